Background: an optimization exercise with open tools, aiming at small area. Do not read the settings as production practice. In this exercise RTL edits were held to simulation tests only and were not proved equivalent to the original. The runs stand in the order in which they began. Some may have run side by side, so a run need not build on the results above it, and the first need not be the original design. Some runs may be left out. An edit can pass the tests and still lose a function that they never use.

[flow/design.v]
module keccak_next_round(in, out);
    input [7:0] in;
    output [7:0] out;
    assign out[0] = in[7];
    assign out[1] = in[0]^ in[4]^ in[5]^ in[6];
    assign out[2] = in[1]^ in[5]^ in[6]^ in[7];
    assign out[3] = in[0]^ in[2]^ in[4]^ in[5]^ in[7];
    assign out[4] = in[0]^ in[1]^ in[3]^ in[4];
    assign out[5] = in[1]^ in[2]^ in[4]^ in[5];
    assign out[6] = in[2]^ in[3]^ in[5]^ in[6];
    assign out[7] = in[3]^ in[4]^ in[6]^ in[7];
endmodule
module keccak_key_expand(in, out);
    input [7:0] in;
    output [31:0] out;
    assign out = {in[5], 15'b0, in[4], 7'b0, in[3], 3'b0, in[2], 1'b0, in[1], in[0]};
endmodule
module keccak_theta(in, out);
    input [799:0] in;
    output [799:0] out;
    wire [31:0] parity [4:0];
    genvar i;
    generate
    for (i = 0; i < 5; i = i+1)
    begin : loop1
        assign parity[i] = in[((i)*(32)) +: 32] ^ in[((i+5)*(32)) +: 32] ^ in[((i+10)*(32)) +: 32] ^ in[((i+15)*(32)) +: 32] ^ in[((i+20)*(32)) +: 32];
    end
    endgenerate
    generate
    for (i = 0; i < 25; i = i+1)
    begin : loop2
        wire [31:0] tmp = {parity[(i+1)%5][30:0], parity[(i+1)%5][31]};
        assign out[((i)*(32)) +: 32] = in[((i)*(32)) +: 32] ^ parity[(i+4)%5] ^ tmp;
    end
    endgenerate
endmodule
module keccak_rho(in, out);
    input [799:0] in;
    output [799:0] out;
    assign out = {
        in[785:768],in[799:786],
        in[743:736],in[767:744],
        in[706:704],in[735:707],
        in[701:672],in[703:702],
        in[653:640],in[671:654],
        in[631:608],in[639:632],
        in[586:576],in[607:587],
        in[560:544],in[575:561],
        in[530:512],in[543:531],
        in[502:480],in[511:503],
        in[472:448],in[479:473],
        in[422:416],in[447:423],
        in[404:384],in[415:405],
        in[373:352],in[383:374],
        in[348:320],in[351:349],
        in[299:288],in[319:300],
        in[264:256],in[287:265],
        in[249:224],in[255:250],
        in[211:192],in[223:212],
        in[187:160],in[191:188],
        in[132:128],in[159:133],
        in[99:96],in[127:100],
        in[65:64],in[95:66],
        in[62:32],in[63:63],
        in[31:0]
    };
endmodule
module keccak_pi(in, out);
    input [799:0] in;
    output [799:0] out;
    genvar x;
    genvar y;
    generate
    for (x = 0; x < 5; x = x+1)
    begin : outer
        for (y = 0; y < 5; y = y+1)
        begin : loop
            assign out[(((((0*x+1*y)%5)+5*((2*x+3*y)%5)))*(32)) +: 32] = in[(((((x)%5)+5*((y)%5)))*(32)) +: 32];
        end
    end
    endgenerate
endmodule
module keccak_chi(in, out);
    input [799:0] in;
    output [799:0] out;
    genvar i;
    generate
    for (i = 0; i < 25; i = i+1)
    begin : loop
        localparam i1 = i-(i%5)+((i+1)%5);
        localparam i2 = i-(i%5)+((i+2)%5);
        assign out[((i)*(32)) +: 32] = in[((i)*(32)) +: 32] ^ ((~in[((i1)*(32)) +: 32]) & in[((i2)*(32)) +: 32]);
    end
    endgenerate
endmodule
module keccak_iota(in, roundkey, out);
    input [799:0] in;
    input [7:0] roundkey;
    output [799:0] out;
    wire [31:0] expanded;
    keccak_key_expand re(roundkey, expanded);
    assign out = {in[799:32], in[31:0] ^ expanded};
endmodule    
module keccak_round_comb(in, roundkey, out);
    input [799:0] in;
    input [7:0] roundkey;
    output [799:0] out;
    wire [799:0] midstate [4:0];
    keccak_theta  theta (in, midstate[0]);
    keccak_rho    rho   (midstate[0], midstate[1]);
    keccak_pi     pi    (midstate[1], midstate[2]);
    keccak_chi    chi   (midstate[2], midstate[3]);
    keccak_iota   iota  (midstate[3], roundkey, out);
endmodule
module keccak_padding(in, out);
    parameter WIDTH = 0;
    input [WIDTH-1:0] in;
    output [807:0] out;
    assign out = {8'h35, {799-WIDTH{1'b0}}, 1'b1, in};
endmodule
module keccak_hasher(clk, rst, in, read, out, write);
    parameter WIDTH = 0;  
    parameter THROUGHPUT = 0;  
    localparam ROUNDS = 12;
    localparam UNROLLING = ROUNDS / THROUGHPUT;
    input clk;
    input rst;
    input [WIDTH-1:0] in;
    input read;
    output [255:0] out;
    output write;
    reg [799:0] state;
    reg [THROUGHPUT-1:0] progress;
    wire [807:0] padded;
    keccak_padding #(WIDTH) padder(in, padded);
    wire [7:0] key [ROUNDS:0];
    assign key[0] = padded[807:800];
    genvar i, j;
    generate
    for (i = 0; i < ROUNDS; i = i+1)
    begin : keys
        keccak_next_round next(key[i], key[i+1]);
    end
    endgenerate
    wire [THROUGHPUT-1:0] step = {progress[THROUGHPUT-2:0], read};
    wire [799:0] mid [UNROLLING:0];
    assign mid[0] = read ? padded[799:0] : state;
    generate
    for (i = 0; i < UNROLLING; i = i+1)
    begin : rounds
        reg [7:0] rk;
        integer s;
        always @(*)
        begin
            rk = 8'b0;
            for (s = 0; s < THROUGHPUT; s = s+1)
                if (step[s])
                    rk = rk | key[s*UNROLLING+i];
        end
        keccak_round_comb round(mid[i], rk, mid[i+1]);
    end
    endgenerate
    always @(posedge clk)
    begin
        state <= mid[UNROLLING];
        progress <= rst ? {THROUGHPUT{1'b0}} : {progress[THROUGHPUT-2:0], read};
    end
    assign out = state[255:0];
    assign write = progress[THROUGHPUT-1];
endmodule
module odo_keccak800(clk, rst, in, read, out, write);
    input clk;
    input rst;
    input [639:0] in;
    input read;
    output [255:0] out;
    output write;
    keccak_hasher #(640, 4) hash(clk, rst, in, read, out, write);
endmodule
[flow/run.sh]
#!/bin/bash
# synth_recipe.tcl (not shown) runs the flow's synth.tcl, then flattens the netlist and writes it again
# the make line also repeats each setting of config.mk as NAME=value (left out here)
make -C /OpenROAD-flow-scripts/flow DESIGN_CONFIG=/design/flow/config.mk WORK_HOME=/design/flow/orfs CLKGATE_MAP_FILE= SYNTH_SCRIPT=/design/flow/synth_recipe.tcl finish
[flow/config.mk]
export PLATFORM = sky130hd
export DESIGN_NAME = odo_keccak800
export DESIGN_NICKNAME = odo_keccak800
export VERILOG_FILES = /design/flow/design.v
export SDC_FILE = /design/flow/constraint.sdc
export NUM_CORES = 4
export LEC_CHECK = 0
export CAP_MARGIN = 40
export CORE_MARGIN = 2
export CORE_UTILIZATION = 25
export PLACE_DENSITY = 0.32
export SLEW_MARGIN = 40
[flow/constraint.sdc]
create_clock -name core_clock -period 5.0 [get_ports {clk}]
set_input_delay 1.0000 -clock core_clock [delete_from_list [all_inputs] [get_ports {clk}]]
set_output_delay 1.0000 -clock core_clock [all_outputs]
set_load 0.01 [all_outputs]
==> metrics.log, run 1 <==
[metrics] distinct cell type count after synthesis: 33
[metrics] number of primary I/O pins: 900
[metrics] Fail Reasons: negative setup slack
[metrics] Global Route Usage Sum: 0.541
[metrics] highest fanout seen on the critical path: 7
[metrics] Final Wtd Congestion: 1.26
[metrics] Die Outline Area: 600000 µm²
[metrics] most numerous cell types in the synthesized netlist: sky130_fd_sc_hd__xnor3_1, sky130_fd_sc_hd__xnor2_1, sky130_fd_sc_hd__xor2_1
[metrics] Die X-Extent: 774 µm
[metrics] leftover overflow at the end of global routing: 0
[metrics] pin count of the biggest net entering global routing: 65
[metrics] number of global-route vias before repair: 143k
[metrics] time the worst path needs with I/O delays and setup: 7.27 ns
[metrics] f_max: 0.138 GHz
[metrics] sink count of the clock tree: 804
[metrics] clock network latency to the later pin of the worst-skew pair: 1.06 ns
[metrics] Post-Synthesis Net Count: 12.5k
[metrics] Area growth syn-to-layout: 83.8%
[metrics] DP Cell Count: 28.5k
[metrics] number of rows created at floorplan: 282
[metrics] most frequently used flop master after synthesis: sky130_fd_sc_hd__dfxtp_1
[metrics] number of hold violations in the final report: 0
[metrics] core area: 591000 µm²
[metrics] count of flip-flops with a built-in enable after synthesis: 0
[metrics] routed vias/inst: 5.31
[metrics] type of the tightest min-delay check: reg -> reg
[metrics] vertical extent of the die: 774 µm
[metrics] port buffer count: 899
[metrics] Worst slew margin: 0.386
[metrics] category of the worst setup path launch point: input pin
[metrics] wire length reported by the detailed router: 1690000 µm
[metrics] clock slew at reported path FFs: 0.06 ns
[metrics] share of synthesized flip-flops with an asynchronous set or reset: 0
[metrics] type of the worst setup path: in -> reg
[metrics] part of the Yosys area used for sequential elements: 0.108
[metrics] antenna violations before repair: 287
[metrics] top post-synthesis cells by area: sky130_fd_sc_hd__xnor3_1, sky130_fd_sc_hd__xnor2_1, sky130_fd_sc_hd__dfxtp_1, sky130_fd_sc_hd__xor2_1, sky130_fd_sc_hd__mux2i_1
[metrics] largest area contributor in the netlist: sky130_fd_sc_hd__xnor3_1
[metrics] total setup violations reported at the end of the flow: 800
[metrics] gate count after technology mapping: 11.9k
[metrics] number of storage elements in the synthesis netlist: 804
[metrics] type of element capturing the critical path: register
[metrics] final standard cell count with taps included and fillers excluded: 29.3k
[metrics] vias after detailed routing: 156k
[metrics] WL/cell: 57.6 µm
[metrics] Iteration-0 DRC Markers: 23.1k
[metrics] H-tree levels: 3
[metrics] fraction of post-synthesis cell area in the top cell type by area: 0.407
[metrics] Clk Tree Root Cell: sky130_fd_sc_hd__clkbuf_16
[metrics] global-route wire length before repair: 1970000 µm
[metrics] Arrival @ worst endpoint: 8.16 ns
[metrics] run status: finished with violations
[metrics] maximum buffer depth of the clock tree: 4
[metrics] final worst-path cycle share: 1.45
[metrics] slew at the pin with the worst max-slew slack: 0.921 ns
[metrics] unrepaired setup endpoints after global routing: yes
[metrics] CTS Buf Count: 122
[metrics] Synth Warn #: 3
[metrics] mean instance size in the synthesized netlist: 12.5 µm²
[metrics] Post-DP HPWL: 1550000 µm
[metrics] number of max-slew violations in the final report: 0
[metrics] CTS tree: built
[metrics] share of post-route cells with drive strength above 1: 0.530
[metrics] Hold-fix buffers, CTS: 0
[metrics] net total in the final layout: 21.8k
[metrics] number of detailed-routing iterations run before antenna repair: 6
[metrics] Cell Area, Synth: 148000 µm²
[metrics] remaining routing DRC violations: 0
[metrics] fin worst setup slack: -2.27 ns
[metrics] count of nets left with antenna violations after detail routing: 0
[metrics] Max-cap violations: 0
[metrics] data required time of the worst path: 5.89 ns
[metrics] worst clock skew: 0.134 ns
[metrics] cell with the most instances after synthesis: sky130_fd_sc_hd__xnor3_1
[metrics] starting density of the core: 0.251
registers in the layout, indices dropped and copies added (netlist names):
signal	count
hash.state	800
hash.progress	4
routing by layer:
layer,wire length [µm],vias up,track usage
li1,-,58100,-
met1,585000,80300,0.580
met2,626000,13400,0.698
met3,255000,3670,0.332
met4,218000,82,0.562
met5,3000,-,0.00277
critical path: stages:
cell and delay, ns:
sky130_fd_sc_hd__buf_16 0.18, sky130_fd_sc_hd__clkinv_16 0.16, sky130_fd_sc_hd__clkbuf_16 0.33, sky130_fd_sc_hd__buf_4 0.15, sky130_fd_sc_hd__mux2i_2 0.16, sky130_fd_sc_hd__buf_12 0.16
sky130_fd_sc_hd__buf_12 0.13, sky130_fd_sc_hd__xnor2_4 0.28, sky130_fd_sc_hd__buf_4 0.18, sky130_fd_sc_hd__buf_6 0.10, sky130_fd_sc_hd__xnor3_1 0.34, sky130_fd_sc_hd__buf_12 0.18
sky130_fd_sc_hd__nand2_1 0.19, sky130_fd_sc_hd__xnor2_2 0.15, sky130_fd_sc_hd__xnor3_2 0.43, sky130_fd_sc_hd__xnor2_4 0.19, sky130_fd_sc_hd__buf_12 0.15, sky130_fd_sc_hd__buf_16 0.15
sky130_fd_sc_hd__buf_12 0.20, sky130_fd_sc_hd__xnor3_4 0.61, sky130_fd_sc_hd__nor2b_1 0.21, sky130_fd_sc_hd__xnor2_1 0.18, sky130_fd_sc_hd__xnor3_2 0.35, sky130_fd_sc_hd__xnor2_4 0.27
sky130_fd_sc_hd__buf_4 0.26, sky130_fd_sc_hd__xnor3_2 0.48, sky130_fd_sc_hd__nand2b_1 0.13, sky130_fd_sc_hd__xnor2_1 0.48
through the flow:
step	worst slack, ns	instance area (µm²)	util	TNS (ns)	hold WS (ns)
final	-2.27	273000	0.462	-1560.85	0.615
after detailed placement	-4.16	256000	0.434	-2748.27	0.597
after global routing	-2.08	272000	0.461	-1498.53	0.633
after global placement	-4.37	256000	0.434	-2781.59	0.566
after floorplan	-1.19	153000	-	-884.49	0.470
after CTS	-1.97	265000	0.449	-1421.05	0.612
worst paths after layout:
kind                                         end  depth (start not counted)        startpoint  slack, ns
worst max-delay path             hash.state[285]                         28              read      -2.27
worst min-delay path            hash.progress[2]                          2  hash.progress[1]       0.61
worst max register to register   hash.state[649]                         23   hash.state[108]      -2.17
worst min register to register  hash.progress[2]                          2  hash.progress[1]       0.61
layout by cell type, fill, tap and decap left out, types with 31 or more instances in the layout:
| master | netlist | layout |
|---|---|---|
| sky130_fd_sc_hd__buf_4 | 311 | 6535 |
| sky130_fd_sc_hd__xnor3_1 | 2684 | 2076 |
| sky130_fd_sc_hd__xnor2_1 | 2610 | 2018 |
| sky130_fd_sc_hd__buf_12 | 0 | 1988 |
| sky130_fd_sc_hd__xor2_1 | 1178 | 904 |
| sky130_fd_sc_hd__clkdlybuf4s50_1 | 0 | 896 |
| sky130_fd_sc_hd__nand2_1 | 840 | 825 |
| sky130_fd_sc_hd__dfxtp_1 | 804 | 764 |
| sky130_fd_sc_hd__nor2_1 | 755 | 697 |
| sky130_fd_sc_hd__mux2i_1 | 855 | 680 |
| sky130_fd_sc_hd__xnor2_2 | 195 | 617 |
| sky130_fd_sc_hd__xnor3_2 | 0 | 577 |
| sky130_fd_sc_hd__nor2b_1 | 603 | 568 |
| sky130_fd_sc_hd__nand2b_1 | 354 | 337 |
| sky130_fd_sc_hd__xnor2_4 | 117 | 287 |
| sky130_fd_sc_hd__diode_2 | 0 | 274 |
| sky130_fd_sc_hd__xor2_2 | 53 | 225 |
| sky130_fd_sc_hd__xor3_1 | 235 | 175 |
| sky130_fd_sc_hd__mux2i_4 | 12 | 149 |
| sky130_fd_sc_hd__clkbuf_16 | 0 | 130 |
| sky130_fd_sc_hd__xor2_4 | 13 | 115 |
| sky130_fd_sc_hd__buf_6 | 32 | 103 |
| sky130_fd_sc_hd__mux2i_2 | 54 | 92 |
| sky130_fd_sc_hd__xor3_2 | 4 | 59 |
| sky130_fd_sc_hd__mux2_2 | 49 | 47 |
| sky130_fd_sc_hd__nor2_2 | 0 | 46 |
| sky130_fd_sc_hd__xnor3_4 | 0 | 31 |
| sky130_fd_sc_hd__dfxtp_2 | 0 | 31 |
logic make-up after synthesis:
| family | synth area share |
|---|---|
| XOR/XNOR | 0.721 |
| AND/OR/NAND/NOR | 0.0811 |
| multiplexers | 0.0682 |
| flip-flops | 0.108 |
| buffers and inverters | 0.0216 |
| AO/OA/AOI/OAI | 0.0000674 |
repair_timing:
| item | in CTS | in global routing |
|---|---|---|
| gates resized for setup | 769 | 884 |
| pin swaps | 175 | 344 |
| endpoints found under the setup margin | 800 | 800 |
| setup buffers | 91 | 211 |
| gates cloned | 1 | 9 |
area by class of cell:
class	instances	area, µm²
sequential	804	16200
multi-input combinational	10600	142000
timing repair buffer	9559	99800
fill	53000	318000
inverter	3	37.5
tap	7810	9770
clock buffer	159	3440
antenna	274	686
timing repair inverter	3	61.3
clock inverter	65	877
Power of run 1 is not shown: default switching activity piles up to over one toggle a cycle in this logic, so the estimate is an artifact.
==> run 2, diff against run 1 <==
--- a/flow/design.v
+++ b/flow/design.v
@@ -17,2 +17,31 @@
 endmodule
+module keccak_xor(a, b, y);
+    parameter W = 32;
+    input [W-1:0] a;
+    input [W-1:0] b;
+    output [W-1:0] y;
+    assign y = a ^ b;
+endmodule
+module keccak_xnor(a, b, y);
+    parameter W = 32;
+    input [W-1:0] a;
+    input [W-1:0] b;
+    output [W-1:0] y;
+    assign y = ~(a ^ b);
+endmodule
+module keccak_orn(a, b, y);
+    parameter W = 32;
+    input [W-1:0] a;
+    input [W-1:0] b;
+    output [W-1:0] y;
+    assign y = a | (~b);
+endmodule
+module keccak_muxn(s, a, b, y);
+    parameter W = 32;
+    input s;
+    input [W-1:0] a;
+    input [W-1:0] b;
+    output [W-1:0] y;
+    assign y = ~(s ? b : a);
+endmodule
 module keccak_theta(in, out);
@@ -20,3 +49,3 @@
     output [799:0] out;
-    wire [31:0] parity [4:0];
+    wire [159:0] p01, p23, p03, parity, rotated, d;
     genvar i;
@@ -25,3 +54,11 @@
     begin : loop1
-        assign parity[i] = in[((i)*(32)) +: 32] ^ in[((i+5)*(32)) +: 32] ^ in[((i+10)*(32)) +: 32] ^ in[((i+15)*(32)) +: 32] ^ in[((i+20)*(32)) +: 32];
+        keccak_xor x01(in[((i)*(32)) +: 32], in[((i+5)*(32)) +: 32], p01[((i)*(32)) +: 32]);
+        keccak_xor x23(in[((i+10)*(32)) +: 32], in[((i+15)*(32)) +: 32], p23[((i)*(32)) +: 32]);
+        keccak_xor x03(p01[((i)*(32)) +: 32], p23[((i)*(32)) +: 32], p03[((i)*(32)) +: 32]);
+        keccak_xor x04(p03[((i)*(32)) +: 32], in[((i+20)*(32)) +: 32], parity[((i)*(32)) +: 32]);
+        assign rotated[((i)*(32)) +: 32] = {parity[32*i+30:32*i], parity[32*i+31]};
+    end
+    for (i = 0; i < 5; i = i+1)
+    begin : loop2
+        keccak_xor xd(parity[(((i+4)%5)*(32)) +: 32], rotated[(((i+1)%5)*(32)) +: 32], d[((i)*(32)) +: 32]);
     end
@@ -30,5 +67,4 @@
     for (i = 0; i < 25; i = i+1)
-    begin : loop2
-        wire [31:0] tmp = {parity[(i+1)%5][30:0], parity[(i+1)%5][31]};
-        assign out[((i)*(32)) +: 32] = in[((i)*(32)) +: 32] ^ parity[(i+4)%5] ^ tmp;
+    begin : loop3
+        keccak_xor xo(in[((i)*(32)) +: 32], d[((i%5)*(32)) +: 32], out[((i)*(32)) +: 32]);
     end
@@ -82,5 +118,9 @@
 endmodule
-module keccak_chi(in, out);
-    input [799:0] in;
-    output [799:0] out;
+module keccak_chi_iota(in, roundkey, out);
+    parameter INV = 0;
+    input [799:0] in;
+    input [7:0] roundkey;
+    output [799:0] out;
+    wire [31:0] expanded = {roundkey[5], 15'b0, roundkey[4], 7'b0, roundkey[3], 3'b0,
+                            roundkey[2], 1'b0, roundkey[1], roundkey[0]};
     genvar i;
@@ -91,7 +131,27 @@
         localparam i2 = i-(i%5)+((i+2)%5);
-        assign out[((i)*(32)) +: 32] = in[((i)*(32)) +: 32] ^ ((~in[((i1)*(32)) +: 32]) & in[((i2)*(32)) +: 32]);
-    end
-    endgenerate
-endmodule
-module keccak_iota(in, roundkey, out);
+        wire [31:0] a;
+        wire [31:0] t;
+        if (i == 0)
+        begin : lane0
+            assign a = in[((i)*(32)) +: 32] ^ expanded;
+        end
+        else
+        begin : lanen
+            assign a = in[((i)*(32)) +: 32];
+        end
+        if (INV)
+        begin : inv
+            keccak_orn n(in[((i2)*(32)) +: 32], in[((i1)*(32)) +: 32], t);
+            keccak_xor x(a, t, out[((i)*(32)) +: 32]);
+        end
+        else
+        begin : noinv
+            keccak_orn n(in[((i1)*(32)) +: 32], in[((i2)*(32)) +: 32], t);
+            keccak_xnor x(a, t, out[((i)*(32)) +: 32]);
+        end
+    end
+    endgenerate
+endmodule
+module keccak_round_comb(in, roundkey, out);
+    parameter INV = 0;  
     input [799:0] in;
@@ -99,16 +159,45 @@
     output [799:0] out;
-    wire [31:0] expanded;
-    keccak_key_expand re(roundkey, expanded);
-    assign out = {in[799:32], in[31:0] ^ expanded};
-endmodule    
-module keccak_round_comb(in, roundkey, out);
-    input [799:0] in;
-    input [7:0] roundkey;
-    output [799:0] out;
-    wire [799:0] midstate [4:0];
-    keccak_theta  theta (in, midstate[0]);
-    keccak_rho    rho   (midstate[0], midstate[1]);
-    keccak_pi     pi    (midstate[1], midstate[2]);
-    keccak_chi    chi   (midstate[2], midstate[3]);
-    keccak_iota   iota  (midstate[3], roundkey, out);
+    function [799:0] rho;
+        input [799:0] in;
+        rho = {
+            in[785:768],in[799:786],
+            in[743:736],in[767:744],
+            in[706:704],in[735:707],
+            in[701:672],in[703:702],
+            in[653:640],in[671:654],
+            in[631:608],in[639:632],
+            in[586:576],in[607:587],
+            in[560:544],in[575:561],
+            in[530:512],in[543:531],
+            in[502:480],in[511:503],
+            in[472:448],in[479:473],
+            in[422:416],in[447:423],
+            in[404:384],in[415:405],
+            in[373:352],in[383:374],
+            in[348:320],in[351:349],
+            in[299:288],in[319:300],
+            in[264:256],in[287:265],
+            in[249:224],in[255:250],
+            in[211:192],in[223:212],
+            in[187:160],in[191:188],
+            in[132:128],in[159:133],
+            in[99:96],in[127:100],
+            in[65:64],in[95:66],
+            in[62:32],in[63:63],
+            in[31:0]
+        };
+    endfunction
+    function [799:0] pi;
+        input [799:0] in;
+        integer x, y;
+        begin
+            pi = 800'b0;
+            for (x = 0; x < 5; x = x+1)
+                for (y = 0; y < 5; y = y+1)
+                    pi[(((((0*x+1*y)%5)+5*((2*x+3*y)%5)))*(32)) +: 32] = in[(((((x)%5)+5*((y)%5)))*(32)) +: 32];
+        end
+    endfunction
+    wire [799:0] after_theta;
+    keccak_theta    theta (in, after_theta);
+    keccak_chi_iota #(INV) chi (pi(rho(after_theta)), roundkey, out);
 endmodule
@@ -124,3 +213,2 @@
     localparam ROUNDS = 12;
-    localparam UNROLLING = ROUNDS / THROUGHPUT;
     input clk;
@@ -132,39 +220,43 @@
     reg [799:0] state;
-    reg [THROUGHPUT-1:0] progress;
-    wire [807:0] padded;
-    keccak_padding #(WIDTH) padder(in, padded);
-    wire [7:0] key [ROUNDS:0];
-    assign key[0] = padded[807:800];
-    genvar i, j;
-    generate
-    for (i = 0; i < ROUNDS; i = i+1)
-    begin : keys
-        keccak_next_round next(key[i], key[i+1]);
-    end
-    endgenerate
-    wire [THROUGHPUT-1:0] step = {progress[THROUGHPUT-2:0], read};
-    wire [799:0] mid [UNROLLING:0];
-    assign mid[0] = read ? padded[799:0] : state;
-    generate
-    for (i = 0; i < UNROLLING; i = i+1)
-    begin : rounds
-        reg [7:0] rk;
-        integer s;
-        always @(*)
+    reg [3:0] progress;
+    genvar i;
+    wire [807:0] padded = {8'h35, {799-WIDTH{1'b0}}, 1'b1, in};
+    function [7:0] key;
+        input integer r;
+        integer j;
+        reg [7:0] k;
         begin
-            rk = 8'b0;
-            for (s = 0; s < THROUGHPUT; s = s+1)
-                if (step[s])
-                    rk = rk | key[s*UNROLLING+i];
-        end
-        keccak_round_comb round(mid[i], rk, mid[i+1]);
-    end
-    endgenerate
+            k = 8'h35;
+            for (j = 0; j < r; j = j+1)
+                k = {k[3]^k[4]^k[6]^k[7], k[2]^k[3]^k[5]^k[6], k[1]^k[2]^k[4]^k[5],
+                     k[0]^k[1]^k[3]^k[4], k[0]^k[2]^k[4]^k[5]^k[7], k[1]^k[5]^k[6]^k[7],
+                     k[0]^k[4]^k[5]^k[6], k[7]};
+            key = k;
+        end
+    endfunction
+    wire load = ~(progress[0] | progress[1] | progress[2]);
+    wire [7:0] key_a = progress[0] ? key(2) : progress[1] ? key(5) :
+                       progress[2] ? key(8) : key(11);
+    wire [7:0] key_b0 = progress[0] ? key(3) : progress[1] ? key(6) :
+                        progress[2] ? key(9) : key(0);
+    wire [7:0] key_b1 = progress[0] ? key(4) : progress[1] ? key(7) :
+                        progress[2] ? key(10) : key(1);
+    wire [799:0] after_a, start_n, after_b0, after_b1;
+    keccak_round_comb round_a(state, key_a, after_a);
+    generate
+    for (i = 0; i < 640; i = i+1)
+    begin : muxes
+        keccak_muxn #(1) mux(load, after_a[i], padded[i], start_n[i]);
+    end
+    endgenerate
+    assign start_n[799:640] = ~(load ? padded[799:640] : after_a[799:640]);
+    keccak_round_comb #(1) round_b0(start_n, key_b0, after_b0);
+    keccak_round_comb round_b1(after_b0, key_b1, after_b1);
     always @(posedge clk)
     begin
-        state <= mid[UNROLLING];
-        progress <= rst ? {THROUGHPUT{1'b0}} : {progress[THROUGHPUT-2:0], read};
-    end
-    assign out = state[255:0];
-    assign write = progress[THROUGHPUT-1];
+        state <= after_b1;
+        progress <= rst ? 4'b0 : {progress[2:0], read};
+    end
+    assign out = after_a[255:0];
+    assign write = progress[3];
 endmodule
--- a/flow/config.mk
+++ b/flow/config.mk
@@ -7,6 +7,8 @@
 export LEC_CHECK = 0
-export CAP_MARGIN = 40
+export CAP_MARGIN = 20
 export CORE_MARGIN = 2
-export CORE_UTILIZATION = 25
-export PLACE_DENSITY = 0.32
-export SLEW_MARGIN = 40
+export CORE_UTILIZATION = 45
+export PLACE_DENSITY = 0.55
+export SLEW_MARGIN = 20
+export SYNTH_HIERARCHICAL = 1
+export SYNTH_MINIMUM_KEEP_SIZE = 0
==> run 2 against run 1 <==
Compared with the run above: area after synthesis down 32%; synthesized cell count decreased by 5.2%; the run now fails in global routing.
==> metrics.log, run 2 <==
[metrics] run status: did not finish
[metrics] last step reached: global routing
[metrics] Err: [ERROR GRT-0116] Global routing finished with congestion. Check the congestion regions in the DRC Viewer.
[metrics] count of flip-flops with a built-in enable after synthesis: 0 (unchanged)
[metrics] H-tree levels: 3 (unchanged)
[metrics] sink count of the clock tree: 804 (unchanged)
[metrics] leftover overflow at the end of global routing: 23.2k
[metrics] share of synthesized flip-flops with an asynchronous set or reset: 0 (unchanged)
[metrics] fraction of post-synthesis cell area in the top cell type by area: 0.484 (+0.0767)
[metrics] Post-Synthesis Net Count: 11.9k (-4.9%)
[metrics] most frequently used flop master after synthesis: sky130_fd_sc_hd__dfxtp_1
[metrics] Synth Warn #: 9 (+6)
[metrics] cell with the most instances after synthesis: sky130_fd_sc_hd__xor2_1
[metrics] Die X-Extent: 479 µm (-38%)
[metrics] starting density of the core: 0.452 (+0.201)
[metrics] CTS Buf Count: 99 (-19%)
[metrics] largest area contributor in the netlist: sky130_fd_sc_hd__xor2_1
[metrics] mean instance size in the synthesized netlist: 9.03 µm² (-28%)
[metrics] top post-synthesis cells by area: sky130_fd_sc_hd__xor2_1, sky130_fd_sc_hd__dfxtp_1, sky130_fd_sc_hd__nand2b_1, sky130_fd_sc_hd__xnor2_1, sky130_fd_sc_hd__mux2i_1
[metrics] number of global-route vias before repair: 183k
[metrics] pin count of the biggest net entering global routing: 66
[metrics] gate count after technology mapping: 11.3k (-5.2%)
[metrics] vertical extent of the die: 479 µm (-38%)
[metrics] number of storage elements in the synthesis netlist: 804 (unchanged)
[metrics] Clk Tree Root Cell: sky130_fd_sc_hd__clkbuf_16
[metrics] port buffer count: 899 (unchanged)
[metrics] number of primary I/O pins: 900 (unchanged)
[metrics] Post-DP HPWL: 902000 µm (-42%)
[metrics] maximum buffer depth of the clock tree: 3 (-1)
[metrics] Global Route Usage Sum: 1.05
[metrics] distinct cell type count after synthesis: 20 (-39%)
[metrics] number of rows created at floorplan: 174 (-38%)
[metrics] global-route wire length before repair: 1710000 µm
[metrics] Cell Area, Synth: 102000 µm² (-32%)
[metrics] part of the Yosys area used for sequential elements: 0.158 (+0.0499)
[metrics] Final Wtd Congestion: 1.75 (+38%)
[metrics] most numerous cell types in the synthesized netlist: sky130_fd_sc_hd__xor2_1, sky130_fd_sc_hd__nand2b_1, sky130_fd_sc_hd__xnor2_1
[metrics] Hold-fix buffers, CTS: 0 (unchanged)
## run 2: changes by cell type after synthesis, moves of 81 or more
cell	previous run	this run
sky130_fd_sc_hd__nor2_1	755	3
sky130_fd_sc_hd__xor2_1	1178	5618
sky130_fd_sc_hd__nand2_1	840	129
sky130_fd_sc_hd__buf_2	83	2
sky130_fd_sc_hd__xor3_1	235	0
sky130_fd_sc_hd__buf_4	311	0
sky130_fd_sc_hd__xnor2_2	195	0
sky130_fd_sc_hd__xnor2_4	117	0
sky130_fd_sc_hd__nor2b_1	603	3
sky130_fd_sc_hd__xnor3_1	2684	0
sky130_fd_sc_hd__nand2b_1	354	2401
sky130_fd_sc_hd__xnor2_1	2610	1600
sky130_fd_sc_hd__mux2i_1	855	640
## run 2: through the flow
stage	setup WS [ns]	instances	cell area, µm²	setup TNS (ns)	hold slack [ns]
floorplan	-12.47	11300	105000	-9905.80	0.473
global placement	-3.77	23300	184000	-2014.94	0.587
detailed placement	-3.23	23300	184000	-2014.08	0.623
CTS	-1.65	24100	208000	-1249.80	0.633
## run 2: worst min path at each step
stage / startpoint / endpoint / slack, ns
after global placement: hash.progress[2] / hash.progress[3] / 0.59
after CTS: hash.progress[2] / hash.progress[3] / 0.63
after floorplan: hash.progress[1] / hash.progress[2] / 0.47
after detailed placement: hash.progress[2] / hash.progress[3] / 0.62
## run 2: kinds of logic after synthesis
kind of cell | synth area share
xor+xnor | 0.622
simple gates | 0.155
compound gates | 0.000197
mux | 0.0630
other cells | 0.0000369
flops | 0.158
buf+inv | 0.00161
## run 2: Yosys stat by module (local to each module, per instance), excerpt
| module | cells inside | area, µm² |
|---|---|---|
| keccak_xnor | 32 | 280 |
| keccak_orn | 32 | 200 |
| keccak_xor | 32 | 280 |
## run 2: what timing repair did
action | in CTS
pin swaps | 878
resized for setup | 2280
endpoints found under the setup margin | 985
buffers inserted | 576
## run 2: layer usage
metal,GRT usage,overflow
met1,0.925,790
met2,1.38,18600
met3,0.839,494
met4,1.05,3280
met5,0.730,35
==> run 3, diff against run 2 <==
--- a/flow/config.mk
+++ b/flow/config.mk
@@ -7,7 +7,7 @@
 export LEC_CHECK = 0
-export CAP_MARGIN = 20
+export CAP_MARGIN = 10
 export CORE_MARGIN = 2
-export CORE_UTILIZATION = 45
-export PLACE_DENSITY = 0.55
-export SLEW_MARGIN = 20
+export CORE_UTILIZATION = 60
+export PLACE_DENSITY = 0.7
+export SLEW_MARGIN = 10
 export SYNTH_HIERARCHICAL = 1
==> run 3 against run 2 <==
Compared with the run above: the run fails in detailed placement; synthesized cell count unchanged; area after synthesis unchanged.
==> metrics.log, run 3 <==
[metrics] cell with the most instances after synthesis: sky130_fd_sc_hd__xor2_1
[metrics] largest area contributor in the netlist: sky130_fd_sc_hd__xor2_1
[metrics] share of synthesized flip-flops with an asynchronous set or reset: 0 (unchanged)
[metrics] run status: did not finish
[metrics] last step reached: detailed placement
[metrics] most numerous cell types in the synthesized netlist: sky130_fd_sc_hd__xor2_1, sky130_fd_sc_hd__nand2b_1, sky130_fd_sc_hd__xnor2_1
[metrics] Cell Area, Synth: 102000 µm² (unchanged)
[metrics] mean instance size in the synthesized netlist: 9.03 µm² (unchanged)
[metrics] fraction of post-synthesis cell area in the top cell type by area: 0.484 (unchanged)
[metrics] number of rows created at floorplan: 151 (-13%)
[metrics] Die X-Extent: 416 µm (-13%)
[metrics] Post-Synthesis Net Count: 11.9k (unchanged)
[metrics] gate count after technology mapping: 11.3k (unchanged)
[metrics] Err: [ERROR DPL-0038] Utilization greater than 100%, impossible to legalize
[metrics] number of primary I/O pins: 900 (unchanged)
[metrics] most frequently used flop master after synthesis: sky130_fd_sc_hd__dfxtp_1
[metrics] port buffer count: 899 (unchanged)
[metrics] part of the Yosys area used for sequential elements: 0.158 (unchanged)
[metrics] distinct cell type count after synthesis: 20 (unchanged)
[metrics] top post-synthesis cells by area: sky130_fd_sc_hd__xor2_1, sky130_fd_sc_hd__dfxtp_1, sky130_fd_sc_hd__nand2b_1, sky130_fd_sc_hd__xnor2_1, sky130_fd_sc_hd__mux2i_1
[metrics] starting density of the core: 0.602 (+0.149)
[metrics] number of storage elements in the synthesis netlist: 804 (unchanged)
[metrics] vertical extent of the die: 416 µm (-13%)
[metrics] Synth Warn #: 9 (unchanged)
[metrics] Final Wtd Congestion: 1.98 (+13%)
[metrics] count of flip-flops with a built-in enable after synthesis: 0 (unchanged)
[run 3: cell families after synthesis]
logic type | count (synthesis) | synth area share
AO/OA/AOI/OAI | 3 | 0.000197
AND/OR/NAND/NOR | 2567 | 0.155
other | 1 | 0.0000369
flip-flops | 804 | 0.158
XOR/XNOR | 7218 | 0.622
multiplexers | 640 | 0.0630
buffers and inverters | 22 | 0.00161
[run 3: worst max path at each step]
stage	from	endpoint	slack [ns]	cells after the start
global placement	hash.state[390]	hash.state[297]	-4.07	29
floorplan	hash.progress[0]	hash.state[250]	-12.47	19
[run 3: per-stage QoR]
stage | worst slack (ns) | hold WS (ns) | setup TNS [ns]
after global placement | -4.07 | 0.591 | -2407.31
after floorplan | -12.47 | 0.473 | -9905.80
[run 3: modules after synthesis, one instance, submodules excluded, a selection]
module,flops+latches,cell area (µm²)
keccak_xnor,0,280
keccak_orn,0,200
keccak_xor,0,280
==> run 4, diff against run 3 <==
--- a/flow/config.mk
+++ b/flow/config.mk
@@ -7,7 +7,8 @@
 export LEC_CHECK = 0
-export CAP_MARGIN = 10
+export CAP_MARGIN = 20
 export CORE_MARGIN = 2
-export CORE_UTILIZATION = 60
-export PLACE_DENSITY = 0.7
-export SLEW_MARGIN = 10
+export CORE_UTILIZATION = 45
+export GPL_TIMING_DRIVEN = 0
+export PLACE_DENSITY = 0.55
+export SLEW_MARGIN = 20
 export SYNTH_HIERARCHICAL = 1
==> run 4 against run 3 <==
Compared with the run above: the run fails in global routing; synthesized cell count unchanged; area after synthesis unchanged.
==> metrics.log, run 4 <==
[metrics] gate count after technology mapping: 11.3k (unchanged)
[metrics] port buffer count: 899 (unchanged)
[metrics] mux contribution to synthesized area: 0.0630 (unchanged)
[metrics] number of rows created at floorplan: 174 (+15%)
[metrics] number of global-route vias before repair: 138k
[metrics] Cell Area, Synth: 102000 µm² (unchanged)
[metrics] count of flip-flops with a built-in enable after synthesis: 0 (unchanged)
[metrics] Clk Tree Root Cell: sky130_fd_sc_hd__clkbuf_16
[metrics] most numerous cell types in the synthesized netlist: sky130_fd_sc_hd__xor2_1, sky130_fd_sc_hd__nand2b_1, sky130_fd_sc_hd__xnor2_1
[metrics] vertical extent of the die: 479 µm (+15%)
[metrics] most frequently used flop master after synthesis: sky130_fd_sc_hd__dfxtp_1
[metrics] part of the Yosys area used for sequential elements: 0.158 (unchanged)
[metrics] share of synthesized flip-flops with an asynchronous set or reset: 0 (unchanged)
[metrics] leftover overflow at the end of global routing: 14.2k
[metrics] largest family of logic cells by synthesized area: XOR/XNOR gates
[metrics] adder-cell area share of the yosys netlist: 0 (unchanged)
[metrics] Post-DP HPWL: 879000 µm
[metrics] sink count of the clock tree: 804
[metrics] Synth Warn #: 9 (unchanged)
[metrics] maximum buffer depth of the clock tree: 3
[metrics] CTS Buf Count: 96
[metrics] Err: [ERROR GRT-0116] Global routing finished with congestion. Check the congestion regions in the DRC Viewer.
[metrics] cell with the most instances after synthesis: sky130_fd_sc_hd__xor2_1
[metrics] Final Wtd Congestion: 1.71 (-14%)
[metrics] fraction of post-synthesis cell area in the top cell type by area: 0.484 (unchanged)
[metrics] XOR/XNOR Fraction of Synth Area: 0.622 (unchanged)
[metrics] H-tree levels: 3
[metrics] compound-cell area share of the yosys netlist: 0.000197 (unchanged)
[metrics] global-route wire length before repair: 1540000 µm
[metrics] Die X-Extent: 479 µm (+15%)
[metrics] distinct cell type count after synthesis: 20 (unchanged)
[metrics] Post-Synthesis Net Count: 11.9k (unchanged)
[metrics] mean instance size in the synthesized netlist: 9.03 µm² (unchanged)
[metrics] Global Route Usage Sum: 0.965
[metrics] synthesized-area fraction occupied by and/or/nand/nor cells: 0.155 (unchanged)
[metrics] run status: did not finish
[metrics] starting density of the core: 0.452 (-0.149)
[metrics] top post-synthesis cells by area: sky130_fd_sc_hd__xor2_1, sky130_fd_sc_hd__dfxtp_1, sky130_fd_sc_hd__nand2b_1, sky130_fd_sc_hd__xnor2_1, sky130_fd_sc_hd__mux2i_1
[metrics] last step reached: global routing
[metrics] number of primary I/O pins: 900 (unchanged)
[metrics] pin count of the biggest net entering global routing: 31
[metrics] number of storage elements in the synthesis netlist: 804 (unchanged)
[metrics] largest area contributor in the netlist: sky130_fd_sc_hd__xor2_1
==> run 4: cell counts after synthesis <==
No cell type changed its count.
==> run 4: metrics by stage <==
stage / setup TNS (ns) / instance area, µm² / utilization / instances / setup WS (ns)
4_1_cts: -2349.03 / 181000 / 0.806 / 16800 / -2.94
3_5_place_dp: -4182.49 / 132000 / 0.588 / 15600 / -6.68
3_3_place_gp: - / 118000 / 0.525 / 15100 / -24.72
2_1_floorplan: -9905.80 / 105000 / - / 11300 / -12.47
==> run 4: cell families after synthesis <==
| family | after synthesis |
|---|---|
| multiplexers | 640 |
| XOR/XNOR | 7218 |
| AND/OR/NAND/NOR | 2567 |
| AO/OA/AOI/OAI | 3 |
| flip-flops | 804 |
| other | 1 |
| buffers and inverters | 22 |
==> run 4: how the worst min path moves through the flow <==
stage                                 from          endpoint  slack (ns)  cells past startpoint
after floorplan           hash.progress[1]  hash.progress[2]        0.47                      2
after detailed placement  hash.progress[0]  hash.progress[1]        0.55                      1
after global placement    hash.progress[1]  hash.progress[2]        0.52                      2
after CTS                 hash.progress[0]  hash.progress[1]        0.56                      1
==> run 4: routing by layer <==
metal	GRT overflow	GRT usage
met2	11200	1.19
met5	32	0.693
met1	306	0.902
met3	270	0.820
met4	2387	0.933
==> run 4: timing repair <==
item / 4_1_cts
resized for setup: 3467
gates cloned: 7
buffers inserted: 1060
pin swaps: 397
setup endpoints to repair: 1056
hold buffers: 0
==> run 4: Yosys stat by module (local to each module, per instance), a selection <==
module / times used / cell area [µm²] / cells / flip-flops and latches
keccak_orn: 75 / 200 / 32 / 0
keccak_xor: 175 / 280 / 32 / 0
keccak_xnor: 50 / 280 / 32 / 0
==> run 5, diff against run 4 <==
--- a/flow/config.mk
+++ b/flow/config.mk
@@ -9,5 +9,5 @@
 export CORE_MARGIN = 2
-export CORE_UTILIZATION = 45
+export CORE_UTILIZATION = 35
 export GPL_TIMING_DRIVEN = 0
-export PLACE_DENSITY = 0.55
+export PLACE_DENSITY = 0.45
 export SLEW_MARGIN = 20
==> run 5 against run 4 <==
Compared with the run above: area after synthesis unchanged; synthesized cell count unchanged; the flow again stops in global routing.
==> metrics.log, run 5 <==
[metrics] run status: did not finish
[metrics] last step reached: global routing
[metrics] Err: [ERROR GRT-0116] Global routing finished with congestion. Check the congestion regions in the DRC Viewer.
[metrics] vertical extent of the die: 543 µm (+13%)
[metrics] most frequently used flop master after synthesis: sky130_fd_sc_hd__dfxtp_1
[metrics] fraction of post-synthesis cell area in the top cell type by area: 0.484 (unchanged)
[metrics] largest area contributor in the netlist: sky130_fd_sc_hd__xor2_1
[metrics] gate count after technology mapping: 11.3k (unchanged)
[metrics] part of the Yosys area used for sequential elements: 0.158 (unchanged)
[metrics] number of rows created at floorplan: 197 (+13%)
[metrics] pin count of the biggest net entering global routing: 29
[metrics] maximum buffer depth of the clock tree: 3 (unchanged)
[metrics] leftover overflow at the end of global routing: 7114
[metrics] Hold-fix buffers, CTS: 0 (unchanged)
[metrics] Cell Area, Synth: 102000 µm² (unchanged)
[metrics] count of flip-flops with a built-in enable after synthesis: 0 (unchanged)
[metrics] Clk Tree Root Cell: sky130_fd_sc_hd__clkbuf_16
[metrics] most numerous cell types in the synthesized netlist: sky130_fd_sc_hd__xor2_1, sky130_fd_sc_hd__nand2b_1, sky130_fd_sc_hd__xnor2_1
[metrics] global-route wire length before repair: 1720000 µm
[metrics] mean instance size in the synthesized netlist: 9.03 µm² (unchanged)
[metrics] CTS Buf Count: 104 (+8.3%)
[metrics] cell with the most instances after synthesis: sky130_fd_sc_hd__xor2_1
[metrics] Post-DP HPWL: 982000 µm (+12%)
[metrics] Global Route Usage Sum: 0.847
[metrics] Final Wtd Congestion: 1.53 (-10%)
[metrics] number of global-route vias before repair: 140k
[metrics] number of storage elements in the synthesis netlist: 804 (unchanged)
[metrics] port buffer count: 899 (unchanged)
[metrics] Die X-Extent: 543 µm (+13%)
[metrics] Post-Synthesis Net Count: 11.9k (unchanged)
[metrics] sink count of the clock tree: 804 (unchanged)
[metrics] distinct cell type count after synthesis: 20 (unchanged)
[metrics] share of synthesized flip-flops with an asynchronous set or reset: 0 (unchanged)
[metrics] starting density of the core: 0.352 (-0.0999)
[metrics] top post-synthesis cells by area: sky130_fd_sc_hd__xor2_1, sky130_fd_sc_hd__dfxtp_1, sky130_fd_sc_hd__nand2b_1, sky130_fd_sc_hd__xnor2_1, sky130_fd_sc_hd__mux2i_1
[metrics] Synth Warn #: 9 (unchanged)
[metrics] number of primary I/O pins: 900 (unchanged)
[metrics] H-tree levels: 3 (unchanged)
## run 5: cell counts after synthesis
No cell type changed its count.
## run 5: metal layers
layer,track usage,GRT overflow
met1,0.845,77
met4,0.780,2114
met3,0.745,78
met5,0.567,4
met2,0.988,4841
## run 5: modules after synthesis, one instance, submodules excluded, a selection
module	times used	flip-flops and latches	cells inside	cell area [µm²]
keccak_orn	75	0	32	200
keccak_xnor	50	0	32	280
keccak_xor	175	0	32	280
## run 5: repair_timing
item	CTS
buffers inserted	1246
gates resized for setup	3768
hold endpoints to repair	0
gates cloned	12
setup endpoints to repair	1056
pin swaps	583
## run 5: cells by family after synthesis
logic type / after synthesis / synth area share
mux: 640 / 0.0630
flops: 804 / 0.158
simple gates: 2567 / 0.155
buf+inv: 22 / 0.00161
other cells: 1 / 0.0000369
xor+xnor: 7218 / 0.622
compound gates: 3 / 0.000197
## run 5: how the worst max path moves through the flow
stage | endpoint | slack, ns | from
3_5_place_dp | hash.state[426] | -6.93 | hash.state[270]
2_1_floorplan | hash.state[250] | -12.47 | hash.progress[0]
3_3_place_gp | hash.state[102] | -27.11 | hash.progress[0]
4_1_cts | hash.state[102] | -2.91 | hash.state[453]
## run 5: per-stage QoR
stage	hold slack, ns	setup slack (ns)	util	cell area (µm²)	instances
floorplan	0.473	-12.47	-	105000	11300
global placement	0.528	-27.11	0.412	119000	15900
detailed placement	0.578	-6.93	0.482	139000	16500
CTS	0.586	-2.91	0.669	193000	17900
==> run 6, diff against run 5 <==
--- a/flow/design.v
+++ b/flow/design.v
@@ -38,8 +38,12 @@
 endmodule
-module keccak_muxn(s, a, b, y);
-    parameter W = 32;
-    input s;
-    input [W-1:0] a;
-    input [W-1:0] b;
-    output [W-1:0] y;
+module keccak_muxn(clk, s_next, a, b, y);
+    parameter W = 32;
+    input clk;
+    input s_next;
+    input [W-1:0] a;
+    input [W-1:0] b;
+    output [W-1:0] y;
+    reg s;
+    always @(posedge clk)
+        s <= s_next;
     assign y = ~(s ? b : a);
@@ -154,3 +158,3 @@
 endmodule
-module keccak_round_comb(in, roundkey, out);
+module keccak_rpci(in, roundkey, out);
     parameter INV = 0;  
@@ -199,5 +203,3 @@
     endfunction
-    wire [799:0] after_theta;
-    keccak_theta    theta (in, after_theta);
-    keccak_chi_iota #(INV) chi (pi(rho(after_theta)), roundkey, out);
+    keccak_chi_iota #(INV) chi (pi(rho(in)), roundkey, out);
 endmodule
@@ -219,5 +221,5 @@
     output write;
-    reg [799:0] state;
-    reg [3:0] progress;
     genvar i;
+    reg [799:0] ra, rb, rc;
+    reg [ROUNDS-1:0] progress;
     wire [807:0] padded = {8'h35, {799-WIDTH{1'b0}}, 1'b1, in};
@@ -236,27 +238,33 @@
     endfunction
-    wire load = ~(progress[0] | progress[1] | progress[2]);
-    wire [7:0] key_a = progress[0] ? key(2) : progress[1] ? key(5) :
-                       progress[2] ? key(8) : key(11);
-    wire [7:0] key_b0 = progress[0] ? key(3) : progress[1] ? key(6) :
-                        progress[2] ? key(9) : key(0);
-    wire [7:0] key_b1 = progress[0] ? key(4) : progress[1] ? key(7) :
-                        progress[2] ? key(10) : key(1);
-    wire [799:0] after_a, start_n, after_b0, after_b1;
-    keccak_round_comb round_a(state, key_a, after_a);
-    generate
-    for (i = 0; i < 640; i = i+1)
+    wire [7:0] key_a = (progress[0] ? key(0) : 8'b0) | (progress[3] ? key(3) : 8'b0) |
+                       (progress[6] ? key(6) : 8'b0) | (progress[9] ? key(9) : 8'b0);
+    wire [7:0] key_b = (progress[1] ? key(1) : 8'b0) | (progress[4] ? key(4) : 8'b0) |
+                       (progress[7] ? key(7) : 8'b0) | (progress[10] ? key(10) : 8'b0);
+    wire [7:0] key_c = (progress[2] ? key(2) : 8'b0) | (progress[5] ? key(5) : 8'b0) |
+                       (progress[8] ? key(8) : 8'b0) | (progress[11] ? key(11) : 8'b0);
+    wire load = ~(progress[2] | progress[5] | progress[8]);
+    wire load_next = rst | ~(progress[1] | progress[4] | progress[7]);
+    wire [799:0] xa, xb, xc, start_n, ta_n, tb, tc;
+    keccak_rpci #(1) rpci_a(ra, key_a, xa);
+    keccak_theta     theta_b(xa, tb);
+    keccak_rpci #(0) rpci_b(rb, key_b, xb);
+    keccak_theta     theta_c(xb, tc);
+    keccak_rpci #(0) rpci_c(rc, key_c, xc);
+    generate
+    for (i = 0; i < 20; i = i+1)
     begin : muxes
-        keccak_muxn #(1) mux(load, after_a[i], padded[i], start_n[i]);
-    end
-    endgenerate
-    assign start_n[799:640] = ~(load ? padded[799:640] : after_a[799:640]);
-    keccak_round_comb #(1) round_b0(start_n, key_b0, after_b0);
-    keccak_round_comb round_b1(after_b0, key_b1, after_b1);
+        keccak_muxn #(32) mux(clk, load_next, xc[((i)*(32)) +: 32], padded[((i)*(32)) +: 32], start_n[((i)*(32)) +: 32]);
+    end
+    endgenerate
+    assign start_n[799:640] = ~(load ? padded[799:640] : xc[799:640]);
+    keccak_theta     theta_a(start_n, ta_n);
     always @(posedge clk)
     begin
-        state <= after_b1;
-        progress <= rst ? 4'b0 : {progress[2:0], read};
-    end
-    assign out = after_a[255:0];
-    assign write = progress[3];
+        ra <= ta_n;
+        rb <= tb;
+        rc <= tc;
+        progress <= rst ? {ROUNDS{1'b0}} : {progress[ROUNDS-2:0], read};
+    end
+    assign out = xc[255:0];
+    assign write = progress[ROUNDS-1];
 endmodule
--- a/flow/config.mk
+++ b/flow/config.mk
@@ -9,5 +9,5 @@
 export CORE_MARGIN = 2
-export CORE_UTILIZATION = 35
+export CORE_UTILIZATION = 30
 export GPL_TIMING_DRIVEN = 0
-export PLACE_DENSITY = 0.45
+export PLACE_DENSITY = 0.4
 export SLEW_MARGIN = 20
==> run 6 against run 5 <==
Compared with the run above: synthesized cell count grew 15%; area after synthesis grew 33%; the layout now fails its checks (max-capacitance violations, max-slew violations, negative setup slack).
==> metrics.log, run 6 <==
[metrics] Max-cap violations: 33
[metrics] data required time of the worst path: 5.82 ns
[metrics] H-tree levels: 5 (+2)
[metrics] Hold-fix buffers, CTS: 0 (unchanged)
[metrics] Fail Reasons: max-capacitance violations, max-slew violations, negative setup slack
[metrics] DR WL met3: 221000 µm
[metrics] Worst slew margin: -0.619
[metrics] vertical extent of the die: 676 µm (+24%)
[metrics] fin worst setup slack: -0.855 ns
[metrics] count of nets left with antenna violations after detail routing: 0
[metrics] WL/cell: 60.8 µm
[metrics] Die Outline Area: 457000 µm²
[metrics] core area: 449000 µm²
[metrics] number of rows created at floorplan: 246 (+25%)
[metrics] summed negative setup slack over all endpoints: -45.71 ns
[metrics] final worst-path cycle share: 1.17
[metrics] category of the worst setup path launch point: register
[metrics] final cell utilization of the core: 0.401
[metrics] pin count of the biggest net entering global routing: 21
[metrics] maximum buffer depth of the clock tree: 4 (+1)
[metrics] run status: finished with violations
[metrics] starting density of the core: 0.301 (-0.0510)
[metrics] Clk Tree Root Cell: sky130_fd_sc_hd__clkbuf_16
[metrics] highest metal layer used by the detailed router: met5
[metrics] Cell Area, Synth: 135000 µm² (+33%)
[metrics] largest registers: hash.ra: 800 flops, hash.rb: 800 flops, hash.rc: 800 flops
[metrics] port buffer count: 899 (unchanged)
[metrics] type of the tightest min-delay check: reg -> reg
[metrics] sink count of the clock tree: 2432 (+200%)
[metrics] CTS Buf Count: 309 (+200%)
[metrics] Synth Warn #: 10 (+1)
[metrics] type of the worst setup path: reg -> reg
[metrics] gate count after technology mapping: 13.0k (+15%)
[metrics] met2 wire length: 535000 µm
[metrics] mean instance size in the synthesized netlist: 10.4 µm² (+16%)
[metrics] Iteration-0 DRC Markers: 25.3k
[metrics] remaining routing DRC violations: 0
[metrics] CTS tree: built
[metrics] clock network latency to the later pin of the worst-skew pair: 1.07 ns
[metrics] number of primary I/O pins: 900 (unchanged)
[metrics] f_max: 0.171 GHz
[metrics] Die X-Extent: 676 µm (+24%)
[metrics] Final Wtd Congestion: 1.26 (-17%)
[metrics] most common cell after layout, fill and taps aside: sky130_fd_sc_hd__xor2_1
[metrics] Post-Synthesis Net Count: 13.6k (+14%)
[metrics] share of post-route cells with drive strength above 1: 0.110
[metrics] routed vias/inst: 5.78
[metrics] number of detailed-routing iterations run before antenna repair: 7
[metrics] Area growth syn-to-layout: 33.0%
[metrics] worst clock skew: 0.0870 ns
[metrics] number of filler instances in the final layout: 44.4k
[metrics] clock slew at reported path FFs: 0.07 ns
[metrics] antenna violations before repair: 780
[metrics] vias after detailed routing: 136k
[metrics] wire length reported by the detailed router: 1430000 µm
[metrics] Global Route Usage Sum: 0.602
[metrics] number of global-route vias before repair: 109k
[metrics] number of hold violations in the final report: 0
[metrics] leftover overflow at the end of global routing: 0
[metrics] Post-DP HPWL: 1270000 µm (+29%)
[metrics] global-route wire length before repair: 1650000 µm
[metrics] total setup violations reported at the end of the flow: 192
[metrics] slew at the pin with the worst max-slew slack: 2.42 ns
[metrics] number of max-slew violations in the final report: 213
[metrics] type of element capturing the critical path: register
[metrics] Arrival @ worst endpoint: 6.68 ns
[metrics] time the worst path needs with I/O delays and setup: 5.85 ns
[metrics] highest fanout seen on the critical path: 10
[metrics] met1 WL: 497000 µm
[metrics] commonest cells after routing, fill and taps aside: sky130_fd_sc_hd__xor2_1, sky130_fd_sc_hd__nand2b_1, sky130_fd_sc_hd__dfxtp_1
[metrics] net total in the final layout: 15.1k
## run 6: per-layer routing
| metal | up-vias | track usage |
|---|---|---|
| met2 | 16800 | 0.779 |
| li1 | 45700 | - |
| met3 | 5467 | 0.407 |
| met4 | 192 | 0.603 |
| met1 | 68000 | 0.625 |
| met5 | - | 0.0363 |
## run 6: path summary, 6_finish.rpt
check	cells past startpoint	from	endpoint	slack, ns
worst min-delay path	1	hash.progress[9]	hash.progress[10]	0.50
worst min register to register	1	hash.progress[9]	hash.progress[10]	0.50
worst max register to register	8	hash.muxes[3].mux.s	hash.ra[788]	-0.85
worst max-delay path	8	hash.muxes[3].mux.s	hash.ra[788]	-0.85
## run 6: worst max-delay path, stage by stage, from the launching register on
cell	delay, ns
sky130_fd_sc_hd__dfxtp_1	0.33
sky130_fd_sc_hd__buf_6	0.37
sky130_fd_sc_hd__buf_8	0.35
sky130_fd_sc_hd__mux2i_1	0.59
sky130_fd_sc_hd__xor2_1	0.22
sky130_fd_sc_hd__xor2_1	0.22
sky130_fd_sc_hd__xor2_1	1.48
sky130_fd_sc_hd__xor2_1	0.65
sky130_fd_sc_hd__xor2_1	1.30
## run 6: what timing repair did
action | 4_1_cts | 5_1_grt
resized for setup | 30 | 11
endpoints found under the setup margin | 25 | 11
cloned | 0 | 0
setup buffers | 1 | 1
pin swaps | 1 | 1
## run 6: layout make-up
cell class	count	area, µm²	share of cell area
plain buffers	98	1290	0.00715
clock inverters	148	2160	0.0120
multi-input cells	10400	91300	0.507
well taps	5952	7450	0.0414
repair buffers	1155	13100	0.0727
diodes	2914	7290	0.0405
clock buffers	411	8670	0.0481
inverters	1	6.26	0.0000348
flip-flops and latches	2432	48800	0.271
## run 6: metrics by stage
stage	std cells	hold WS [ns]	instance area (µm²)	setup WS, ns
floorplan	13000	0.446	135000	2.27
global placement	19800	0.473	152000	-1.78
detailed placement	20100	0.484	161000	-0.978
CTS	20600	0.496	172000	-0.0162
global route	22200	0.514	177000	-1.02
finish	23600	0.498	180000	-0.855
Power of run 6 is left out for the same reason.
==> run 7, diff against run 6 <==
--- a/flow/config.mk
+++ b/flow/config.mk
@@ -9,5 +9,4 @@
 export CORE_MARGIN = 2
-export CORE_UTILIZATION = 30
-export GPL_TIMING_DRIVEN = 0
-export PLACE_DENSITY = 0.4
+export CORE_UTILIZATION = 25
+export PLACE_DENSITY = 0.32
 export SLEW_MARGIN = 20
==> run 7 against run 6 <==
Compared with the run above: still fails the layout checks on max-capacitance violations, max-slew violations, negative setup slack; clock skew increased by 0.016 ns; worst hold slack better by 0.026 ns; area after synthesis unchanged; utilization shrank 5.4 points; register-to-register slack gained 0.75 ns; cell count increased by 11%; maximum frequency up 15%; via count fell by 3.1%; critical path depth unchanged.
==> metrics.log, run 7 <==
[metrics] depth of the worst register-to-register path: 8 (unchanged)
[metrics] clock network latency to the later pin of the worst-skew pair: 1.09 ns (+0.02 ns)
[metrics] sink count of the clock tree: 2432 (unchanged)
[metrics] type of element capturing the critical path: register
[metrics] routed vias/inst: 5.06 (-12%)
[metrics] wire length reported by the detailed router: 1540000 µm (+7.7%)
[metrics] Fail Reasons: max-capacitance violations, max-slew violations, negative setup slack
[metrics] Synth Warn #: 10 (unchanged)
[metrics] Die X-Extent: 740 µm (+9.5%)
[metrics] minimum setup slack among reg-to-reg paths: -0.10 ns (+0.75 ns)
[metrics] CTS Buf Count: 322 (+4.2%)
[metrics] fin worst setup slack: -0.104 ns (+0.751 ns)
[metrics] Global Route Usage Sum: 0.538 (-0.0638)
[metrics] mean instance size in the synthesized netlist: 10.4 µm² (unchanged)
[metrics] share of post-route cells with drive strength above 1: 0.171 (+0.0612)
[metrics] largest registers: hash.ra: 800 flops, hash.rb: 800 flops, hash.rc: 800 flops
[metrics] Worst slew margin: -0.187 (+0.432)
[metrics] gate count after technology mapping: 13.0k (unchanged)
[metrics] Post-Synthesis Net Count: 13.6k (unchanged)
[metrics] port buffer count: 899 (unchanged)
[metrics] count of nets left with antenna violations after detail routing: 0 (unchanged)
[metrics] postcts setup bufs: 0 (-1)
[metrics] Die Outline Area: 547000 µm² (+20%)
[metrics] finished layout cell area: 188000 µm² (+4.2%)
[metrics] number of hold violations in the final report: 0 (unchanged)
[metrics] starting density of the core: 0.251 (-0.0508)
[metrics] antenna violations before repair: 730 (-6.4%)
[metrics] highest fanout seen on the critical path: 19 (+9)
[metrics] Iteration-0 DRC Markers: 22.3k (-12%)
[metrics] Cell Area, Synth: 135000 µm² (unchanged)
[metrics] core area: 540000 µm² (+20%)
[metrics] number of rows created at floorplan: 270 (+9.8%)
[metrics] final worst-path cycle share: 1.02 (-0.150)
[metrics] maximum buffer depth of the clock tree: 4 (unchanged)
[metrics] number of primary I/O pins: 900 (unchanged)
[metrics] slew at the pin with the worst max-slew slack: 1.78 ns (-0.639 ns)
[metrics] Arrival @ worst endpoint: 5.96 ns (-0.72 ns)
[metrics] vertical extent of the die: 740 µm (+9.5%)
[metrics] CTS tree: built
[metrics] unrepaired setup endpoints after global routing: no
[metrics] pin count of the biggest net entering global routing: 79 (+280%)
[metrics] Hold-fix buffers, CTS: 0 (unchanged)
[metrics] Clk Tree Root Cell: sky130_fd_sc_hd__clkbuf_16
[metrics] worst clock skew: 0.103 ns (+0.0162 ns)
[metrics] Post-DP HPWL: 1400000 µm (+11%)
[metrics] global-route wire length before repair: 1760000 µm (+6.5%)
[metrics] run status: finished with violations
[metrics] type of the worst setup path: reg -> reg
[metrics] vias after detailed routing: 132k (-3.1%)
[metrics] clock slew at reported path FFs: 0.06 ns (about the same)
[metrics] commonest cells after routing, fill and taps aside: sky130_fd_sc_hd__xor2_1, sky130_fd_sc_hd__nand2b_1, sky130_fd_sc_hd__dfxtp_1
[metrics] number of detailed-routing iterations run before antenna repair: 5 (-2)
[metrics] most common cell after layout, fill and taps aside: sky130_fd_sc_hd__xor2_1
[metrics] WL/cell: 59.1 µm (-2.8%)
[metrics] category of the worst setup path launch point: register
[metrics] H-tree levels: 5 (unchanged)
[metrics] total setup violations reported at the end of the flow: 1 (-99%)
[metrics] number of global-route vias before repair: 112k (+3.1%)
[metrics] net total in the final layout: 16.5k (+9.6%)
[metrics] remaining routing DRC violations: 0 (unchanged)
[metrics] f_max: 0.196 GHz (+15%)
[metrics] total cell area at the placement stage: 169000 µm² (+5.3%)
[metrics] type of the tightest min-delay check: reg -> reg
[metrics] CTS-repair resized insts: 0 (-100%)
[metrics] leftover overflow at the end of global routing: 0 (unchanged)
[metrics] worst hold slack: 0.524 ns (+0.0264 ns)
[metrics] data required time of the worst path: 5.86 ns (+0.04 ns)
[metrics] Max-cap violations: 2 (-94%)
[metrics] Final Wtd Congestion: 1.16 (-8.0%)
[metrics] depth of the worst hold-timing path: 1 (unchanged)
[metrics] time the worst path needs with I/O delays and setup: 5.10 ns (-0.751 ns)
[metrics] number of max-slew violations in the final report: 13 (-94%)
[metrics] number of filler instances in the final layout: 55.8k (+26%)
[metrics] Area growth syn-to-layout: 38.6%
-- run 7: critical path, cell delays in order (launching register included) --
cell and delay [ns]:
sky130_fd_sc_hd__dfxtp_4 1.09, sky130_fd_sc_hd__buf_4 0.42, sky130_fd_sc_hd__mux2i_1 0.71, sky130_fd_sc_hd__xor2_1 0.24
sky130_fd_sc_hd__xor2_1 0.20, sky130_fd_sc_hd__xor2_1 0.94, sky130_fd_sc_hd__xor2_1 0.24, sky130_fd_sc_hd__buf_4 0.27
sky130_fd_sc_hd__xor2_1 0.61
-- run 7: through the flow --
step                TNS (ns)  setup WS (ns)   util  std cells
finish                -0.104         -0.104  0.347      26100
global placement       -5.70          -1.78  0.313      22800
floorplan                  0           2.27      -      13000
detailed placement         0          0.296  0.313      22800
global route               0          0.146  0.344      25300
CTS                        0         0.0987  0.335      23400
-- run 7: routing by layer --
layer	up-vias	track usage	wire length, µm
met1	67400	0.615	575000
met3	3483	0.262	200000
met2	12400	0.697	579000
li1	48500	-	-
met5	-	0	1180
met4	176	0.565	187000
-- run 7: area by class of cell --
| type | instances | area (µm²) | area share |
|---|---|---|---|
| Multi-Input combinational cell | 10400 | 88400 | 0.471 |
| Sequential cell | 2432 | 48800 | 0.260 |
| Timing Repair Buffer | 2688 | 23100 | 0.123 |
| Clock buffer | 433 | 9160 | 0.0488 |
| Tap cell | 7208 | 9020 | 0.0481 |
| Antenna cell | 2723 | 6810 | 0.0363 |
| Clock inverter | 156 | 2220 | 0.0118 |
| Inverter | 1 | 8.76 | 0.0000467 |
-- run 7: worst paths after layout --
check	end	from
max reg2reg	hash.ra[251]	hash.muxes[8].mux.s
min reg2reg	hash.progress[9]	hash.progress[8]
max	hash.ra[251]	hash.muxes[8].mux.s
min	hash.progress[9]	hash.progress[8]
Power of run 7 is left out for the same reason.
==> run 8, diff against run 7 <==
--- a/flow/config.mk
+++ b/flow/config.mk
@@ -7,7 +7,9 @@
 export LEC_CHECK = 0
-export CAP_MARGIN = 20
+export CAP_MARGIN = 10
 export CORE_MARGIN = 2
-export CORE_UTILIZATION = 25
-export PLACE_DENSITY = 0.32
-export SLEW_MARGIN = 20
+export CORE_UTILIZATION = 45
+export CTS_BUF_LIST = sky130_fd_sc_hd__clkbuf_8
+export GPL_TIMING_DRIVEN = 0
+export PLACE_DENSITY = 0.55
+export SLEW_MARGIN = 10
 export SYNTH_HIERARCHICAL = 1
==> run 8 against run 7 <==
Compared with the run above: the flow now stops in global routing; synthesized cell count unchanged; area after synthesis unchanged.
==> metrics.log, run 8 <==
[metrics] Synth Warn #: 10 (unchanged)
[metrics] CTS Buf Count: 417 (+30%)
[metrics] Die X-Extent: 552 µm (-25%)
[metrics] Post-Synthesis Net Count: 13.6k (unchanged)
[metrics] Cell Area, Synth: 135000 µm² (unchanged)
[metrics] number of global-route vias before repair: 137k
[metrics] port buffer count: 899 (unchanged)
[metrics] Global Route Usage Sum: 0.819
[metrics] number of rows created at floorplan: 201 (-26%)
[metrics] number of primary I/O pins: 900 (unchanged)
[metrics] Post-DP HPWL: 1010000 µm (-28%)
[metrics] gate count after technology mapping: 13.0k (unchanged)
[metrics] last step reached: global routing
[metrics] mean instance size in the synthesized netlist: 10.4 µm² (unchanged)
[metrics] Setup Slack @ Placement: -0.370 ns (-0.667 ns)
[metrics] leftover overflow at the end of global routing: 5490
[metrics] H-tree levels: 5 (unchanged)
[metrics] maximum buffer depth of the clock tree: 4 (unchanged)
[metrics] pin count of the biggest net entering global routing: 21
[metrics] Hold-fix buffers, CTS: 0 (unchanged)
[metrics] Clk Tree Root Cell: sky130_fd_sc_hd__clkbuf_8
[metrics] global-route wire length before repair: 1710000 µm
[metrics] starting density of the core: 0.452 (+0.201)
[metrics] run status: did not finish
[metrics] vertical extent of the die: 552 µm (-25%)
[metrics] Err: [ERROR GRT-0116] Global routing finished with congestion. Check the congestion regions in the DRC Viewer.
[metrics] sink count of the clock tree: 2432 (unchanged)
[metrics] Final Wtd Congestion: 1.40 (+21%)
## run 8: timing repair
action / 4_1_cts
setup buffers: 0
hold endpoints to repair: 0
cloned: 0
endpoints found under the setup margin: 2
gates resized for setup: 1
## run 8: how the worst max path moves through the flow
stage	cells after the start	end	from	slack, ns
floorplan	11	hash.ra[130]	hash.progress[2]	2.27
global placement	7	hash.ra[714]	in[202]	-0.92
detailed placement	7	hash.ra[287]	in[158]	-0.37
CTS	8	hash.ra[287]	hash.muxes[4].mux.s	-0.006
## run 8: stage by stage
stage,std cells,area [µm²]
after global placement,17800,149000
after floorplan,13000,135000
after CTS,18700,163000
after detailed placement,18000,153000
## run 8: routing by layer
layer / overflow / global-route usage
met5: 2 / 0.457
met4: 1596 / 0.734
met3: 26 / 0.718
met2: 3845 / 0.946
met1: 21 / 0.839
==> run 9, diff against run 8 <==
--- a/flow/config.mk
+++ b/flow/config.mk
@@ -7,9 +7,9 @@
 export LEC_CHECK = 0
-export CAP_MARGIN = 10
+export CAP_MARGIN = 15
 export CORE_MARGIN = 2
-export CORE_UTILIZATION = 45
-export CTS_BUF_LIST = sky130_fd_sc_hd__clkbuf_8
+export CORE_UTILIZATION = 38
+export CTS_BUF_LIST = sky130_fd_sc_hd__clkbuf_4 sky130_fd_sc_hd__clkbuf_8
 export GPL_TIMING_DRIVEN = 0
-export PLACE_DENSITY = 0.55
-export SLEW_MARGIN = 10
+export PLACE_DENSITY = 0.47
+export SLEW_MARGIN = 15
 export SYNTH_HIERARCHICAL = 1
==> run 9 against run 8 <==
Compared with the run above: the flow again stops in global routing; area after synthesis stayed put; synthesized cell count stayed put.
==> metrics.log, run 9 <==
[metrics] Global Route Usage Sum: 0.733
[metrics] Err: [ERROR GRT-0116] Global routing finished with congestion. Check the congestion regions in the DRC Viewer.
[metrics] maximum buffer depth of the clock tree: 4 (unchanged)
[metrics] last step reached: global routing
[metrics] number of rows created at floorplan: 219 (+9.0%)
[metrics] gate count after technology mapping: 13.0k (unchanged)
[metrics] Hold-fix buffers, CTS: 0 (unchanged)
[metrics] number of global-route vias before repair: 133k
[metrics] DP Cell Count: 18.8k (+4.5%)
[metrics] H-tree levels: 5 (unchanged)
[metrics] leftover overflow at the end of global routing: 2406
[metrics] port buffer count: 899 (unchanged)
[metrics] Synth Warn #: 10 (unchanged)
[metrics] mean instance size in the synthesized netlist: 10.4 µm² (unchanged)
[metrics] starting density of the core: 0.381 (-0.0708)
[metrics] sink count of the clock tree: 2432 (unchanged)
[metrics] CTS Buf Count: 438 (+5.0%)
[metrics] global-route wire length before repair: 1750000 µm
[metrics] Cell Area, Synth: 135000 µm² (unchanged)
[metrics] pin count of the biggest net entering global routing: 21
[metrics] Clk Tree Root Cell: sky130_fd_sc_hd__clkbuf_8
[metrics] Final Wtd Congestion: 1.36 (-3.0%)
[metrics] Post-DP HPWL: 1090000 µm (+8.8%)
[metrics] Die X-Extent: 601 µm (+8.8%)
[metrics] number of primary I/O pins: 900 (unchanged)
[metrics] Setup Slack @ Placement: -0.560 ns (-0.189 ns)
[metrics] total cell area at the placement stage: 155000 µm² (+1.4%)
[metrics] Post-Synthesis Net Count: 13.6k (unchanged)
[metrics] vertical extent of the die: 601 µm (+8.8%)
[metrics] run status: did not finish
[metrics] postcts setup bufs: 0 (unchanged)
-- run 9: worst min-delay path by stage --
| stage | from | endpoint | slack (ns) | depth (start not counted) |
|---|---|---|---|---|
| after floorplan | hash.progress[6] | hash.progress[7] | 0.45 | 1 |
| after CTS | read | hash.progress[0] | 0.29 | 2 |
| after global placement | hash.progress[7] | hash.progress[8] | 0.47 | 1 |
| after detailed placement | hash.progress[8] | hash.progress[9] | 0.48 | 1 |
-- run 9: per-layer routing --
layer / overflow / GRT usage
met1: 4 / 0.782
met2: 1556 / 0.873
met3: 11 / 0.590
met4: 832 / 0.652
met5: 3 / 0.223
-- run 9: repair_timing --
action | 4_1_cts
setup endpoints to repair | 21
resized for setup | 12
pin swaps | 1
-- run 9: stage by stage --
step	util	hold WS, ns
2_1_floorplan	-	0.446
3_3_place_gp	0.423	0.472
3_5_place_dp	0.437	0.485
4_1_cts	0.465	0.290
==> run 10, diff against run 9 <==
==> flow/config.mk (replaced) <==
export PLATFORM = sky130hd
export DESIGN_NAME = odo_keccak800
export DESIGN_NICKNAME = odo_keccak800
export VERILOG_FILES = /design/flow/design.v
export SDC_FILE = /design/flow/constraint.sdc
export NUM_CORES = 4
export LEC_CHECK = 0
export CAP_MARGIN = 35
export CORE_MARGIN = 2
export CORE_UTILIZATION = 25
export CTS_BUF_LIST = sky130_fd_sc_hd__clkbuf_8
export GPL_TIMING_DRIVEN = 0
export PLACE_DENSITY = 0.32
export SETUP_SLACK_MARGIN = 0.7
export SLEW_MARGIN = 35
export SYNTH_HIERARCHICAL = 1
export SYNTH_MINIMUM_KEEP_SIZE = 0
==> run 10 against run 9 <==
Compared with the run above: the layout now fails its checks (antenna violations, max-capacitance violations, max-slew violations); area after synthesis did not move; synthesized cell count did not move.
==> metrics.log, run 10 <==
[metrics] vias after detailed routing: 128k
[metrics] CP Cell Sequence: nand2b_1 -> xnor2_1 -> xor2_1 -> xor2_1 -> xor2_1 -> xor2_2 -> xor2_2
[metrics] Post-Synthesis Net Count: 13.6k (unchanged)
[metrics] unrepaired setup endpoints after global routing: yes
[metrics] buffering stage count on the worst path with inverters included: 0
[metrics] Worst slew margin: -0.0469
[metrics] number of max-slew violations in the final report: 15
[metrics] Final Wtd Congestion: 1.16 (-15%)
[metrics] fin worst setup slack: 0.157 ns
[metrics] slowest CP cell: sky130_fd_sc_hd__xor2_2
[metrics] net total in the final layout: 15.3k
[metrics] Fail Reasons: antenna violations, max-capacitance violations, max-slew violations
[metrics] maximum buffer depth of the clock tree: 4 (unchanged)
[metrics] starting density of the core: 0.251 (-0.131)
[metrics] summed negative setup slack over all endpoints: 0 ns
[metrics] final standard cell count with taps included and fillers excluded: 25.5k
[metrics] data required time of the worst path: 6.05 ns
[metrics] Max-cap violations: 1
[metrics] delay of the slowest cell on the worst path: 1.22 ns
[metrics] leftover overflow at the end of global routing: 0
[metrics] Iteration-0 DRC Markers: 21.4k
[metrics] Area growth syn-to-layout: 44.7%
[metrics] most common cell after layout, fill and taps aside: sky130_fd_sc_hd__xor2_1
[metrics] share of post-route cells with drive strength above 1: 0.197
[metrics] Crit path top cell by count: sky130_fd_sc_hd__xor2_1
[metrics] Setup Slack @ Placement: -1.04 ns (-0.478 ns)
[metrics] clock slew at reported path FFs: 0.07 ns
[metrics] highest fanout seen on the critical path: 14
[metrics] remaining routing DRC violations: 0
[metrics] number of rows created at floorplan: 270 (+23%)
[metrics] type of element capturing the critical path: register
[metrics] count of nets left with antenna violations after detail routing: 3
[metrics] routed vias/inst: 5.00
[metrics] pin count of the biggest net entering global routing: 23
[metrics] f_max: 0.206 GHz
[metrics] WL/cell: 59.9 µm
[metrics] clock network latency to the later pin of the worst-skew pair: 1.39 ns
[metrics] slew at the pin with the worst max-slew slack: 1.57 ns
[metrics] commonest cells after routing, fill and taps aside: sky130_fd_sc_hd__xor2_1, sky130_fd_sc_hd__nand2b_1, sky130_fd_sc_hd__dfxtp_1
[metrics] sink count of the clock tree: 2432 (unchanged)
[metrics] Synth Warn #: 10 (unchanged)
[metrics] Post-DP HPWL: 1380000 µm (+26%)
[metrics] type of the tightest min-delay check: in -> reg
[metrics] final worst-path cycle share: 0.969
[metrics] number of primary I/O pins: 900 (unchanged)
[metrics] run status: finished with violations
[metrics] Die Outline Area: 547000 µm²
[metrics] type of the worst setup path: reg -> reg
[metrics] Top Family by Delay on Critical Path: XOR/XNOR gates
[metrics] time the worst path needs with I/O delays and setup: 4.84 ns
[metrics] Global Route Usage Sum: 0.536
[metrics] number of global-route vias before repair: 107k
[metrics] CTS Buf Count: 474 (+8.2%)
[metrics] number of hold violations in the final report: 0
[metrics] total setup violations reported at the end of the flow: 0
[metrics] Clk Tree Root Cell: sky130_fd_sc_hd__clkbuf_8
[metrics] mean instance size in the synthesized netlist: 10.4 µm² (unchanged)
[metrics] antenna violations before repair: 804
[metrics] Cell Area, Synth: 135000 µm² (unchanged)
[metrics] CTS tree: built
[metrics] vertical extent of the die: 740 µm (+23%)
[metrics] DP Cell Count: 21.4k (+14%)
[metrics] Arrival @ worst endpoint: 5.89 ns
[metrics] H-tree levels: 5 (unchanged)
[metrics] minimum setup slack among reg-to-reg paths: 0.16 ns
[metrics] Die X-Extent: 740 µm (+23%)
[metrics] largest registers: hash.ra: 800 flops, hash.rb: 800 flops, hash.rc: 800 flops
[metrics] core area: 540000 µm²
[metrics] gate count after technology mapping: 13.0k (unchanged)
[metrics] number of detailed-routing iterations run before antenna repair: 6
[metrics] global-route wire length before repair: 1740000 µm
[metrics] port buffer count: 899 (unchanged)
[metrics] worst clock skew: 0.142 ns
[metrics] category of the worst setup path launch point: register
[metrics] wire length reported by the detailed router: 1530000 µm
[run 10: worst reg2reg max path: stages (launching register included)]
cell                       delay [ns]
sky130_fd_sc_hd__dfxtp_2         0.91
sky130_fd_sc_hd__nand2b_1        0.22
sky130_fd_sc_hd__xnor2_1         0.37
sky130_fd_sc_hd__xor2_1          0.33
sky130_fd_sc_hd__xor2_1          0.24
sky130_fd_sc_hd__xor2_1          0.67
sky130_fd_sc_hd__xor2_2          0.58
sky130_fd_sc_hd__xor2_2          1.22
[run 10: worst paths after layout]
kind	startpoint	depth (start not counted)	endpoint
setup / recovery	hash.rb[717]	7	hash.rc[683]
hold / removal	read	2	hash.progress[0]
setup reg to reg	hash.rb[717]	7	hash.rc[683]
hold reg to reg	hash.progress[7]	1	hash.progress[8]
[run 10: through the flow]
step                      hold slack, ns   util  instance area [µm²]
after floorplan                    0.446      -               135000
after global placement             0.480  0.284               153000
after detailed placement           0.492  0.320               173000
after global routing               0.241  0.358               193000
final                              0.212  0.363               196000
after CTS                          0.146  0.345               186000
[run 10: area by class of cell]
type	instances	area (µm²)
clock buffer	618	8510
antenna	3223	8070
fill	54600	344000
timing repair buffer	1235	15100
tap	7208	9020
buffer	98	1300
inverter	1	11.3
clock inverter	263	2330
sequential	2432	49000
multi-input combinational	10400	103000
[run 10: timing repair]
action                     CTS  global route
hold buffers                 0             0
setup endpoints to repair  556           118
gates resized for setup    345            85
pin swaps                    9             9
setup buffers                9             7
[run 10: routing by layer]
metal  wire length, µm  track usage  vias up
met2            584000        0.693    12700
met1            569000        0.606    65100
met4            180000        0.557      200
li1                  -            -    45900
met5              1640      0.00314        -
met3            196000        0.277     3607
Power of run 10 is left out for the same reason.
==> run 11, diff against run 10 <==
--- a/flow/config.mk
+++ b/flow/config.mk
@@ -7,3 +7,3 @@
 export LEC_CHECK = 0
-export CAP_MARGIN = 35
+export CAP_MARGIN = 50
 export CORE_MARGIN = 2
@@ -14,3 +14,3 @@
 export SETUP_SLACK_MARGIN = 0.7
-export SLEW_MARGIN = 35
+export SLEW_MARGIN = 50
 export SYNTH_HIERARCHICAL = 1
==> run 11 against run 10 <==
Compared with the run above: fails the layout checks on antenna violations; area after synthesis did not move; register-to-register slack better by 0.14 ns; global-route usage rose by 0.089 points; worst setup slack improved by 0.14 ns; die area did not move; count of clock-buffer cells in the layout fell by 11; wire length barely moved; synthesized cell count stayed put; first-iteration DRC count fell by 6.1%; via count hardly changed; critical endpoint is now hash.ra[484].
==> metrics.log, run 11 <==
[metrics] run status: finished with violations
[metrics] Fail Reasons: antenna violations
[metrics] worst hold slack: 0.157 ns (-0.0552 ns)
[metrics] total setup violations reported at the end of the flow: 0 (unchanged)
[metrics] delay of the slowest cell on the worst path: 0.63 ns (-0.59 ns)
[metrics] global-route wire length before repair: 1740000 µm (+0.13%)
[metrics] clock slew at reported path FFs: 0.06 ns (about the same)
[metrics] Arrival @ worst endpoint: 5.88 ns (about the same)
[metrics] number of rows created at floorplan: 270 (unchanged)
[metrics] Die X-Extent: 740 µm (unchanged)
[metrics] leftover overflow at the end of global routing: 0 (unchanged)
[metrics] clock network latency to the later pin of the worst-skew pair: 1.42 ns (+0.03 ns)
[metrics] slowest CP cell: sky130_fd_sc_hd__xor2_2
[metrics] mean instance size in the synthesized netlist: 10.4 µm² (unchanged)
[metrics] DP Cell Count: 21.5k (+0.57%)
[metrics] CTS Buf Count: 477 (+0.63%)
[metrics] net total in the final layout: 15.5k (+0.89%)
[metrics] Worst slew margin: 0.315 (+0.362)
[metrics] final standard cell count with taps included and fillers excluded: 25.5k (-0.21%)
[metrics] Hold-fix buffers, CTS: 0 (unchanged)
[metrics] multi-input logic area: 112000 µm² (+8.7%)
[metrics] wire length reported by the detailed router: 1530000 µm (about the same)
[metrics] highest fanout seen on the critical path: 12 (-2)
[metrics] antenna violations before repair: 769 (-4.4%)
[metrics] unrepaired setup endpoints after global routing: yes
[metrics] type of element capturing the critical path: register
[metrics] type of the tightest min-delay check: in -> reg
[metrics] Die Outline Area: 547000 µm² (unchanged)
[metrics] final cell utilization of the core: 0.383 (+0.0204)
[metrics] pin count of the biggest net entering global routing: 25 (+8.7%)
[metrics] port buffer count: 899 (unchanged)
[metrics] area taken by flip-flops and latches: 49300 µm² (+0.74%)
[metrics] Max-cap violations: 0 (-1)
[metrics] core area: 540000 µm² (unchanged)
[metrics] number of filler instances in the final layout: 53.1k (-2.9%)
[metrics] sink count of the clock tree: 2432 (unchanged)
[metrics] routed vias/inst: 5.00 (+0.12%)
[metrics] share of post-route cells with drive strength above 1: 0.254 (+0.0571)
[metrics] f_max: 0.213 GHz (+2.9%)
[metrics] number of global-route vias before repair: 108k (+1.1%)
[metrics] time the worst path needs with I/O delays and setup: 4.71 ns (-0.137 ns)
[metrics] Global Route Usage Sum: 0.537 (+0.000888)
[metrics] count of nets left with antenna violations after detail routing: 1 (-2)
[metrics] Clk Tree Root Cell: sky130_fd_sc_hd__clkbuf_8
[metrics] most common cell after layout, fill and taps aside: sky130_fd_sc_hd__xor2_1
[metrics] category of the worst setup path launch point: register
[metrics] starting density of the core: 0.251 (unchanged)
[metrics] H-tree levels: 5 (unchanged)
[metrics] WL/cell: 60.1 µm (+0.18%)
[metrics] finished layout cell area: 207000 µm² (+5.6%)
[metrics] Crit path top cell by count: sky130_fd_sc_hd__xor2_1
[metrics] gate count after technology mapping: 13.0k (unchanged)
[metrics] commonest cells after routing, fill and taps aside: sky130_fd_sc_hd__xor2_1, sky130_fd_sc_hd__nand2b_1, sky130_fd_sc_hd__dfxtp_1
[metrics] worst clock skew: 0.143 ns (+0.000565 ns)
[metrics] slew at the pin with the worst max-slew slack: 1.03 ns (-0.543 ns)
[metrics] Iteration-0 DRC Markers: 20.1k (-6.1%)
[metrics] Cell Area, Synth: 135000 µm² (unchanged)
[metrics] CP Cell Sequence: buf_6 -> buf_8 -> mux2i_1 -> xor2_1 -> xor2_1 -> xor2_1 -> xor2_2 -> xor2_4
[metrics] total cell area at the placement stage: 186000 µm² (+7.9%)
[metrics] remaining routing DRC violations: 0 (unchanged)
[metrics] number of detailed-routing iterations run before antenna repair: 6 (unchanged)
[metrics] vertical extent of the die: 740 µm (unchanged)
[metrics] type of the worst setup path: reg -> reg
[metrics] minimum setup slack among reg-to-reg paths: 0.29 ns (+0.14 ns)
[metrics] data required time of the worst path: 6.17 ns (+0.12 ns)
[metrics] Synth Warn #: 10 (unchanged)
[metrics] Post-Synthesis Net Count: 13.6k (unchanged)
[metrics] maximum buffer depth of the clock tree: 4 (unchanged)
[metrics] number of max-slew violations in the final report: 0 (-15)
[metrics] number of hold violations in the final report: 0 (unchanged)
[metrics] Area growth syn-to-layout: 52.8%
[metrics] Final Wtd Congestion: 1.16 (unchanged)
[metrics] Post-DP HPWL: 1380000 µm (about the same)
[metrics] vias after detailed routing: 127k (-0.095%)
[metrics] CTS tree: built
[metrics] final worst-path cycle share: 0.941 (-0.0274)
[metrics] number of primary I/O pins: 900 (unchanged)
[metrics] largest registers: hash.ra: 800 flops, hash.rb: 800 flops, hash.rc: 800 flops
## run 11: layout make-up
type                            count  area share
Multi-Input combinational cell  10400       0.539
Sequential cell                  2432       0.238
Inverter                            1   0.0000544
Buffer                             98     0.00630
Timing Repair Buffer             1368      0.0838
Tap cell                         7208      0.0436
Antenna cell                     3028      0.0366
Clock inverter                    282      0.0117
Clock buffer                      607      0.0404
## run 11: worst max-delay path: cells and delay by family (launching register included)
| kind | cells | cell delay (ns) |
|---|---|---|
| xor gates and xnor gates | 5 | 2.71 |
| DFF | 1 | 0.33 |
| muxes | 1 | 0.52 |
| buffers and inverters | 2 | 0.75 |
## run 11: path summary, 6_finish.rpt
kind                              from                to  cells past startpoint
setup / recovery  hash.muxes[16].mux.s      hash.ra[484]                      8
hold / removal                    read  hash.progress[0]                      2
setup reg to reg  hash.muxes[16].mux.s      hash.ra[484]                      8
hold reg to reg       hash.progress[7]  hash.progress[8]                      1
## run 11: metrics by stage
step / setup slack [ns] / TNS (ns)
floorplan: 2.27 / 0
global placement: -2.48 / -319.87
detailed placement: -0.524 / -3.39
CTS: 0.545 / 0
global route: 0.450 / 0
finish: 0.294 / 0
## run 11: routing by layer
metal	routed length (µm)	vias to the layer above	part of all wire	global-route usage
met2	580000	12400	0.38	0.690
met5	1410	-	0.00092	0.00577
met1	567000	65500	0.37	0.604
li1	-	45800	-	-
met4	184000	188	0.12	0.568
met3	197000	3553	0.13	0.281
## run 11: timing repair
action	4_1_cts	5_1_grt
pin swaps	11	3
gates resized for setup	67	9
endpoints found under the setup margin	98	20
buffers inserted	12	6
Power of run 11 is left out for the same reason.
==> run 12, diff against run 11 <==
==> flow/flow/run.sh (new file) <==
#!/bin/bash
# The standard layout (standard.sh: the standard synthesis and the
# standard ORFS steps), with one change: the buffer that ORFS puts on every
# input and output port is the platform's smallest buffer (buf_1) instead of
# ORFS's default choice. make's full output goes to standard_flow.log in the
# work folder.
set -euo pipefail
export BUFFER_PORTS_ARGS="-buffer_cell sky130_fd_sc_hd__buf_1"
bash standard.sh "BUFFER_PORTS_ARGS=$BUFFER_PORTS_ARGS" finish > standard_flow.log 2>&1
==> flow/standard.sh (new file) <==
#!/bin/bash
# synth_recipe.tcl (not shown) runs the flow's synth.tcl, then flattens the netlist and writes it again
# the make line also repeats each setting of config.mk as NAME=value (left out here)
make -C /OpenROAD-flow-scripts/flow DESIGN_CONFIG=/design/flow/config.mk WORK_HOME=/design/flow/orfs CLKGATE_MAP_FILE= SYNTH_SCRIPT=/design/flow/synth_recipe.tcl "${@:-finish}"
removed: flow/run.sh
==> run 12 against run 11 <==
Compared with the run above: the layout still fails its checks (antenna violations); die area did not move; sequential share of layout area rose by 0.77 points; final area fell by 3.1%; critical endpoint is now hash.ra[661].
==> metrics.log, run 12 <==
[metrics] most common cell after layout, fill and taps aside: sky130_fd_sc_hd__xor2_1
[metrics] number of max-slew violations in the final report: 0 (unchanged)
[metrics] FF-to-FF End: hash.ra[661]
[metrics] number of rows created at floorplan: 270 (unchanged)
[metrics] Synth Warn #: 10 (unchanged)
[metrics] type of element capturing the critical path: register
[metrics] starting density of the core: 0.251 (unchanged)
[metrics] unrepaired setup endpoints after global routing: no
[metrics] clock slew at reported path FFs: 0.07 ns (about the same)
[metrics] vias after detailed routing: 126k (-0.78%)
[metrics] antenna violations before repair: 787 (+2.3%)
[metrics] Die X-Extent: 740 µm (unchanged)
[metrics] sink count of the clock tree: 2432 (unchanged)
[metrics] gate count after technology mapping: 13.0k (unchanged)
[metrics] beginning of the critical path: hash.muxes[6].mux.s
[metrics] worst clock skew: 0.126 ns (-0.0171 ns)
[metrics] minimum setup slack among reg-to-reg paths: 0.43 ns (+0.14 ns)
[metrics] M2 GR Usage: 0.687 (-0.00311)
[metrics] Worst slew margin: 0.307 (-0.00857)
[metrics] number of detailed-routing iterations run before antenna repair: 7 (+1)
[metrics] remaining routing DRC violations: 0 (unchanged)
[metrics] highest fanout seen on the critical path: 10 (-2)
[metrics] Crit path top cell by count: sky130_fd_sc_hd__xor2_1
[metrics] Clk Tree Root Cell: sky130_fd_sc_hd__clkbuf_8
[metrics] global routing's busiest layer: met2
[metrics] met1 track demand over resource in global routing: 0.618 (+0.0133)
[metrics] Area growth syn-to-layout: 48.1%
[metrics] final worst-path cycle share: 0.913 (-0.0277)
[metrics] slowest CP cell: sky130_fd_sc_hd__mux2i_2
[metrics] maximum buffer depth of the clock tree: 4 (unchanged)
[metrics] net total in the final layout: 15.4k (-0.14%)
[metrics] global-route wire length before repair: 1740000 µm (about the same)
[metrics] Global Route Usage Sum: 0.537 (about the same)
[metrics] vertical extent of the die: 740 µm (unchanged)
[metrics] CTS Buf Count: 477 (unchanged)
[metrics] slew at the pin with the worst max-slew slack: 1.04 ns (+0.0128 ns)
[metrics] depth of the worst hold-timing path: 3 (+1)
[metrics] Iteration-0 DRC Markers: 20.8k (+3.4%)
[metrics] H-tree levels: 5 (unchanged)
[metrics] type of the tightest min-delay check: in -> reg
[metrics] time the worst path needs with I/O delays and setup: 4.57 ns (-0.138 ns)
[metrics] core area: 540000 µm² (unchanged)
[metrics] worst hold slack: 0.0247 ns (-0.132 ns)
[metrics] data required time of the worst path: 6.20 ns (+0.03 ns)
[metrics] Post-Synthesis Net Count: 13.6k (unchanged)
[metrics] hold-critical path endpoint: hash.ra[181]
[metrics] total setup violations reported at the end of the flow: 0 (unchanged)
[metrics] Max-cap violations: 0 (unchanged)
[metrics] largest registers: hash.ra: 800 flops, hash.rb: 800 flops, hash.rc: 800 flops
[metrics] Arrival @ worst endpoint: 5.77 ns (-0.11 ns)
[metrics] number of hold violations in the final report: 0 (unchanged)
[metrics] pin count of the biggest net entering global routing: 24 (-4.0%)
[metrics] run status: finished with violations
[metrics] port buffer count: 899 (unchanged)
[metrics] clock network latency to the later pin of the worst-skew pair: 1.40 ns (-0.02 ns)
[metrics] min-delay src: in[181]
[metrics] Die Outline Area: 547000 µm² (unchanged)
[metrics] Top Family by Delay on Critical Path: XOR/XNOR gates
[metrics] final cell utilization of the core: 0.371 (-0.0117)
[metrics] number of global-route vias before repair: 108k (-0.053%)
[metrics] buffering stage count on the worst path with inverters included: 2 (unchanged)
[metrics] routing usage on met3: 0.270 (-0.0112)
[metrics] wire length reported by the detailed router: 1530000 µm (-0.12%)
[metrics] Fail Reasons: antenna violations
[metrics] launching point of the worst reg2reg path: hash.muxes[6].mux.s
[metrics] number of primary I/O pins: 900 (unchanged)
[metrics] CTS tree: built
[metrics] type of the worst setup path: reg -> reg
[metrics] commonest cells after routing, fill and taps aside: sky130_fd_sc_hd__xor2_1, sky130_fd_sc_hd__nand2b_1, sky130_fd_sc_hd__dfxtp_1
[metrics] count of nets left with antenna violations after detail routing: 2 (+1)
[metrics] mean instance size in the synthesized netlist: 10.4 µm² (unchanged)
[metrics] Cell Area, Synth: 135000 µm² (unchanged)
[metrics] CP Cell Sequence: buf_6 -> buf_8 -> mux2i_2 -> xor2_1 -> xor2_1 -> xor2_4 -> xor2_2 -> xor2_1
[metrics] delay of the slowest cell on the worst path: 0.63 ns (about the same)
[metrics] depth of the worst register-to-register path: 8 (unchanged)
[metrics] category of the worst setup path launch point: register
[metrics] leftover overflow at the end of global routing: 0 (unchanged)
[metrics] Post-DP HPWL: 1380000 µm (+0.29%)
[metrics] Final Wtd Congestion: 1.24 (+6.7%)
[metrics] share of post-route cells with drive strength above 1: 0.256 (+0.00280)
[metrics] routed vias/inst: 5.01 (+0.18%)
[metrics] f_max: 0.219 GHz (+3.0%)
[metrics] WL/cell: 60.6 µm (+0.86%)
==> run 12: how the worst max path moves through the flow <==
stage                        end  slack [ns]  depth (start not counted)
finish              hash.ra[661]        0.43                          8
global route        hash.ra[758]        0.68                          8
CTS                       out[1]        0.60                          8
detailed placement  hash.ra[673]        0.21                         11
global placement    hash.rb[232]       -2.29                          6
floorplan           hash.ra[130]        2.27                         11
==> run 12: metal layers <==
metal | part of all wire | vias to the layer above
met5 | 0.0014 | -
met4 | 0.12 | 174
met3 | 0.13 | 3416
met2 | 0.38 | 12300
met1 | 0.37 | 65100
li1 | - | 45500
==> run 12: final cells by class <==
type	instances	area, µm²
flip-flops and latches	2432	49400
clock buffers	626	8620
plain buffers	98	1300
multi-input cells	10400	112000
well taps	7208	9020
repair buffers	1346	11100
diodes	2812	7040
clock inverters	255	2390
fillers	54000	340000
inverters	1	6.26
==> run 12: worst min-delay path, cell delays in order <==
cell	delay (ns)
sky130_fd_sc_hd__buf_1	0.07
sky130_fd_sc_hd__mux2i_1	0.12
sky130_fd_sc_hd__xor2_1	0.15
==> run 12: repair_timing <==
item,in CTS,in global routing
setup buffers,5,0
pin swaps,4,2
gates cloned,0,0
setup endpoints to repair,30,6
hold buffers,33,0
endpoints found under the hold margin,33,0
gates resized for setup,18,2
==> run 12: through the flow <==
step	cell area (µm²)	worst slack [ns]	cells	setup TNS, ns
after CTS	192000	0.602	22400	0
after detailed placement	180000	0.211	21500	0
after global placement	148000	-2.29	21100	-219.01
after floorplan	135000	2.27	13000	0
final	201000	0.433	25200	0
after global routing	198000	0.682	24200	0
Power of run 12 is left out for the same reason.
==> run 13, diff against run 12 <==
==> flow/run.sh (new file) <==
#!/bin/bash
# synth_recipe.tcl (not shown) runs the flow's synth.tcl, then flattens the netlist and writes it again
# the make line also repeats each setting of config.mk as NAME=value (left out here)
make -C /OpenROAD-flow-scripts/flow DESIGN_CONFIG=/design/flow/config.mk WORK_HOME=/design/flow/orfs CLKGATE_MAP_FILE= SYNTH_SCRIPT=/design/flow/synth_recipe.tcl finish
--- a/flow/config.mk
+++ b/flow/config.mk
@@ -7,10 +7,10 @@
 export LEC_CHECK = 0
-export CAP_MARGIN = 50
+export CAP_MARGIN = 45
 export CORE_MARGIN = 2
-export CORE_UTILIZATION = 25
+export CORE_UTILIZATION = 26
 export CTS_BUF_LIST = sky130_fd_sc_hd__clkbuf_8
 export GPL_TIMING_DRIVEN = 0
-export PLACE_DENSITY = 0.32
+export PLACE_DENSITY = 0.33
 export SETUP_SLACK_MARGIN = 0.7
-export SLEW_MARGIN = 50
+export SLEW_MARGIN = 45
 export SYNTH_HIERARCHICAL = 1
removed: flow/flow/run.sh
removed: flow/standard.sh
==> run 13 against run 12 <==
Compared with the run above: the layout still fails its checks (antenna violations); count of clock-buffer cells in the layout fell by 3; maximum frequency shrank 1.7%; wire length down 2.5%; sequential share of layout area is 0.11 points higher; area after synthesis did not move; cell count down 0.75%; via count rose by 1.0%; synthesized cell count did not move; critical endpoint is now hash.ra[571].
==> metrics.log, run 13 <==
[metrics] leftover overflow at the end of global routing: 0 (unchanged)
[metrics] sink count of the clock tree: 2432 (unchanged)
[metrics] routed vias/inst: 5.10 (+1.8%)
[metrics] final worst-path cycle share: 0.929 (+0.0157)
[metrics] vias after detailed routing: 128k (+1.0%)
[metrics] number of primary I/O pins: 900 (unchanged)
[metrics] Worst slew margin: 0.269 (-0.0375)
[metrics] met1 WL: 545000 µm (-4.6%)
[metrics] Die X-Extent: 726 µm (-1.9%)
[metrics] worst clock skew: 0.111 ns (-0.0145 ns)
[metrics] gate count after technology mapping: 13.0k (unchanged)
[metrics] number of filler instances in the final layout: 51.7k (-4.3%)
[metrics] Top Family by Delay on Critical Path: XOR/XNOR gates
[metrics] met2 wire length: 563000 µm (-2.4%)
[metrics] CTS Buf Count: 475 (-0.42%)
[metrics] Synth Warn #: 10 (unchanged)
[metrics] clock slew at reported path FFs: 0.06 ns (about the same)
[metrics] slowest CP cell: sky130_fd_sc_hd__xor2_1
[metrics] number of detailed-routing iterations run before antenna repair: 7 (unchanged)
[metrics] run status: finished with violations
[metrics] area taken by flip-flops and latches: 49100 µm² (-0.45%)
[metrics] Iteration-0 DRC Markers: 21.1k (+1.5%)
[metrics] antenna violations before repair: 779 (-1.0%)
[metrics] Hold-fix buffers, CTS: 0 (-100%)
[metrics] Post-Synthesis Net Count: 13.6k (unchanged)
[metrics] Arrival @ worst endpoint: 5.74 ns (-0.03 ns)
[metrics] data required time of the worst path: 6.09 ns (-0.11 ns)
[metrics] Area growth syn-to-layout: 46.8%
[metrics] WL/cell: 59.5 µm (-1.8%)
[metrics] highest metal layer used by the detailed router: met5
[metrics] minimum setup slack among reg-to-reg paths: 0.35 ns (-0.08 ns)
[metrics] Global Route Usage Sum: 0.543 (+0.00540)
[metrics] type of element capturing the critical path: register
[metrics] Setup Slack @ Placement: -0.451 ns (-0.662 ns)
[metrics] number of rows created at floorplan: 265 (-1.9%)
[metrics] CTS tree: built
[metrics] number of max-slew violations in the final report: 0 (unchanged)
[metrics] Clk Tree Root Cell: sky130_fd_sc_hd__clkbuf_8
[metrics] time the worst path needs with I/O delays and setup: 4.65 ns (+0.0784 ns)
[metrics] Fail Reasons: antenna violations
[metrics] wire length reported by the detailed router: 1490000 µm (-2.5%)
[metrics] Post-DP HPWL: 1340000 µm (-3.0%)
[metrics] remaining routing DRC violations: 0 (unchanged)
[metrics] pin count of the biggest net entering global routing: 24 (unchanged)
[metrics] Cell Area, Synth: 135000 µm² (unchanged)
[metrics] f_max: 0.215 GHz (-1.7%)
[metrics] number of global-route vias before repair: 107k (-1.0%)
[metrics] Max-cap violations: 0 (unchanged)
[metrics] vertical extent of the die: 726 µm (-1.9%)
[metrics] category of the worst setup path launch point: register
[metrics] largest registers: hash.ra: 800 flops, hash.rb: 800 flops, hash.rc: 800 flops
[metrics] net total in the final layout: 15.3k (-0.63%)
[metrics] type of the worst setup path: reg -> reg
[metrics] core area: 520000 µm² (-3.8%)
[metrics] multi-input logic area: 106000 µm² (-5.3%)
[metrics] fin worst setup slack: 0.354 ns (-0.0784 ns)
[metrics] port buffer count: 899 (unchanged)
[metrics] share of post-route cells with drive strength above 1: 0.217 (-0.0390)
[metrics] Final Wtd Congestion: 1.18 (-4.6%)
[metrics] clock network latency to the later pin of the worst-skew pair: 1.34 ns (-0.06 ns)
[metrics] buffering stage count on the worst path with inverters included: 2 (unchanged)
[metrics] total setup violations reported at the end of the flow: 0 (unchanged)
[metrics] number of hold violations in the final report: 0 (unchanged)
[metrics] mean instance size in the synthesized netlist: 10.4 µm² (unchanged)
[metrics] Crit path top cell by count: sky130_fd_sc_hd__xor2_1
[metrics] count of nets left with antenna violations after detail routing: 1 (-1)
[metrics] H-tree levels: 5 (unchanged)
[metrics] global-route wire length before repair: 1700000 µm (-2.6%)
[metrics] Die Outline Area: 526000 µm² (-3.8%)
[metrics] unrepaired setup endpoints after global routing: yes
[metrics] CP Cell Sequence: buf_6 -> buf_8 -> mux2i_2 -> xor2_1 -> xor2_1 -> xor2_2 -> xor2_4 -> xor2_1
[metrics] DR WL met3: 194000 µm (-0.57%)
[metrics] maximum buffer depth of the clock tree: 4 (unchanged)
[metrics] slew at the pin with the worst max-slew slack: 1.10 ns (+0.0571 ns)
[metrics] type of the tightest min-delay check: in -> reg
[metrics] commonest cells after routing, fill and taps aside: sky130_fd_sc_hd__xor2_1, sky130_fd_sc_hd__nand2b_1, sky130_fd_sc_hd__dfxtp_1
[metrics] most common cell after layout, fill and taps aside: sky130_fd_sc_hd__xor2_1
[metrics] delay of the slowest cell on the worst path: 0.73 ns (+0.10 ns)
[metrics] highest fanout seen on the critical path: 10 (unchanged)
[metrics] starting density of the core: 0.260 (+0.00978)
run 13: layout make-up:
class                      count  area share
multi-input combinational  10400       0.533
sequential                  2432       0.247
timing repair buffer        1251      0.0773
tap                         6942      0.0437
clock buffer                 623      0.0431
antenna                     2982      0.0375
clock inverter               261      0.0120
buffer                        98     0.00652
inverter                       1   0.0000567
run 13: worst reg2reg max path: cells and delay by family (launching register included):
family / cells / cell delay, ns
xor gates and xnor gates: 5 / 2.61
buffers and inverters: 2 / 0.76
muxes: 1 / 0.75
DFF: 1 / 0.32
run 13: path summary, 6_finish.rpt:
| check | depth (start not counted) | end | from |
|---|---|---|---|
| setup / recovery | 8 | hash.ra[571] | hash.muxes[1].mux.s |
| hold / removal | 2 | hash.progress[0] | read |
| setup reg to reg | 8 | hash.ra[571] | hash.muxes[1].mux.s |
| hold reg to reg | 1 | hash.progress[11] | hash.progress[10] |
run 13: stage by stage:
step	hold WS [ns]	TNS, ns	area (µm²)	instances	util
2_1_floorplan	0.446	0	135000	13000	-
3_3_place_gp	0.478	-215.59	153000	20800	0.294
3_5_place_dp	0.501	-2.16	178000	21200	0.343
4_1_cts	0.186	0	190000	22100	0.365
5_1_grt	0.282	0	196000	23900	0.377
6_report	0.270	0	199000	25000	0.382
run 13: metal layers:
layer	track usage	vias to the layer above
met5	0.0132	-
met4	0.586	194
met3	0.287	3559
met2	0.697	13100
met1	0.605	65300
li1	-	45600
run 13: timing repair:
| action | CTS | global route |
|---|---|---|
| gates resized for setup | 65 | 21 |
| pin swaps | 6 | 2 |
| setup endpoints to repair | 233 | 27 |
| buffers inserted | 7 | 1 |
Power of run 13 is left out for the same reason.
==> run 14, diff against run 13 <==
--- a/flow/config.mk
+++ b/flow/config.mk
@@ -7,10 +7,9 @@
 export LEC_CHECK = 0
-export CAP_MARGIN = 45
+export CAP_MARGIN = 35
 export CORE_MARGIN = 2
-export CORE_UTILIZATION = 26
+export CORE_UTILIZATION = 25
 export CTS_BUF_LIST = sky130_fd_sc_hd__clkbuf_8
-export GPL_TIMING_DRIVEN = 0
-export PLACE_DENSITY = 0.33
-export SETUP_SLACK_MARGIN = 0.7
-export SLEW_MARGIN = 45
+export PLACE_DENSITY = 0.32
+export SETUP_SLACK_MARGIN = 0.5
+export SLEW_MARGIN = 35
 export SYNTH_HIERARCHICAL = 1
==> run 14 against run 13 <==
Compared with the run above: the run now finishes clean; final area fell by 5.2%; die area up 4.0%; flip-flop and latch count unchanged; utilization down 3.4 points; maximum frequency up 0.67%.
==> metrics.log, run 14 <==
[metrics] Post-DP HPWL: 1400000 µm (+4.5%)
[metrics] vertical extent of the die: 740 µm (+2.0%)
[metrics] unrepaired setup endpoints after global routing: no
[metrics] count of nets left with antenna violations after detail routing: 0 (-1)
[metrics] Global Route Usage Sum: 0.540 (-0.00322)
[metrics] number of detailed-routing iterations run before antenna repair: 6 (-1)
[metrics] final standard cell count with taps included and fillers excluded: 26.5k (+6.0%)
[metrics] port buffer count: 899 (unchanged)
[metrics] core area: 540000 µm² (+3.9%)
[metrics] highest fanout seen on the critical path: 6 (-4)
[metrics] time the worst path needs with I/O delays and setup: 4.62 ns (-0.0308 ns)
[metrics] multi-input logic area: 89200 µm² (-16%)
[metrics] mean instance size in the synthesized netlist: 10.4 µm² (unchanged)
[metrics] leftover overflow at the end of global routing: 0 (unchanged)
[metrics] Die Outline Area: 547000 µm² (+4.0%)
[metrics] share of post-route cells with drive strength above 1: 0.189 (-0.0289)
[metrics] wire length reported by the detailed router: 1550000 µm (+3.8%)
[metrics] minimum setup slack among reg-to-reg paths: 0.38 ns (+0.03 ns)
[metrics] run status: timing/DRC/antenna clean
[metrics] area taken by flip-flops and latches: 49000 µm² (-0.33%)
[metrics] global-route wire length before repair: 1770000 µm (+4.3%)
[metrics] maximum buffer depth of the clock tree: 4 (unchanged)
[metrics] clock network latency to the later pin of the worst-skew pair: 1.36 ns (+0.02 ns)
[metrics] final worst-path cycle share: 0.923 (-0.00615)
[metrics] f_max: 0.217 GHz (+0.67%)
[metrics] total cell area at the placement stage: 170000 µm² (-4.4%)
[metrics] CTS Buf Count: 479 (+0.84%)
[metrics] remaining routing DRC violations: 0 (unchanged)
[metrics] Arrival @ worst endpoint: 5.80 ns (+0.06 ns)
[metrics] number of filler instances in the final layout: 55.9k (+8.3%)
[metrics] Hold-fix buffers, CTS: 0 (unchanged)
[metrics] net total in the final layout: 16.7k (+8.8%)
[metrics] Final Wtd Congestion: 1.16 (-1.8%)
[metrics] Die X-Extent: 740 µm (+2.0%)
[metrics] category of the worst setup path launch point: register
[metrics] antenna violations before repair: 736 (-5.5%)
[metrics] Clk Tree Root Cell: sky130_fd_sc_hd__clkbuf_8
[metrics] routed vias/inst: 5.05 (-1.1%)
[metrics] Post-Synthesis Net Count: 13.6k (unchanged)
[metrics] type of the worst setup path: reg -> reg
[metrics] gate count after technology mapping: 13.0k (unchanged)
[metrics] starting density of the core: 0.251 (-0.00978)
[metrics] type of the tightest min-delay check: in -> reg
[metrics] Cell Area, Synth: 135000 µm² (unchanged)
[metrics] pin count of the biggest net entering global routing: 79 (+230%)
[metrics] type of element capturing the critical path: register
[metrics] Iteration-0 DRC Markers: 21.8k (+3.4%)
[metrics] number of global-route vias before repair: 114k (+6.7%)
[metrics] DP Cell Count: 22.8k (+7.6%)
[metrics] number of max-slew violations in the final report: 0 (unchanged)
[metrics] clock slew at reported path FFs: 0.07 ns (about the same)
[metrics] finished layout cell area: 188000 µm² (-5.2%)
[metrics] Max-cap violations: 0 (unchanged)
[metrics] WL/cell: 58.2 µm (-2.1%)
[metrics] commonest cells after routing, fill and taps aside: sky130_fd_sc_hd__xor2_1, sky130_fd_sc_hd__nand2b_1, sky130_fd_sc_hd__dfxtp_1
[metrics] number of hold violations in the final report: 0 (unchanged)
[metrics] number of primary I/O pins: 900 (unchanged)
[metrics] H-tree levels: 5 (unchanged)
[metrics] largest registers: hash.ra: 800 flops, hash.rb: 800 flops, hash.rc: 800 flops
[metrics] number of rows created at floorplan: 270 (+1.9%)
[metrics] data required time of the worst path: 6.18 ns (+0.09 ns)
[metrics] most common cell after layout, fill and taps aside: sky130_fd_sc_hd__xor2_1
[metrics] Area growth syn-to-layout: 39.1%
[metrics] Synth Warn #: 10 (unchanged)
[metrics] slew at the pin with the worst max-slew slack: 1.31 ns (+0.218 ns)
[metrics] vias after detailed routing: 134k (+4.8%)
[metrics] total setup violations reported at the end of the flow: 0 (unchanged)
[metrics] CTS tree: built
[metrics] sink count of the clock tree: 2432 (unchanged)
[metrics] Worst slew margin: 0.124 (-0.146)
[metrics] worst clock skew: 0.0939 ns (-0.0175 ns)
[run 14: cell type report]
class | count | share of cell area
Inverter | 1 | 0.0000465
Antenna cell | 2883 | 0.0383
Tap cell | 7208 | 0.0479
Clock inverter | 262 | 0.0112
Timing Repair Buffer | 2695 | 0.124
Multi-Input combinational cell | 10400 | 0.474
Clock buffer | 618 | 0.0452
Sequential cell | 2432 | 0.260
[run 14: repair_timing]
| item | CTS | global route |
|---|---|---|
| pin swaps | 1 | 0 |
| buffers inserted | 1 | 0 |
| resized for setup | 11 | 2 |
| endpoints found under the setup margin | 9 | 2 |
[run 14: routing by layer]
layer,GRT usage,vias up,share of wire
met5,0.000175,-,0.0011
met3,0.268,3659,0.13
met1,0.614,68000,0.37
li1,-,49100,-
met4,0.567,172,0.12
met2,0.698,13100,0.37
[run 14: final timing paths]
kind | from | endpoint | cells past startpoint
min | in[90] | hash.ra[90] | 3
min reg2reg | hash.progress[8] | hash.progress[9] | 1
max reg2reg | hash.muxes[7].mux.s | hash.ra[213] | 9
max | hash.muxes[7].mux.s | hash.ra[213] | 9
[run 14: critical path, cell delays in order (launching register included)]
cell                      delay [ns]
sky130_fd_sc_hd__dfxtp_4        0.81
sky130_fd_sc_hd__buf_12         0.28
sky130_fd_sc_hd__buf_4          0.21
sky130_fd_sc_hd__mux2i_1        0.77
sky130_fd_sc_hd__xor2_1         0.25
sky130_fd_sc_hd__xor2_1         0.25
sky130_fd_sc_hd__xor2_2         0.76
sky130_fd_sc_hd__xor2_1         0.20
sky130_fd_sc_hd__buf_4          0.23
sky130_fd_sc_hd__xor2_1         0.55
[run 14: metrics by stage]
| stage | hold WS (ns) | TNS, ns | util | worst slack [ns] |
|---|---|---|---|---|
| detailed placement | 0.510 | 0 | 0.315 | 0.463 |
| floorplan | 0.446 | 0 | - | 2.27 |
| global route | 0.426 | 0 | 0.344 | 0.521 |
| CTS | 0.342 | 0 | 0.335 | 0.349 |
| global placement | 0.517 | -5.70 | 0.313 | -1.78 |
| finish | 0.399 | 0 | 0.349 | 0.385 |
Power of run 14 is left out for the same reason.
==> run 15, diff against run 14 <==
--- a/flow/design.v
+++ b/flow/design.v
@@ -223,3 +223,4 @@
     reg [799:0] ra, rb, rc;
-    reg [ROUNDS-1:0] progress;
+    reg [ROUNDS:0] progress;
+    reg [255:0] result;
     wire [807:0] padded = {8'h35, {799-WIDTH{1'b0}}, 1'b1, in};
@@ -265,6 +266,7 @@
         rc <= tc;
-        progress <= rst ? {ROUNDS{1'b0}} : {progress[ROUNDS-2:0], read};
-    end
-    assign out = xc[255:0];
-    assign write = progress[ROUNDS-1];
+        progress <= rst ? {(ROUNDS+1){1'b0}} : {progress[ROUNDS-1:0], read};
+        result <= xc[255:0];
+    end
+    assign out = result;
+    assign write = progress[ROUNDS];
 endmodule
--- a/flow/config.mk
+++ b/flow/config.mk
@@ -7,3 +7,3 @@
 export LEC_CHECK = 0
-export CAP_MARGIN = 35
+export CAP_MARGIN = 40
 export CORE_MARGIN = 2
@@ -11,5 +11,6 @@
 export CTS_BUF_LIST = sky130_fd_sc_hd__clkbuf_8
+export GPL_TIMING_DRIVEN = 0
 export PLACE_DENSITY = 0.32
-export SETUP_SLACK_MARGIN = 0.5
-export SLEW_MARGIN = 35
+export SETUP_SLACK_MARGIN = 0.6
+export SLEW_MARGIN = 40
 export SYNTH_HIERARCHICAL = 1
==> run 15 against run 14 <==
Compared with the run above: worst hold slack got worse by 0.18 ns; worst setup slack got worse by 0.24 ns; critical path depth fell by 1; clock skew rose by 0.020 ns; register-to-register slack got worse by 0.24 ns; final area rose by 7.0%; non-clock buffer count fell by 1411; synthesized cell count rose by 2.0%; die area rose by 3.8%; via count fell by 5.8%; global-route usage fell by 2.1 points; highest routed layer unchanged.
==> metrics.log, run 15 <==
[metrics] Max-cap violations: 0 (unchanged)
[metrics] unrepaired setup endpoints after global routing: yes
[metrics] Cell Area, Synth: 141000 µm² (+3.8%)
[metrics] min-delay src: read
[metrics] type of element capturing the critical path: register
[metrics] number of filler instances in the final layout: 56.4k (+0.90%)
[metrics] beginning of the critical path: hash.rc[200]
[metrics] Post-Synthesis Net Count: 13.9k (+1.9%)
[metrics] type of the worst setup path: reg -> reg
[metrics] clock network latency to the later pin of the worst-skew pair: 1.44 ns (+0.08 ns)
[metrics] mean instance size in the synthesized netlist: 10.6 µm² (+1.8%)
[metrics] type of the tightest min-delay check: in -> reg
[metrics] worst clock skew: 0.114 ns (+0.0202 ns)
[metrics] Synth Warn #: 10 (unchanged)
[metrics] Worst slew margin: 0.154 (+0.0301)
[metrics] Clk Tree Root Cell: sky130_fd_sc_hd__clkbuf_8
[metrics] summed negative setup slack over all endpoints: 0 ns (unchanged)
[metrics] sink count of the clock tree: 2689 (+11%)
[metrics] commonest cells after routing, fill and taps aside: sky130_fd_sc_hd__xor2_1, sky130_fd_sc_hd__dfxtp_1, sky130_fd_sc_hd__nand2b_1
[metrics] CTS tree: built
[metrics] largest registers: hash.ra: 800 flops, hash.rb: 800 flops, hash.rc: 800 flops
[metrics] leftover overflow at the end of global routing: 0 (unchanged)
[metrics] launching point of the worst reg2reg path: hash.rc[200]
[metrics] routed vias/inst: 4.85 (-3.8%)
[metrics] Die X-Extent: 754 µm (+1.9%)
[metrics] slew at the pin with the worst max-slew slack: 1.27 ns (-0.0452 ns)
[metrics] net total in the final layout: 15.6k (-6.5%)
[metrics] number of primary I/O pins: 900 (unchanged)
[metrics] WL/cell: 58.8 µm (+1.1%)
[metrics] CTS Buf Count: 555 (+16%)
[metrics] antenna violations before repair: 781 (+6.1%)
[metrics] port buffer count: 899 (unchanged)
[metrics] category of the worst setup path launch point: register
[metrics] number of rows created at floorplan: 275 (+1.9%)
[metrics] number of hold violations in the final report: 0 (unchanged)
[metrics] Die Outline Area: 568000 µm² (+3.8%)
[metrics] Iteration-0 DRC Markers: 20.3k (-6.9%)
[metrics] Hold-fix buffers, CTS: 0 (unchanged)
[metrics] wire length reported by the detailed router: 1530000 µm (-1.0%)
[metrics] Global Route Usage Sum: 0.518 (-0.0212)
[metrics] highest fanout seen on the critical path: 9 (+3)
[metrics] starting density of the core: 0.251 (about the same)
[metrics] remaining routing DRC violations: 0 (unchanged)
[metrics] number of detailed-routing iterations run before antenna repair: 6 (unchanged)
[metrics] maximum buffer depth of the clock tree: 4 (unchanged)
[metrics] gate count after technology mapping: 13.2k (+2.0%)
[metrics] f_max: 0.206 GHz (-5.0%)
[metrics] Arrival @ worst endpoint: 6.03 ns (+0.23 ns)
[metrics] final worst-path cycle share: 0.972 (+0.0486)
[metrics] clock slew at reported path FFs: 0.06 ns (about the same)
[metrics] pin count of the biggest net entering global routing: 21 (-73%)
[metrics] H-tree levels: 6 (+1)
[metrics] data required time of the worst path: 6.18 ns (about the same)
[metrics] vertical extent of the die: 754 µm (+1.9%)
[metrics] number of max-slew violations in the final report: 0 (unchanged)
[metrics] global-route wire length before repair: 1740000 µm (-1.4%)
[metrics] count of nets left with antenna violations after detail routing: 0 (unchanged)
[metrics] Final Wtd Congestion: 1.14 (-2.1%)
[metrics] time the worst path needs with I/O delays and setup: 4.86 ns (+0.243 ns)
[metrics] core area: 561000 µm² (+3.8%)
[metrics] most common cell after layout, fill and taps aside: sky130_fd_sc_hd__xor2_1
[metrics] vias after detailed routing: 126k (-5.8%)
[metrics] total setup violations reported at the end of the flow: 0 (unchanged)
[metrics] Area growth syn-to-layout: 43.4%
[metrics] run status: timing/DRC/antenna clean
[metrics] Post-DP HPWL: 1380000 µm (-1.6%)
[metrics] share of post-route cells with drive strength above 1: 0.196 (+0.00767)
[metrics] number of global-route vias before repair: 108k (-5.5%)
==> run 15: critical path, stage by stage (launching register included) <==
cell	delay (ns)
sky130_fd_sc_hd__dfxtp_1	0.87
sky130_fd_sc_hd__nand2b_1	0.30
sky130_fd_sc_hd__xnor2_1	0.13
sky130_fd_sc_hd__mux2i_1	0.52
sky130_fd_sc_hd__xor2_1	0.22
sky130_fd_sc_hd__xor2_1	0.24
sky130_fd_sc_hd__xor2_2	0.69
sky130_fd_sc_hd__xor2_2	0.72
sky130_fd_sc_hd__xor2_2	0.89
==> run 15: path summary, 6_finish.rpt <==
path         slack, ns  cells past startpoint               end
min               0.22                      2  hash.progress[0]
min reg2reg       0.50                      1  hash.result[248]
max reg2reg       0.14                      8      hash.ra[789]
max               0.14                      8      hash.ra[789]
==> run 15: what timing repair did <==
item                       CTS  global route
gates resized for setup     85            29
pin swaps                    3             3
setup endpoints to repair  261            34
buffers inserted             2             3
==> run 15: layer usage <==
layer | vias up | part of all wire | global-route usage
li1 | 46600 | - | -
met1 | 65000 | 0.38 | 0.609
met2 | 11500 | 0.38 | 0.672
met3 | 2925 | 0.12 | 0.242
met4 | 184 | 0.12 | 0.517
met5 | - | 0.0010 | 0
==> run 15: area by class of cell <==
cell class / count / area (µm²) / area share
multi-input combinational: 10400 / 102000 / 0.508
antenna: 3127 / 7830 / 0.0388
timing repair buffer: 1186 / 14800 / 0.0735
inverter: 1 / 8.76 / 0.0000435
clock buffer: 695 / 9570 / 0.0475
clock inverter: 282 / 2020 / 0.0100
tap: 7479 / 9360 / 0.0464
buffer: 98 / 1290 / 0.00640
sequential: 2689 / 54200 / 0.269
==> run 15: metrics by stage <==
step | instances | util | hold slack, ns | instance area [µm²] | setup WS [ns]
global route | 25200 | 0.356 | 0.235 | 199000 | 0.292
CTS | 22900 | 0.343 | 0.153 | 192000 | 0.551
finish | 26000 | 0.360 | 0.217 | 202000 | 0.142
global placement | 21600 | 0.283 | 0.476 | 159000 | -2.89
floorplan | 13200 | - | 0.444 | 141000 | 2.36
detailed placement | 21900 | 0.321 | 0.489 | 180000 | -0.813
Power of run 15 is left out for the same reason.
==> run 16, diff against run 15 <==
--- a/flow/design.v
+++ b/flow/design.v
@@ -223,4 +223,3 @@
     reg [799:0] ra, rb, rc;
-    reg [ROUNDS:0] progress;
-    reg [255:0] result;
+    reg [ROUNDS-1:0] progress;
     wire [807:0] padded = {8'h35, {799-WIDTH{1'b0}}, 1'b1, in};
@@ -266,7 +265,6 @@
         rc <= tc;
-        progress <= rst ? {(ROUNDS+1){1'b0}} : {progress[ROUNDS-1:0], read};
-        result <= xc[255:0];
-    end
-    assign out = result;
-    assign write = progress[ROUNDS];
+        progress <= rst ? {ROUNDS{1'b0}} : {progress[ROUNDS-2:0], read};
+    end
+    assign out = xc[255:0];
+    assign write = progress[ROUNDS-1];
 endmodule
==> flow/flow/run.sh (new file) <==
#!/bin/bash
# The standard layout (standard.sh: the standard synthesis and the
# standard ORFS steps), with one change: the buffer that ORFS puts on every
# input and output port is the platform's smallest buffer (buf_1) instead of
# ORFS's default choice. make's full output goes to standard_flow.log in the
# work folder.
set -euo pipefail
export BUFFER_PORTS_ARGS="-buffer_cell sky130_fd_sc_hd__buf_1"
bash standard.sh "BUFFER_PORTS_ARGS=$BUFFER_PORTS_ARGS" finish > standard_flow.log 2>&1
==> flow/standard.sh (new file) <==
#!/bin/bash
# synth_recipe.tcl (not shown) runs the flow's synth.tcl, then flattens the netlist and writes it again
# the make line also repeats each setting of config.mk as NAME=value (left out here)
make -C /OpenROAD-flow-scripts/flow DESIGN_CONFIG=/design/flow/config.mk WORK_HOME=/design/flow/orfs CLKGATE_MAP_FILE= SYNTH_SCRIPT=/design/flow/synth_recipe.tcl "${@:-finish}"
--- a/flow/config.mk
+++ b/flow/config.mk
@@ -7,3 +7,3 @@
 export LEC_CHECK = 0
-export CAP_MARGIN = 40
+export CAP_MARGIN = 35
 export CORE_MARGIN = 2
@@ -11,6 +11,5 @@
 export CTS_BUF_LIST = sky130_fd_sc_hd__clkbuf_8
-export GPL_TIMING_DRIVEN = 0
 export PLACE_DENSITY = 0.32
-export SETUP_SLACK_MARGIN = 0.6
-export SLEW_MARGIN = 40
+export SETUP_SLACK_MARGIN = 0.5
+export SLEW_MARGIN = 35
 export SYNTH_HIERARCHICAL = 1
removed: flow/run.sh
==> run 16 against run 15 <==
Compared with the run above: sequential share of layout area shrank 0.16 points; worst hold slack lost 0.17 ns; maximum frequency is essentially flat; count of clock-buffer cells in the layout is 54 lower; register-to-register slack hardly changed; global-route usage up 1.9 points; cell count rose by 1.3%; first-iteration DRC count is 6.0% higher; largest cell class unchanged.
==> metrics.log, run 16 <==
[metrics] type of the worst setup path: reg -> reg
[metrics] clock slew at reported path FFs: 0.06 ns (about the same)
[metrics] Post-Synthesis Net Count: 13.6k (-1.9%)
[metrics] count of nets left with antenna violations after detail routing: 0 (unchanged)
[metrics] Top Family by Delay on Critical Path: XOR/XNOR gates
[metrics] highest metal layer used by the detailed router: met5
[metrics] time the worst path needs with I/O delays and setup: 4.86 ns (+0.00218 ns)
[metrics] number of hold violations in the final report: 0 (unchanged)
[metrics] DR WL met3: 199000 µm (+6.1%)
[metrics] CTS tree: built
[metrics] Max-cap violations: 0 (unchanged)
[metrics] global-route wire length before repair: 1760000 µm (+1.0%)
[metrics] met2 wire length: 580000 µm (about the same)
[metrics] run status: timing/DRC/antenna clean
[metrics] Iteration-0 DRC Markers: 21.5k (+6.0%)
[metrics] slowest CP cell: sky130_fd_sc_hd__dfxtp_4
[metrics] gate count after technology mapping: 13.0k (-1.9%)
[metrics] highest fanout seen on the critical path: 15 (+6)
[metrics] Global Route Usage Sum: 0.538 (+0.0192)
[metrics] largest registers: hash.ra: 800 flops, hash.rb: 800 flops, hash.rc: 800 flops
[metrics] data required time of the worst path: 6.14 ns (-0.04 ns)
[metrics] number of filler instances in the final layout: 56.5k (+0.11%)
[metrics] remaining routing DRC violations: 0 (unchanged)
[metrics] Area growth syn-to-layout: 35.3%
[metrics] maximum buffer depth of the clock tree: 4 (unchanged)
[metrics] routed vias/inst: 5.04 (+3.9%)
[metrics] vias after detailed routing: 133k (+5.2%)
[metrics] worst hold slack: 0.0433 ns (-0.173 ns)
[metrics] number of global-route vias before repair: 114k (+5.7%)
[metrics] type of element capturing the critical path: register
[metrics] number of primary I/O pins: 900 (unchanged)
[metrics] buffering stage count on the worst path with inverters included: 1 (+1)
[metrics] wire length reported by the detailed router: 1540000 µm (+0.47%)
[metrics] unrepaired setup endpoints after global routing: no
[metrics] commonest cells after routing, fill and taps aside: sky130_fd_sc_hd__xor2_1, sky130_fd_sc_hd__nand2b_1, sky130_fd_sc_hd__dfxtp_1
[metrics] sink count of the clock tree: 2432 (-9.6%)
[metrics] net total in the final layout: 16.6k (+6.2%)
[metrics] Final Wtd Congestion: 1.19 (+4.6%)
[metrics] Cell Area, Synth: 135000 µm² (-3.7%)
[metrics] WL/cell: 58.4 µm (-0.78%)
[metrics] final cell utilization of the core: 0.339 (-0.0205)
[metrics] Clk Tree Root Cell: sky130_fd_sc_hd__clkbuf_8
[metrics] CP Cell Sequence: buf_12 -> mux2i_1 -> xor2_1 -> xor2_1 -> xor2_1 -> xor2_1 -> xor2_1
[metrics] number of max-slew violations in the final report: 0 (unchanged)
[metrics] core area: 540000 µm² (-3.6%)
[metrics] Die X-Extent: 740 µm (-1.8%)
[metrics] Arrival @ worst endpoint: 6.00 ns (-0.03 ns)
[metrics] slew at the pin with the worst max-slew slack: 1.22 ns (-0.0502 ns)
[metrics] category of the worst setup path launch point: register
[metrics] total setup violations reported at the end of the flow: 0 (unchanged)
[metrics] Worst slew margin: 0.187 (+0.0334)
[metrics] final worst-path cycle share: 0.972 (about the same)
[metrics] Synth Warn #: 10 (unchanged)
[metrics] number of detailed-routing iterations run before antenna repair: 9 (+3)
[metrics] clock network latency to the later pin of the worst-skew pair: 1.38 ns (-0.06 ns)
[metrics] f_max: 0.206 GHz (about the same)
[metrics] H-tree levels: 6 (unchanged)
[metrics] number of rows created at floorplan: 270 (-1.8%)
[metrics] type of the tightest min-delay check: in -> reg
[metrics] delay of the slowest cell on the worst path: 0.90 ns (about the same)
[metrics] starting density of the core: 0.251 (about the same)
[metrics] leftover overflow at the end of global routing: 0 (unchanged)
[metrics] Crit path top cell by count: sky130_fd_sc_hd__xor2_1
[metrics] mean instance size in the synthesized netlist: 10.4 µm² (-1.8%)
[metrics] antenna violations before repair: 734 (-6.0%)
[metrics] share of post-route cells with drive strength above 1: 0.188 (-0.00830)
[metrics] CTS Buf Count: 518 (-6.7%)
[metrics] Post-DP HPWL: 1400000 µm (+1.3%)
[metrics] postcts setup bufs: 0 (-2)
[metrics] most common cell after layout, fill and taps aside: sky130_fd_sc_hd__xor2_1
[metrics] vertical extent of the die: 740 µm (-1.8%)
[metrics] Die Outline Area: 547000 µm² (-3.6%)
[metrics] met1 WL: 573000 µm (-1.6%)
[metrics] worst clock skew: 0.0888 ns (-0.0253 ns)
[metrics] port buffer count: 899 (unchanged)
[metrics] pin count of the biggest net entering global routing: 79 (+280%)
[run 16: final timing paths]
check	from	end	slack [ns]	depth (start not counted)
setup reg to reg	hash.muxes[6].mux.s	hash.ra[239]	0.14	7
hold / removal	in[120]	hash.ra[120]	0.04	3
hold reg to reg	hash.progress[9]	hash.progress[10]	0.50	1
setup / recovery	hash.muxes[6].mux.s	hash.ra[239]	0.14	7
[run 16: metrics by stage]
stage          instance area, µm²  setup slack (ns)  TNS [ns]  std cells
2_1_floorplan              135000              2.27         0      13000
3_3_place_gp               162000             -2.04    -10.20      22600
3_5_place_dp               165000             0.185         0      22600
4_1_cts                    176000             0.491         0      23600
5_1_grt                    181000             0.507         0      25400
6_report                   183000             0.140         0      26300
[run 16: cell type report]
class	instances	area, µm²	share of cell area
inverter	1	8.76	0.0000478
timing repair buffer	2554	17100	0.0936
antenna	2774	6940	0.0379
clock buffer	641	8820	0.0482
tap	7208	9020	0.0492
clock inverter	275	2190	0.0120
sequential	2432	49000	0.267
multi-input combinational	10400	90100	0.492
[run 16: per-layer routing]
metal / vias to the layer above / global-route usage
met5: - / 0.00341
met4: 188 / 0.566
met3: 3606 / 0.273
met2: 12600 / 0.692
met1: 67700 / 0.609
li1: 48700 / -
[run 16: repair_timing]
item | in CTS | in global routing
setup endpoints to repair | 9 | 1
hold buffers | 19 | 0
gates resized for setup | 9 | 1
endpoints found under the hold margin | 19 | 0
[run 16: worst reg2reg max path, cell delays in order (launching register included)]
cell and delay (ns):
sky130_fd_sc_hd__dfxtp_4 0.90, sky130_fd_sc_hd__buf_12 0.38, sky130_fd_sc_hd__mux2i_1 0.67, sky130_fd_sc_hd__xor2_1 0.26, sky130_fd_sc_hd__xor2_1 0.20, sky130_fd_sc_hd__xor2_1 0.90, sky130_fd_sc_hd__xor2_1 0.57, sky130_fd_sc_hd__xor2_1 0.78
Power of run 16 is left out for the same reason.
==> run 17, diff against run 16 <==
==> flow/run.sh (new file) <==
#!/bin/bash
# synth_recipe.tcl (not shown) runs the flow's synth.tcl, then flattens the netlist and writes it again
# the make line also repeats each setting of config.mk as NAME=value (left out here)
make -C /OpenROAD-flow-scripts/flow DESIGN_CONFIG=/design/flow/config.mk WORK_HOME=/design/flow/orfs CLKGATE_MAP_FILE= SYNTH_SCRIPT=/design/flow/synth_recipe.tcl finish
--- a/flow/config.mk
+++ b/flow/config.mk
@@ -10,3 +10,3 @@
 export CORE_UTILIZATION = 25
-export CTS_BUF_LIST = sky130_fd_sc_hd__clkbuf_8
+export CTS_BUF_LIST = sky130_fd_sc_hd__clkbuf_4
 export PLACE_DENSITY = 0.32
removed: flow/flow/run.sh
removed: flow/standard.sh
==> run 17 against run 16 <==
Compared with the run above: the layout now fails its checks (antenna violations); highest routed layer unchanged; clock skew grew 0.044 ns; non-clock buffer count grew 599; cell count grew 4.1%; synthesized cell count is the same; die area is the same; maximum frequency grew 4.0%; register-to-register slack gained 0.25 ns; wire length grew 0.79%; via count grew 3.3%; worst hold slack lost 0.089 ns; utilization grew 1.8 points; largest cell class unchanged.
==> metrics.log, run 17 <==
[metrics] data required time of the worst path: 4.00 ns (-2.14 ns)
[metrics] Fail Reasons: antenna violations
[metrics] leftover overflow at the end of global routing: 0 (unchanged)
[metrics] number of detailed-routing iterations run before antenna repair: 6 (-3)
[metrics] share of post-route cells with drive strength above 1: 0.214 (+0.0260)
[metrics] largest registers: hash.ra: 800 flops, hash.rb: 800 flops, hash.rc: 800 flops
[metrics] time the worst path needs with I/O delays and setup: 4.67 ns (-0.186 ns)
[metrics] worst hold slack: -0.0461 ns (-0.0894 ns)
[metrics] antenna violations before repair: 738 (+0.54%)
[metrics] sink count of the clock tree: 2432 (unchanged)
[metrics] remaining routing DRC violations: 0 (unchanged)
[metrics] vertical extent of the die: 740 µm (unchanged)
[metrics] Die X-Extent: 740 µm (unchanged)
[metrics] Die Outline Area: 547000 µm² (unchanged)
[metrics] number of primary I/O pins: 900 (unchanged)
[metrics] CP Cell Sequence: nor3_4 -> buf_12 -> nand2b_4 -> buf_6 -> xor2_2 -> xnor2_2 -> buf_4
[metrics] vias after detailed routing: 137k (+3.3%)
[metrics] type of the worst setup path: reg -> out
[metrics] worst clock skew: 0.133 ns (+0.0442 ns)
[metrics] finished layout cell area: 193000 µm² (+5.4%)
[metrics] slowest CP cell: sky130_fd_sc_hd__dfxtp_1
[metrics] maximum buffer depth of the clock tree: 4 (unchanged)
[metrics] starting density of the core: 0.251 (unchanged)
[metrics] Max-cap violations: 0 (unchanged)
[metrics] Clk Tree Root Cell: sky130_fd_sc_hd__clkbuf_4
[metrics] net total in the final layout: 17.4k (+5.0%)
[metrics] mean instance size in the synthesized netlist: 10.4 µm² (unchanged)
[metrics] pin count of the biggest net entering global routing: 79 (unchanged)
[metrics] highest metal layer used by the detailed router: met5
[metrics] Iteration-0 DRC Markers: 22.6k (+5.0%)
[metrics] number of rows created at floorplan: 270 (unchanged)
[metrics] H-tree levels: 6 (unchanged)
[metrics] gate count after technology mapping: 13.0k (unchanged)
[metrics] Setup Slack @ Placement: 0.463 ns (+0.278 ns)
[metrics] fin worst setup slack: 0.326 ns (+0.186 ns)
[metrics] slew at the pin with the worst max-slew slack: 1.20 ns (-0.0166 ns)
[metrics] Top Family by Delay on Critical Path: buffers and inverters
[metrics] DR WL met3: 202000 µm (+1.7%)
[metrics] number of global-route vias before repair: 119k (+4.0%)
[metrics] met1 WL: 575000 µm (+0.34%)
[metrics] total cell area at the placement stage: 170000 µm² (+3.4%)
[metrics] CTS Buf Count: 753 (+45%)
[metrics] buffering stage count on the worst path with inverters included: 3 (+2)
[metrics] WL/cell: 56.5 µm (-3.2%)
[metrics] unrepaired setup endpoints after global routing: yes
[metrics] Arrival @ worst endpoint: 3.67 ns (-2.33 ns)
[metrics] core area: 540000 µm² (unchanged)
[metrics] Post-Synthesis Net Count: 13.6k (unchanged)
[metrics] global-route wire length before repair: 1780000 µm (+0.98%)
[metrics] category of the worst setup path launch point: register
[metrics] Cell Area, Synth: 135000 µm² (unchanged)
[metrics] run status: finished with violations
[metrics] Global Route Usage Sum: 0.541 (+0.00364)
[metrics] clock slew at reported path FFs: 0.07 ns (about the same)
[metrics] type of the tightest min-delay check: in -> reg
[metrics] multi-input logic area: 90300 µm² (+0.27%)
[metrics] number of filler instances in the final layout: 56.1k (-0.71%)
[metrics] clock network latency to the later pin of the worst-skew pair: 2.05 ns (+0.67 ns)
[metrics] Worst slew margin: 0.198 (+0.0111)
[metrics] f_max: 0.214 GHz (+4.0%)
[metrics] CTS tree: built
[metrics] final worst-path cycle share: 0.935 (-0.0372)
[metrics] most common cell after layout, fill and taps aside: sky130_fd_sc_hd__xor2_1
[metrics] count of nets left with antenna violations after detail routing: 1 (+1)
[metrics] commonest cells after routing, fill and taps aside: sky130_fd_sc_hd__xor2_1, sky130_fd_sc_hd__nand2b_1, sky130_fd_sc_hd__dfxtp_1
[metrics] final cell utilization of the core: 0.357 (+0.0182)
[metrics] area taken by flip-flops and latches: 49100 µm² (+0.34%)
[metrics] Synth Warn #: 10 (unchanged)
[metrics] port buffer count: 899 (unchanged)
[metrics] met2 wire length: 581000 µm (about the same)
[metrics] Final Wtd Congestion: 1.16 (-2.3%)
[metrics] type of element capturing the critical path: output pin
[metrics] total setup violations reported at the end of the flow: 0 (unchanged)
[metrics] wire length reported by the detailed router: 1550000 µm (+0.79%)
[metrics] Post-DP HPWL: 1400000 µm (+0.30%)
[metrics] Area growth syn-to-layout: 42.6%
[metrics] routed vias/inst: 5.00 (-0.75%)
[metrics] number of hold violations in the final report: 1 (+1)
[metrics] delay of the slowest cell on the worst path: 0.35 ns (-0.55 ns)
[metrics] number of max-slew violations in the final report: 0 (unchanged)
[metrics] highest fanout seen on the critical path: 3 (-12)
[run 17: changes by cell type in the layout (fill, tap and decap cells not counted), sizes merged, moves of 8 or more]
cell           change
inv              -149
buf              -709
dlygate4sd3      +412
dlygate4sd2       +41
clkdlybuf4s50    +853
clkinv           +173
bufinv             -8
diode             +54
clkbuf           +407
[run 17: final cells by class]
type	count	share of cell area
diodes	2828	0.0367
clock buffers	1047	0.0407
clock inverters	293	0.00889
inverters	1	0.0000454
multi-input cells	10400	0.468
flip-flops and latches	2432	0.255
well taps	7208	0.0467
repair buffers	3153	0.144
[run 17: stage by stage]
stage / TNS (ns) / std cells
after floorplan: 0 / 13000
after global placement: -5.70 / 22800
after detailed placement: 0 / 22800
after CTS: 0 / 24600
after global routing: 0 / 26600
final: 0 / 27400
[run 17: per-layer routing]
| metal | global-route usage | up-vias |
|---|---|---|
| met5 | 0.00489 | - |
| met4 | 0.571 | 176 |
| met3 | 0.268 | 3927 |
| met2 | 0.700 | 13000 |
| met1 | 0.615 | 69300 |
| li1 | - | 50800 |
[run 17: worst paths after layout]
| kind | to | slack, ns | from | depth (start not counted) |
|---|---|---|---|---|
| worst max-delay path | out[15] | 0.33 | hash.progress[8] | 7 |
| worst min-delay path | hash.ra[235] | -0.05 | in[235] | 3 |
| worst max register to register | hash.rb[530] | 0.39 | hash.ra[546] | 7 |
| worst min register to register | hash.progress[6] | 0.57 | hash.progress[5] | 1 |
[run 17: repair_timing]
item	4_1_cts	5_1_grt
hold buffers	431	0
hold endpoints to repair	431	0
setup buffers	28	0
endpoints found under the setup margin	150	10
pin swaps	60	2
gates resized for setup	301	12
[run 17: worst reg2reg max path: cells and delay by family (launching register included)]
kind / cells / cell delay, ns
XOR/XNOR: 6 / 3.41
flip-flops: 1 / 0.79
AND/OR/NAND/NOR: 1 / 0.17
Power of run 17 is left out for the same reason.
==> run 18, diff against run 17 <==
--- a/flow/config.mk
+++ b/flow/config.mk
@@ -9,5 +9,5 @@
 export CORE_MARGIN = 2
-export CORE_UTILIZATION = 25
-export CTS_BUF_LIST = sky130_fd_sc_hd__clkbuf_4
-export PLACE_DENSITY = 0.32
+export CORE_UTILIZATION = 28
+export CTS_BUF_LIST = sky130_fd_sc_hd__clkbuf_8
+export PLACE_DENSITY = 0.36
 export SETUP_SLACK_MARGIN = 0.5
==> run 18 against run 17 <==
Compared with the run above: the layout fails its checks (max-capacitance violations, max-slew violations, negative setup slack); cell count decreased by 9.1%; largest cell class unchanged; critical path depth increased by 3; wire length decreased by 4.3%; register-to-register slack got worse by 0.70 ns.
==> metrics.log, run 18 <==
[metrics] run status: finished with violations
[metrics] Fail Reasons: max-capacitance violations, max-slew violations, negative setup slack
[metrics] global-route wire length before repair: 1700000 µm (-4.2%)
[metrics] worst hold slack: 0.250 ns (+0.296 ns)
[metrics] core area: 482000 µm² (-11%)
[metrics] slew at the pin with the worst max-slew slack: 1.84 ns (+0.636 ns)
[metrics] Cell Area, Synth: 135000 µm² (unchanged)
[metrics] commonest cells after routing, fill and taps aside: sky130_fd_sc_hd__xor2_1, sky130_fd_sc_hd__nand2b_1, sky130_fd_sc_hd__dfxtp_1
[metrics] finished layout cell area: 183000 µm² (-5.1%)
[metrics] most common cell after layout, fill and taps aside: sky130_fd_sc_hd__xor2_1
[metrics] met1 WL: 520000 µm (-9.6%)
[metrics] time the worst path needs with I/O delays and setup: 5.31 ns (+0.636 ns)
[metrics] min-delay src: read
[metrics] remaining routing DRC violations: 0 (unchanged)
[metrics] clock slew at reported path FFs: 0.07 ns (about the same)
[metrics] mean instance size in the synthesized netlist: 10.4 µm² (unchanged)
[metrics] gate count after technology mapping: 13.0k (unchanged)
[metrics] highest fanout seen on the critical path: 12 (+9)
[metrics] type of element capturing the critical path: register
[metrics] Setup Slack @ Placement: -0.00348 ns (-0.467 ns)
[metrics] type of the tightest min-delay check: in -> reg
[metrics] total setup violations reported at the end of the flow: 1 (+1)
[metrics] WL/cell: 59.5 µm (+5.3%)
[metrics] pin count of the biggest net entering global routing: 64 (-19%)
[metrics] category of the worst setup path launch point: register
[metrics] CTS Buf Count: 468 (-38%)
[metrics] number of primary I/O pins: 900 (unchanged)
[metrics] count of nets left with antenna violations after detail routing: 0 (-1)
[metrics] DR WL met3: 217000 µm (+7.1%)
[metrics] Die Outline Area: 489000 µm² (-11%)
[metrics] largest registers: hash.ra: 800 flops, hash.rb: 800 flops, hash.rc: 800 flops
[metrics] Synth Warn #: 10 (unchanged)
[metrics] vertical extent of the die: 699 µm (-5.5%)
[metrics] total cell area at the placement stage: 167000 µm² (-2.1%)
[metrics] data required time of the worst path: 6.05 ns (+2.05 ns)
[metrics] CTS-repair resized insts: 8 (-97%)
[metrics] CTS tree: built
[metrics] Global Route Usage Sum: 0.578 (+0.0369)
[metrics] number of detailed-routing iterations run before antenna repair: 8 (+2)
[metrics] number of global-route vias before repair: 116k (-2.0%)
[metrics] Top Family by Delay on Critical Path: XOR/XNOR gates
[metrics] buffering stage count on the worst path with inverters included: 2 (-1)
[metrics] f_max: 0.188 GHz (-12%)
[metrics] sink count of the clock tree: 2432 (unchanged)
[metrics] number of max-slew violations in the final report: 13 (+13)
[metrics] share of post-route cells with drive strength above 1: 0.175 (-0.0392)
[metrics] slowest CP cell: sky130_fd_sc_hd__xor2_2
[metrics] Iteration-0 DRC Markers: 24.2k (+6.9%)
[metrics] CP Cell Sequence: nand2b_1 -> xnor2_1 -> mux2i_1 -> xor2_1 -> xor2_1 -> xor2_2 -> buf_4 -> xor2_1 -> buf_4 -> xor2_2
[metrics] area taken by flip-flops and latches: 48900 µm² (-0.43%)
[metrics] antenna violations before repair: 700 (-5.1%)
[metrics] Hold-fix buffers, CTS: 0 (-100%)
[metrics] Post-DP HPWL: 1330000 µm (-5.0%)
[metrics] met2 wire length: 550000 µm (-5.3%)
[metrics] Arrival @ worst endpoint: 6.36 ns (+2.69 ns)
[metrics] launching point of the worst reg2reg path: hash.rc[717]
[metrics] summed negative setup slack over all endpoints: -0.310 ns (-0.310 ns)
[metrics] beginning of the critical path: hash.rc[717]
[metrics] starting density of the core: 0.281 (+0.0304)
[metrics] Area growth syn-to-layout: 35.3%
[metrics] number of rows created at floorplan: 255 (-5.6%)
[metrics] Post-Synthesis Net Count: 13.6k (unchanged)
[metrics] clock network latency to the later pin of the worst-skew pair: 1.41 ns (-0.64 ns)
[metrics] delay of the slowest cell on the worst path: 1.39 ns (+1.04 ns)
[metrics] net total in the final layout: 16.5k (-5.5%)
[metrics] number of filler instances in the final layout: 48.5k (-14%)
[metrics] multi-input logic area: 88400 µm² (-2.1%)
[metrics] fin worst setup slack: -0.310 ns (-0.636 ns)
[metrics] worst clock skew: 0.160 ns (+0.0273 ns)
[metrics] maximum buffer depth of the clock tree: 4 (unchanged)
[metrics] port buffer count: 899 (unchanged)
[metrics] type of the worst setup path: reg -> reg
[metrics] routed vias/inst: 5.52 (+10%)
[metrics] H-tree levels: 5 (-1)
[metrics] final worst-path cycle share: 1.06 (+0.127)
[metrics] postcts setup bufs: 0 (-100%)
[metrics] Worst slew margin: -0.226 (-0.424)
[metrics] leftover overflow at the end of global routing: 0 (unchanged)
[metrics] number of hold violations in the final report: 0 (-1)
[metrics] Crit path top cell by count: sky130_fd_sc_hd__xor2_1
[metrics] vias after detailed routing: 137k (+0.17%)
[metrics] wire length reported by the detailed router: 1480000 µm (-4.3%)
[metrics] Final Wtd Congestion: 1.24 (+6.9%)
[metrics] Die X-Extent: 699 µm (-5.5%)
[metrics] Max-cap violations: 1 (+1)
[metrics] highest metal layer used by the detailed router: met5
[metrics] Clk Tree Root Cell: sky130_fd_sc_hd__clkbuf_8
## run 18: through the flow
step                std cells   util
finish                  24900  0.380
global route            23900  0.375
CTS                     22700  0.368
detailed placement      21800  0.346
global placement        21800  0.344
floorplan               13000      -
## run 18: worst paths after layout
path / slack, ns / cells past startpoint / end
setup / recovery: -0.31 / 10 / hash.ra[426]
hold / removal: 0.25 / 2 / hash.progress[0]
setup reg to reg: -0.31 / 10 / hash.ra[426]
hold reg to reg: 0.50 / 1 / hash.progress[6]
## run 18: area by class of cell
| class | instances | share of cell area |
|---|---|---|
| antenna | 2253 | 0.0308 |
| clock buffer | 599 | 0.0450 |
| clock inverter | 262 | 0.0124 |
| inverter | 1 | 0.0000478 |
| multi-input combinational | 10400 | 0.483 |
| sequential | 2432 | 0.267 |
| tap | 6425 | 0.0439 |
| timing repair buffer | 2486 | 0.118 |
## run 18: per-layer routing
metal,global-route usage,vias to the layer above
li1,-,48000
met1,0.607,68500
met2,0.746,15600
met3,0.352,5056
met4,0.634,212
met5,0.0245,-
Power of run 18 is left out for the same reason.
==> run 19, diff against run 18 <==
==> flow/flow/run.sh (new file) <==
#!/bin/bash
# The standard layout (standard.sh: the standard synthesis and the
# standard ORFS steps), with one change: the buffer that ORFS puts on every
# input and output port is the platform's smallest buffer (buf_1) instead of
# ORFS's default choice. make's full output goes to standard_flow.log in the
# work folder.
set -euo pipefail
export BUFFER_PORTS_ARGS="-buffer_cell sky130_fd_sc_hd__buf_1"
bash standard.sh "BUFFER_PORTS_ARGS=$BUFFER_PORTS_ARGS" finish > standard_flow.log 2>&1
==> flow/standard.sh (new file) <==
#!/bin/bash
# synth_recipe.tcl (not shown) runs the flow's synth.tcl, then flattens the netlist and writes it again
# the make line also repeats each setting of config.mk as NAME=value (left out here)
make -C /OpenROAD-flow-scripts/flow DESIGN_CONFIG=/design/flow/config.mk WORK_HOME=/design/flow/orfs CLKGATE_MAP_FILE= SYNTH_SCRIPT=/design/flow/synth_recipe.tcl "${@:-finish}"
--- a/flow/config.mk
+++ b/flow/config.mk
@@ -7,9 +7,9 @@
 export LEC_CHECK = 0
-export CAP_MARGIN = 35
+export CAP_MARGIN = 30
 export CORE_MARGIN = 2
-export CORE_UTILIZATION = 28
+export CORE_UTILIZATION = 25
 export CTS_BUF_LIST = sky130_fd_sc_hd__clkbuf_8
-export PLACE_DENSITY = 0.36
-export SETUP_SLACK_MARGIN = 0.5
-export SLEW_MARGIN = 35
+export PLACE_DENSITY = 0.32
+export SETUP_SLACK_MARGIN = 0.7
+export SLEW_MARGIN = 30
 export SYNTH_HIERARCHICAL = 1
removed: flow/run.sh
==> run 19 against run 18 <==
Compared with the run above: critical endpoint is now hash.ra[202]; cell count rose by 5.5%; highest routed layer unchanged; critical path type unchanged; area after synthesis did not move; fails the layout checks on antenna violations; worst setup slack improved by 0.55 ns.
==> metrics.log, run 19 <==
[metrics] net total in the final layout: 16.6k (+0.60%)
[metrics] time the worst path needs with I/O delays and setup: 4.76 ns (-0.551 ns)
[metrics] Arrival @ worst endpoint: 5.87 ns (-0.49 ns)
[metrics] type of the tightest min-delay check: in -> reg
[metrics] slowest CP cell: sky130_fd_sc_hd__xor2_4
[metrics] number of hold violations in the final report: 0 (unchanged)
[metrics] CP Cell Sequence: nand2b_1 -> xnor2_1 -> mux2i_1 -> xor2_1 -> xor2_1 -> xor2_1 -> xor2_4 -> xor2_4
[metrics] pin count of the biggest net entering global routing: 79 (+23%)
[metrics] delay of the slowest cell on the worst path: 0.75 ns (-0.64 ns)
[metrics] Post-Synthesis Net Count: 13.6k (unchanged)
[metrics] slew at the pin with the worst max-slew slack: 1.41 ns (-0.431 ns)
[metrics] Cell Area, Synth: 135000 µm² (unchanged)
[metrics] minimum setup slack among reg-to-reg paths: 0.24 ns (+0.55 ns)
[metrics] run status: finished with violations
[metrics] count of nets left with antenna violations after detail routing: 1 (+1)
[metrics] commonest cells after routing, fill and taps aside: sky130_fd_sc_hd__xor2_1, sky130_fd_sc_hd__nand2b_1, sky130_fd_sc_hd__dfxtp_1
[metrics] Worst Setup EP: hash.ra[202]
[metrics] type of the worst setup path: reg -> reg
[metrics] depth of the worst hold-timing path: 3 (+1)
[metrics] wire length reported by the detailed router: 1540000 µm (+3.8%)
[metrics] category of the worst setup path launch point: register
[metrics] gate count after technology mapping: 13.0k (unchanged)
[metrics] Max-cap violations: 0 (-1)
[metrics] total setup violations reported at the end of the flow: 0 (-1)
[metrics] remaining routing DRC violations: 0 (unchanged)
[metrics] port buffer count: 899 (unchanged)
[metrics] number of global-route vias before repair: 114k (-2.3%)
[metrics] most common cell after layout, fill and taps aside: sky130_fd_sc_hd__xor2_1
[metrics] routed vias/inst: 5.06 (-8.2%)
[metrics] core area: 540000 µm² (+12%)
[metrics] maximum buffer depth of the clock tree: 4 (unchanged)
[metrics] number of rows created at floorplan: 270 (+5.9%)
[metrics] Crit path top cell by count: sky130_fd_sc_hd__xor2_1
[metrics] Area growth syn-to-layout: 35.1%
[metrics] type of element capturing the critical path: register
[metrics] number of detailed-routing iterations run before antenna repair: 6 (-2)
[metrics] beginning of the critical path: hash.rc[540]
[metrics] worst clock skew: 0.115 ns (-0.0458 ns)
[metrics] CTS tree: built
[metrics] Die X-Extent: 740 µm (+5.8%)
[metrics] Fail Reasons: antenna violations
[metrics] Clk Tree Root Cell: sky130_fd_sc_hd__clkbuf_8
[metrics] number of max-slew violations in the final report: 0 (-13)
[metrics] finished layout cell area: 183000 µm² (-0.10%)
[metrics] share of post-route cells with drive strength above 1: 0.184 (+0.00931)
[metrics] data required time of the worst path: 6.11 ns (+0.06 ns)
[metrics] number of filler instances in the final layout: 56.5k (+16%)
[metrics] number of primary I/O pins: 900 (unchanged)
[metrics] FF-to-FF End: hash.ra[202]
[metrics] antenna violations before repair: 707 (+1.0%)
[metrics] global-route wire length before repair: 1760000 µm (+3.4%)
[metrics] vias after detailed routing: 133k (-3.2%)
[metrics] largest registers: hash.ra: 800 flops, hash.rb: 800 flops, hash.rc: 800 flops
[metrics] sink count of the clock tree: 2432 (unchanged)
[metrics] final worst-path cycle share: 0.952 (-0.110)
[metrics] Global Route Usage Sum: 0.538 (-0.0403)
[metrics] total cell area at the placement stage: 164000 µm² (-1.5%)
[metrics] f_max: 0.210 GHz (+12%)
[metrics] launching point of the worst reg2reg path: hash.rc[540]
[metrics] clock slew at reported path FFs: 0.07 ns (about the same)
[metrics] Iteration-0 DRC Markers: 21.2k (-12%)
[metrics] unrepaired setup endpoints after global routing: yes
[metrics] starting density of the core: 0.251 (-0.0304)
[metrics] H-tree levels: 5 (unchanged)
[metrics] clock network latency to the later pin of the worst-skew pair: 1.40 ns (about the same)
[metrics] Worst slew margin: 0.0612 (+0.287)
[metrics] Die Outline Area: 547000 µm² (+12%)
[metrics] Post-DP HPWL: 1400000 µm (+4.9%)
[metrics] WL/cell: 58.6 µm (-1.6%)
[metrics] CTS Buf Count: 480 (+2.6%)
[metrics] depth of the worst register-to-register path: 8 (-2)
[metrics] vertical extent of the die: 740 µm (+5.8%)
[metrics] Synth Warn #: 10 (unchanged)
[metrics] mean instance size in the synthesized netlist: 10.4 µm² (unchanged)
[metrics] Final Wtd Congestion: 1.19 (-4.2%)
[metrics] highest fanout seen on the critical path: 12 (unchanged)
[metrics] leftover overflow at the end of global routing: 0 (unchanged)
[run 19: repair_timing]
action	CTS	global route
endpoints found under the hold margin	34	0
hold buffers	34	0
pin swaps	2	1
setup buffers	3	0
endpoints found under the setup margin	28	8
gates resized for setup	26	8
[run 19: final cells by class]
type                       count  area, µm²  share of cell area
tap                         7208       9020              0.0493
inverter                       1       8.76           0.0000479
sequential                  2432      48900               0.267
clock buffer                 622       8560              0.0468
multi-input combinational  10400      89700               0.490
timing repair buffer        2573      17400              0.0948
antenna                     2733       6840              0.0374
clock inverter               266       2560              0.0140
[run 19: metrics by stage]
| stage | instances | setup WS, ns | hold WS [ns] | TNS, ns | utilization |
|---|---|---|---|---|---|
| floorplan | 13000 | 2.27 | 0.446 | 0 | - |
| global placement | 22600 | -2.04 | 0.483 | -10.20 | 0.301 |
| detailed placement | 22600 | 0.0846 | 0.494 | 0 | 0.304 |
| CTS | 23500 | 0.510 | 0.00122 | 0 | 0.326 |
| global route | 25400 | 0.501 | 0.0588 | 0 | 0.335 |
| finish | 26300 | 0.241 | 0.0381 | 0 | 0.339 |
[run 19: worst min path at each step]
| stage | start | endpoint | slack (ns) |
|---|---|---|---|
| after global placement | hash.progress[9] | hash.progress[10] | 0.48 |
| final | in[278] | hash.ra[278] | 0.04 |
| after detailed placement | hash.progress[6] | hash.progress[7] | 0.49 |
| after global routing | in[378] | hash.ra[378] | 0.06 |
| after floorplan | hash.progress[6] | hash.progress[7] | 0.45 |
| after CTS | in[278] | hash.ra[278] | 0.001 |
[run 19: critical path, delay by kind of cell, from the launching register on]
family           cells  cell delay, ns
XOR/XNOR             6            3.14
AND/OR/NAND/NOR      1            0.28
multiplexers         1            0.51
flip-flops           1            0.52
[run 19: per-layer routing]
metal / vias to the layer above / wire length, µm / global-route usage
met4: 156 / 187000 / 0.559
met5: - / 1100 / 0
met1: 67800 / 576000 / 0.619
met3: 3612 / 199000 / 0.259
met2: 12900 / 576000 / 0.695
li1: 48600 / - / -
Power of run 19 is left out for the same reason.
==> run 20, diff against run 19 <==
--- a/flow/config.mk
+++ b/flow/config.mk
@@ -7,3 +7,3 @@
 export LEC_CHECK = 0
-export CAP_MARGIN = 30
+export CAP_MARGIN = 32
 export CORE_MARGIN = 2
@@ -12,4 +12,4 @@
 export PLACE_DENSITY = 0.32
-export SETUP_SLACK_MARGIN = 0.7
-export SLEW_MARGIN = 30
+export SETUP_SLACK_MARGIN = 0.6
+export SLEW_MARGIN = 32
 export SYNTH_HIERARCHICAL = 1
==> run 20 against run 19 <==
Compared with the run above: the run now finishes clean; area after synthesis unchanged; maximum frequency up 0.75%; final area fell by 0.25%; clock skew grew 0.0083 ns; worst hold slack gained 0.019 ns; via count decreased by 0.58%; synthesized cell count stayed put; die area is the same; sequential share of layout area increased by 0.078 points; utilization decreased by 0.084 points; largest cell class unchanged.
==> metrics.log, run 20 <==
[metrics] CTS tree: built
[metrics] pin count of the biggest net entering global routing: 79 (unchanged)
[metrics] Post-DP HPWL: 1400000 µm (about the same)
[metrics] slew at the pin with the worst max-slew slack: 1.34 ns (-0.0688 ns)
[metrics] Crit path top cell by count: sky130_fd_sc_hd__xor2_1
[metrics] Global Route Usage Sum: 0.537 (about the same)
[metrics] vias after detailed routing: 132k (-0.58%)
[metrics] leftover overflow at the end of global routing: 0 (unchanged)
[metrics] routed vias/inst: 5.05 (-0.20%)
[metrics] most common cell after layout, fill and taps aside: sky130_fd_sc_hd__xor2_1
[metrics] wire length reported by the detailed router: 1540000 µm (-0.22%)
[metrics] Final Wtd Congestion: 1.19 (unchanged)
[metrics] worst clock skew: 0.123 ns (+0.00830 ns)
[metrics] number of global-route vias before repair: 113k (-0.52%)
[metrics] type of the worst setup path: reg -> reg
[metrics] DP Cell Count: 22.6k (-0.0044%)
[metrics] maximum buffer depth of the clock tree: 4 (unchanged)
[metrics] final standard cell count with taps included and fillers excluded: 26.2k (-0.38%)
[metrics] Iteration-0 DRC Markers: 21.9k (+3.6%)
[metrics] net total in the final layout: 16.6k (+0.048%)
[metrics] CP Cell Sequence: xnor2_1 -> mux2i_1 -> xor2_1 -> xor2_1 -> xor2_1 -> xor2_2 -> xor2_1 -> buf_4
[metrics] category of the worst setup path launch point: register
[metrics] Area growth syn-to-layout: 34.8%
[metrics] CTS Buf Count: 477 (-0.63%)
[metrics] number of filler instances in the final layout: 56.5k (+0.064%)
[metrics] global-route wire length before repair: 1760000 µm (-0.18%)
[metrics] clock slew at reported path FFs: 0.06 ns (about the same)
[metrics] number of primary I/O pins: 900 (unchanged)
[metrics] unrepaired setup endpoints after global routing: no
[metrics] number of max-slew violations in the final report: 0 (unchanged)
[metrics] f_max: 0.212 GHz (+0.75%)
[metrics] WL/cell: 58.7 µm (+0.17%)
[metrics] gate count after technology mapping: 13.0k (unchanged)
[metrics] final worst-path cycle share: 0.945 (-0.00708)
[metrics] number of detailed-routing iterations run before antenna repair: 6 (unchanged)
[metrics] Synth Warn #: 10 (unchanged)
[metrics] mean instance size in the synthesized netlist: 10.4 µm² (unchanged)
[metrics] Die X-Extent: 740 µm (unchanged)
[metrics] Arrival @ worst endpoint: 5.94 ns (+0.07 ns)
[metrics] port buffer count: 899 (unchanged)
[metrics] delay of the slowest cell on the worst path: 1.03 ns (+0.28 ns)
[metrics] count of nets left with antenna violations after detail routing: 0 (-1)
[metrics] number of hold violations in the final report: 0 (unchanged)
[metrics] remaining routing DRC violations: 0 (unchanged)
[metrics] H-tree levels: 5 (unchanged)
[metrics] share of post-route cells with drive strength above 1: 0.183 (-0.000812)
[metrics] Max-cap violations: 0 (unchanged)
[metrics] slowest CP cell: sky130_fd_sc_hd__dfxtp_1
[metrics] Post-Synthesis Net Count: 13.6k (unchanged)
[metrics] sink count of the clock tree: 2432 (unchanged)
[metrics] Clk Tree Root Cell: sky130_fd_sc_hd__clkbuf_8
[metrics] number of rows created at floorplan: 270 (unchanged)
[metrics] starting density of the core: 0.251 (unchanged)
[metrics] largest registers: hash.ra: 800 flops, hash.rb: 800 flops, hash.rc: 800 flops
[metrics] total setup violations reported at the end of the flow: 0 (unchanged)
[metrics] Cell Area, Synth: 135000 µm² (unchanged)
[metrics] type of element capturing the critical path: register
[metrics] core area: 540000 µm² (unchanged)
[metrics] Die Outline Area: 547000 µm² (unchanged)
[metrics] clock network latency to the later pin of the worst-skew pair: 1.38 ns (-0.02 ns)
[metrics] antenna violations before repair: 724 (+2.4%)
[metrics] vertical extent of the die: 740 µm (unchanged)
[metrics] time the worst path needs with I/O delays and setup: 4.72 ns (-0.0354 ns)
[metrics] run status: timing/DRC/antenna clean
[metrics] type of the tightest min-delay check: in -> reg
[metrics] highest fanout seen on the critical path: 5 (-7)
[metrics] data required time of the worst path: 6.22 ns (+0.11 ns)
[metrics] commonest cells after routing, fill and taps aside: sky130_fd_sc_hd__xor2_1, sky130_fd_sc_hd__nand2b_1, sky130_fd_sc_hd__dfxtp_1
[metrics] Worst slew margin: 0.107 (+0.0459)
==> run 20: cell types whose count changed in the layout (fill, tap and decap cells not counted), sizes merged <==
cell / change
clkbuf: -9
dlygate4sd3: +11
diode: -97
inv: +24
clkinv: -21
clkinvlp: -1
bufinv: -8
==> run 20: repair_timing <==
action | in CTS | in global routing
endpoints found under the hold margin | 45 | 0
endpoints found under the setup margin | 16 | 3
hold buffers | 45 | 0
gates resized for setup | 15 | 3
setup buffers | 4 | 0
==> run 20: worst max-delay path: cells and delay by family, from the launching register on <==
| family | cells | cell delay [ns] |
|---|---|---|
| flops | 1 | 1.03 |
| xor+xnor | 6 | 2.47 |
| buf+inv | 1 | 0.28 |
| mux | 1 | 0.76 |
==> run 20: stage by stage <==
stage	instance area, µm²	setup WS [ns]	hold WS (ns)	util	TNS, ns
floorplan	135000	2.27	0.446	-	0
global placement	162000	-2.04	0.483	0.301	-10.20
detailed placement	164000	0.134	0.485	0.304	0
CTS	176000	0.554	0.000956	0.325	0
global route	180000	0.558	0.0743	0.334	0
finish	183000	0.277	0.0571	0.338	0
==> run 20: path summary, 6_finish.rpt <==
kind	start	to	slack, ns	cells after the start
hold reg to reg	hash.progress[9]	hash.progress[10]	0.51	1
hold / removal	in[583]	hash.ra[583]	0.06	3
setup reg to reg	hash.rc[528]	hash.ra[477]	0.28	8
setup / recovery	hash.rc[528]	hash.ra[477]	0.28	8
==> run 20: cell type report <==
cell class / instances / area [µm²] / share of cell area
repair buffers: 2584 / 17500 / 0.0956
flip-flops and latches: 2432 / 48900 / 0.268
clock inverters: 260 / 2230 / 0.0122
diodes: 2636 / 6600 / 0.0361
clock buffers: 613 / 8440 / 0.0462
multi-input cells: 10400 / 89800 / 0.492
inverters: 1 / 8.76 / 0.0000480
well taps: 7208 / 9020 / 0.0494
==> run 20: routing by layer <==
metal / share of wire / up-vias / track usage
met2: 0.38 / 12600 / 0.696
met3: 0.12 / 3634 / 0.259
met5: 0.00085 / - / 0.000524
met4: 0.12 / 200 / 0.559
met1: 0.38 / 67300 / 0.617
li1: - / 48500 / -
Power of run 20 is left out for the same reason.

## afterwards: timing with drivers on the ports
How much do the figures lean on ideal ports? The routed layouts below were timed once more, with nothing changed but the port constraints.
Step 1 assumes that a clkbuf_16 drives the clock port and a buf_2 every other input.
Step 2 moves the port delays by t, midway between the first and last clock arrival at a register: inputs arrive t later, outputs are due t later. That takes back most of the time a late clock gives input paths.
Slacks: no drivers / after step 1 / after step 2; pairs: no drivers / after step 1.
run | t, ns | slack for setup (ns) | hold WS [ns] | worst setup path after step 2 | worst register clock-pin slew, ns | worst slew at a driven data input, ns
run 1 | 1.151 | -2.269 / -2.204 / -3.355 | 0.615 / 0.615 / 0.615 | input to register | 0.08 / 0.08 | 0.18
run 6 | 1.168 | -0.855 / -0.855 / -1.151 | 0.498 / 0.406 / 0.498 | input to register | 0.07 / 0.07 | 0.15
run 7 | 1.188 | -0.104 / -0.104 / -0.104 | 0.524 / 0.524 / 0.524 | register to register | 0.07 / 0.07 | 0.16
run 10 | 1.456 | 0.157 / 0.157 / -0.161 | 0.212 / 0.116 / 0.512 | input to register | 0.08 / 0.08 | 0.20
run 11 | 1.492 | 0.294 / 0.294 / 0.155 | 0.157 / 0.055 / 0.523 | input to register | 0.09 / 0.09 | 0.19
run 12 | 1.478 | 0.433 / 0.433 / 0.284 | 0.025 / -0.084 / 0.490 | input to register | 0.08 / 0.08 | 0.18
run 13 | 1.434 | 0.354 / 0.354 / 0.056 | 0.270 / 0.153 / 0.506 | input to register | 0.08 / 0.08 | 0.11
run 14 | 1.455 | 0.385 / 0.330 / 0.271 | 0.399 / 0.291 / 0.575 | input to register | 0.08 / 0.08 | 0.18
run 15 | 1.526 | 0.142 / 0.142 / -0.105 | 0.217 / 0.125 / 0.503 | input to register | 0.08 / 0.08 | 0.20
run 16 | 1.472 | 0.140 / 0.140 / 0.140 | 0.043 / -0.066 / 0.499 | register to register | 0.08 / 0.08 | 0.20
run 17 | 2.133 | 0.326 / 0.176 / -0.262 | -0.046 / -0.170 / 0.567 | input to register | 0.09 / 0.09 | 0.14
run 18 | 1.482 | -0.310 / -0.310 / -0.484 | 0.250 / 0.132 / 0.496 | input to register | 0.09 / 0.09 | 0.19
run 19 | 1.492 | 0.241 / 0.241 / 0.241 | 0.038 / -0.079 / 0.506 | register to register | 0.08 / 0.08 | 0.24
run 20 | 1.461 | 0.277 / 0.277 / 0.097 | 0.057 / -0.038 / 0.510 | input to register | 0.08 / 0.08 | 0.18
For run 1, which loses most, drivers alone change the setup slack by +0.065 ns; drivers and shift together by -1.086 ns.
